What follows belongs to an exercise in optimizing a design on an open flow for small area, a short achievable clock period and few clock cycles; a production flow would make more cautious choices.
Where RTL was checked, it was by simulation tests only, not by an equivalence proof against the original.
Order is by start time. A run may have started before the one above it ended, and the first run may already hold edits.
Some runs may be left out. An edit can pass the tests and still lose a function that they never use.
No functional check of the RTL was part of runs 1, 4, 18 and 22.
No activity file was given, so power comes from the tool's default toggle rates.

==> design.v <==
module alu (output reg [7:0] dataOut,
            input [7:0]      dataInACC,  
            input [7:0]      dataIn,  
            input [1:0]      control,  
            input [7:0]      pc
           );
    always @ (pc or control or dataIn or dataInACC) begin
        if(control == 2'b00) begin             
            dataOut = dataInACC + dataIn;
        end else if(control == 2'b01) begin    
            dataOut = ~(dataInACC & dataIn);
        end else if(control == 2'b10) begin    
            if(dataInACC !=   8'b0000_0000) begin
                dataOut =   pc;
            end else begin
                dataOut =   dataIn;
            end
        end else begin                         
            if(dataInACC < dataIn) begin
                dataOut = 8'b0000_0001;
            end else begin
                dataOut = 8'b0000_0000;
            end
        end
    end
endmodule
module controlunit(input            clk,
                   input [2:0]      opcode,
                   output reg [1:0] cntr_alu, 
                   output reg       regWE,  
                   output reg       memWE,  
                   output reg       brnch,  
                   output reg       selAluIn, 
                   output reg       lw, 
                   output reg       accWE,  
                   output reg       selAccIn, 
                   output reg       selMemIn 
                    );
    always @ (opcode) begin
        cntr_alu = 2'b00;
        selAluIn = 0;
        lw = 0;
        selAccIn = 0;
        case (opcode)
            3'b000: begin  
                memWE = 0;
                regWE = 0;
                brnch = 0;
                accWE = 1;
                selAccIn = 0;
                selMemIn = 0;
            end
            3'b001: begin  
                memWE = 0;
                regWE = 0;
                brnch = 0;
                accWE = 1;
                selAccIn = 1;
                selMemIn = 0;
            end
            3'b010: begin  
                memWE = 0;
                regWE = 1;
                brnch = 0;
                accWE = 0;
                selAluIn = 1;
                lw = 0;
                cntr_alu = 2'b00;
                selMemIn = 0;
            end
            3'b011: begin  
                memWE = 0;
                regWE = 1;
                brnch = 0;
                accWE = 0;
                selAluIn = 1;
                lw = 0;
                cntr_alu = 2'b01;
                selMemIn = 0;
            end
            3'b100: begin  
                memWE = 0;
                regWE = 1;  
                lw = 0;
                brnch = 1;
                accWE = 0;
                selAluIn = 0;
                cntr_alu = 2'b10;
                selMemIn = 0;
            end
            3'b101: begin  
                memWE = 0;
                regWE = 1;
                brnch = 0;
                accWE = 0;
                selAluIn = 1;
                lw = 0;
                cntr_alu = 2'b11;
                selMemIn = 0;
            end
            3'b110: begin  
                memWE = 1;
                regWE = 0;
                brnch = 0;
                accWE = 0;
                selMemIn = 1;
            end
            default: begin  
                memWE = 0;
                regWE = 1;
                brnch = 0;
                accWE = 0;
                lw = 1;
                selMemIn = 1;
            end
      endcase
    end
endmodule
module mux2to1(output reg [7:0] dout,
               input [7:0]      din1,
               input [7:0]      din2,
               input            select  
              );
    always @ (din1 or din2 or select) begin
        if(select == 1'b0) begin
            dout = din1;
        end
        else begin
            dout = din2;
        end
    end
endmodule
module signexten(output reg [7:0] dout,  
                 input [4:0]      din
                );
    always @ (din) begin
        dout = {{3{din[4]}},din};  
    end
endmodule
module accumulator(output reg [7:0] data_out,  
                   input [7:0]      data_in,  
                   input            enable,  
                   input            clk,
                   input            rst
                  );
    reg [7:0] acc;
    always @ (*) begin
        data_out = acc;
    end
    always @ (posedge clk) begin
        if (rst) begin
            acc <= 8'b0000_0000;
        end else if (enable) begin
            acc <= data_in;
        end
    end
endmodule
module pc(output reg [7:0] dout,  
          input [7:0]      din,  
          input            clk,
          input            rst,
          input            step,  
          input            control  
         );
    always @ (posedge clk) begin
        if (rst) begin
            dout <= 8'b0000_0000;
        end else if (step) begin
            if (control == 1) begin
                dout <= din;  
            end else begin
                dout <= dout + 1;  
            end
        end
    end
endmodule
module shiftregs(output reg [7:0] data_out,
                 output [7:0]     v0,  
                 output           halt_req,  
                 input [4:0]      address,  
                 input [7:0]      data_in,  
                 input            enable,  
                 input            clk,
                 input            rst
                );
    reg [7:0] regfile [0:31];  
    always @ (*) begin
        data_out = regfile[address];  
    end
    assign v0 = regfile[1];
    assign halt_req = regfile[31] != 8'b0000_0000;
    integer i;
    always @ (posedge clk) begin
        if (rst) begin  
            for (i = 0; i < 32; i = i + 1)
                regfile[i] <= (i == 29) ? 8'b1111_1111 : 8'b0000_0000;
        end else if (enable) begin
            regfile[address] <= data_in;
        end
    end
endmodule
module processor(input            clk,
                 input            rst,         
                 output [7:0]     mem_addr,
                 output           mem_we,
                 output [7:0]     mem_wdata,
                 input  [7:0]     mem_rdata,   
                 output           halted,
                 output [7:0]     v0
                );
    localparam S_FETCH = 2'd0, S_EXEC = 2'd1, S_LOAD = 2'd2, S_HALT = 2'd3;
    reg [1:0] state;
    reg [7:0] instr;
    wire regWE, memWE, brnch, alu_sc, lw, accWE, acc_sc, mem_sc, halt_req;
    wire [1:0] cntr_alu;
    wire [7:0] addr, ext_imm, regIn, regOut, alu_out, acc_out, acc_in, pc_inc;
    wire       exec = (state == S_EXEC);
    wire       load = (state == S_LOAD);
    wire [7:0] cur_instr = exec ? mem_rdata : instr;
    wire [2:0] opcode = cur_instr[7:5];
    wire [4:0] immediate = cur_instr[4:0];
    controlunit cu(clk, opcode, cntr_alu, regWE, memWE, brnch, alu_sc, lw, accWE, acc_sc, mem_sc);
    wire acc_n0 = |acc_out;
    wire brnch_yes = acc_n0 & brnch;  
    wire step = exec & ~(lw & regWE);    
    pc pc(addr, regOut, clk, rst, step | load, brnch_yes & exec);
    assign pc_inc = addr + 8'd1;
    mux2to1 m1(mem_addr, addr, acc_out, exec & mem_sc);  
    assign mem_we = exec & memWE;
    assign mem_wdata = regOut;
    mux2to1 m2(regIn, alu_out, mem_rdata, load);  
    shiftregs regfile(regOut, v0, halt_req, immediate, regIn,
                      (exec & regWE & ~lw) | load, clk, rst);  
    mux2to1 m3(acc_in, regOut, ext_imm, acc_sc);  
    accumulator accum(acc_out, acc_in, accWE & exec, clk, rst);
    alu alu(alu_out, acc_out, regOut, cntr_alu, pc_inc);
    signexten se(ext_imm, immediate);
    assign halted = (state == S_HALT);
    always @ (posedge clk) begin
        if (rst) begin
            state <= S_FETCH;
            instr <= 8'b0000_0000;
        end else begin
            case (state)
                S_FETCH: state <= halt_req ? S_HALT : S_EXEC;  
                S_EXEC: begin
                    instr <= mem_rdata;
                    state <= (lw & regWE) ? S_LOAD : S_FETCH;
                end
                S_LOAD: state <= S_FETCH;
                default: state <= S_HALT;
            endcase
        end
    end
endmodule
==> run.sh <==
#!/bin/bash
# synth_recipe.tcl (not shown) runs the flow's synth.tcl, then flattens the netlist and writes it again
# the make line also repeats each setting of config.mk as NAME=value (left out here)
make -C /OpenROAD-flow-scripts/flow DESIGN_CONFIG=/design/flow/config.mk WORK_HOME=/design/flow/orfs CLKGATE_MAP_FILE= SYNTH_SCRIPT=/design/flow/synth_recipe.tcl finish
==> config.mk <==
export PLATFORM = sky130hd
export DESIGN_NAME = processor
export DESIGN_NICKNAME = processor
export VERILOG_FILES = /design/flow/design.v
export SDC_FILE = /design/flow/constraint.sdc
export NUM_CORES = 4
export LEC_CHECK = 0
export CAP_MARGIN = 20
export CORE_MARGIN = 2
export CORE_UTILIZATION = 40
export SLEW_MARGIN = 20
==> constraint.sdc <==
create_clock -name core_clock -period 6.0 [get_ports {clk}]
set_input_delay 1.2000 -clock core_clock [delete_from_list [all_inputs] [get_ports {clk}]]
set_output_delay 1.2000 -clock core_clock [all_outputs]
set_load 0.01 [all_outputs]
==> flow_metrics.tcl, run 1 <==
set metrics [dict create \
    drc 0 \
    required_ns 4.80 \
    drtIter0Drc 1148 \
    ys_seq_elements 282 \
    hold_violations 0 \
    power_frac_comb_pct 41.4 \
    slew_headroom_pct 29.93 \
    syn_area_um2 14240 \
    clock_sink_count 282 \
    antenna_found_initial 0 \
    min_path_type "flop to flop" \
    clk-insertion-delay-late_ns 0.57 \
    cp.arrival_ns 4.68 \
    viasPerCell 5.878 \
    die_area_um2 37120 \
    layout-drive-gt1-share_pct 18.17 \
    drv_slew 0 \
    die_w_um 192.7 \
    grt_max_degree 44 \
    antennaDiodeCount 0 \
    p_sw_mw 2.717 \
    r2r_setup_slack_ns 0.56 \
    timing.final.crit_share_pct 97.98 \
    worstSetupPathType "flop to output port" \
    synth_warnings 8 \
    skew_ns 0.01441 \
    final_area_um2 16460 \
    ys_seq_area_share_pct 57.66 \
    place_congestion 0.9217 \
    swShare_pct 37.94 \
    syn_to_final_growth_pct 15.64 \
    max_freq_mhz 170.1 \
    cts.path.max_buffers 3 \
    fin_crit_ns 5.879 \
    overflow 0 \
    post_cts_buffers 0 \
    clk_pin_slew_worst_paths_ns 0.06 \
    vias 10440 \
    synth_ff_type "edfxtp_1" \
    grt_pass1_wl_um 63430 \
    critical_path.slowest_cell "or3b_1" \
    syn_nets 1254 \
    cp_common_cell "buf_4" \
    grt_use_total_pct 23.08 \
    netlist_instances 1221 \
    postRouteAntennaNets 0 \
    cts-root-buf "clkbuf_16" \
    tightest_slew_ns 1.048 \
    crit_path_cell_trace "inv_1 -> ha_1 -> or3b_1 -> buf_4 -> buf_4 -> a21oi_1 -> nor4_1 -> o22ai_1 -> nor4b_4 -> buf_4 -> clkdlybuf4s50_1" \
    peakVddDrop_mv 0.3930 \
    io_buffers 35 \
    maxCapViolations 0 \
    detailed_place_hpwl_um 28970 \
    slowest_delay_ns 0.62 \
    drt-total-wl_um 42630 \
    fillers 3157 \
    clkPwrFrac_pct 26.5 \
    grt_pass1_vias 9927 \
    die_h_um 192.7 \
    outcome "no timing/DRC/antenna violations" \
    setup_viol 0 \
    end_kind "output port" \
    boundaryPins 36 \
    h-tree-depth 1 \
    whs_ns 0.5205 \
    rows 69 \
    wl_per_cell_um 24.00 \
    first_pass_iters 6 \
    synth-edff-count 256 \
    power_frac_seq_pct 32.1 \
    core-area_um2 35310 \
    rsz0062_at_grt "no" \
    fin_nets 1324 \
    cts_buffers 30 \
    async_reset_ff_share_pct 0 \
    p_leak_nw 6.021 \
    powerDensity_nw_per_um2 435.1 \
    initial_core_util_pct 40.32 \
    cp_max_fo 13 \
    cts_tree "done" \
    syn_area_per_cell_um2 11.66 \
    yosysUniqueCellTypes 88 \
    cp-start-kind "flop" \
    dpl_cell_area_um2 15440 \
    fin_tns_setup_ns 0 \
    p_int_mw 4.445 \
]
## path summary, 6_finish.rpt
check                           startpoint                endpoint  depth (start not counted)
worst max-delay path              state[1]            mem_wdata[1]                         11
worst min-delay path            pc.dout[6]              pc.dout[6]                          2
worst max register to register    state[1]  regfile.regfile[12][7]                         17
worst min register to register  pc.dout[6]              pc.dout[6]                          2
## area by class of cell
type / instances / area [um2] / share of cell area (%)
clock inverters: 23 / 249.0 / 1.513
well taps: 461 / 576.8 / 3.504
repair buffers: 120 / 1164 / 7.069
flip-flops and latches: 282 / 8208 / 49.86
clock buffers: 33 / 762.0 / 4.629
inverters: 22 / 82.58 / 0.5016
multi-input cells: 835 / 5420 / 32.93
## registers in the layout, indices dropped and copies added, names as in the netlist
signal,cells
state,2
pc.dout,8
regfile.regfile,256
instr,8
accum.acc,8
## power by group through the flow
stage / clock network, mW / registers [mW] / logic, mW
6_report: 1.90 / 2.30 / 2.96
3_3_place_gp: 0 / 2.34 / 2.91
3_5_place_dp: 0 / 2.34 / 2.93
2_1_floorplan: 0 / 2.31 / 1.80
5_1_grt: 1.99 / 2.31 / 3.11
4_1_cts: 1.92 / 2.30 / 2.94
## synthesized netlist by cell type, types with 18 or more instances
cell	number	area, um2
dfxtp_1	26	520.5
inv_1	21	78.83
nor2_1	259	972.2
a21oi_1	118	590.6
o22ai_1	18	112.6
mux2i_1	19	190.2
edfxtp_1	256	7687
mux4_2	26	585.6
buf_2	21	105.1
ha_1	22	275.3
buf_4	20	150.1
nand2_1	91	341.6
o21ai_0	28	140.1
nor2_2	30	187.7
clkbuf_1	21	78.83
## per-layer routing
layer	global-route usage, %	wire length [um]	up-vias
li1	-	-	4652
met1	31.19	17630	5171
met2	37.65	20000	525
met3	3.492	3317	92
met4	8.544	1678	0
met5	0	0	-
## layout by cell type, fill, tap and decap left out, types with 7 or more instances in the layout
cell type        Yosys  routed
clkbuf_16            0      30
o41ai_1             15      12
inv_1               21      21
nand2_1             91      91
mux2i_1             19      19
buf_4               20      71
dfxtp_1             26      26
buf_12               3      14
edfxtp_1           256     256
nor3_1               7       7
nand2_2              8       8
nand3_1             16      16
mux4_2              26      26
clkinv_1             1       9
nor4_1              13      13
o22ai_1             18      18
nor2_2              30      30
nor2_1             259     259
a21oi_1            118     118
mux2_2              11      11
ha_1                22      22
clkdlybuf4s50_1      0      35
o21ai_0             28      28
nand2b_1             9       9
## repair_timing
item | in CTS | in global routing
setup endpoints to repair | 1 | 1
gates cloned | 0 | 0
resized for setup | 1 | 1
hold buffers | 0 | 0
## worst max-delay path: cells and delay by family, from the launching register on
| family | cells | cell delay [ns] |
|---|---|---|
| simple gates | 3 | 1.57 |
| flops | 1 | 0.33 |
| buf+inv | 5 | 1.33 |
| compound gates | 2 | 0.32 |
| fa+ha+maj | 1 | 0.55 |
## through the flow
step                      setup WS (ns)  util [%]  cells  power (mW)
after global routing            0.03721     46.62   1776       7.413
after CTS                        0.1346     46.60   1776       7.154
final                            0.1209     46.62   1776       7.162
after floorplan                   1.163         -   1221       4.117
after global placement          -0.1390     43.69   1720       5.253
after detailed placement        -0.1680     43.72   1720       5.268
## cell families after synthesis
family	count (synthesis)	share of synthesized area, %
flip-flops	282	57.66
buffers and inverters	104	4.588
AND/OR/NAND/NOR	487	15.91
multiplexers	60	7.031
XOR/XNOR	12	0.7383
AO/OA/AOI/OAI	253	12.01
adder cells (fa/ha/maj)	23	2.074
==> run 2: changes to the inputs <==
==> design.v (replaced) <==
module alu(output reg [7:0] y,
           input      [7:0] a,
           input      [7:0] b,
           input      [1:0] op
          );
    always @(*) begin
        case (op)
            2'b00:   y = a + b;
            2'b01:   y = ~(a & b);
            2'b10:   y = {7'b0, a < b};
            default: y = b;
        endcase
    end
endmodule
module shiftregs(output [7:0] data_out,
                 output [7:0] v0,        
                 input  [4:0] raddr,
                 input  [4:0] waddr,
                 input  [7:0] data_in,
                 input        enable,
                 input        clk,
                 input        rst
                );
    wire [7:0] q [0:31];
    wire [7:0] wd0  = rst ? 8'h00 : data_in;
    wire [7:0] wdsp = rst ? 8'hFF : data_in;
    genvar i;
    generate
        for (i = 0; i < 32; i = i + 1) begin : r
            reg [7:0] d;
            always @(posedge clk)
                if (rst | (enable & (waddr == i)))
                    d <= (i == 29) ? wdsp : wd0;
            assign q[i] = d;
        end
    endgenerate
    assign data_out = q[raddr];
    assign v0 = q[1];
endmodule
module processor(input            clk,
                 input            rst,         
                 output [7:0]     mem_addr,
                 output           mem_we,
                 output [7:0]     mem_wdata,
                 input  [7:0]     mem_rdata,   
                 output           halted,
                 output [7:0]     v0
                );
    reg  [7:0] ar;         
    reg        mv;         
    reg  [7:0] ir;         
    reg        xv;         
    reg  [7:0] acc;
    reg  [7:0] b;          
    reg  [4:0] rw;         
    reg  [1:0] opw;        
    reg        wv;         
    reg        we_q;
    reg  [7:0] wd_q;
    reg        d1;         
    reg        ld1, ld2;   
    reg        halt_q;
    wire [2:0] op = ir[7:5];
    wire [4:0] ri = ir[4:0];
    wire       ex = xv & ~halt_q;
    wire [7:0] rr, wres;
    wire       wen = wv & ~halt_q;
    shiftregs regfile(rr, v0, ri, rw, wres, wen, clk, rst);
    alu wb(wres, acc, b, opw);
    wire [7:0] rv = (wv & (rw == ri)) ? wres : rr;
    wire is_acm  = (op == 3'd0);
    wire is_acmi = (op == 3'd1);
    wire is_bnz  = (op == 3'd4);
    wire is_lw   = (op == 3'd7);
    wire is_sw   = (op == 3'd6);
    wire wr_op   = (op == 3'd2) | (op == 3'd3) | (op == 3'd5);
    wire taken = ex & is_bnz & (|acc);
    wire memop = ex & op[2] & op[1];
    wire [7:0] pcx1 = ar - 8'd1;    
    wire halt_set = wv & ~halt_q & (rw == 5'd31) & (|wres);
    assign mem_addr  = ar;
    assign mem_we    = we_q;
    assign mem_wdata = wd_q;
    assign halted    = halt_q;
    always @(posedge clk) begin
        ir   <= mem_rdata;
        wd_q <= rv;
        b    <= ld2 ? mem_rdata : (ex & (is_bnz | memop)) ? pcx1 : rv;
        opw  <= ld2 ? 2'b11 : {op[2], op[2] ^ op[0]};
        if (xv) rw <= ri;
        if (rst) begin
            ar     <= 8'd0;
            mv     <= 1'b0;
            xv     <= 1'b0;
            acc    <= 8'd0;
            wv     <= 1'b0;
            we_q   <= 1'b0;
            d1     <= 1'b0;
            ld1    <= 1'b0;
            ld2    <= 1'b0;
            halt_q <= 1'b0;
        end else begin
            ar     <= d1 ? b : taken ? rv : memop ? acc : ar + 8'd1;
            mv     <= ~(taken | memop | d1);
            xv     <= mv & ~(taken | memop);
            if (ex & is_acm)  acc <= rv;
            if (ex & is_acmi) acc <= {{3{ri[4]}}, ri};
            wv     <= (ex & (wr_op | taken)) | ld2;
            we_q   <= ex & is_sw & ~halt_set;
            d1     <= memop;
            ld1    <= memop & is_lw;
            ld2    <= ld1;
            halt_q <= halt_q | halt_set;
        end
    end
endmodule
==> run 2 against run 1 <==
- global-route usage is 1.5 points higher
- combinational power down 82%
- via count shrank 7.1%
- critical endpoint is now ar[6]
- synthesized area fell by 6.1%
- first-iteration DRC count grew 17%
- largest cell class unchanged
==> flow_metrics.tcl, run 2 <==
set metrics [dict create \
    powerDensity_nw_per_um2 341.9 \
    cts_buffers 31 \
    post_cts_buffers 0 \
    synth_area_leader_cell "edfxtp_1" \
    grt_max_degree 33 \
    cts-root-buf "clkbuf_16" \
    async_reset_ff_share_pct 0 \
    cp_max_fo 24 \
    yosys.area_share.simple_pct 14.38 \
    clock_sink_count 311 \
    drc 0 \
    clk-insertion-delay-late_ns 0.57 \
    synth_top_area_share_pct 58.65 \
    largest_reg_flops 256 \
    place_congestion 1.022 \
    cts.path.max_buffers 3 \
    synth_ff_type "edfxtp_1" \
    vias 9702 \
    netlist_instances 1041 \
    timing.final.crit_share_pct 60.19 \
    core-area_um2 32700 \
    skew_ns 0.01773 \
    crit_start "ir[3]" \
    slowest_delay_ns 0.79 \
    layout.cells.non_filler 1540 \
    boundaryPins 36 \
    cp-start-kind "flop" \
    wl_per_cell_um 28.43 \
    layout-drive-gt1-share_pct 9.563 \
    netlist_top_cells_count "261 x edfxtp_1, 73 x nand2_1, 61 x nor2_1, 56 x nand3_1, 50 x dfxtp_1" \
    dpl_cell_area_um2 14280 \
    rsz0062_at_grt "no" \
    grt_pass1_wl_um 63920 \
    rows 66 \
    worstSetupPathType "flop to flop" \
    ctsResizeCount 0 \
    hold_violations 0 \
    fin_util_pct 46.79 \
    fin_nets 1102 \
    clkPwrFrac_pct 37.9 \
    layout_common_cells "261 x edfxtp_1, 73 x nand2_1, 56 x nand3_1, 53 x nor2_1, 50 x dfxtp_1" \
    syn_area_um2 13360 \
    grt_use_total_pct 24.56 \
    postRouteAntennaNets 0 \
    final_common_cell "edfxtp_1" \
    synth-edff-count 261 \
    top_register "regfile.r.d" \
    slew_headroom_pct 26.60 \
    postCtsHoldBufs 0 \
    antenna_found_initial 1 \
    synth_warnings 3 \
    dp.cells 1482 \
    cts_tree "done" \
    p_leak_nw 5.508 \
    p_int_mw 3.927 \
    peakVddDrop_mv 0.2372 \
    crit_path_cell_trace "and3b_1 -> buf_4 -> and3_1 -> a2111oi_0 -> nand3_1 -> nor4_1 -> o22ai_1 -> a221o_1" \
    first_pass_iters 5 \
    hold_start "ld1" \
    drtIter0Drc 1339 \
    synth_top_family_by_area "simple AND/OR/NAND/NOR gates" \
    p_sw_mw 1.304 \
    setup_viol 0 \
    clk_pin_slew_worst_paths_ns 0.06 \
    synth_compound_area_share_pct 12.83 \
    maxCapViolations 0 \
    cp.arrival_ns 4.06 \
    fin_tns_setup_ns 0 \
    io_buffers 35 \
    max_freq_mhz 276.9 \
    antennaDiodeCount 0 \
    drv_slew 0 \
    die_area_um2 34880 \
    end_kind "flop" \
    grt_pass1_vias 9116 \
    synthTopCellsByArea "edfxtp_1 59%, dfxtp_1 7.5%, a32oi_1 2.4%" \
    fin_crit_ns 3.611 \
    muxShareOfSynthArea_pct 0.8708 \
    synth_xor_xnor_area_share_pct 1.180 \
    tightest_slew_ns 1.093 \
    fillers 2960 \
    synth_adder_area_share_pct 1.835 \
    ys_seq_elements 311 \
    post-place-ws_ns 2.275 \
    initial_core_util_pct 40.86 \
    overflow 0 \
    swShare_pct 24.93 \
    outcome "no timing/DRC/antenna violations" \
    required_ns 6.45 \
    yosysUniqueCellTypes 73 \
    syn_area_per_cell_um2 12.84 \
    h-tree-depth 1 \
    ys_seq_area_share_pct 66.14 \
    die_w_um 186.8 \
    detailed_place_hpwl_um 29740 \
    die_h_um 186.8 \
    viasPerCell 6.300 \
    power_frac_comb_pct 10.3 \
    min_path_type "flop to flop" \
    finalWorstSetupSlack_ns 2.389 \
    syn_nets 1070 \
    drt-total-wl_um 43780 \
    final_area_um2 15300 \
    power_frac_seq_pct 51.8 \
    r2r_start "ir[3]" \
    critical_path.slowest_cell "dfxtp_1" \
    synth.most_common_cell "edfxtp_1" \
    syn_to_final_growth_pct 14.50 \
]
## run 2: changes by cell type in the layout (fill, tap and decap cells not counted), moves of 36 or more
cell,change
and3_1,+42
nor2_1,-206
a21oi_1,-97
a32oi_1,+36
buf_4,-44
nand3_1,+40
## run 2: kinds of logic (layout without fill, tap and decap cells)
kind of cell,count (synthesis),count (layout)
adders and majority gates,19,19
xor gates and xnor gates,18,18
and+or+nand+nor,365,365
DFF,311,311
muxes,11,11
AOI/OAI and AO/OA,231,231
buffers and inverters,86,143
## run 2: critical path: cells and delay by family, from the launching register on
family          cells  cell delay, ns
simple gates        4            1.32
compound gates      3            1.11
buf+inv             1            0.25
flops               1            0.79
## run 2: path summary, 6_finish.rpt
check | cells past startpoint | slack [ns] | end
setup / recovery | 8 | 2.39 | ar[6]
hold / removal | 1 | 0.45 | ld2
setup reg to reg | 8 | 2.39 | ar[6]
hold reg to reg | 1 | 0.45 | ld2
## run 2: through the flow
step / power, mW / hold WS (ns)
floorplan: 2.998 / 0.4029
CTS: 5.225 / 0.4544
finish: 5.231 / 0.4510
global route: 5.374 / 0.4622
detailed placement: 3.279 / 0.4361
global placement: 3.275 / 0.4187
## run 2: cell type report
class | instances | area, um2 | share of cell area (%)
multi-input combinational | 644 | 4250 | 27.78
clock buffer | 40 | 809.5 | 5.291
tap | 442 | 553.0 | 3.614
sequential | 311 | 8838 | 57.76
clock inverter | 18 | 210.2 | 1.374
inverter | 23 | 86.33 | 0.5642
timing repair buffer | 62 | 553.0 | 3.614
## run 2: per-layer routing
metal | track usage [%] | routed length [um] | vias up
met3 | 5.247 | 4917 | 103
met1 | 35.45 | 18120 | 4795
met2 | 36.19 | 18890 | 649
li1 | - | - | 4155
met5 | 0 | 0 | -
met4 | 9.646 | 1855 | 0
## run 2: power groups by stage
stage	clock (mW)	combinational, mW	sequential [mW]
3_3_place_gp	0	0.526	2.75
6_report	1.98	0.541	2.71
4_1_cts	1.99	0.532	2.71
5_1_grt	2.07	0.574	2.73
2_1_floorplan	0	0.296	2.70
3_5_place_dp	0	0.530	2.75
Testbench counts for the RTL of run 2, summed over its fixed seeds: cycles 33,942.
==> run 3: changes to the inputs <==
--- a/config.mk
+++ b/config.mk
@@ -9,3 +9,4 @@
 export CORE_MARGIN = 2
 export CORE_UTILIZATION = 40
+export SETUP_SLACK_MARGIN = 3.2
 export SLEW_MARGIN = 20
==> run 3 against run 2 <==
- highest routed layer unchanged
- critical endpoint is now acc[0]
- clock skew increased by 0.0019 ns
- clock-buffer cell count is 1 lower
- die area is the same
- combinational power up 18%
- largest power group unchanged
==> flow_metrics.tcl, run 3 <==
set metrics [dict create \
    final_area_um2 16150 \
    seqCellArea_um2 8889 \
    boundaryPins 36 \
    core-area_um2 32700 \
    timing.final.crit_share_pct 47.36 \
    drv_slew 0 \
    max_freq_mhz 351.9 \
    rows 66 \
    synth_top_family_by_area "simple AND/OR/NAND/NOR gates" \
    power_frac_seq_pct 51.7 \
    slowest_delay_ns 0.43 \
    place_congestion 1.005 \
    synth_xor_xnor_area_share_pct 1.180 \
    fin_nets 1147 \
    powerDensity_nw_per_um2 325.6 \
    synth_compound_area_share_pct 12.83 \
    critical_path.slowest_cell "or3_4" \
    final_common_cell "edfxtp_1" \
    cts-root-buf "clkbuf_16" \
    end_kind "flop" \
    p_leak_nw 5.820 \
    p_int_mw 3.879 \
    dpl_cell_area_um2 14260 \
    postRouteAntennaNets 0 \
    rsz0062_at_grt "yes" \
    grt_max_degree 34 \
    top_register "regfile.r.d" \
    detailed_place_hpwl_um 29830 \
    crit_path_cell_trace "bufbuf_16 -> and3b_2 -> and3_1 -> a2111oi_1 -> nand4_1 -> or3_4 -> or2_1 -> a32o_1" \
    fillers 2916 \
    fin_tns_setup_ns 0 \
    post-place-ws_ns 2.373 \
    dp.cells 1483 \
    synth_adder_area_share_pct 1.835 \
    drtIter0Drc 1488 \
    cts_tree "done" \
    skew_ns 0.01968 \
    viasPerCell 6.280 \
    clk_pin_slew_worst_paths_ns 0.07 \
    h-tree-depth 1 \
    clock_sink_count 311 \
    hold_violations 0 \
    async_reset_ff_share_pct 0 \
    slew_headroom_pct 34.38 \
    first_pass_iters 5 \
    swShare_pct 26.24 \
    grt_pass1_wl_um 65210 \
    multi_input_area_um2 4614 \
    power_frac_comb_pct 12.1 \
    fin_util_pct 49.38 \
    muxShareOfSynthArea_pct 0.8708 \
    syn_to_final_growth_pct 20.85 \
    grt_pass1_vias 9356 \
    yosysUniqueCellTypes 73 \
    vias 9954 \
    wl_per_cell_um 28.54 \
    overflow 0 \
    clk-insertion-delay-late_ns 0.58 \
    cp_max_fo 12 \
    outcome "no timing/DRC/antenna violations" \
    drt-total-wl_um 45240 \
    cts.path.max_buffers 3 \
    initial_core_util_pct 40.86 \
    synth.most_common_cell "edfxtp_1" \
    netlist_instances 1041 \
    synth_top_area_share_pct 58.65 \
    setup_viol 0 \
    drc 0 \
    required_ns 6.46 \
    die_area_um2 34880 \
    synth_warnings 3 \
    peakVddDrop_mv 0.2207 \
    yosys.area_share.simple_pct 14.38 \
    synth_ff_type "edfxtp_1" \
    syn_area_per_cell_um2 12.84 \
    maxCapViolations 0 \
    io_buffers 35 \
    layout.cells.non_filler 1585 \
    largest_reg_flops 256 \
    ys_seq_area_share_pct 66.14 \
    die_w_um 186.8 \
    worstSetupPathType "flop to flop" \
    layout_common_cells "261 x edfxtp_1, 73 x nand2_1, 53 x nand3_1, 50 x buf_4, 49 x nor2_1" \
    clkPwrFrac_pct 36.2 \
    layout-drive-gt1-share_pct 20.12 \
    finalWorstSetupSlack_ns 3.158 \
    antenna_found_initial 0 \
    netlist_top_cells_count "261 x edfxtp_1, 73 x nand2_1, 61 x nor2_1, 56 x nand3_1, 50 x dfxtp_1" \
    syn_area_um2 13360 \
    antennaDiodeCount 0 \
    syn_nets 1070 \
    p_sw_mw 1.380 \
    tightest_slew_ns 0.9820 \
    cp-start-kind "flop" \
    cp.arrival_ns 3.30 \
    grt_use_total_pct 25.21 \
    min_path_type "flop to flop" \
    postCtsHoldBufs 0 \
    synth_area_leader_cell "edfxtp_1" \
    die_h_um 186.8 \
    synthTopCellsByArea "edfxtp_1 59%, dfxtp_1 7.5%, a32oi_1 2.4%" \
    ys_seq_elements 311 \
    fin_crit_ns 2.842 \
    synth-edff-count 261 \
    cts_buffers 31 \
]
## run 3: repair_timing
| action | CTS | global route |
|---|---|---|
| setup buffers | 6 | 33 |
| setup endpoints to repair | 223 | 389 |
| cloned | 5 | 0 |
| pin swaps | 11 | 19 |
| resized for setup | 82 | 54 |
## run 3: cell type report
cell class | instances | area share, %
Timing Repair inverter | 1 | 0.04649
Tap cell | 442 | 3.425
Timing Repair Buffer | 104 | 6.322
Sequential cell | 311 | 55.04
Clock buffer | 39 | 5.052
Multi-Input combinational cell | 646 | 28.57
Inverter | 23 | 0.5578
Clock inverter | 19 | 0.9840
## run 3: metrics by stage
step | total power [mW] | hold slack [ns]
2_1_floorplan | 2.998 | 0.4029
3_3_place_gp | 3.271 | 0.4180
3_5_place_dp | 3.276 | 0.4369
4_1_cts | 5.196 | 0.4394
5_1_grt | 5.402 | 0.4580
6_report | 5.259 | 0.4366
## run 3: logic make-up after synthesis
kind of cell,after synthesis
buffers and inverters,86
and+or+nand+nor,365
AOI/OAI and AO/OA,231
xor gates and xnor gates,18
adders and majority gates,19
DFF,311
muxes,11
## run 3: power by group through the flow
stage	sequential (mW)	clock, mW	combinational [mW]
after CTS	2.71	1.91	0.577
after floorplan	2.70	0	0.297
after detailed placement	2.75	0	0.525
after global placement	2.75	0	0.519
after global routing	2.73	1.99	0.677
final	2.72	1.90	0.638
## run 3: final timing paths
| kind | start | endpoint | slack [ns] | cells after the start |
|---|---|---|---|---|
| setup / recovery | ir[3] | acc[0] | 3.16 | 8 |
| hold / removal | ld1 | ld2 | 0.44 | 1 |
| setup reg to reg | ir[3] | acc[0] | 3.16 | 8 |
| hold reg to reg | ld1 | ld2 | 0.44 | 1 |
## run 3: worst max-delay path: cells and delay by family (launching register included)
kind,cells,cell delay (ns)
buffers and inverters,1,0.29
flip-flops,1,0.39
AND/OR/NAND/NOR,5,1.43
AO/OA/AOI/OAI,2,0.63
## run 3: layer usage
layer  GRT usage (%)  wire (um)  vias to the layer above
met2           38.02      19700                      676
met4           7.998       1693                        0
met3           5.398       5327                      103
li1                -          -                     4244
met1           36.36      18510                     4931
met5          0.1374          0                        -
==> run 4: changes to the inputs <==
--- a/design.v
+++ b/design.v
@@ -61,7 +61,13 @@
     reg        ld1, ld2;   
     reg        halt_q;
+    reg  [7:0] pm, px;     
+    reg        mp, xp;     
+    reg        bv;         
+    reg  [7:0] btb_pc, btb_tgt;
+    reg        chk;        
     wire [2:0] op = ir[7:5];
     wire [4:0] ri = ir[4:0];
-    wire       ex = xv & ~halt_q;
+    wire       mis = chk & (wd_q != btb_tgt);
+    wire       ex = xv & ~halt_q & ~mis;
     wire [7:0] rr, wres;
     wire       wen = wv & ~halt_q;
@@ -75,7 +81,11 @@
     wire is_sw   = (op == 3'd6);
     wire wr_op   = (op == 3'd2) | (op == 3'd3) | (op == 3'd5);
-    wire taken = ex & is_bnz & (|acc);
+    wire anz   = |acc;
+    wire taken = ex & is_bnz & anz & ~xp;                  
+    wire ptake = ex & is_bnz & anz & xp;                   
     wire memop = ex & op[2] & op[1];
-    wire [7:0] pcx1 = ar - 8'd1;    
+    wire seqfx = ex & xp & ~(is_bnz & anz) & ~memop;       
+    wire [7:0] pcx1 = px + 8'd1;
+    wire hit   = bv & (ar == btb_pc);
     wire halt_set = wv & ~halt_q & (rw == 5'd31) & (|wres);
     assign mem_addr  = ar;
@@ -89,4 +99,14 @@
         opw  <= ld2 ? 2'b11 : {op[2], op[2] ^ op[0]};
         if (xv) rw <= ri;
+        pm   <= ar;
+        px   <= pm;
+        mp   <= hit;
+        xp   <= mp;
+        if (taken) begin
+            btb_pc  <= px;
+            btb_tgt <= rv;
+        end else if (mis) begin
+            btb_tgt <= wd_q;
+        end
         if (rst) begin
             ar     <= 8'd0;
@@ -100,11 +120,16 @@
             ld2    <= 1'b0;
             halt_q <= 1'b0;
+            bv     <= 1'b0;
+            chk    <= 1'b0;
         end else begin
-            ar     <= d1 ? b : taken ? rv : memop ? acc : ar + 8'd1;
-            mv     <= ~(taken | memop | d1);
-            xv     <= mv & ~(taken | memop);
+            ar     <= d1 ? b : mis ? wd_q : taken ? rv : seqfx ? pcx1 :
+                      memop ? acc : hit ? btb_tgt : ar + 8'd1;
+            mv     <= ~(mis | taken | seqfx | memop | d1);
+            xv     <= mv & ~(mis | taken | seqfx | memop);
+            if (taken) bv <= 1'b1;
+            chk    <= ptake;
             if (ex & is_acm)  acc <= rv;
             if (ex & is_acmi) acc <= {{3{ri[4]}}, ri};
-            wv     <= (ex & (wr_op | taken)) | ld2;
+            wv     <= (ex & (wr_op | (is_bnz & anz))) | ld2;
             we_q   <= ex & is_sw & ~halt_set;
             d1     <= memop;
==> run 4 against run 3 <==
- still clean on timing, DRC and antenna
- fmax fell by 1.6%
- hold slack got worse by 0.11 ns
- combinational power fell by 2%
- synthesized area rose by 8.6%
- first-iteration DRC count rose by 2.3%
- power rose by 12%
- via count rose by 2.5%
- global-route usage fell by 1.2 points
- critical path type unchanged
- largest cell class unchanged
- largest power group unchanged
- highest routed layer unchanged
==> flow_metrics.tcl, run 4 <==
set metrics [dict create \
    die_area_um2 37830 \
    postRouteAntennaNets 0 \
    drt-total-wl_um 46600 \
    dpl_cell_area_um2 15430 \
    boundaryPins 36 \
    grt_pass1_vias 9741 \
    swShare_pct 25.15 \
    p_int_mw 4.427 \
    rows 69 \
    end_kind "flop" \
    reg2reg_to "ar[4]" \
    maxCapViolations 0 \
    core-area_um2 35660 \
    yosysUniqueCellTypes 75 \
    outcome "no timing/DRC/antenna violations" \
    cp.arrival_ns 3.31 \
    max_freq_mhz 346.2 \
    synth_area_leader_cell "edfxtp_1" \
    r2r_setup_slack_ns 3.11 \
    async_reset_ff_share_pct 0 \
    layout.cells.non_filler 1648 \
    drtIter0Drc 1522 \
    grt_use_total_pct 24.05 \
    vias 10210 \
    peakVddDrop_mv 0.2696 \
    place_congestion 1.019 \
    tightest_slew_ns 1.046 \
    clk-insertion-delay-late_ns 0.54 \
    grt_max_degree 47 \
    antenna_found_initial 1 \
    critical_path.slowest_cell "nor4_4" \
    dp.cells 1562 \
    syn_nets 1127 \
    antennaDiodeCount 0 \
    die_h_um 194.5 \
    rr_worst_depth 10 \
    timing.final.crit_share_pct 48.14 \
    min_delay_path_depth 0 \
    layout_common_cells "277 x edfxtp_1, 63 x nand2_1, 56 x nor2_1, 53 x dfxtp_1, 46 x a22oi_1" \
    final_common_cell "edfxtp_1" \
    fin_nets 1188 \
    cts_buffers 37 \
    finalWorstSetupSlack_ns 3.111 \
    overflow 0 \
    largest_reg_flops 256 \
    layout-drive-gt1-share_pct 18.20 \
    netlist_instances 1098 \
    detailed_place_hpwl_um 30520 \
    synth_top_area_share_pct 57.31 \
    cts-root-buf "clkbuf_16" \
    drv_slew 0 \
    io_buffers 35 \
    fillers 3137 \
    min_path_type "flop to flop" \
    netlist_top_cells_count "277 x edfxtp_1, 75 x nor2_1, 70 x dfxtp_1, 64 x nand2_1, 47 x a22oi_1" \
    p_leak_nw 6.204 \
    whs_ns 0.3232 \
    min_to "px[3]" \
    power_frac_seq_pct 50.6 \
    ys_seq_elements 347 \
    viasPerCell 6.194 \
    initial_core_util_pct 40.71 \
    die_w_um 194.5 \
    hold_start "pm[3]" \
    required_ns 6.42 \
    first_pass_iters 6 \
    syn_area_um2 14520 \
    syn_to_final_growth_pct 19.08 \
    cts_tree "done" \
    synthTopCellsByArea "edfxtp_1 57%, dfxtp_1 9.7%, a22oi_1 2.4%" \
    clock_sink_count 347 \
    post-place-ws_ns 2.297 \
    cp_max_fo 17 \
    power_frac_comb_pct 10.5 \
    r2r_start "ir[4]" \
    slowest_delay_ns 0.46 \
    wl_per_cell_um 28.28 \
    powerDensity_nw_per_um2 342.2 \
    cp-start-kind "flop" \
    fin_tns_setup_ns 0 \
    synth.most_common_cell "edfxtp_1" \
    drc 0 \
    grt_pass1_wl_um 66560 \
    hold_violations 0 \
    syn_area_per_cell_um2 13.22 \
    cts.path.max_buffers 3 \
    critical-path-top-delay-family "simple AND/OR/NAND/NOR gates" \
    slew_headroom_pct 29.64 \
    ys_seq_area_share_pct 66.96 \
    h-tree-depth 2 \
    worstSetupPathType "flop to flop" \
    final_area_um2 17280 \
    fin_crit_ns 2.889 \
    clkPwrFrac_pct 38.9 \
    top_register "regfile.r.d" \
    clk_pin_slew_worst_paths_ns 0.06 \
    skew_ns 0.01621 \
    cp_num_buf_inv 2 \
    synth_warnings 3 \
    synth-edff-count 277 \
    crit_path_cell_trace "buf_8 -> nor2b_2 -> buf_4 -> and3_1 -> a2111oi_4 -> nand4_1 -> nor4_4 -> o22ai_4 -> a221oi_2 -> o21ai_1" \
    synth_ff_type "edfxtp_1" \
    setup_viol 0 \
    rsz0062_at_grt "yes" \
    p_sw_mw 1.488 \
]
[run 4: cell count changes after synthesis, moves of 12 or more]
cell,delta
xor2_1,+14
a22oi_1,+23
edfxtp_1,+16
nor2_1,+14
o21ai_0,-16
o21bai_1,+12
a21o_1,+13
a21oi_1,+13
and3_1,-20
a211oi_1,-12
dfxtp_1,+20
nand3_1,-14
[run 4: cells by family after synthesis]
family / Yosys count / share of synthesized area (%)
flip-flops: 347 / 66.96
AO/OA/AOI/OAI: 255 / 13.13
XOR/XNOR: 38 / 2.293
multiplexers: 17 / 1.258
buffers and inverters: 87 / 2.595
AND/OR/NAND/NOR: 335 / 12.08
adder cells (fa/ha/maj): 19 / 1.690
[run 4: worst max-delay path by stage]
stage | from | endpoint | slack, ns | cells past startpoint
2_1_floorplan | rst | regfile.r[0].d[2] | 3.11 | 4
3_3_place_gp | b[4] | regfile.r[9].d[5] | 2.34 | 7
3_5_place_dp | ir[3] | ar[4] | 2.30 | 8
4_1_cts | ir[4] | ar[4] | 3.04 | 10
5_1_grt | ir[1] | acc[0] | 3.03 | 9
6_report | ir[4] | ar[4] | 3.11 | 10
[run 4: routing by layer]
metal	GRT usage, %	share of wire (%)	routed length [um]
met5	0	0	0
met4	10.09	4.5	2079
met3	5.223	9.2	4288
met2	38.98	46	21640
met1	31.36	40	18590
[run 4: final cells by class]
type / count / area (um2) / area share [%]
clock buffer: 51 / 1066 / 6.168
tap: 461 / 576.8 / 3.337
sequential: 347 / 9751 / 56.41
inverter: 30 / 115.1 / 0.6660
timing repair buffer: 77 / 742.0 / 4.293
clock inverter: 16 / 160.2 / 0.9266
multi-input combinational: 666 / 4873 / 28.20
[run 4: timing repair]
item	4_1_cts	5_1_grt
endpoints found under the hold margin	0	0
hold buffers	0	0
resized for setup	64	44
setup buffers	1	16
pin swaps	2	10
endpoints found under the setup margin	186	221
gates cloned	1	1
[run 4: power groups by stage]
stage	logic (mW)	registers [mW]	clock network, mW
2_1_floorplan	0.306	2.98	0
3_3_place_gp	0.527	3.03	0
3_5_place_dp	0.533	3.03	0
4_1_cts	0.565	2.99	2.32
5_1_grt	0.659	3.01	2.42
6_report	0.624	2.99	2.30
[run 4: through the flow]
step	utilization, %	power, mW
3_3_place_gp	43.23	3.561
4_1_cts	47.42	5.877
6_report	48.48	5.915
2_1_floorplan	-	3.287
3_5_place_dp	43.28	3.568
5_1_grt	48.48	6.087
==> run 5: changes to the inputs <==
--- a/design.v
+++ b/design.v
@@ -61,13 +61,7 @@
     reg        ld1, ld2;   
     reg        halt_q;
-    reg  [7:0] pm, px;     
-    reg        mp, xp;     
-    reg        bv;         
-    reg  [7:0] btb_pc, btb_tgt;
-    reg        chk;        
     wire [2:0] op = ir[7:5];
     wire [4:0] ri = ir[4:0];
-    wire       mis = chk & (wd_q != btb_tgt);
-    wire       ex = xv & ~halt_q & ~mis;
+    wire       ex = xv & ~halt_q;
     wire [7:0] rr, wres;
     wire       wen = wv & ~halt_q;
@@ -81,11 +75,7 @@
     wire is_sw   = (op == 3'd6);
     wire wr_op   = (op == 3'd2) | (op == 3'd3) | (op == 3'd5);
-    wire anz   = |acc;
-    wire taken = ex & is_bnz & anz & ~xp;                  
-    wire ptake = ex & is_bnz & anz & xp;                   
+    wire taken = ex & is_bnz & (|acc);
     wire memop = ex & op[2] & op[1];
-    wire seqfx = ex & xp & ~(is_bnz & anz) & ~memop;       
-    wire [7:0] pcx1 = px + 8'd1;
-    wire hit   = bv & (ar == btb_pc);
+    wire [7:0] pcx1 = ar - 8'd1;    
     wire halt_set = wv & ~halt_q & (rw == 5'd31) & (|wres);
     assign mem_addr  = ar;
@@ -99,14 +89,4 @@
         opw  <= ld2 ? 2'b11 : {op[2], op[2] ^ op[0]};
         if (xv) rw <= ri;
-        pm   <= ar;
-        px   <= pm;
-        mp   <= hit;
-        xp   <= mp;
-        if (taken) begin
-            btb_pc  <= px;
-            btb_tgt <= rv;
-        end else if (mis) begin
-            btb_tgt <= wd_q;
-        end
         if (rst) begin
             ar     <= 8'd0;
@@ -120,16 +100,11 @@
             ld2    <= 1'b0;
             halt_q <= 1'b0;
-            bv     <= 1'b0;
-            chk    <= 1'b0;
         end else begin
-            ar     <= d1 ? b : mis ? wd_q : taken ? rv : seqfx ? pcx1 :
-                      memop ? acc : hit ? btb_tgt : ar + 8'd1;
-            mv     <= ~(mis | taken | seqfx | memop | d1);
-            xv     <= mv & ~(mis | taken | seqfx | memop);
-            if (taken) bv <= 1'b1;
-            chk    <= ptake;
+            ar     <= d1 ? b : taken ? rv : memop ? acc : ar + 8'd1;
+            mv     <= ~(taken | memop | d1);
+            xv     <= mv & ~(taken | memop);
             if (ex & is_acm)  acc <= rv;
             if (ex & is_acmi) acc <= {{3{ri[4]}}, ri};
-            wv     <= (ex & (wr_op | (is_bnz & anz))) | ld2;
+            wv     <= (ex & (wr_op | taken)) | ld2;
             we_q   <= ex & is_sw & ~halt_set;
             d1     <= memop;
--- a/config.mk
+++ b/config.mk
@@ -9,4 +9,7 @@
 export CORE_MARGIN = 2
 export CORE_UTILIZATION = 40
+export CTS_BUF_LIST = sky130_fd_sc_hd__clkbuf_16
+export CTS_CLUSTER_DIAMETER = 100
+export CTS_CLUSTER_SIZE = 22
 export SETUP_SLACK_MARGIN = 3.2
 export SLEW_MARGIN = 20
==> run 5 against run 4 <==
- still clean on timing, DRC and antenna
- sequential power down 9.4%
- hold slack better by 0.12 ns
- clock power down 43%
- critical path type unchanged
- largest power group unchanged
==> flow_metrics.tcl, run 5 <==
set metrics [dict create \
    powerDensity_nw_per_um2 296.3 \
    ys_seq_elements 311 \
    end_kind "flop" \
    setup_viol 0 \
    yosysUniqueCellTypes 73 \
    die_w_um 186.8 \
    core-area_um2 32700 \
    die_area_um2 34880 \
    max_freq_mhz 354.8 \
    skew_ns 0.02627 \
    netlist_instances 1041 \
    fin_nets 1144 \
    syn_area_um2 13360 \
    final_area_um2 15800 \
    min_delay_path_depth 1 \
    postCtsHoldBufs 0 \
    rows 66 \
    syn_nets 1070 \
    dp.cells 1483 \
    boundaryPins 36 \
    layout_common_cells "261 x edfxtp_1, 69 x nand2_1, 59 x buf_4, 54 x nand3_1, 44 x nor2_1" \
    clock_sink_count 311 \
    synth_area_leader_cell "edfxtp_1" \
    cp.arrival_ns 3.22 \
    vias 9925 \
    final_common_cell "edfxtp_1" \
    largest_reg_flops 256 \
    synth_top_area_share_pct 58.65 \
    antennaDiodeCount 0 \
    cts.path.max_buffers 3 \
    cp_max_fo 5 \
    min_path_type "flop to flop" \
    maxCapViolations 0 \
    cp-start-kind "flop" \
    syn_to_final_growth_pct 18.26 \
    drtIter0Drc 1499 \
    fin_crit_ns 2.818 \
    viasPerCell 6.350 \
    hold_violations 0 \
    post-place-ws_ns 2.373 \
    clk-insertion-delay-late_ns 0.54 \
    finalWorstSetupSlack_ns 3.182 \
    layout.cells.non_filler 1563 \
    timing.final.crit_share_pct 46.97 \
    dpl_cell_area_um2 14260 \
    clk_pin_slew_worst_paths_ns 0.09 \
    drt-total-wl_um 45260 \
    cts_tree "done" \
    place_congestion 1.005 \
    grt_use_total_pct 25.06 \
    grt_max_degree 34 \
    power_mw 4.683 \
    top_register "regfile.r.d" \
    synth_ff_type "edfxtp_1" \
    async_reset_ff_share_pct 0 \
    worstSetupPathType "flop to flop" \
    fin_tns_setup_ns 0 \
    synth-edff-count 261 \
    layout-drive-gt1-share_pct 19.09 \
    synthTopCellsByArea "edfxtp_1 59%, dfxtp_1 7.5%, a32oi_1 2.4%" \
    synth.most_common_cell "edfxtp_1" \
    rsz0062_at_grt "yes" \
    h-tree-depth 1 \
    cts_buffers 18 \
    grt_pass1_wl_um 64670 \
    outcome "no timing/DRC/antenna violations" \
    antenna_found_initial 0 \
    netlist_top_cells_count "261 x edfxtp_1, 73 x nand2_1, 61 x nor2_1, 56 x nand3_1, 50 x dfxtp_1" \
    io_buffers 35 \
    p_leak_nw 5.676 \
    synth_warnings 3 \
    cts-root-buf "clkbuf_16" \
    initial_core_util_pct 40.86 \
    grt_pass1_vias 9272 \
    postRouteAntennaNets 0 \
    overflow 0 \
    fin_util_pct 48.32 \
    die_h_um 186.8 \
    rr_worst_depth 9 \
    fillers 2929 \
    required_ns 6.40 \
    whs_ns 0.4434 \
    drc 0 \
    tightest_slew_ns 0.9730 \
    peakVddDrop_mv 0.2354 \
    wl_per_cell_um 28.96 \
    syn_area_per_cell_um2 12.84 \
    detailed_place_hpwl_um 29830 \
    first_pass_iters 6 \
    slew_headroom_pct 34.55 \
    ys_seq_area_share_pct 66.14 \
    drv_slew 0 \
]
[run 5: path summary, 6_finish.rpt]
check	from	to	slack, ns
max	b[2]	we_q	3.18
min	ld1	ld2	0.44
max reg2reg	b[2]	we_q	3.18
min reg2reg	ld1	ld2	0.44
[run 5: repair_timing]
| action | CTS | global route |
|---|---|---|
| setup buffers | 15 | 34 |
| pin swaps | 12 | 13 |
| endpoints found under the setup margin | 271 | 239 |
| gates resized for setup | 79 | 50 |
| cloned | 3 | 2 |
[run 5: routing by layer]
metal / GRT usage, % / part of all wire (%)
met1: 35.34 / 40
met2: 37.56 / 43
met3: 6.489 / 13
met4: 8.669 / 4.2
met5: 0 / 0
[run 5: cell type report]
| cell class | count | area, um2 | share of cell area, % |
|---|---|---|---|
| Tap cell | 442 | 553.0 | 3.500 |
| Timing Repair Buffer | 113 | 1136 | 7.189 |
| Timing Repair inverter | 1 | 7.507 | 0.04751 |
| Inverter | 23 | 90.09 | 0.5701 |
| Clock inverter | 6 | 35.03 | 0.2217 |
| Sequential cell | 311 | 8874 | 56.15 |
| Multi-Input combinational cell | 647 | 4607 | 29.15 |
| Clock buffer | 20 | 500.5 | 3.167 |
[run 5: kinds of logic after synthesis]
family / synth area share, %
XOR/XNOR: 1.180
flip-flops: 66.14
AND/OR/NAND/NOR: 14.38
multiplexers: 0.8708
adder cells (fa/ha/maj): 1.835
buffers and inverters: 2.762
AO/OA/AOI/OAI: 12.83
[run 5: critical path, cell delays in order, from the launching register on]
cell and delay, ns:
dfxtp_1 0.47, inv_1 0.08, ha_1 0.36, nor2b_2 0.20, a211oi_2 0.22, mux2_2 0.40
nor2_4 0.19, and4b_1 0.22, nand4_1 0.18, a2111oi_2 0.40
[run 5: power by group]
part	internal, mW	leakage (nW)	total (mW)	switching (mW)
clock network	0.605	0.280	1.32	0.713
registers	2.59	3.07	2.71	0.120
logic	0.240	2.32	0.653	0.414
total	3.44	5.68	4.68	1.25
Testbench counts for the RTL of run 5, summed over its fixed seeds: cycles 33,942.
==> run 6: changes to the inputs <==
--- a/design.v
+++ b/design.v
@@ -15,5 +15,6 @@
 module shiftregs(output [7:0] data_out,
                  output [7:0] v0,        
-                 input  [4:0] raddr,
+                 input  [3:0] rsel_hi,   
+                 input  [7:0] rsel_lo,   
                  input  [4:0] waddr,
                  input  [7:0] data_in,
@@ -35,5 +36,12 @@
         end
     endgenerate
-    assign data_out = q[raddr];
+    reg [7:0] rd;
+    integer k;
+    always @(*) begin
+        rd = 8'h00;
+        for (k = 0; k < 32; k = k + 1)
+            rd = rd | ({8{rsel_hi[k / 8] & rsel_lo[k % 8]}} & q[k]);
+    end
+    assign data_out = rd;
     assign v0 = q[1];
 endmodule
@@ -50,4 +58,6 @@
     reg        mv;         
     reg  [7:0] ir;         
+    reg  [3:0] sel_hi;     
+    reg  [7:0] sel_lo;     
     reg        xv;         
     reg  [7:0] acc;
@@ -61,10 +71,16 @@
     reg        ld1, ld2;   
     reg        halt_q;
+    reg  [7:0] pm;         
+    reg        mp, xp;     
+    reg        bv;         
+    reg  [7:0] btb_nx, btb_tgt;    
+    reg        chk;        
     wire [2:0] op = ir[7:5];
     wire [4:0] ri = ir[4:0];
-    wire       ex = xv & ~halt_q;
+    wire       mis = chk & (wd_q != btb_tgt);
+    wire       ex = xv & ~halt_q & ~mis;
     wire [7:0] rr, wres;
     wire       wen = wv & ~halt_q;
-    shiftregs regfile(rr, v0, ri, rw, wres, wen, clk, rst);
+    shiftregs regfile(rr, v0, sel_hi, sel_lo, rw, wres, wen, clk, rst);
     alu wb(wres, acc, b, opw);
     wire [7:0] rv = (wv & (rw == ri)) ? wres : rr;
@@ -75,7 +91,12 @@
     wire is_sw   = (op == 3'd6);
     wire wr_op   = (op == 3'd2) | (op == 3'd3) | (op == 3'd5);
-    wire taken = ex & is_bnz & (|acc);
+    wire anz   = |acc;
+    wire taken = ex & is_bnz & anz & ~xp;                  
+    wire ptake = ex & is_bnz & anz & xp;                   
     wire memop = ex & op[2] & op[1];
-    wire [7:0] pcx1 = ar - 8'd1;    
+    wire seqfx = ex & xp & ~(is_bnz & anz) & ~memop;       
+    wire [7:0] pcx1 = xp ? btb_nx : pm;
+    wire [7:0] ar1  = ar + 8'd1;
+    wire hit   = bv & (ar1 == btb_nx);
     wire halt_set = wv & ~halt_q & (rw == 5'd31) & (|wres);
     assign mem_addr  = ar;
@@ -85,8 +106,19 @@
     always @(posedge clk) begin
         ir   <= mem_rdata;
+        sel_hi <= 4'b0001 << mem_rdata[4:3];
+        sel_lo <= 8'b0000_0001 << mem_rdata[2:0];
         wd_q <= rv;
         b    <= ld2 ? mem_rdata : (ex & (is_bnz | memop)) ? pcx1 : rv;
         opw  <= ld2 ? 2'b11 : {op[2], op[2] ^ op[0]};
         if (xv) rw <= ri;
+        pm   <= ar;
+        mp   <= hit;
+        xp   <= mp;
+        if (taken) begin
+            btb_nx  <= pm;
+            btb_tgt <= rv;
+        end else if (mis) begin
+            btb_tgt <= wd_q;
+        end
         if (rst) begin
             ar     <= 8'd0;
@@ -100,11 +132,16 @@
             ld2    <= 1'b0;
             halt_q <= 1'b0;
+            bv     <= 1'b0;
+            chk    <= 1'b0;
         end else begin
-            ar     <= d1 ? b : taken ? rv : memop ? acc : ar + 8'd1;
-            mv     <= ~(taken | memop | d1);
-            xv     <= mv & ~(taken | memop);
+            ar     <= d1 ? b : mis ? wd_q : taken ? rv : seqfx ? pcx1 :
+                      memop ? acc : hit ? btb_tgt : ar1;
+            mv     <= ~(mis | taken | seqfx | memop | d1);
+            xv     <= mv & ~(mis | taken | seqfx | memop);
+            if (taken) bv <= 1'b1;
+            chk    <= ptake;
             if (ex & is_acm)  acc <= rv;
             if (ex & is_acmi) acc <= {{3{ri[4]}}, ri};
-            wv     <= (ex & (wr_op | taken)) | ld2;
+            wv     <= (ex & (wr_op | (is_bnz & anz))) | ld2;
             we_q   <= ex & is_sw & ~halt_set;
             d1     <= memop;
--- a/config.mk
+++ b/config.mk
@@ -6,4 +6,5 @@
 export NUM_CORES = 4
 export LEC_CHECK = 0
+export ABC_AREA = 1
 export CAP_MARGIN = 20
 export CORE_MARGIN = 2
==> run 6 against run 5 <==
- fmax fell by 4.5%
- die area grew 13%
- clock skew shrank 0.00095 ns
- flip-flop and latch count up 40
- synthesized area is 13% higher
- setup slack lost 0.13 ns
- critical path depth decreased by 3
- routed wire length rose by 3.9%
- hold slack got worse by 0.11 ns
==> flow_metrics.tcl, run 6 <==
set metrics [dict create \
    slew_headroom_pct 19.73 \
    cts_buffers 19 \
    peakVddDrop_mv 0.2363 \
    grt_pass1_vias 10580 \
    required_ns 6.17 \
    skew_ns 0.02531 \
    h-tree-depth 1 \
    clock_sink_count 351 \
    synth_ff_type "edfxtp_1" \
    seqCellArea_um2 9816 \
    largest_reg_flops 256 \
    drtIter0Drc 1427 \
    fin_nets 1595 \
    hold_violations 0 \
    cts_tree "done" \
    setup_viol 0 \
    wl_per_cell_um 22.48 \
    fin_crit_ns 2.951 \
    final_common_cell "nand2_1" \
    antenna_found_initial 0 \
    fillers 3615 \
    layout.cells.non_filler 2091 \
    synth.most_common_cell "nand2_1" \
    initial_core_util_pct 40.44 \
    ys_seq_elements 351 \
    syn_to_final_growth_pct 10.99 \
    dp.cells 2054 \
    synth_top_area_share_pct 54.87 \
    drt-total-wl_um 47020 \
    die_area_um2 39470 \
    syn_nets 1552 \
    die_h_um 198.7 \
    max_freq_mhz 338.9 \
    drv_slew 0 \
    cts-root-buf "clkbuf_16" \
    core-area_um2 37490 \
    synth-edff-count 277 \
    cp-start-kind "flop" \
    rows 71 \
    grt_pass1_wl_um 68570 \
    clk-insertion-delay-late_ns 0.54 \
    netlist_instances 1524 \
    timing.final.crit_share_pct 49.19 \
    post_cts_buffers 0 \
    io_buffers 35 \
    async_reset_ff_share_pct 0 \
    die_w_um 198.7 \
    grt_use_total_pct 23.91 \
    cts.path.max_buffers 3 \
    powerDensity_nw_per_um2 290.8 \
    drc 0 \
    synthTopCellsByArea "edfxtp_1 55%, nand2_1 11%, dfxtp_1 9.8%" \
    top_register "regfile.r.d" \
    viasPerCell 5.339 \
    tightest_slew_ns 1.201 \
    boundaryPins 36 \
    multi_input_area_um2 4461 \
    ys_seq_area_share_pct 64.64 \
    place_congestion 1.019 \
    synth_area_leader_cell "edfxtp_1" \
    synth_warnings 3 \
    first_pass_iters 6 \
    final_area_um2 16830 \
    outcome "no timing/DRC/antenna violations" \
    netlist_top_cells_count "432 x nand2_1, 277 x edfxtp_1, 211 x inv_1, 129 x nor2_1, 74 x dfxtp_1" \
    power_mw 4.893 \
    p_leak_nw 7.121 \
    dpl_cell_area_um2 16150 \
    syn_area_um2 15160 \
    overflow 0 \
    detailed_place_hpwl_um 34000 \
    clk_pin_slew_worst_paths_ns 0.10 \
    syn_area_per_cell_um2 9.947 \
    layout-drive-gt1-share_pct 8.038 \
    antennaDiodeCount 0 \
    cp_max_fo 31 \
    rsz0062_at_grt "yes" \
    worstSetupPathType "flop to flop" \
    maxCapViolations 0 \
    min_path_type "flop to flop" \
    layout_common_cells "431 x nand2_1, 277 x edfxtp_1, 223 x inv_1, 121 x nor2_1, 63 x dfxtp_1" \
    vias 11160 \
    fin_tns_setup_ns 0 \
    end_kind "flop" \
    yosysUniqueCellTypes 45 \
    cp.arrival_ns 3.12 \
    grt_max_degree 41 \
    postRouteAntennaNets 0 \
]
## run 6: cell count changes after synthesis, sizes merged, moves of 14 or more
cell / previous run / this run
nand2: 73 / 438
inv: 23 / 245
nor2: 61 / 134
and3: 43 / 0
o21ai: 42 / 82
a32oi: 36 / 0
clkbuf: 41 / 16
a22oi: 24 / 0
dfxtp: 50 / 74
edfxtp: 261 / 277
nor2b: 14 / 0
o22ai: 3 / 17
## run 6: metrics by stage
step           util [%]  worst slack (ns)  hold WS [ns]
2_1_floorplan         -             3.294        0.3096
3_3_place_gp      43.07             2.659        0.3124
3_5_place_dp      43.07             2.594        0.3210
4_1_cts           44.53             3.197        0.3361
5_1_grt           44.88             3.053        0.3454
6_report          44.88             3.049        0.3358
## run 6: logic make-up (layout without fill, tap and decap cells)
family / Yosys count / after routing / share of synthesized area, %
AOI/OAI and AO/OA: 178 / 178 / 7.214
xor gates and xnor gates: 10 / 10 / 0.5777
adders and majority gates: 18 / 18 / 1.535
buffers and inverters: 272 / 328 / 6.801
DFF: 351 / 351 / 64.64
muxes: 1 / 1 / 0.06603
and+or+nand+nor: 694 / 694 / 19.16
## run 6: repair_timing
item                       in CTS  in global routing
hold buffers                    0                  0
gates resized for setup         9                 47
setup endpoints to repair      15                355
## run 6: layout make-up
cell class                 instances  share of cell area [%]
sequential                       351                   58.34
multi-input combinational        901                   26.51
inverter                         247                   5.510
tap                              511                   3.800
clock buffer                      19                   2.826
timing repair buffer              47                   2.655
clock inverter                    15                  0.3644
## run 6: layer usage
layer  vias up  share of wire, %  global-route usage, %
met4         0               3.2                  7.546
met5         -                 0                      0
met2       563                46                  37.98
li1       5150                 -                      -
met1      5367                42                  33.82
met3        84               8.9                  3.628
## run 6: power breakdown
part           internal [mW]  switching (mW)  total (mW)
combinational          0.150           0.394       0.543
sequential              2.87           0.116        2.99
clock                  0.584           0.779        1.36
## run 6: worst paths after layout
kind         startpoint                  to  slack [ns]  cells past startpoint
min reg2reg          mp                  xp        0.34                      0
max reg2reg        b[0]  regfile.r[20].d[1]        3.05                      6
min                  mp                  xp        0.34                      0
max                b[0]  regfile.r[20].d[1]        3.05                      6
## run 6: worst max-delay path: stages (launching register included)
cell	delay [ns]
dfxtp_1	0.38
ha_1	0.29
fa_1	0.52
nand2_1	0.06
o211ai_1	0.10
o21ai_0	0.30
nor2_4	0.92
Testbench counts for the RTL of run 6, summed over its fixed seeds: cycles 30,572.
==> run 7: changes to the inputs <==
--- a/config.mk
+++ b/config.mk
@@ -6,5 +6,4 @@
 export NUM_CORES = 4
 export LEC_CHECK = 0
-export ABC_AREA = 1
 export CAP_MARGIN = 20
 export CORE_MARGIN = 2
@@ -13,4 +12,4 @@
 export CTS_CLUSTER_DIAMETER = 100
 export CTS_CLUSTER_SIZE = 22
-export SETUP_SLACK_MARGIN = 3.2
+export SETUP_SLACK_MARGIN = 3.5
 export SLEW_MARGIN = 20
==> run 7 against run 6 <==
- first-iteration DRC count down 4.8%
- flip-flop and latch count unchanged
- die area down 4.1%
- hold slack about the same
- power up 3.8%
- combinational power up 33%
- synthesized cell count down 28%
- register-to-register slack better by 0.29 ns
- critical endpoint is now ar[6]
==> flow_metrics.tcl, run 7 <==
set metrics [dict create \
    outcome "no timing/DRC/antenna violations" \
    first_pass_iters 7 \
    syn_area_um2 14530 \
    peakVddDrop_mv 0.1638 \
    vias 10020 \
    largest_reg_flops 256 \
    whs_ns 0.3357 \
    swShare_pct 26.38 \
    hold_violations 0 \
    cts-root-buf "clkbuf_16" \
    clk-insertion-delay-late_ns 0.54 \
    synth_top_area_share_pct 57.27 \
    power_frac_seq_pct 59.1 \
    synthTopCellsByArea "edfxtp_1 57%, dfxtp_1 10%, a22oi_1 3.8%" \
    final_area_um2 17120 \
    antennaDiodeCount 0 \
    fillers 3106 \
    tightest_slew_ns 0.7843 \
    finalWorstSetupSlack_ns 3.335 \
    netlist_instances 1091 \
    p_sw_mw 1.339 \
    rows 69 \
    syn_area_per_cell_um2 13.31 \
    cp_num_buf_inv 2 \
    cp.arrival_ns 3.12 \
    postRouteAntennaNets 0 \
    clock_sink_count 351 \
    die_w_um 194.6 \
    worstSetupPathType "flop to flop" \
    power_mw 5.077 \
    place_congestion 0.9053 \
    cts.path.max_buffers 3 \
    cp_max_fo 4 \
    slew_headroom_pct 47.59 \
    cp-start-kind "flop" \
    synth.most_common_cell "edfxtp_1" \
    wl_per_cell_um 27.16 \
    slowest_delay_ns 0.40 \
    end_kind "flop" \
    dpl_cell_area_um2 15360 \
    cts_buffers 19 \
    viasPerCell 6.135 \
    syn_to_final_growth_pct 17.89 \
    overflow 0 \
    synth_ff_type "edfxtp_1" \
    p_leak_nw 6.109 \
    drtIter0Drc 1358 \
    powerDensity_nw_per_um2 296.5 \
    rsz0062_at_grt "yes" \
    antenna_found_initial 3 \
    timing.final.crit_share_pct 44.41 \
    critical_path.slowest_cell "fa_2" \
    post-place-ws_ns 2.536 \
    top_register "regfile.r.d" \
    power_frac_comb_pct 14.2 \
    syn_nets 1119 \
    p_int_mw 3.738 \
    multi_input_area_um2 4927 \
    core-area_um2 35660 \
    grt_max_degree 77 \
    drt-total-wl_um 44350 \
    required_ns 6.45 \
    die_area_um2 37850 \
    max_freq_mhz 375.3 \
    clkPwrFrac_pct 26.7 \
    async_reset_ff_share_pct 0 \
    drv_slew 0 \
    grt_use_total_pct 22.87 \
    layout-drive-gt1-share_pct 21.76 \
    critical-path-top-delay-family "compound AO/OA/AOI/OAI gates" \
    fin_nets 1187 \
    skew_ns 0.01995 \
    synth_area_leader_cell "edfxtp_1" \
    layout_common_cells "277 x edfxtp_1, 69 x nand2_1, 69 x a22oi_1, 64 x nor2_1, 51 x buf_4" \
    detailed_place_hpwl_um 28080 \
    synth_warnings 3 \
    seqCellArea_um2 9878 \
    final_common_cell "edfxtp_1" \
    io_buffers 35 \
    maxCapViolations 0 \
    grt_pass1_wl_um 64090 \
    netlist_top_cells_count "277 x edfxtp_1, 74 x a22oi_1, 74 x dfxtp_1, 72 x nand2_1, 72 x nor2_1" \
    ys_seq_area_share_pct 67.46 \
    initial_core_util_pct 40.74 \
    cts_tree "done" \
    fin_crit_ns 2.665 \
    die_h_um 194.6 \
    fin_tns_setup_ns 0 \
    cp_common_cell "buf_6" \
    grt_pass1_vias 9484 \
    yosysUniqueCellTypes 78 \
    boundaryPins 36 \
    crit_path_cell_trace "ha_4 -> fa_2 -> nor2b_4 -> o21a_1 -> a2111oi_4 -> xor2_1 -> a21oi_2 -> buf_6 -> buf_6 -> a21oi_4 -> nand2_2 -> a31oi_2" \
    postCtsHoldBufs 0 \
    clk_pin_slew_worst_paths_ns 0.10 \
    setup_viol 0 \
    synth-edff-count 277 \
    min_path_type "flop to flop" \
    drc 0 \
    h-tree-depth 1 \
    ys_seq_elements 351 \
]
run 7: cell count changes after synthesis, moves of 29 or more:
cell and delta:
inv_2 -31, nand3_1 -32, o21ai_0 -41, nand2_1 -360, a21oi_1 +31, nand4_1 -29
inv_1 -181, nor2_1 -57, a22oi_1 +74
run 7: power groups by stage:
stage | Combinational (mW) | Sequential [mW] | Clock [mW]
after CTS | 0.673 | 3.00 | 1.37
after detailed placement | 0.564 | 3.05 | 0
after global placement | 0.558 | 3.04 | 0
final | 0.723 | 3.00 | 1.35
after floorplan | 0.333 | 3.00 | 0
after global routing | 0.767 | 3.02 | 1.46
run 7: metrics by stage:
step / std cells / util (%)
after floorplan: 1091 / -
after global placement: 1545 / 43.01
after detailed placement: 1546 / 43.08
after CTS: 1610 / 46.89
after global routing: 1633 / 48.03
final: 1633 / 48.03
run 7: cells by family (layout without fill, tap and decap cells):
family / count (synthesis) / after routing / synth area share [%]
DFF: 351 / 351 / 67.46
buffers and inverters: 98 / 178 / 2.955
AOI/OAI and AO/OA: 301 / 301 / 15.26
and+or+nand+nor: 272 / 273 / 9.260
xor gates and xnor gates: 31 / 31 / 1.964
adders and majority gates: 18 / 18 / 1.602
muxes: 20 / 20 / 1.490
run 7: per-layer routing:
| layer | global-route usage, % | vias to the layer above | part of all wire, % |
|---|---|---|---|
| li1 | - | 4363 | - |
| met1 | 32.67 | 5058 | 43 |
| met2 | 34.90 | 494 | 44 |
| met3 | 4.668 | 101 | 9.4 |
| met4 | 7.578 | 2 | 3.5 |
| met5 | 0 | - | 0.036 |
run 7: repair_timing:
item | 4_1_cts | 5_1_grt
cloned | 4 | 1
buffers inserted | 26 | 22
endpoints found under the setup margin | 330 | 211
pin swaps | 33 | 28
resized for setup | 173 | 53
run 7: final cells by class:
class | instances | share of cell area [%]
Tap cell | 461 | 3.368
Timing Repair Buffer | 109 | 6.189
Clock buffer | 19 | 2.777
Inverter | 35 | 0.8476
Multi-Input combinational cell | 643 | 28.77
Sequential cell | 351 | 57.69
Clock inverter | 15 | 0.3580
run 7: path summary, 6_finish.rpt:
check	start	endpoint	slack [ns]	depth (start not counted)
setup / recovery	b[0]	ar[6]	3.34	12
hold / removal	mp	xp	0.34	0
setup reg to reg	b[0]	ar[6]	3.34	12
hold reg to reg	mp	xp	0.34	0
==> run 8: changes to the inputs <==
--- a/config.mk
+++ b/config.mk
@@ -12,4 +12,4 @@
 export CTS_CLUSTER_DIAMETER = 100
 export CTS_CLUSTER_SIZE = 22
-export SETUP_SLACK_MARGIN = 3.5
+export SETUP_SLACK_MARGIN = 3.8
 export SLEW_MARGIN = 20
==> run 8 against run 7 <==
- still clean on timing, DRC and antenna
- clock power barely moved
- sequential share of layout area fell by 5.4 points
- die area stayed put
- highest routed layer unchanged
==> flow_metrics.tcl, run 8 <==
set metrics [dict create \
    detailed_place_hpwl_um 28210 \
    seqCellArea_um2 9922 \
    syn_area_um2 14530 \
    ys_seq_elements 351 \
    vias 10730 \
    hold_violations 0 \
    postRouteAntennaNets 0 \
    cts-root-buf "clkbuf_16" \
    initial_core_util_pct 40.74 \
    min_path_type "flop to flop" \
    layout_common_cells "277 x edfxtp_1, 98 x buf_4, 71 x a22oi_1, 63 x nand2_1, 61 x buf_6" \
    cp_num_buf_inv 0 \
    cp.arrival_ns 3.04 \
    syn_nets 1119 \
    ys_seq_area_share_pct 67.46 \
    rsz0062_at_grt "yes" \
    drtIter0Drc 1604 \
    async_reset_ff_share_pct 0 \
    cp_common_cell "a2111oi_4" \
    critical-path-top-delay-family "compound AO/OA/AOI/OAI gates" \
    cp-start-kind "flop" \
    multi_input_area_um2 5384 \
    boundaryPins 36 \
    layout.cells.non_filler 1750 \
    synth.most_common_cell "edfxtp_1" \
    cp_max_fo 3 \
    syn_area_per_cell_um2 13.31 \
    timing.final.crit_share_pct 43.49 \
    synth_top_area_share_pct 57.27 \
    powerDensity_nw_per_um2 281.4 \
    peakVddDrop_mv 0.2073 \
    crit_path_cell_trace "ha_4 -> fa_2 -> nor2b_4 -> o21a_1 -> a2111oi_4 -> xor2_1 -> a21oi_4 -> and3_4 -> nand3_2 -> a2111oi_4" \
    maxCapViolations 0 \
    wl_per_cell_um 28.08 \
    skew_ns 0.01246 \
    netlist_instances 1091 \
    tightest_slew_ns 0.7324 \
    drt-total-wl_um 49130 \
    overflow 0 \
    largest_reg_flops 256 \
    place_congestion 0.8755 \
    first_pass_iters 6 \
    synthTopCellsByArea "edfxtp_1 57%, dfxtp_1 10%, a22oi_1 3.8%" \
    top_register "regfile.r.d" \
    drv_slew 0 \
    syn_to_final_growth_pct 30.62 \
    clk-insertion-delay-late_ns 0.53 \
    h-tree-depth 1 \
    grt_pass1_wl_um 68740 \
    cts_buffers 19 \
    fin_tns_setup_ns 0 \
    slew_headroom_pct 51.14 \
    netlist_top_cells_count "277 x edfxtp_1, 74 x a22oi_1, 74 x dfxtp_1, 72 x nand2_1, 72 x nor2_1" \
    grt_use_total_pct 24.72 \
    cts.path.max_buffers 3 \
    fillers 2921 \
    end_kind "flop" \
    synth_warnings 3 \
    layout-drive-gt1-share_pct 34.76 \
    synth_area_leader_cell "edfxtp_1" \
    io_buffers 35 \
    required_ns 6.43 \
    antennaDiodeCount 0 \
    rows 69 \
    outcome "no timing/DRC/antenna violations" \
    synth-edff-count 277 \
    postCtsHoldBufs 0 \
    die_h_um 194.6 \
    critical_path.slowest_cell "dfxtp_4" \
    fin_nets 1304 \
    grt_pass1_vias 10330 \
    worstSetupPathType "flop to flop" \
    slowest_delay_ns 0.38 \
    clock_sink_count 351 \
    die_w_um 194.6 \
    final_common_cell "edfxtp_1" \
    grt_max_degree 75 \
    yosysUniqueCellTypes 78 \
    p_leak_nw 6.855 \
    die_area_um2 37850 \
    max_freq_mhz 383.3 \
    cts_tree "done" \
    fin_crit_ns 2.609 \
    viasPerCell 6.130 \
    dp.cells 1541 \
    core-area_um2 35660 \
    synth_ff_type "edfxtp_1" \
    setup_viol 0 \
    clk_pin_slew_worst_paths_ns 0.10 \
    antenna_found_initial 0 \
    drc 0 \
]
## run 8: cell counts after synthesis
No cell type changed its count.
## run 8: final timing paths
kind / startpoint / end / slack, ns / depth (start not counted)
setup / recovery: b[0] / we_q / 3.39 / 10
hold reg to reg: mp / xp / 0.35 / 0
hold / removal: mp / xp / 0.35 / 0
setup reg to reg: b[0] / we_q / 3.39 / 10
## run 8: metal layers
| metal | vias to the layer above | part of all wire (%) | GRT usage [%] |
|---|---|---|---|
| met5 | - | 0.13 | 1.277 |
| met1 | 5274 | 39 | 33.11 |
| met4 | 2 | 4.7 | 9.772 |
| met2 | 691 | 47 | 39.64 |
| li1 | 4613 | - | - |
| met3 | 147 | 9.7 | 4.772 |
## run 8: kinds of logic after synthesis
logic type	count (synthesis)	share of synthesized area (%)
flops	351	67.46
compound gates	301	15.26
simple gates	272	9.260
buf+inv	98	2.955
xor+xnor	31	1.964
mux	20	1.490
fa+ha+maj	18	1.602
## run 8: power breakdown
part | internal (mW) | total, mW | switching, mW | leakage (nW)
Sequential | 2.88 | 3.00 | 0.118 | 3.44
Combinational | 0.434 | 0.981 | 0.547 | 3.11
Clock | 0.584 | 1.36 | 0.776 | 0.313
## run 8: what timing repair did
item / in CTS / in global routing
pin swaps: 63 / 55
setup buffers: 100 / 58
resized for setup: 358 / 103
cloned: 10 / 7
setup endpoints to repair: 597 / 341
## run 8: area by class of cell
type | instances | area share, %
flip-flops and latches | 351 | 52.29
clock buffers | 19 | 2.506
well taps | 461 | 3.040
repair inverters | 2 | 0.1451
clock inverters | 15 | 0.3231
inverters | 35 | 0.8837
repair buffers | 217 | 12.43
multi-input cells | 650 | 28.38
## run 8: per-stage QoR
stage | power (mW) | hold WS, ns | setup slack, ns | utilization [%] | cell area, um2
floorplan | 3.361 | 0.3096 | 3.571 | - | 14740
global placement | 3.624 | 0.3116 | 2.871 | 43.42 | 15480
detailed placement | 3.636 | 0.3233 | 2.873 | 43.43 | 15490
CTS | 5.188 | 0.3451 | 3.409 | 50.12 | 17870
global route | 5.492 | 0.3520 | 3.312 | 53.21 | 18970
finish | 5.339 | 0.3461 | 3.391 | 53.21 | 18970
==> run 9: changes to the inputs <==
--- a/config.mk
+++ b/config.mk
@@ -12,4 +12,4 @@
 export CTS_CLUSTER_DIAMETER = 100
 export CTS_CLUSTER_SIZE = 22
-export SETUP_SLACK_MARGIN = 3.8
+export SETUP_SLACK_MARGIN = 3.2
 export SLEW_MARGIN = 20
==> run 9 against run 8 <==
- still clean
- via count is 10% lower
- clock-buffer cell count stayed put
- clock power hardly changed
- non-clock buffer count is 151 lower
- hold slack worse by 0.011 ns
- routed wire length is 13% lower
- final cell count is 9.1% lower
- synthesized area stayed put
- global-route usage is 2.4 points lower
- power is 7.0% lower
- first-iteration DRC count is 9.9% lower
- critical path depth is 9 lower
- critical path type is now flop to output port
- critical endpoint is now mem_addr[2]
==> flow_metrics.tcl, run 9 <==
set metrics [dict create \
    rsz0062_at_grt "yes" \
    postRouteAntennaNets 0 \
    worstSetupPathType "flop to output port" \
    boundaryPins 36 \
    skew_ns 0.01540 \
    r2r_setup_slack_ns 3.26 \
    fin_crit_ns 2.757 \
    clock_sink_count 351 \
    required_ns 4.80 \
    layout_common_cells "277 x edfxtp_1, 73 x a22oi_1, 71 x nand2_1, 64 x nor2_1, 54 x dfxtp_1" \
    cts.path.max_buffers 3 \
    cts_buffers 19 \
    largest_reg_flops 256 \
    h-tree-depth 1 \
    die_h_um 194.6 \
    fin_tns_setup_ns 0 \
    min_delay_path_depth 0 \
    place_congestion 0.8638 \
    cts_tree "done" \
    syn_area_per_cell_um2 13.31 \
    clk-insertion-delay-late_ns 0.54 \
    async_reset_ff_share_pct 0 \
    synthTopCellsByArea "edfxtp_1 57%, dfxtp_1 10%, a22oi_1 3.8%" \
    cp.arrival_ns 1.56 \
    drt-total-wl_um 42630 \
    setup_viol 0 \
    crit_start "ar[2]" \
    netlist_instances 1091 \
    max_freq_mhz 362.7 \
    synth_top_area_share_pct 57.27 \
    layout-drive-gt1-share_pct 13.02 \
    rows 69 \
    hold_violations 0 \
    syn_nets 1119 \
    top_register "regfile.r.d" \
    yosysUniqueCellTypes 78 \
    first_pass_iters 7 \
    maxCapViolations 0 \
    synth.most_common_cell "edfxtp_1" \
    critical_path.slowest_cell "clkdlybuf4s50_1" \
    grt_pass1_wl_um 62770 \
    critical_path_depth 1 \
    grt_use_total_pct 22.33 \
    dpl_cell_area_um2 15370 \
    final_area_um2 16260 \
    min_to "xp" \
    reg2reg_to "regfile.r[24].d[6]" \
    overflow 0 \
    hold_start "mp" \
    wl_per_cell_um 26.81 \
    cp_max_fo 9 \
    viasPerCell 6.074 \
    cts-root-buf "clkbuf_16" \
    final_common_cell "edfxtp_1" \
    synth-edff-count 277 \
    drv_slew 0 \
    synth_ff_type "edfxtp_1" \
    synth_warnings 3 \
    ys_seq_area_share_pct 67.46 \
    postCtsHoldBufs 0 \
    crit_path_cell_trace "clkdlybuf4s50_1" \
    tightest_slew_ns 0.9153 \
    p_leak_nw 5.678 \
    initial_core_util_pct 40.74 \
    cp_num_buf_inv 1 \
    rr_worst_depth 8 \
    timing.final.crit_share_pct 45.95 \
    antenna_found_initial 1 \
    syn_to_final_growth_pct 11.93 \
    slowest_delay_ns 0.58 \
    outcome "no timing/DRC/antenna violations" \
    die_area_um2 37850 \
    synth_area_leader_cell "edfxtp_1" \
    critical-path-top-delay-family "buffers and inverters" \
    ys_seq_elements 351 \
    vias 9657 \
    die_w_um 194.6 \
    fin_util_pct 45.60 \
    fin_nets 1144 \
    finalWorstSetupSlack_ns 3.243 \
    powerDensity_nw_per_um2 305.4 \
    r2r_start "b[0]" \
    core-area_um2 35660 \
    post-place-ws_ns 2.559 \
    syn_area_um2 14530 \
    grt_max_degree 44 \
    fillers 3237 \
    drtIter0Drc 1445 \
    netlist_top_cells_count "277 x edfxtp_1, 74 x a22oi_1, 74 x dfxtp_1, 72 x nand2_1, 72 x nor2_1" \
    end_kind "output port" \
    whs_ns 0.3349 \
    drc 0 \
    clk_pin_slew_worst_paths_ns 0.09 \
    cp-start-kind "flop" \
    slew_headroom_pct 38.94 \
    detailed_place_hpwl_um 27380 \
    grt_pass1_vias 9495 \
    io_buffers 35 \
    antennaDiodeCount 0 \
    min_path_type "flop to flop" \
    peakVddDrop_mv 0.1884 \
]
-- run 9: cell counts after synthesis --
No cell type changed its count.
-- run 9: area by class of cell --
| cell class | count | area (um2) | share of cell area [%] |
|---|---|---|---|
| Clock buffer | 19 | 475.5 | 2.924 |
| Sequential cell | 351 | 9829 | 60.46 |
| Tap cell | 461 | 576.8 | 3.548 |
| Inverter | 35 | 138.9 | 0.8542 |
| Timing Repair Buffer | 66 | 608.1 | 3.740 |
| Multi-Input combinational cell | 643 | 4568 | 28.10 |
| Clock inverter | 15 | 61.31 | 0.3771 |
-- run 9: worst max-delay path by stage --
stage                                   end
final                           mem_addr[2]
after global routing                  ar[5]
after floorplan                        we_q
after global placement    regfile.r[7].d[6]
after detailed placement  regfile.r[1].d[6]
after CTS                 regfile.r[3].d[7]
-- run 9: where the power goes --
part | internal, mW | switching, mW
logic | 0.214 | 0.399
clock network | 0.583 | 0.769
registers | 2.88 | 0.122
total | 3.68 | 1.29
-- run 9: logic make-up after synthesis --
family          Yosys count  share of synthesized area [%]
compound gates          301                          15.26
fa+ha+maj                18                          1.602
flops                   351                          67.46
xor+xnor                 31                          1.964
buf+inv                  98                          2.955
mux                      20                          1.490
simple gates            272                          9.260
-- run 9: per-layer routing --
layer / track usage [%] / up-vias / routed length, um
met5: 0 / - / 0
met4: 7.436 / 0 / 1401
met3: 5.240 / 69 / 4375
met2: 33.82 / 511 / 18900
met1: 31.63 / 4796 / 17950
li1: - / 4281 / -
-- run 9: metrics by stage --
step	instances	total power [mW]
after detailed placement	1548	3.608
after CTS	1586	4.955
after floorplan	1091	3.336
after global placement	1548	3.600
after global routing	1590	5.132
final	1590	4.966
-- run 9: timing repair --
action,4_1_cts,5_1_grt
pin swaps,9,6
setup endpoints to repair,205,241
cloned,1,0
gates resized for setup,35,34
endpoints found under the hold margin,0,0
buffers inserted,3,4
==> run 10: changes to the inputs <==
--- a/design.v
+++ b/design.v
@@ -76,13 +76,22 @@
     reg  [7:0] btb_nx, btb_tgt;    
     reg        chk;        
+    reg  [7:0] wq;         
+    reg  [4:0] rw2;        
+    reg        rv2;        
+    reg        fwdb;       
+    reg        accfix;     
     wire [2:0] op = ir[7:5];
     wire [4:0] ri = ir[4:0];
     wire       mis = chk & (wd_q != btb_tgt);
-    wire       ex = xv & ~halt_q & ~mis;
+    wire       ex0 = xv & ~halt_q & ~mis;
     wire [7:0] rr, wres;
-    wire       wen = wv & ~halt_q;
-    shiftregs regfile(rr, v0, sel_hi, sel_lo, rw, wres, wen, clk, rst);
-    alu wb(wres, acc, b, opw);
-    wire [7:0] rv = (wv & (rw == ri)) ? wres : rr;
+    wire       wen = rv2 & ~halt_q;
+    shiftregs regfile(rr, v0, sel_hi, sel_lo, rw2, wq, wen, clk, rst);
+    wire [7:0] acc_e = accfix ? wq : acc;
+    wire [7:0] b_e   = fwdb ? wq : b;
+    alu wb(wres, acc_e, b_e, opw);
+    wire [7:0] rv  = (rv2 & (rw2 == ri)) ? wq : rr;
+    wire       whz = wv & (rw == ri);        
+    wire       p31 = (wv & (rw == 5'd31)) | (rv2 & (rw2 == 5'd31));
     wire is_acm  = (op == 3'd0);
     wire is_acmi = (op == 3'd1);
@@ -91,5 +100,7 @@
     wire is_sw   = (op == 3'd6);
     wire wr_op   = (op == 3'd2) | (op == 3'd3) | (op == 3'd5);
-    wire anz   = |acc;
+    wire rp    = ex0 & ((whz & (is_bnz | is_sw)) | (is_sw & p31));    
+    wire ex    = ex0 & ~rp;
+    wire anz   = |acc_e;
     wire taken = ex & is_bnz & anz & ~xp;                  
     wire ptake = ex & is_bnz & anz & xp;                   
@@ -97,7 +108,8 @@
     wire seqfx = ex & xp & ~(is_bnz & anz) & ~memop;       
     wire [7:0] pcx1 = xp ? btb_nx : pm;
+    wire [7:0] pcx  = pcx1 - 8'd1;
     wire [7:0] ar1  = ar + 8'd1;
     wire hit   = bv & (ar1 == btb_nx);
-    wire halt_set = wv & ~halt_q & (rw == 5'd31) & (|wres);
+    wire halt_set = rv2 & ~halt_q & (rw2 == 5'd31) & (|wq);
     assign mem_addr  = ar;
     assign mem_we    = we_q;
@@ -112,4 +124,7 @@
         opw  <= ld2 ? 2'b11 : {op[2], op[2] ^ op[0]};
         if (xv) rw <= ri;
+        wq   <= wres;
+        rw2  <= rw;
+        fwdb <= whz & xv & wr_op;
         pm   <= ar;
         mp   <= hit;
@@ -132,17 +147,21 @@
             ld2    <= 1'b0;
             halt_q <= 1'b0;
+            rv2    <= 1'b0;
+            accfix <= 1'b0;
             bv     <= 1'b0;
             chk    <= 1'b0;
         end else begin
-            ar     <= d1 ? b : mis ? wd_q : taken ? rv : seqfx ? pcx1 :
-                      memop ? acc : hit ? btb_tgt : ar1;
-            mv     <= ~(mis | taken | seqfx | memop | d1);
-            xv     <= mv & ~(mis | taken | seqfx | memop);
+            ar     <= d1 ? b : mis ? wd_q : rp ? pcx : taken ? rv : seqfx ? pcx1 :
+                      memop ? acc_e : hit ? btb_tgt : ar1;
+            mv     <= ~(mis | rp | taken | seqfx | memop | d1);
+            xv     <= mv & ~(mis | rp | taken | seqfx | memop);
             if (taken) bv <= 1'b1;
             chk    <= ptake;
-            if (ex & is_acm)  acc <= rv;
-            if (ex & is_acmi) acc <= {{3{ri[4]}}, ri};
+            acc    <= (ex & is_acm)  ? rv :
+                      (ex & is_acmi) ? {{3{ri[4]}}, ri} : acc_e;
+            accfix <= ex & is_acm & whz;
+            rv2    <= wv;
             wv     <= (ex & (wr_op | (is_bnz & anz))) | ld2;
-            we_q   <= ex & is_sw & ~halt_set;
+            we_q   <= ex & is_sw;
             d1     <= memop;
             ld1    <= memop & is_lw;
==> run 10 against run 9 <==
- highest routed layer unchanged
- clock-buffer cell count rose by 2
- clock skew rose by 0.012 ns
- sequential power rose by 4%
- synthesized area rose by 5.4%
- critical endpoint is now v0[0]
- global-route usage rose by 0.62 points
==> flow_metrics.tcl, run 10 <==
set metrics [dict create \
    min_path_type "flop to flop" \
    detailed_place_hpwl_um 28730 \
    antenna_found_initial 0 \
    largest_reg_flops 256 \
    clk_pin_slew_worst_paths_ns 0.09 \
    core-area_um2 37670 \
    synth_warnings 3 \
    ys_seq_elements 367 \
    top_register "regfile.r.d" \
    postCtsHoldBufs 0 \
    power_frac_comb_pct 11.2 \
    p_int_mw 3.842 \
    slowest_delay_ns 0.57 \
    dpl_cell_area_um2 16210 \
    ys_seq_area_share_pct 66.09 \
    syn_area_um2 15310 \
    fin_crit_ns 2.761 \
    netlist_top_cells_count "277 x edfxtp_1, 90 x dfxtp_1, 73 x nand2_1, 66 x a22oi_1, 65 x nor2_1" \
    tightest_slew_ns 1.052 \
    yosysUniqueCellTypes 69 \
    power_frac_seq_pct 60.0 \
    die_area_um2 39860 \
    rows 71 \
    critical-path-top-delay-family "buffers and inverters" \
    clk-insertion-delay-late_ns 0.54 \
    cts.path.max_buffers 3 \
    maxCapViolations 0 \
    seqCellArea_um2 10160 \
    initial_core_util_pct 40.65 \
    fillers 3428 \
    synth_ff_type "edfxtp_1" \
    critical_path.slowest_cell "clkdlybuf4s50_1" \
    h-tree-depth 1 \
    io_buffers 35 \
    worstSetupPathType "flop to output port" \
    powerDensity_nw_per_um2 304.1 \
    cp.arrival_ns 1.56 \
    clock_sink_count 367 \
    final_common_cell "edfxtp_1" \
    drt-total-wl_um 45410 \
    syn_nets 1176 \
    cp_max_fo 2 \
    multi_input_area_um2 4942 \
    overflow 0 \
    first_pass_iters 6 \
    swShare_pct 25.95 \
    final_area_um2 17060 \
    drv_slew 0 \
    hold_violations 0 \
    crit_path_cell_trace "clkdlybuf4s50_1" \
    viasPerCell 6.017 \
    end_kind "output port" \
    cts_tree "done" \
    postRouteAntennaNets 0 \
    clkPwrFrac_pct 28.8 \
    skew_ns 0.02764 \
    cts_buffers 21 \
    rr_worst_depth 7 \
    grt_use_total_pct 22.94 \
    antennaDiodeCount 0 \
    grt_pass1_wl_um 66140 \
    layout-drive-gt1-share_pct 13.03 \
    finalWorstSetupSlack_ns 3.239 \
    post-place-ws_ns 2.827 \
    die_w_um 199.6 \
    place_congestion 0.9185 \
    cp_num_buf_inv 1 \
    die_h_um 199.6 \
    whs_ns 0.3330 \
    syn_area_per_cell_um2 13.35 \
    required_ns 4.80 \
    boundaryPins 36 \
    p_sw_mw 1.347 \
    slew_headroom_pct 29.57 \
    peakVddDrop_mv 0.1912 \
    syn_to_final_growth_pct 11.45 \
    fin_tns_setup_ns 0 \
    max_freq_mhz 362.1 \
    drc 0 \
    setup_viol 0 \
    synth.most_common_cell "edfxtp_1" \
    outcome "no timing/DRC/antenna violations" \
    netlist_instances 1147 \
    cts-root-buf "clkbuf_16" \
    wl_per_cell_um 26.82 \
    layout_common_cells "277 x edfxtp_1, 73 x nand2_1, 72 x dfxtp_1, 66 x a22oi_1, 65 x nor2_1" \
    fin_nets 1197 \
    synth_area_leader_cell "edfxtp_1" \
    async_reset_ff_share_pct 0 \
    drtIter0Drc 1372 \
    cp-start-kind "flop" \
    synth_top_area_share_pct 54.33 \
    vias 10190 \
    synth-edff-count 277 \
    timing.final.crit_share_pct 46.02 \
    fin_util_pct 45.30 \
    min_delay_path_depth 0 \
    rsz0062_at_grt "yes" \
    grt_max_degree 49 \
    grt_pass1_vias 9762 \
    p_leak_nw 6.071 \
    critical_path_depth 1 \
    synthTopCellsByArea "edfxtp_1 54%, dfxtp_1 12%, a22oi_1 3.2%" \
]
==> run 10: cell types whose count changed in the layout (fill, tap and decap cells not counted), moves of 7 or more <==
cell,delta
dfxtp_1,+18
nor3_1,-16
mux2_2,+15
xnor2_1,+13
a22o_1,+12
o21ai_0,+12
or2_2,+10
a221oi_1,+8
mux2i_1,+8
a22oi_1,-7
nor2b_1,+7
nor2b_4,+7
o211ai_1,-7
o22ai_1,-7
==> run 10: timing repair <==
action | 4_1_cts | 5_1_grt
hold endpoints to repair | 0 | 0
setup buffers | 3 | 11
pin swaps | 2 | 9
resized for setup | 15 | 27
endpoints found under the setup margin | 30 | 45
gates cloned | 0 | 0
==> run 10: worst paths after layout <==
kind / slack (ns) / from / endpoint
max: 3.24 / regfile.r[1].d[0] / v0[0]
min: 0.33 / mp / xp
max reg2reg: 3.25 / sel_hi[3] / btb_tgt[6]
min reg2reg: 0.33 / mp / xp
==> run 10: per-stage QoR <==
stage	cells	power (mW)
4_1_cts	1682	5.185
2_1_floorplan	1147	3.441
3_3_place_gp	1642	3.714
5_1_grt	1693	5.358
3_5_place_dp	1642	3.722
6_report	1693	5.188
==> run 10: layout make-up <==
| cell class | count | area share (%) |
|---|---|---|
| sequential | 367 | 59.52 |
| timing repair buffer | 68 | 3.556 |
| clock buffer | 21 | 3.080 |
| clock inverter | 16 | 0.5206 |
| multi-input combinational | 683 | 28.96 |
| inverter | 27 | 0.6086 |
| tap | 511 | 3.747 |
==> run 10: layer usage <==
layer	track usage, %	up-vias	routed length, um
li1	-	4451	-
met1	33.95	5109	19480
met2	33.86	540	19990
met3	4.506	87	4467
met4	7.298	0	1475
met5	0	-	0
==> run 10: cell families after synthesis <==
kind of cell               after synthesis  share of synthesized area [%]
muxes                                   43                          2.966
DFF                                    367                          66.09
AOI/OAI and AO/OA                      310                          15.05
adders and majority gates               19                          1.602
buffers and inverters                   97                          2.705
and+or+nand+nor                        267                          8.793
xor gates and xnor gates                44                          2.787
==> run 10: power groups by stage <==
| stage | combinational [mW] | clock (mW) | sequential, mW |
|---|---|---|---|
| global route | 0.619 | 1.60 | 3.14 |
| finish | 0.579 | 1.49 | 3.12 |
| CTS | 0.558 | 1.52 | 3.11 |
| global placement | 0.549 | 0 | 3.17 |
| detailed placement | 0.554 | 0 | 3.17 |
| floorplan | 0.334 | 0 | 3.11 |
Testbench counts for the RTL of run 10, summed over its fixed seeds: cycles 30,636.
==> run 11: changes to the inputs <==
--- a/config.mk
+++ b/config.mk
@@ -12,4 +12,4 @@
 export CTS_CLUSTER_DIAMETER = 100
 export CTS_CLUSTER_SIZE = 22
-export SETUP_SLACK_MARGIN = 3.2
+export SETUP_SLACK_MARGIN = 3.7
 export SLEW_MARGIN = 20
==> run 11 against run 10 <==
- via count is 6.7% higher
- critical path type is now flop to flop
- synthesized area unchanged
- sequential power about the same
- critical endpoint is now btb_tgt[0]
- largest power group unchanged
- final cell count increased by 6.6%
- flip-flop and latch count is the same
==> flow_metrics.tcl, run 11 <==
set metrics [dict create \
    outcome "no timing/DRC/antenna violations" \
    layout.cells.non_filler 1804 \
    r2r_setup_slack_ns 3.41 \
    clock_sink_count 367 \
    end_kind "flop" \
    top_register "regfile.r.d" \
    place_congestion 0.8950 \
    drt-total-wl_um 48270 \
    clk_pin_slew_worst_paths_ns 0.10 \
    power_mw 5.355 \
    seqCellArea_um2 10240 \
    die_area_um2 39860 \
    grtUsageMet1_pct 32.94 \
    netlist_instances 1147 \
    drtIter0Drc 1502 \
    peakVddDrop_mv 0.1876 \
    crit_start "sel_lo[3]" \
    cp_max_fo 4 \
    fin_nets 1308 \
    drv_slew 0 \
    postRouteAntennaNets 0 \
    die_w_um 199.6 \
    reg2reg_to "btb_tgt[0]" \
    powerDensity_nw_per_um2 280.5 \
    die_h_um 199.6 \
    skew_ns 0.03353 \
    synth-edff-count 277 \
    post-place-ws_ns 2.792 \
    fin_tns_setup_ns 0 \
    min_to "xp" \
    h-tree-depth 1 \
    timing.final.crit_share_pct 43.22 \
    cts.path.max_buffers 3 \
    dp.cells 1640 \
    largest_reg_flops 256 \
    grtUsageMet3_pct 5.722 \
    viasPerCell 6.027 \
    grt_max_degree 55 \
    rows 71 \
    met2_usage_pct 36.18 \
    final_common_cell "edfxtp_1" \
    cts-root-buf "clkbuf_16" \
    syn_area_um2 15310 \
    cp-start-kind "flop" \
    fillers 3238 \
    max_freq_mhz 385.6 \
    finalWorstSetupSlack_ns 3.407 \
    multi_input_area_um2 5758 \
    tightest_slew_ns 0.7903 \
    rr_worst_depth 7 \
    syn_area_per_cell_um2 13.35 \
    grt_pass1_wl_um 68140 \
    syn_nets 1176 \
    hold_start "mp" \
    postCtsHoldBufs 0 \
    fin_crit_ns 2.593 \
    drc 0 \
    rsz0062_at_grt "yes" \
    antennaDiodeCount 0 \
    layout-drive-gt1-share_pct 33.57 \
    layout_common_cells "277 x edfxtp_1, 92 x buf_4, 66 x nand2_1, 62 x nor2_1, 55 x a22oi_1" \
    required_ns 6.31 \
    ys_seq_area_share_pct 66.09 \
    vias 10870 \
    min_path_type "flop to flop" \
    p_leak_nw 6.964 \
    boundaryPins 36 \
    yosysUniqueCellTypes 69 \
    cts_buffers 20 \
    syn_to_final_growth_pct 24.70 \
    core-area_um2 37670 \
    grt_use_total_pct 23.54 \
    antenna_found_initial 0 \
    synth_warnings 3 \
    ys_seq_elements 367 \
    busiest_layer "met2" \
    cts_tree "done" \
    synth_ff_type "edfxtp_1" \
    first_pass_iters 5 \
    min_delay_path_depth 0 \
    r2r_start "sel_lo[3]" \
    synth.most_common_cell "edfxtp_1" \
    slew_headroom_pct 47.32 \
    setup_viol 0 \
    synth_top_area_share_pct 54.33 \
    wl_per_cell_um 26.75 \
    cp.arrival_ns 2.90 \
    grt_pass1_vias 10220 \
    netlist_top_cells_count "277 x edfxtp_1, 90 x dfxtp_1, 73 x nand2_1, 66 x a22oi_1, 65 x nor2_1" \
    worstSetupPathType "flop to flop" \
    synthTopCellsByArea "edfxtp_1 54%, dfxtp_1 12%, a22oi_1 3.2%" \
    overflow 0 \
    maxCapViolations 0 \
    async_reset_ff_share_pct 0 \
    synth_area_leader_cell "edfxtp_1" \
    detailed_place_hpwl_um 28490 \
    initial_core_util_pct 40.65 \
    hold_violations 0 \
    io_buffers 35 \
    clk-insertion-delay-late_ns 0.55 \
]
-- run 11: cell count changes in the layout (fill, tap and decap cells not counted), moves of 12 or more --
cell,change
buf_6,+26
a21o_2,+12
dfxtp_1,-23
dfxtp_4,+22
buf_4,+63
buf_2,+21
a21oi_1,-15
a21o_1,-12
o21ai_0,-16
buf_12,+16
clkdlybuf4s50_1,-25
-- run 11: worst max path at each step --
stage / slack [ns] / to / depth (start not counted)
after CTS: 3.45 / btb_tgt[2] / 6
after global routing: 3.32 / btb_tgt[0] / 7
after floorplan: 3.48 / regfile.r[0].d[3] / 2
final: 3.41 / btb_tgt[0] / 7
after detailed placement: 2.79 / regfile.r[1].d[3] / 3
after global placement: 2.83 / regfile.r[1].d[3] / 3
-- run 11: report_power, final --
group          leakage (nW)  switching [mW]  internal, mW  total, mW
Sequential             3.57           0.147          2.98       3.12
Combinational          3.05           0.443         0.315      0.757
Clock                 0.344           0.808         0.665       1.47
-- run 11: layer usage --
layer / share of wire [%] / up-vias
li1: - / 4687
met1: 40 / 5369
met2: 45 / 708
met3: 11 / 108
met4: 3.6 / 0
met5: 0 / -
-- run 11: timing repair --
action                                  CTS  global route
endpoints found under the setup margin  520           332
resized for setup                       312           129
setup buffers                            69            48
pin swaps                                53            71
cloned                                    6             5
-- run 11: cell type report --
type | instances | area share (%)
clock buffer | 22 | 2.883
clock inverter | 14 | 0.2818
inverter | 27 | 0.5963
multi-input combinational | 687 | 30.16
sequential | 367 | 53.64
tap | 511 | 3.349
timing repair buffer | 176 | 9.096
-- run 11: critical path, cell delays in order, from the launching register on --
cell,delay (ns)
dfxtp_4,0.39
buf_12,0.13
a222oi_1,0.37
nand3_1,0.24
a222oi_1,0.60
a41oi_2,0.20
buf_6,0.19
mux2_4,0.25
-- run 11: kinds of logic after synthesis --
logic type,after synthesis,synth area share (%)
AO/OA/AOI/OAI,310,15.05
AND/OR/NAND/NOR,267,8.793
multiplexers,43,2.966
flip-flops,367,66.09
adder cells (fa/ha/maj),19,1.602
XOR/XNOR,44,2.787
buffers and inverters,97,2.705
-- run 11: per-stage QoR --
step / util, % / hold WS (ns) / instance area, um2
final: 50.69 / 0.3291 / 19090
after global routing: 50.69 / 0.3380 / 19090
after CTS: 48.06 / 0.3305 / 18100
after detailed placement: 42.88 / 0.3146 / 16150
after global placement: 42.88 / 0.3103 / 16150
after floorplan: - / 0.3096 / 15360
==> run 12: changes to the inputs <==
--- a/config.mk
+++ b/config.mk
@@ -12,4 +12,4 @@
 export CTS_CLUSTER_DIAMETER = 100
 export CTS_CLUSTER_SIZE = 22
-export SETUP_SLACK_MARGIN = 3.7
+export SETUP_SLACK_MARGIN = 3.5
 export SLEW_MARGIN = 20
==> run 12 against run 11 <==
- global-route usage decreased by 1.4 points
- flip-flop and latch count unchanged
- design area decreased by 8.5%
- still clean
- critical path depth unchanged
- synthesized area unchanged
==> flow_metrics.tcl, run 12 <==
set metrics [dict create \
    core-area_um2 37670 \
    die_h_um 199.6 \
    wl_per_cell_um 25.89 \
    fin_nets 1217 \
    netlist_instances 1147 \
    layout_common_cells "277 x edfxtp_1, 71 x nand2_1, 66 x a22oi_1, 65 x nor2_1, 61 x dfxtp_1" \
    fin_tns_setup_ns 0 \
    synthTopCellsByArea "edfxtp_1 54%, dfxtp_1 12%, a22oi_1 3.2%" \
    hold_violations 0 \
    min_delay_path_depth 0 \
    min_to "xp" \
    initial_core_util_pct 40.65 \
    whs_ns 0.3333 \
    hold_start "mp" \
    drt-total-wl_um 44350 \
    first_pass_iters 7 \
    syn_to_final_growth_pct 14.09 \
    timing.final.crit_share_pct 43.81 \
    cts_tree "done" \
    syn_nets 1176 \
    cts_buffers 20 \
    rsz0062_at_grt "yes" \
    cts.path.max_buffers 3 \
    boundaryPins 36 \
    ys_seq_area_share_pct 66.09 \
    tightest_slew_ns 1.114 \
    setup_viol 0 \
    synth_warnings 3 \
    layout-drive-gt1-share_pct 17.89 \
    synth_top_area_share_pct 54.33 \
    required_ns 6.29 \
    drtIter0Drc 1388 \
    grt_use_total_pct 22.17 \
    worstSetupPathType "flop to flop" \
    synth.most_common_cell "edfxtp_1" \
    overflow 0 \
    peakVddDrop_mv 0.1701 \
    grt_pass1_vias 9746 \
    outcome "no timing/DRC/antenna violations" \
    drv_slew 0 \
    slew_headroom_pct 25.58 \
    synth_area_leader_cell "edfxtp_1" \
    viasPerCell 5.910 \
    synth-edff-count 277 \
    antennaDiodeCount 0 \
    rows 71 \
    netlist_top_cells_count "277 x edfxtp_1, 90 x dfxtp_1, 73 x nand2_1, 66 x a22oi_1, 65 x nor2_1" \
    syn_area_per_cell_um2 13.35 \
    yosysUniqueCellTypes 69 \
    cp_max_fo 6 \
    cp.arrival_ns 2.92 \
    reg2reg_to "btb_tgt[0]" \
    ys_seq_elements 367 \
    grt_pass1_wl_um 64210 \
    place_congestion 0.8939 \
    cp-start-kind "flop" \
    antenna_found_initial 0 \
    clock_sink_count 367 \
    drc 0 \
    largest_reg_flops 256 \
    io_buffers 35 \
    rr_worst_depth 7 \
    postRouteAntennaNets 0 \
    end_kind "flop" \
    detailed_place_hpwl_um 28160 \
    skew_ns 0.02486 \
    cts-root-buf "clkbuf_16" \
    grt_max_degree 54 \
    maxCapViolations 0 \
    syn_area_um2 15310 \
    async_reset_ff_share_pct 0 \
    clk-insertion-delay-late_ns 0.55 \
    powerDensity_nw_per_um2 296.0 \
    clk_pin_slew_worst_paths_ns 0.09 \
    fin_crit_ns 2.628 \
    r2r_setup_slack_ns 3.37 \
    r2r_start "sel_lo[3]" \
    p_leak_nw 6.308 \
    final_common_cell "edfxtp_1" \
    h-tree-depth 1 \
    top_register "regfile.r.d" \
    min_path_type "flop to flop" \
    die_area_um2 39860 \
    vias 10120 \
    synth_ff_type "edfxtp_1" \
    max_freq_mhz 380.4 \
    die_w_um 199.6 \
]
run 12: per-stage QoR:
| stage | utilization (%) | total power [mW] | worst slack [ns] | instances | area, um2 |
|---|---|---|---|---|---|
| 6_report | 46.38 | 5.170 | 3.372 | 1713 | 17470 |
| 5_1_grt | 46.38 | 5.341 | 3.336 | 1713 | 17470 |
| 4_1_cts | 45.44 | 5.150 | 3.397 | 1692 | 17120 |
| 3_5_place_dp | 42.86 | 3.712 | 2.865 | 1638 | 16140 |
| 3_3_place_gp | 42.79 | 3.700 | 2.879 | 1638 | 16120 |
| 2_1_floorplan | - | 3.441 | 3.274 | 1147 | 15310 |
run 12: worst max-delay path by stage:
stage,startpoint,endpoint,slack (ns),cells past startpoint
after floorplan,rst,regfile.r[0].d[0],3.27,3
after global placement,rst,regfile.r[1].d[7],2.88,2
after detailed placement,rst,regfile.r[1].d[5],2.86,2
after CTS,sel_lo[3],btb_tgt[2],3.40,7
after global routing,sel_lo[3],btb_tgt[0],3.34,7
final,sel_lo[3],btb_tgt[0],3.37,7
run 12: repair_timing:
item	4_1_cts	5_1_grt
hold buffers	0	0
gates cloned	1	0
resized for setup	99	47
pin swaps	14	14
setup buffers	17	20
setup endpoints to repair	182	80
run 12: routing by layer:
metal	vias up	GRT usage (%)	wire length, um
met1	5068	31.69	19000
met4	0	5.487	936
met3	63	4.371	3955
li1	4489	-	-
met2	504	34.71	20460
met5	-	0	0
run 12: cell type report:
class / count / area [um2]
flip-flops and latches: 367 / 10190
clock buffers: 21 / 525.5
multi-input cells: 683 / 5114
well taps: 511 / 639.4
repair buffers: 89 / 819.5
inverters: 27 / 108.9
clock inverters: 15 / 70.07
fillers: 3391 / 20200
run 12: cell families (layout without fill, tap and decap cells):
group,after synthesis,in the layout,synth area share (%)
flip-flops,367,367,66.09
AO/OA/AOI/OAI,310,310,15.05
AND/OR/NAND/NOR,267,267,8.793
buffers and inverters,97,152,2.705
XOR/XNOR,44,44,2.787
multiplexers,43,43,2.966
adder cells (fa/ha/maj),19,19,1.602
run 12: power by group:
part,total (mW),internal [mW],switching [mW]
Combinational,0.596,0.219,0.377
Clock,1.46,0.643,0.821
Sequential,3.11,2.98,0.134
run 12: critical path, cell delays in order, from the launching register on:
cell	delay [ns]
dfxtp_4	0.37
buf_12	0.14
a222oi_1	0.36
nand3_2	0.19
a222oi_1	0.66
a41oi_2	0.20
buf_6	0.19
mux2_4	0.25
==> run 13: changes to the inputs <==
==> design.v: back to that of run 6 <==
--- a/config.mk
+++ b/config.mk
@@ -8,8 +8,9 @@
 export CAP_MARGIN = 20
 export CORE_MARGIN = 2
-export CORE_UTILIZATION = 40
+export CORE_UTILIZATION = 60
 export CTS_BUF_LIST = sky130_fd_sc_hd__clkbuf_16
 export CTS_CLUSTER_DIAMETER = 100
 export CTS_CLUSTER_SIZE = 22
-export SETUP_SLACK_MARGIN = 3.5
+export PLACE_DENSITY = 0.7
+export SETUP_SLACK_MARGIN = 3.2
 export SLEW_MARGIN = 20
==> run 13 against run 12 <==
- setup slack worse by 0.16 ns
- clock power shrank 8%
- register-to-register slack worse by 0.16 ns
- sequential share of layout area is 2.8 points higher
- sequential power fell by 4%
- clock-buffer cell count decreased by 2
- synthesized area shrank 5.1%
- fmax down 5.6%
- final cell count is 15% lower
- routed wire length is 6.3% lower
==> flow_metrics.tcl, run 13 <==
set metrics [dict create \
    cp_num_buf_inv 0 \
    initial_core_util_pct 61.51 \
    first_pass_iters 6 \
    netlist_instances 1091 \
    dp.cells 1409 \
    timing.final.crit_share_pct 46.42 \
    reg2reg_to "we_q" \
    max_freq_mhz 359.0 \
    clk_pin_slew_worst_paths_ns 0.10 \
    drc 0 \
    peakVddDrop_mv 0.2753 \
    die_h_um 159.6 \
    clock_sink_count 351 \
    top_register "regfile.r.d" \
    required_ns 6.43 \
    slew_headroom_pct 23.82 \
    io_buffers 35 \
    drtIter0Drc 1552 \
    h-tree-depth 1 \
    post-place-ws_ns 2.582 \
    rsz0062_at_grt "yes" \
    crit_path_cell_trace "ha_4 -> fa_2 -> nor2b_1 -> o21bai_1 -> a2111oi_1 -> nor3b_2 -> and4_1 -> and3_4 -> nand3_1 -> a2111oi_2" \
    layout.cells.non_filler 1456 \
    synth_area_leader_cell "edfxtp_1" \
    antennaDiodeCount 0 \
    grt_pass1_wl_um 61160 \
    syn_area_um2 14530 \
    critical-path-top-delay-family "simple AND/OR/NAND/NOR gates" \
    postRouteAntennaNets 0 \
    powerDensity_nw_per_um2 308.8 \
    synthTopCellsByArea "edfxtp_1 57%, dfxtp_1 10%, a22oi_1 3.8%" \
    cp-start-kind "flop" \
    antenna_found_initial 0 \
    crit_path_end "we_q" \
    overflow 0 \
    clk-insertion-delay-late_ns 0.54 \
    syn_area_per_cell_um2 13.31 \
    skew_ns 0.01620 \
    die_w_um 159.6 \
    boundaryPins 36 \
    cts_buffers 19 \
    drt-total-wl_um 41540 \
    synth_top_area_share_pct 57.27 \
    finalWorstSetupSlack_ns 3.215 \
    r2r_setup_slack_ns 3.21 \
    rr_worst_depth 10 \
    netlist_top_cells_count "277 x edfxtp_1, 74 x a22oi_1, 74 x dfxtp_1, 72 x nand2_1, 72 x nor2_1" \
    p_leak_nw 5.719 \
    slowest_delay_ns 0.41 \
    ys_seq_elements 351 \
    crit_start "b[0]" \
    min_path_type "flop to flop" \
    async_reset_ff_share_pct 0 \
    drv_slew 0 \
    synth.most_common_cell "edfxtp_1" \
    cts.path.max_buffers 3 \
    synth-edff-count 277 \
    viasPerCell 6.844 \
    cp.arrival_ns 3.21 \
    layout_common_cells "277 x edfxtp_1, 72 x a22oi_1, 71 x nand2_1, 64 x nor2_1, 60 x dfxtp_1" \
    yosysUniqueCellTypes 78 \
    fin_crit_ns 2.785 \
    setup_viol 0 \
    cts_tree "done" \
    critical_path_depth 10 \
    cp_max_fo 4 \
    end_kind "flop" \
    fin_nets 1152 \
    vias 9965 \
    final_common_cell "edfxtp_1" \
    fin_util_pct 68.06 \
    cts-root-buf "clkbuf_16" \
    grt_max_degree 45 \
    outcome "no timing/DRC/antenna violations" \
    maxCapViolations 0 \
    fin_tns_setup_ns 0 \
    tightest_slew_ns 1.140 \
    rows 56 \
    wl_per_cell_um 28.53 \
    grt_use_total_pct 32.51 \
    worstSetupPathType "flop to flop" \
    syn_to_final_growth_pct 10.65 \
    core-area_um2 23610 \
    die_area_um2 25470 \
    grt_pass1_vias 9250 \
    synth_ff_type "edfxtp_1" \
    r2r_start "b[0]" \
    layout-drive-gt1-share_pct 12.23 \
    detailed_place_hpwl_um 26680 \
    critical_path.slowest_cell "nor3b_2" \
    synth_warnings 3 \
    ys_seq_area_share_pct 67.46 \
    syn_nets 1119 \
    hold_violations 0 \
    place_congestion 0.9071 \
    largest_reg_flops 256 \
]
## run 13: worst reg2reg max path, delay by kind of cell (launching register included)
family,cells,cell delay (ns)
AO/OA/AOI/OAI,3,0.69
adder cells (fa/ha/maj),2,0.53
flip-flops,1,0.37
AND/OR/NAND/NOR,5,1.10
## run 13: per-stage QoR
step	cell area (um2)	total power, mW	hold slack (ns)
after floorplan	14530	3.336	0.3096
after global placement	15200	3.593	0.3125
after detailed placement	15200	3.603	0.3207
after CTS	15930	4.927	0.3426
after global routing	16070	5.090	0.3527
final	16070	4.963	0.3385
## run 13: final cells by class
cell class / count / area (um2)
multi-input combinational: 644 / 4513
fill: 1721 / 7541
tap: 319 / 399.1
timing repair buffer: 73 / 661.9
sequential: 351 / 9822
inverter: 35 / 138.9
clock inverter: 15 / 61.31
clock buffer: 19 / 475.5
## run 13: power by group
group          switching, mW  internal, mW
logic                  0.414         0.218
clock network          0.758         0.583
registers              0.113          2.88
total                   1.28          3.68
## run 13: worst min-delay path by stage
stage / slack, ns / cells past startpoint / to / start
finish: 0.34 / 0 / xp / mp
global route: 0.35 / 0 / xp / mp
CTS: 0.34 / 0 / xp / mp
detailed placement: 0.32 / 0 / xp / mp
global placement: 0.31 / 0 / xp / mp
floorplan: 0.31 / 0 / xp / mp
## run 13: repair_timing
action,in CTS,in global routing
buffers inserted,8,3
gates resized for setup,29,26
cloned,2,0
endpoints found under the setup margin,150,171
hold buffers,0,0
pin swaps,13,11
## run 13: per-layer routing
metal  part of all wire [%]  vias up  global-route usage, %
li1                       -     4290                      -
met1                     41     4903                  50.58
met2                     42      692                  46.30
met3                     14       80                  7.788
met4                    2.6        0                  8.223
met5                      0        -                      0
## run 13: kinds of logic (layout without fill, tap and decap cells)
group,count (synthesis),after routing,share of synthesized area [%]
multiplexers,20,20,1.490
AND/OR/NAND/NOR,272,274,9.260
adder cells (fa/ha/maj),18,18,1.602
buffers and inverters,98,142,2.955
XOR/XNOR,31,31,1.964
AO/OA/AOI/OAI,301,301,15.26
flip-flops,351,351,67.46
Testbench counts for the RTL of run 13, summed over its fixed seeds: cycles 30,572.
==> run 14: changes to the inputs <==
==> design.v: back to that of run 10 <==
--- a/config.mk
+++ b/config.mk
@@ -13,4 +13,4 @@
 export CTS_CLUSTER_SIZE = 22
 export PLACE_DENSITY = 0.7
-export SETUP_SLACK_MARGIN = 3.2
+export SETUP_SLACK_MARGIN = 3.5
 export SLEW_MARGIN = 20
==> run 14 against run 13 <==
- critical path depth fell by 2
- die area grew 5.3%
- routed wire length rose by 6.8%
- hold slack about the same
- combinational power shrank 3.5%
- critical path type unchanged
- synthesized cell count increased by 5.1%
- still clean on timing, DRC and antenna
- synthesized area increased by 5.4%
- non-clock buffer count is 26 higher
- final cell count increased by 5.9%
==> flow_metrics.tcl, run 14 <==
set metrics [dict create \
    outcome "no timing/DRC/antenna violations" \
    postRouteAntennaNets 0 \
    skew_ns 0.02126 \
    core-area_um2 25110 \
    yosys.area_share.simple_pct 8.793 \
    cts-root-buf "clkbuf_16" \
    synth_top_family_by_area "compound AO/OA/AOI/OAI gates" \
    r2r_setup_slack_ns 3.49 \
    grt_pass1_vias 10100 \
    synth_area_leader_cell "edfxtp_1" \
    fin_tns_setup_ns 0 \
    cts_tree "done" \
    die_w_um 163.7 \
    drt-total-wl_um 44350 \
    initial_core_util_pct 60.98 \
    synthTopCellsByArea "edfxtp_1 54%, dfxtp_1 12%, a22oi_1 3.2%" \
    cts.path.max_buffers 3 \
    min_delay_path_depth 0 \
    synth.most_common_cell "edfxtp_1" \
    synth_ff_type "edfxtp_1" \
    syn_area_per_cell_um2 13.35 \
    overflow 0 \
    synth_xor_xnor_area_share_pct 2.787 \
    timing.final.crit_share_pct 41.90 \
    io_buffers 35 \
    clk_pin_slew_worst_paths_ns 0.09 \
    h-tree-depth 1 \
    first_pass_iters 8 \
    slew_headroom_pct 42.39 \
    fin_crit_ns 2.514 \
    seqCellArea_um2 10190 \
    whs_ns 0.3389 \
    ys_seq_elements 367 \
    die_h_um 163.7 \
    setup_viol 0 \
    rr_worst_depth 8 \
    dp.cells 1465 \
    cp_max_fo 4 \
    fin_util_pct 69.12 \
    critical_path.slowest_cell "a222oi_1" \
    dpl_cell_area_um2 16000 \
    synth-edff-count 277 \
    grt_use_total_pct 32.81 \
    layout-drive-gt1-share_pct 18.56 \
    crit_path_cell_trace "buf_12 -> a222oi_1 -> inv_1 -> a221oi_2 -> nand4_1 -> nor2b_4 -> nor2_4 -> mux2_2" \
    wl_per_cell_um 28.76 \
    peakVddDrop_mv 0.2605 \
    hold_violations 0 \
    p_leak_nw 6.356 \
    antenna_found_initial 0 \
    boundaryPins 36 \
    fillers 1801 \
    die_area_um2 26810 \
    grt_pass1_wl_um 64160 \
    clk-insertion-delay-late_ns 0.53 \
    place_congestion 0.9185 \
    layout.cells.non_filler 1542 \
    min_path_type "flop to flop" \
    maxCapViolations 0 \
    detailed_place_hpwl_um 28060 \
    multi_input_area_um2 5126 \
    vias 10550 \
    cts_buffers 20 \
    top_register "regfile.r.d" \
    synth_top_area_share_pct 54.33 \
    muxShareOfSynthArea_pct 2.966 \
    layout_common_cells "277 x edfxtp_1, 72 x nand2_1, 66 x a22oi_1, 63 x nor2_1, 57 x dfxtp_1" \
    drc 0 \
    ys_seq_area_share_pct 66.09 \
    yosysUniqueCellTypes 69 \
    drtIter0Drc 1620 \
    fin_nets 1227 \
    syn_nets 1176 \
    syn_to_final_growth_pct 13.34 \
    powerDensity_nw_per_um2 297.4 \
    antennaDiodeCount 0 \
    end_kind "flop" \
    final_common_cell "edfxtp_1" \
    tightest_slew_ns 0.8636 \
    netlist_instances 1147 \
    final_area_um2 17350 \
    synth_warnings 3 \
    cp-start-kind "flop" \
    synth_compound_area_share_pct 15.05 \
    syn_area_um2 15310 \
    clock_sink_count 367 \
    rows 58 \
    cp.arrival_ns 2.81 \
    netlist_top_cells_count "277 x edfxtp_1, 90 x dfxtp_1, 73 x nand2_1, 66 x a22oi_1, 65 x nor2_1" \
    largest_reg_flops 256 \
    viasPerCell 6.842 \
    rsz0062_at_grt "yes" \
    drv_slew 0 \
    slowest_delay_ns 0.48 \
    required_ns 6.29 \
    max_freq_mhz 397.8 \
    worstSetupPathType "flop to flop" \
    synth_adder_area_share_pct 1.602 \
    grt_max_degree 51 \
    async_reset_ff_share_pct 0 \
]
==> run 14: cell types whose count changed in the layout (fill, tap and decap cells not counted), moves of 8 or more <==
cell             change
clkdlybuf4s50_1     -26
dlygate4sd2_1       +24
nor3_1              -16
buf_4               +13
mux2_2              +13
a22o_1              +12
xnor2_1             +12
nor2b_4             +11
dfxtp_4             +10
or2_2               +10
dfxtp_2              +9
o21ai_0              +9
o22ai_1              -9
a211oi_2             +8
==> run 14: through the flow <==
stage	power [mW]	worst slack, ns
5_1_grt	5.299	3.409
4_1_cts	5.104	3.462
3_3_place_gp	3.699	2.744
3_5_place_dp	3.712	2.890
6_report	5.162	3.486
2_1_floorplan	3.441	3.274
==> run 14: what timing repair did <==
action | 4_1_cts | 5_1_grt
setup buffers | 14 | 24
gates resized for setup | 89 | 60
gates cloned | 0 | 3
hold buffers | 0 | 0
endpoints found under the setup margin | 149 | 60
pin swaps | 8 | 21
==> run 14: final cells by class <==
cell class	count	share of cell area, %
Clock buffer	21	3.028
Tap cell	330	2.379
Clock inverter	15	0.3533
Sequential cell	367	58.72
Multi-Input combinational cell	683	29.54
Inverter	27	0.6128
Timing Repair Buffer	99	5.364
==> run 14: cell families (layout without fill, tap and decap cells) <==
logic type / count (synthesis) / count (layout)
AO/OA/AOI/OAI: 310 / 310
XOR/XNOR: 44 / 44
adder cells (fa/ha/maj): 19 / 19
buffers and inverters: 97 / 162
flip-flops: 367 / 367
multiplexers: 43 / 43
AND/OR/NAND/NOR: 267 / 267
==> run 14: final timing paths <==
kind | to | from
min reg2reg | xp | mp
max | btb_tgt[6] | sel_hi[1]
max reg2reg | btb_tgt[6] | sel_hi[1]
min | xp | mp
==> run 14: report_power, final <==
group,switching (mW),internal (mW)
Combinational,0.379,0.231
Clock,0.787,0.640
Sequential,0.145,2.98
==> run 14: critical path, delay by kind of cell, from the launching register on <==
family,cells,cell delay [ns]
buf+inv,2,0.25
mux,1,0.27
compound gates,2,0.73
flops,1,0.37
simple gates,3,0.66
==> run 14: layer usage <==
| metal | wire length (um) | track usage, % | up-vias | share of wire (%) |
|---|---|---|---|---|
| met2 | 21260 | 53.84 | 746 | 48 |
| met4 | 2065 | 14.39 | 0 | 4.7 |
| li1 | - | - | 4522 | - |
| met5 | 0 | 0 | - | 0 |
| met3 | 4619 | 5.530 | 120 | 10 |
| met1 | 16410 | 43.47 | 5163 | 37 |
Testbench counts for the RTL of run 14, summed over its fixed seeds: cycles 30,636.
==> run 15: changes to the inputs <==
--- a/config.mk
+++ b/config.mk
@@ -11,6 +11,6 @@
 export CTS_BUF_LIST = sky130_fd_sc_hd__clkbuf_16
 export CTS_CLUSTER_DIAMETER = 100
-export CTS_CLUSTER_SIZE = 22
+export CTS_CLUSTER_SIZE = 28
 export PLACE_DENSITY = 0.7
-export SETUP_SLACK_MARGIN = 3.5
+export SETUP_SLACK_MARGIN = 3.4
 export SLEW_MARGIN = 20
==> run 15 against run 14 <==
- combinational power fell by 5.1%
- synthesized area unchanged
- routed wire length decreased by 2.4%
- register-to-register slack worse by 0.16 ns
- critical path type unchanged
==> flow_metrics.tcl, run 15 <==
set metrics [dict create \
    whs_ns 0.3328 \
    netlist_instances 1147 \
    boundaryPins 36 \
    ys_seq_area_share_pct 66.09 \
    die_w_um 163.7 \
    drv_slew 0 \
    powerDensity_nw_per_um2 293.3 \
    hold_violations 0 \
    timing.final.crit_share_pct 44.59 \
    met2_usage_pct 53.76 \
    drc 0 \
    antenna_found_initial 0 \
    clkPwrFrac_pct 26.1 \
    synth_top_area_share_pct 54.33 \
    detailed_place_hpwl_um 28080 \
    required_ns 6.29 \
    grt_pass1_vias 9879 \
    core-area_um2 25110 \
    place_congestion 0.9670 \
    syn_nets 1176 \
    synth_area_leader_cell "edfxtp_1" \
    yosysUniqueCellTypes 69 \
    final_common_cell "edfxtp_1" \
    layout_common_cells "277 x edfxtp_1, 72 x nand2_1, 66 x a22oi_1, 65 x nor2_1, 59 x dfxtp_1" \
    fillers 1846 \
    die_area_um2 26810 \
    tightest_slew_ns 1.018 \
    maxCapViolations 0 \
    dp.cells 1460 \
    rows 58 \
    grt_pass1_wl_um 63000 \
    seqCellArea_um2 10210 \
    h-tree-depth 1 \
    fin_crit_ns 2.675 \
    cp-start-kind "flop" \
    syn_to_final_growth_pct 11.90 \
    setup_viol 0 \
    fin_nets 1222 \
    layout-drive-gt1-share_pct 17.19 \
    synthTopCellsByArea "edfxtp_1 54%, dfxtp_1 12%, a22oi_1 3.2%" \
    die_h_um 163.7 \
    power_frac_comb_pct 11.5 \
    cp_max_fo 11 \
    grt_max_degree 40 \
    swShare_pct 25.71 \
    cts_buffers 17 \
    fin_util_pct 68.23 \
    max_freq_mhz 373.8 \
    power_frac_seq_pct 62.3 \
    top_register "regfile.r.d" \
    async_reset_ff_share_pct 0 \
    layout.cells.non_filler 1534 \
    slew_headroom_pct 32.00 \
    cts-root-buf "clkbuf_16" \
    syn_area_um2 15310 \
    grt_use_total_pct 32.14 \
    p_leak_nw 6.286 \
    drtIter0Drc 1661 \
    ys_seq_elements 367 \
    cts_tree "done" \
    drt-total-wl_um 43300 \
    grtUsageMet3_pct 4.343 \
    p_int_mw 3.734 \
    synth.most_common_cell "edfxtp_1" \
    grtUsageMet1_pct 43.09 \
    largest_reg_flops 256 \
    synth-edff-count 277 \
    fin_tns_setup_ns 0 \
    io_buffers 35 \
    min_path_type "flop to flop" \
    rsz0062_at_grt "yes" \
    clk_pin_slew_worst_paths_ns 0.10 \
    cts.path.max_buffers 3 \
    initial_core_util_pct 60.98 \
    clk-insertion-delay-late_ns 0.53 \
    end_kind "flop" \
    worstSetupPathType "flop to flop" \
    skew_ns 0.02404 \
    viasPerCell 6.749 \
    p_sw_mw 1.292 \
    busiest_layer "met2" \
    multi_input_area_um2 4997 \
    netlist_top_cells_count "277 x edfxtp_1, 90 x dfxtp_1, 73 x nand2_1, 66 x a22oi_1, 65 x nor2_1" \
    wl_per_cell_um 28.23 \
    syn_area_per_cell_um2 13.35 \
    overflow 0 \
    clock_sink_count 367 \
    synth_ff_type "edfxtp_1" \
    first_pass_iters 9 \
    antennaDiodeCount 0 \
    outcome "no timing/DRC/antenna violations" \
    synth_warnings 3 \
    cp.arrival_ns 2.97 \
    postRouteAntennaNets 0 \
    vias 10350 \
    peakVddDrop_mv 0.2722 \
]
## run 15: final timing paths
path,start,cells after the start,slack [ns],endpoint
setup reg to reg,sel_lo[2],7,3.32,btb_tgt[2]
hold reg to reg,mp,0,0.33,xp
setup / recovery,sel_lo[2],7,3.32,btb_tgt[2]
hold / removal,mp,0,0.33,xp
## run 15: critical path, stage by stage, from the launching register on
cell,delay [ns]
dfxtp_4,0.36
buf_12,0.12
buf_4,0.20
a22oi_1,0.23
nand3_1,0.19
a222oi_1,0.68
a31oi_2,0.33
mux2_4,0.33
## run 15: cell families after synthesis
logic type	Yosys count	synth area share [%]
DFF	367	66.09
AOI/OAI and AO/OA	310	15.05
and+or+nand+nor	267	8.793
buffers and inverters	97	2.705
xor gates and xnor gates	44	2.787
muxes	43	2.966
adders and majority gates	19	1.602
## run 15: through the flow
stage               total power, mW  area [um2]  worst slack [ns]
finish                        5.026       17130             3.325
global route                  5.164       17130             3.286
CTS                           4.980       16650             3.353
detailed placement            3.713       15910             2.804
global placement              3.698       15910             2.873
floorplan                     3.441       15310             3.274
## run 15: per-layer routing
metal | wire [um] | share of wire (%)
met2 | 21070 | 49
met5 | 0 | 0
met4 | 1930 | 4.5
met3 | 3947 | 9.1
met1 | 16350 | 38
## run 15: layout make-up
type / instances / share of cell area [%]
Multi-Input combinational cell: 683 / 29.17
Tap cell: 330 / 2.410
Clock inverter: 13 / 0.4309
Inverter: 27 / 0.6208
Timing Repair Buffer: 97 / 5.317
Clock buffer: 17 / 2.483
Sequential cell: 367 / 59.57
## run 15: repair_timing
item | 4_1_cts | 5_1_grt
setup endpoints to repair | 121 | 146
endpoints found under the hold margin | 0 | 0
pin swaps | 9 | 14
gates resized for setup | 83 | 50
setup buffers | 14 | 27
hold buffers | 0 | 0
cloned | 0 | 3
## run 15: power groups by stage
stage / Clock (mW) / Combinational (mW) / Sequential, mW
after floorplan: 0 / 0.334 / 3.11
after global placement: 0 / 0.520 / 3.18
after detailed placement: 0 / 0.529 / 3.18
after CTS: 1.32 / 0.534 / 3.13
after global routing: 1.40 / 0.620 / 3.15
final: 1.31 / 0.579 / 3.13
==> run 16: changes to the inputs <==
==> flow/run.sh (new file) <==
#!/bin/bash
set -euo pipefail
export BUFFER_PORTS_ARGS="-buffer_cell sky130_fd_sc_hd__buf_2"
bash standard.sh > standard_flow.log 2>&1
==> standard.sh (new file) <==
#!/bin/bash
# synth_recipe.tcl (not shown) runs the flow's synth.tcl, then flattens the netlist and writes it again
# the make line also repeats each setting of config.mk as NAME=value (left out here)
make -C /OpenROAD-flow-scripts/flow DESIGN_CONFIG=/design/flow/config.mk WORK_HOME=/design/flow/orfs CLKGATE_MAP_FILE= SYNTH_SCRIPT=/design/flow/synth_recipe.tcl "${@:-finish}"
--- a/config.mk
+++ b/config.mk
@@ -11,6 +11,6 @@
 export CTS_BUF_LIST = sky130_fd_sc_hd__clkbuf_16
 export CTS_CLUSTER_DIAMETER = 100
-export CTS_CLUSTER_SIZE = 28
+export CTS_CLUSTER_SIZE = 22
 export PLACE_DENSITY = 0.7
-export SETUP_SLACK_MARGIN = 3.4
+export SETUP_SLACK_MARGIN = 3.5
 export SLEW_MARGIN = 20
removed: run.sh
==> run 16 against run 15 <==
- first-iteration DRC count up 0.48%
- largest power group unchanged
- hold slack worse by 0.00087 ns
- critical endpoint is now btb_tgt[0]
- via count up 0.55%
- non-clock buffer count unchanged
- register-to-register slack better by 0.14 ns
- clock power up 8%
==> flow_metrics.tcl, run 16 <==
set metrics [dict create \
    outcome "no timing/DRC/antenna violations" \
    fin_tns_setup_ns 0 \
    yosysUniqueCellTypes 69 \
    wl_met2_um 20910 \
    die_area_um2 26810 \
    slew_headroom_pct 26.96 \
    core-area_um2 25110 \
    post-place-ws_ns 2.865 \
    boundaryPins 36 \
    postRouteAntennaNets 0 \
    finalWorstSetupSlack_ns 3.465 \
    largest_reg_flops 256 \
    die_h_um 163.7 \
    clk_pin_slew_worst_paths_ns 0.09 \
    fin_crit_ns 2.535 \
    swShare_pct 25.27 \
    drt-total-wl_um 43610 \
    cts_buffers 20 \
    final_common_cell "edfxtp_1" \
    drtIter0Drc 1669 \
    maxCapViolations 0 \
    highest_layer "met4" \
    slowest_delay_ns 0.43 \
    fin_nets 1225 \
    worstSetupPathType "flop to flop" \
    ys_seq_elements 367 \
    wl_per_cell_um 28.32 \
    skew_ns 0.02008 \
    synth_warnings 3 \
    peakVddDrop_mv 0.2095 \
    cts.path.max_buffers 3 \
    power_frac_comb_pct 11.4 \
    io_buffers 35 \
    layout-drive-gt1-share_pct 19.09 \
    grt_pass1_vias 9807 \
    tightest_slew_ns 1.091 \
    critical_path.slowest_cell "a222oi_1" \
    clk-insertion-delay-late_ns 0.53 \
    crit_path_cell_trace "buf_12 -> buf_4 -> a222oi_1 -> o221ai_1 -> a31oi_1 -> a41oi_2 -> mux2_2" \
    synth_area_leader_cell "edfxtp_1" \
    power_frac_seq_pct 60.8 \
    vias 10410 \
    p_int_mw 3.828 \
    grt_use_total_pct 32.52 \
    grt_max_degree 52 \
    min_path_type "flop to flop" \
    place_congestion 0.8922 \
    die_w_um 163.7 \
    timing.final.crit_share_pct 42.25 \
    synth.most_common_cell "edfxtp_1" \
    rr_worst_depth 7 \
    fin_util_pct 68.23 \
    required_ns 6.29 \
    setup_viol 0 \
    synthTopCellsByArea "edfxtp_1 54%, dfxtp_1 12%, a22oi_1 3.2%" \
    cts_tree "done" \
    clock_sink_count 367 \
    hold_violations 0 \
    min_delay_path_depth 0 \
    hold_start "mp" \
    layout_common_cells "277 x edfxtp_1, 77 x dfxtp_1, 72 x nand2_1, 66 x a22oi_1, 64 x nor2_1" \
    end_kind "flop" \
    netlist_top_cells_count "277 x edfxtp_1, 90 x dfxtp_1, 73 x nand2_1, 66 x a22oi_1, 65 x nor2_1" \
    powerDensity_nw_per_um2 299.0 \
    top_register "regfile.r.d" \
    async_reset_ff_share_pct 0 \
    wl_met3_um 4451 \
    syn_area_um2 15310 \
    grt_pass1_wl_um 62750 \
    cp-start-kind "flop" \
    synth-edff-count 277 \
    r2r_start "sel_lo[1]" \
    m1WireLength_um 15980 \
    first_pass_iters 7 \
    min_to "xp" \
    ys_seq_area_share_pct 66.09 \
    synth_top_area_share_pct 54.33 \
    synth_ff_type "edfxtp_1" \
    drv_slew 0 \
    syn_area_per_cell_um2 13.35 \
    antenna_found_initial 0 \
    clkPwrFrac_pct 27.8 \
    rows 58 \
    initial_core_util_pct 60.98 \
    rsz0062_at_grt "yes" \
    reg2reg_to "btb_tgt[0]" \
    p_leak_nw 6.275 \
    antennaDiodeCount 0 \
    overflow 0 \
    cp_num_buf_inv 2 \
    p_sw_mw 1.294 \
    drc 0 \
    r2r_setup_slack_ns 3.46 \
    syn_nets 1176 \
    detailed_place_hpwl_um 27370 \
    max_freq_mhz 394.5 \
    critical-path-top-delay-family "compound AO/OA/AOI/OAI gates" \
    netlist_instances 1147 \
    h-tree-depth 1 \
    cts-root-buf "clkbuf_16" \
    cp.arrival_ns 2.82 \
    viasPerCell 6.760 \
    cp_max_fo 6 \
    syn_to_final_growth_pct 11.89 \
]
-- run 16: worst max-delay path by stage --
stage | startpoint | endpoint | cells after the start
5_1_grt | accfix | wq[6] | 11
2_1_floorplan | rst | regfile.r[0].d[0] | 3
6_report | sel_lo[1] | btb_tgt[0] | 7
3_5_place_dp | rst | regfile.r[1].d[5] | 3
3_3_place_gp | rst | regfile.r[1].d[5] | 3
4_1_cts | sel_lo[1] | btb_tgt[2] | 6
-- run 16: logic make-up after synthesis --
family	after synthesis	share of synthesized area, %
fa+ha+maj	19	1.602
flops	367	66.09
xor+xnor	44	2.787
compound gates	310	15.05
simple gates	267	8.793
buf+inv	97	2.705
mux	43	2.966
-- run 16: layer usage --
layer | vias to the layer above | track usage [%]
li1 | 4510 | -
met1 | 5083 | 43.22
met2 | 680 | 53.09
met3 | 137 | 5.025
met4 | 0 | 15.23
met5 | - | 0
-- run 16: what timing repair did --
item,CTS,global route
hold buffers,0,0
endpoints found under the hold margin,0,0
pin swaps,9,21
setup buffers,14,19
resized for setup,41,49
endpoints found under the setup margin,147,70
cloned,1,1
-- run 16: cell type report --
type / count / area [um2]
Clock buffer: 21 / 525.5
Clock inverter: 15 / 61.31
Fill cell: 1874 / 7978
Inverter: 27 / 108.9
Multi-Input combinational cell: 683 / 5114
Sequential cell: 367 / 10160
Tap cell: 330 / 412.9
Timing Repair Buffer: 97 / 753.2
-- run 16: metrics by stage --
step | power, mW | hold slack (ns) | area, um2 | cells
2_1_floorplan | 3.441 | 0.3096 | 15310 | 1147
3_3_place_gp | 3.665 | 0.3101 | 15820 | 1469
3_5_place_dp | 3.680 | 0.3186 | 15820 | 1469
4_1_cts | 5.071 | 0.3356 | 16720 | 1520
5_1_grt | 5.269 | 0.3368 | 17130 | 1540
6_report | 5.122 | 0.3319 | 17130 | 1540
-- run 16: power groups by stage --
stage          logic (mW)  registers (mW)  clock network, mW
3_5_place_dp        0.516            3.16                  0
6_report            0.584            3.11               1.42
3_3_place_gp        0.508            3.16                  0
4_1_cts             0.536            3.11               1.43
5_1_grt             0.622            3.13               1.51
2_1_floorplan       0.334            3.11                  0
-- run 16: worst register-to-register path, delay by kind of cell (launching register included) --
family                 cells  cell delay (ns)
buffers and inverters      2             0.30
multiplexers               1             0.38
AO/OA/AOI/OAI              4             1.28
flip-flops                 1             0.36
==> run 17: changes to the inputs <==
==> run.sh (new file) <==
#!/bin/bash
# synth_recipe.tcl (not shown) runs the flow's synth.tcl, then flattens the netlist and writes it again
# the make line also repeats each setting of config.mk as NAME=value (left out here)
make -C /OpenROAD-flow-scripts/flow DESIGN_CONFIG=/design/flow/config.mk WORK_HOME=/design/flow/orfs CLKGATE_MAP_FILE= SYNTH_SCRIPT=/design/flow/synth_recipe.tcl finish
--- a/config.mk
+++ b/config.mk
@@ -13,4 +13,4 @@
 export CTS_CLUSTER_SIZE = 22
 export PLACE_DENSITY = 0.7
-export SETUP_SLACK_MARGIN = 3.5
+export SETUP_SLACK_MARGIN = 3.3
 export SLEW_MARGIN = 20
removed: flow/run.sh
removed: standard.sh
==> run 17 against run 16 <==
- still clean on timing, DRC and antenna
- first-iteration DRC count decreased by 10%
- hold slack got worse by 0.0015 ns
- power decreased by 0.52%
- critical endpoint is now btb_tgt[2]
- largest cell class unchanged
==> flow_metrics.tcl, run 17 <==
set metrics [dict create \
    syn_area_um2 15310 \
    ys_seq_area_share_pct 66.09 \
    power_frac_seq_pct 61.4 \
    viasPerCell 6.751 \
    postCtsHoldBufs 0 \
    r2r_setup_slack_ns 3.22 \
    hold_start "mp" \
    yosys.area_share.simple_pct 8.793 \
    wl_per_cell_um 27.84 \
    ys_seq_elements 367 \
    cts_buffers 20 \
    clkPwrFrac_pct 27.6 \
    netlist_top_cells_count "277 x edfxtp_1, 90 x dfxtp_1, 73 x nand2_1, 66 x a22oi_1, 65 x nor2_1" \
    final_area_um2 16890 \
    synth_top_area_share_pct 54.33 \
    die_w_um 163.7 \
    io_buffers 35 \
    synth.most_common_cell "edfxtp_1" \
    die_h_um 163.7 \
    synth_top_family_by_area "compound AO/OA/AOI/OAI gates" \
    slew_headroom_pct 27.96 \
    largest_reg_flops 256 \
    antenna_found_initial 0 \
    maxCapViolations 0 \
    netlist_instances 1147 \
    muxShareOfSynthArea_pct 2.966 \
    fin_nets 1199 \
    syn_to_final_growth_pct 10.30 \
    hold_violations 0 \
    skew_ns 0.02594 \
    synth_compound_area_share_pct 15.05 \
    synth_xor_xnor_area_share_pct 2.787 \
    yosysUniqueCellTypes 69 \
    drc 0 \
    timing.final.crit_share_pct 46.27 \
    grt_pass1_wl_um 62680 \
    peakVddDrop_mv 0.2782 \
    h-tree-depth 1 \
    drtIter0Drc 1496 \
    clk-insertion-delay-late_ns 0.54 \
    cp.arrival_ns 3.06 \
    p_sw_mw 1.293 \
    vias 10220 \
    p_leak_nw 6.245 \
    layout-drive-gt1-share_pct 14.02 \
    synth-edff-count 277 \
    first_pass_iters 9 \
    layout_common_cells "277 x edfxtp_1, 72 x nand2_1, 66 x a22oi_1, 65 x nor2_1, 64 x dfxtp_1" \
    cts.path.max_buffers 3 \
    die_area_um2 26810 \
    power_frac_comb_pct 11.0 \
    core-area_um2 25110 \
    cp_max_fo 27 \
    syn_nets 1176 \
    clock_sink_count 367 \
    r2r_start "sel_lo[2]" \
    critical_path.slowest_cell "a222oi_1" \
    max_freq_mhz 360.2 \
    cp_common_cell "a222oi_1" \
    antennaDiodeCount 0 \
    grt_max_degree 40 \
    place_congestion 0.9670 \
    min_to "xp" \
    cts-root-buf "clkbuf_16" \
    async_reset_ff_share_pct 0 \
    top_register "regfile.r.d" \
    grt_pass1_vias 9987 \
    p_int_mw 3.803 \
    synth_warnings 3 \
    fin_tns_setup_ns 0 \
    whs_ns 0.3304 \
    worstSetupPathType "flop to flop" \
    cp-start-kind "flop" \
    min_path_type "flop to flop" \
    overflow 0 \
    initial_core_util_pct 60.98 \
    syn_area_per_cell_um2 13.35 \
    dpl_cell_area_um2 15910 \
    tightest_slew_ns 1.078 \
    min_delay_path_depth 0 \
    required_ns 6.28 \
    crit_path_cell_trace "buf_12 -> a222oi_1 -> nand3_1 -> a222oi_1 -> a31oi_2 -> mux2_4" \
    rr_worst_depth 6 \
    powerDensity_nw_per_um2 301.7 \
    setup_viol 0 \
    rows 58 \
    rsz0062_at_grt "yes" \
    detailed_place_hpwl_um 28080 \
    postRouteAntennaNets 0 \
    clk_pin_slew_worst_paths_ns 0.09 \
    slowest_delay_ns 0.72 \
    drt-total-wl_um 42150 \
    fin_crit_ns 2.776 \
    fillers 1858 \
    drv_slew 0 \
    synthTopCellsByArea "edfxtp_1 54%, dfxtp_1 12%, a22oi_1 3.2%" \
    boundaryPins 36 \
    outcome "no timing/DRC/antenna violations" \
    cts_tree "done" \
    end_kind "flop" \
    final_common_cell "edfxtp_1" \
    reg2reg_to "btb_tgt[2]" \
    grt_use_total_pct 32.01 \
    synth_area_leader_cell "edfxtp_1" \
    synth_adder_area_share_pct 1.602 \
    synth_ff_type "edfxtp_1" \
    swShare_pct 25.37 \
]
[run 17: worst max path at each step]
stage,start,end,slack (ns),cells after the start
floorplan,rst,regfile.r[0].d[0],3.27,3
global placement,rst,regfile.r[19].d[2],2.87,3
detailed placement,rst,regfile.r[1].d[6],2.80,3
CTS,sel_lo[2],btb_tgt[2],3.30,6
global route,rw2[1],ar[5],3.28,9
finish,sel_lo[2],btb_tgt[2],3.22,6
[run 17: cells by family after synthesis]
family / after synthesis
flip-flops: 367
buffers and inverters: 97
adder cells (fa/ha/maj): 19
multiplexers: 43
AND/OR/NAND/NOR: 267
XOR/XNOR: 44
AO/OA/AOI/OAI: 310
[run 17: per-stage QoR]
| stage | std cells | total power, mW | util (%) | setup slack (ns) |
|---|---|---|---|---|
| 2_1_floorplan | 1147 | 3.441 | - | 3.274 |
| 3_3_place_gp | 1460 | 3.698 | 63.37 | 2.873 |
| 3_5_place_dp | 1460 | 3.713 | 63.37 | 2.804 |
| 4_1_cts | 1506 | 5.076 | 66.29 | 3.300 |
| 5_1_grt | 1514 | 5.244 | 67.26 | 3.280 |
| 6_report | 1514 | 5.096 | 67.26 | 3.224 |
[run 17: area by class of cell]
| type | count | area (um2) | share of cell area, % |
|---|---|---|---|
| clock buffers | 20 | 500.5 | 2.963 |
| multi-input cells | 683 | 4938 | 29.24 |
| inverters | 27 | 106.4 | 0.6297 |
| clock inverters | 16 | 77.57 | 0.4593 |
| well taps | 330 | 412.9 | 2.445 |
| repair buffers | 71 | 680.7 | 4.030 |
| flip-flops and latches | 367 | 10170 | 60.23 |
[run 17: power by group through the flow]
stage                     Clock (mW)  Combinational [mW]  Sequential [mW]
after floorplan                    0               0.334             3.11
after global placement             0               0.520             3.18
after detailed placement           0               0.529             3.18
after CTS                       1.41               0.538             3.13
after global routing            1.50               0.599             3.15
final                           1.41               0.559             3.13
[run 17: routing by layer]
metal | track usage [%] | share of wire (%) | up-vias
li1 | - | - | 4458
met1 | 42.85 | 38 | 5025
met2 | 52.14 | 48 | 616
met3 | 4.571 | 8.7 | 122
met4 | 15.15 | 5.4 | 0
met5 | 0 | 0 | -
[run 17: critical path: cells and delay by family (launching register included)]
family / cells / cell delay, ns
AO/OA/AOI/OAI: 3 / 1.44
flip-flops: 1 / 0.34
multiplexers: 1 / 0.34
AND/OR/NAND/NOR: 1 / 0.24
buffers and inverters: 1 / 0.17
[run 17: what timing repair did]
| item | CTS | global route |
|---|---|---|
| hold endpoints to repair | 0 | 0 |
| pin swaps | 8 | 10 |
| setup buffers | 10 | 8 |
| setup endpoints to repair | 69 | 70 |
| resized for setup | 42 | 47 |
==> run 18: changes to the inputs <==
--- a/design.v
+++ b/design.v
@@ -15,6 +15,5 @@
 module shiftregs(output [7:0] data_out,
                  output [7:0] v0,        
-                 input  [3:0] rsel_hi,   
-                 input  [7:0] rsel_lo,   
+                 input  [4:0] raddr,
                  input  [4:0] waddr,
                  input  [7:0] data_in,
@@ -36,12 +35,5 @@
         end
     endgenerate
-    reg [7:0] rd;
-    integer k;
-    always @(*) begin
-        rd = 8'h00;
-        for (k = 0; k < 32; k = k + 1)
-            rd = rd | ({8{rsel_hi[k / 8] & rsel_lo[k % 8]}} & q[k]);
-    end
-    assign data_out = rd;
+    assign data_out = q[raddr];
     assign v0 = q[1];
 endmodule
@@ -58,6 +50,4 @@
     reg        mv;         
     reg  [7:0] ir;         
-    reg  [3:0] sel_hi;     
-    reg  [7:0] sel_lo;     
     reg        xv;         
     reg  [7:0] acc;
@@ -87,5 +77,5 @@
     wire [7:0] rr, wres;
     wire       wen = rv2 & ~halt_q;
-    shiftregs regfile(rr, v0, sel_hi, sel_lo, rw2, wq, wen, clk, rst);
+    shiftregs regfile(rr, v0, ri, rw2, wq, wen, clk, rst);
     wire [7:0] acc_e = accfix ? wq : acc;
     wire [7:0] b_e   = fwdb ? wq : b;
@@ -118,6 +108,4 @@
     always @(posedge clk) begin
         ir   <= mem_rdata;
-        sel_hi <= 4'b0001 << mem_rdata[4:3];
-        sel_lo <= 8'b0000_0001 << mem_rdata[2:0];
         wd_q <= rv;
         b    <= ld2 ? mem_rdata : (ex & (is_bnz | memop)) ? pcx1 : rv;
--- a/config.mk
+++ b/config.mk
@@ -13,4 +13,4 @@
 export CTS_CLUSTER_SIZE = 22
 export PLACE_DENSITY = 0.7
-export SETUP_SLACK_MARGIN = 3.3
+export SETUP_SLACK_MARGIN = 3.5
 export SLEW_MARGIN = 20
==> run 18 against run 17 <==
- largest power group unchanged
- synthesized cell count is 8.5% higher
- still clean on timing, DRC and antenna
- clock skew is 0.0055 ns higher
- global-route usage is 8.7 points higher
==> flow_metrics.tcl, run 18 <==
set metrics [dict create \
    outcome "no timing/DRC/antenna violations" \
    detailed_place_hpwl_um 33230 \
    netlist_instances 1244 \
    synth_top_area_share_pct 53.22 \
    power_frac_seq_pct 56.9 \
    antenna_found_initial 0 \
    layout_common_cells "277 x edfxtp_1, 118 x buf_4, 80 x nand3_1, 62 x nor2_1" \
    worstSetupPathType "flop to flop" \
    synth_area_leader_cell "edfxtp_1" \
    cts-root-buf "clkbuf_16" \
    tightest_slew_ns 0.9720 \
    final_common_cell "edfxtp_1" \
    critical-path-top-delay-family "simple AND/OR/NAND/NOR gates" \
    cts_tree "done" \
    initial_core_util_pct 60.49 \
    overflow 0 \
    grt_pass1_vias 11590 \
    clock_sink_count 355 \
    clk_pin_slew_worst_paths_ns 0.10 \
    core-area_um2 25840 \
    cp_num_buf_inv 3 \
    synth_warnings 3 \
    drt-total-wl_um 57850 \
    slowest_delay_ns 0.56 \
    cts_buffers 20 \
    antennaDiodeCount 0 \
    h-tree-depth 1 \
    required_ns 6.45 \
    cp_max_fo 6 \
    clk-insertion-delay-late_ns 0.54 \
    fin_tns_setup_ns 0 \
    ys_seq_elements 355 \
    min_delay_path_depth 0 \
    cp.arrival_ns 3.25 \
    powerDensity_nw_per_um2 272.4 \
    cp-start-kind "flop" \
    postCtsHoldBufs 0 \
    maxCapViolations 0 \
    p_int_mw 3.917 \
    grt_use_total_pct 40.75 \
    cp_common_cell "buf_12" \
    first_pass_iters 9 \
    p_leak_nw 7.543 \
    die_area_um2 27360 \
    vias 12610 \
    synth_ff_type "edfxtp_1" \
    rr_worst_depth 11 \
    synth.most_common_cell "edfxtp_1" \
    power_mw 5.407 \
    grt_pass1_wl_um 78520 \
    syn_to_final_growth_pct 27.00 \
    swShare_pct 27.56 \
    setup_viol 0 \
    top_register "regfile.r.d" \
    place_congestion 0.9638 \
    grt_max_degree 51 \
    die_w_um 165.4 \
    yosysUniqueCellTypes 77 \
    viasPerCell 7.220 \
    postRouteAntennaNets 0 \
    slew_headroom_pct 35.05 \
    drc 0 \
    cts.path.max_buffers 3 \
    p_sw_mw 1.490 \
    largest_reg_flops 256 \
    end_kind "flop" \
    layout-drive-gt1-share_pct 32.60 \
    syn_nets 1273 \
    boundaryPins 36 \
    async_reset_ff_share_pct 0 \
    ys_seq_area_share_pct 63.21 \
    drtIter0Drc 2116 \
    syn_area_per_cell_um2 12.56 \
    netlist_top_cells_count "277 x edfxtp_1, 86 x nand3_1, 78 x dfxtp_1, 78 x nor2_1, 51 x nand2_1" \
    critical_path.slowest_cell "or4_4" \
    timing.final.crit_share_pct 46.69 \
    synthTopCellsByArea "edfxtp_1 53%, dfxtp_1 10%, nand3_1 2.8%" \
    clkPwrFrac_pct 27.0 \
    synth-edff-count 277 \
    wl_per_cell_um 33.13 \
    max_freq_mhz 357.0 \
    hold_violations 0 \
    fin_crit_ns 2.801 \
    critical_path_depth 11 \
    die_h_um 165.4 \
    dp.cells 1562 \
    power_frac_comb_pct 16.1 \
    drv_slew 0 \
    layout.cells.non_filler 1746 \
    peakVddDrop_mv 0.2673 \
    syn_area_um2 15630 \
    crit_path_cell_trace "buf_12 -> buf_16 -> and3_4 -> o21ai_4 -> nand4_1 -> or4_4 -> or3_4 -> a22oi_4 -> buf_12 -> a211oi_2 -> a21o_1" \
    min_path_type "flop to flop" \
    fin_nets 1426 \
    rsz0062_at_grt "yes" \
    io_buffers 35 \
    rows 59 \
    skew_ns 0.03141 \
]
-- run 18: cell types whose count changed after synthesis, sizes merged, moves of 11 or more --
cell / before / now
a221oi: 14 / 3
and3: 4 / 31
xnor2: 19 / 30
nand4: 9 / 30
dfxtp: 90 / 78
a32oi: 1 / 33
nand3: 27 / 86
clkbuf: 32 / 45
a22o: 27 / 8
a22oi: 67 / 16
nor2: 65 / 78
a222oi: 29 / 5
nand2: 73 / 51
-- run 18: final timing paths --
path	end	start	slack, ns
max	b[4]	ir[2]	3.20
min	xp	mp	0.34
max reg2reg	b[4]	ir[2]	3.20
min reg2reg	xp	mp	0.34
-- run 18: cells by family (layout without fill, tap and decap cells) --
kind of cell	Yosys count	after routing	share of synthesized area [%]
AOI/OAI and AO/OA	252	252	11.85
xor gates and xnor gates	46	46	2.842
adders and majority gates	19	19	1.569
buffers and inverters	111	278	2.914
DFF	355	355	63.21
muxes	54	54	3.675
and+or+nand+nor	407	407	13.94
-- run 18: per-layer routing --
metal | track usage (%) | part of all wire (%)
met4 | 28.37 | 9.8
met1 | 50.33 | 33
met3 | 8.841 | 13
met2 | 64.32 | 45
met5 | 0 | 0
-- run 18: area by class of cell --
cell class | count | area (um2)
flip-flops and latches | 355 | 9952
multi-input cells | 778 | 6585
fillers | 1550 | 5989
repair buffers | 210 | 2160
clock buffers | 21 | 525.5
well taps | 335 | 419.2
inverters | 32 | 132.6
clock inverters | 15 | 73.82
-- run 18: repair_timing --
action,CTS,global route
pin swaps,53,61
endpoints found under the setup margin,114,90
gates cloned,7,2
resized for setup,251,144
hold endpoints to repair,0,0
buffers inserted,99,40
-- run 18: power by group through the flow --
stage	Clock [mW]	Combinational [mW]	Sequential [mW]
finish	1.46	0.872	3.08
global route	1.53	0.903	3.09
CTS	1.45	0.739	3.05
detailed placement	0	0.589	3.11
global placement	0	0.581	3.11
floorplan	0	0.363	3.03
-- run 18: metrics by stage --
| step | hold slack (ns) | setup slack, ns | instance area, um2 | utilization (%) |
|---|---|---|---|---|
| after floorplan | 0.3096 | 3.274 | 15660 | - |
| after global placement | 0.3150 | 2.278 | 16320 | 63.18 |
| after detailed placement | 0.3180 | 2.193 | 16330 | 63.22 |
| after CTS | 0.3404 | 3.252 | 18750 | 72.57 |
| after global routing | 0.3508 | 3.146 | 19850 | 76.82 |
| final | 0.3379 | 3.199 | 19850 | 76.82 |
==> run 19: changes to the inputs <==
--- a/design.v
+++ b/design.v
@@ -15,5 +15,5 @@
 module shiftregs(output [7:0] data_out,
                  output [7:0] v0,        
-                 input  [4:0] raddr,
+                 input  [31:0] rsel,     
                  input  [4:0] waddr,
                  input  [7:0] data_in,
@@ -35,5 +35,12 @@
         end
     endgenerate
-    assign data_out = q[raddr];
+    reg [7:0] rd;
+    integer k;
+    always @(*) begin
+        rd = 8'h00;
+        for (k = 0; k < 32; k = k + 1)
+            rd = rd | ({8{rsel[k]}} & q[k]);
+    end
+    assign data_out = rd;
     assign v0 = q[1];
 endmodule
@@ -50,4 +57,5 @@
     reg        mv;         
     reg  [7:0] ir;         
+    reg  [31:0] sel;       
     reg        xv;         
     reg  [7:0] acc;
@@ -77,5 +85,5 @@
     wire [7:0] rr, wres;
     wire       wen = rv2 & ~halt_q;
-    shiftregs regfile(rr, v0, ri, rw2, wq, wen, clk, rst);
+    shiftregs regfile(rr, v0, sel, rw2, wq, wen, clk, rst);
     wire [7:0] acc_e = accfix ? wq : acc;
     wire [7:0] b_e   = fwdb ? wq : b;
@@ -108,4 +116,5 @@
     always @(posedge clk) begin
         ir   <= mem_rdata;
+        sel  <= 32'd1 << mem_rdata[4:0];
         wd_q <= rv;
         b    <= ld2 ? mem_rdata : (ex & (is_bnz | memop)) ? pcx1 : rv;
==> run 19 against run 18 <==
- still clean on timing, DRC and antenna
- die area shrank 0.47%
- via count down 17%
- synthesized area fell by 0.48%
- global-route usage decreased by 6.3 points
- combinational power shrank 37%
- first-iteration DRC count shrank 24%
- sequential power up 6.5%
- critical endpoint is now mem_addr[0]
- largest power group unchanged
==> flow_metrics.tcl, run 19 <==
set metrics [dict create \
    io_buffers 35 \
    clock_sink_count 387 \
    vias 10400 \
    whs_ns 0.3328 \
    netlist_instances 1159 \
    clk_pin_slew_worst_paths_ns 0.09 \
    cts_tree "done" \
    fin_crit_ns 2.523 \
    postRouteAntennaNets 0 \
    reg_top3 "regfile.r.d (256), sel (32)" \
    p_leak_nw 6.311 \
    grt_pass1_vias 10190 \
    initial_core_util_pct 61.41 \
    fin_tns_setup_ns 0 \
    drt-total-wl_um 46170 \
    outcome "no timing/DRC/antenna violations" \
    layout_common_cells "277 x edfxtp_1, 92 x a22oi_1, 89 x nor2_1, 80 x dfxtp_1, 49 x inv_1" \
    peakVddDrop_mv 0.2475 \
    worstSetupPathType "flop to output port" \
    fin_nets 1210 \
    setup_viol 0 \
    h-tree-depth 1 \
    final_common_cell "edfxtp_1" \
    dpl_cell_area_um2 16130 \
    final_area_um2 17280 \
    end_kind "output port" \
    largest_reg_flops 256 \
    synth_warnings 3 \
    detailed_place_hpwl_um 30350 \
    cp_max_fo 4 \
    drtIter0Drc 1606 \
    netlist_top_cells_count "277 x edfxtp_1, 110 x dfxtp_1, 93 x a22oi_1, 93 x nor2_1, 55 x clkbuf_1" \
    rsz0062_at_grt "yes" \
    max_freq_mhz 396.4 \
    skew_ns 0.01549 \
    drv_slew 0 \
    overflow 0 \
    yosysUniqueCellTypes 62 \
    top_register "regfile.r.d" \
    die_w_um 165.0 \
    powerDensity_nw_per_um2 306.6 \
    first_pass_iters 6 \
    syn_nets 1188 \
    tightest_slew_ns 1.027 \
    grt_pass1_wl_um 66440 \
    required_ns 4.80 \
    antenna_found_initial 0 \
    syn_area_per_cell_um2 13.42 \
    die_area_um2 27230 \
    cp-start-kind "flop" \
    synthTopCellsByArea "edfxtp_1 53%, dfxtp_1 14%, a22oi_1 4.5%" \
    cts-root-buf "clkbuf_16" \
    drc 0 \
    clk-insertion-delay-late_ns 0.53 \
    synth_ff_type "edfxtp_1" \
    synth-edff-count 277 \
    grt_max_degree 32 \
    place_congestion 0.9407 \
    grt_use_total_pct 34.47 \
    maxCapViolations 0 \
    syn_to_final_growth_pct 11.07 \
    boundaryPins 36 \
    ys_seq_elements 387 \
    rows 58 \
    async_reset_ff_share_pct 0 \
    synth_top_area_share_pct 53.48 \
    cts_buffers 21 \
    synth_area_leader_cell "edfxtp_1" \
    die_h_um 165.0 \
    cp.arrival_ns 1.32 \
    synth.most_common_cell "edfxtp_1" \
    hold_violations 0 \
    layout-drive-gt1-share_pct 15.31 \
    core-area_um2 25330 \
    ys_seq_area_share_pct 67.64 \
    timing.final.crit_share_pct 42.05 \
    min_path_type "flop to flop" \
    slew_headroom_pct 31.38 \
    viasPerCell 6.822 \
    wl_per_cell_um 30.27 \
    antennaDiodeCount 0 \
    cts.path.max_buffers 3 \
    syn_area_um2 15550 \
]
-- run 19: power by group --
group,leakage [nW],switching (mW),total (mW),internal (mW)
logic,2.25,0.346,0.547,0.201
registers,3.72,0.152,3.28,3.13
clock network,0.345,0.827,1.47,0.644
-- run 19: what timing repair did --
item,CTS,global route
buffers inserted,12,10
pin swaps,5,14
hold buffers,0,0
resized for setup,74,55
gates cloned,1,0
hold endpoints to repair,0,0
setup endpoints to repair,141,123
-- run 19: path summary, 6_finish.rpt --
| kind | from | endpoint | slack [ns] | cells past startpoint |
|---|---|---|---|---|
| worst max-delay path | ar[0] | mem_addr[0] | 3.48 | 2 |
| worst min-delay path | mp | xp | 0.33 | 0 |
| worst max register to register | sel[27] | b[2] | 3.53 | 8 |
| worst min register to register | mp | xp | 0.33 | 0 |
-- run 19: cells by family after synthesis --
group / synth area share [%]
muxes: 2.751
DFF: 67.64
AOI/OAI and AO/OA: 13.14
and+or+nand+nor: 9.235
xor gates and xnor gates: 2.832
buffers and inverters: 2.832
adders and majority gates: 1.577
-- run 19: routing by layer --
layer	wire length [um]	vias to the layer above	GRT usage [%]	part of all wire, %
met2	20990	693	54.39	45
met4	2819	0	17.00	6.1
met3	5157	174	7.233	11
met1	17200	5091	45.72	37
li1	-	4446	-	-
met5	0	-	0	0
-- run 19: layout make-up --
class / count / area, um2
clock buffer: 21 / 525.5
clock inverter: 16 / 67.56
fill: 1749 / 8051
inverter: 35 / 135.1
multi-input combinational: 665 / 4932
sequential: 387 / 10580
tap: 330 / 412.9
timing repair buffer: 71 / 626.9
-- run 19: worst max-delay path, cell delays in order (launching register included) --
cell and delay, ns:
dfxtp_4 0.37, buf_4 0.15, dlygate4sd2_1 0.28
-- run 19: through the flow --
stage / util [%] / total power, mW / worst slack (ns) / cells
global route: 68.21 / 5.444 / 3.371 / 1525
CTS: 66.94 / 5.253 / 3.286 / 1515
detailed placement: 63.68 / 3.834 / 2.874 / 1465
global placement: 63.66 / 3.823 / 2.872 / 1465
floorplan: - / 3.579 / 3.445 / 1159
finish: 68.21 / 5.297 / 3.477 / 1525
Testbench counts for the RTL of run 19, summed over its fixed seeds: cycles 30,636.
==> run 20: changes to the inputs <==
--- a/config.mk
+++ b/config.mk
@@ -13,4 +13,4 @@
 export CTS_CLUSTER_SIZE = 22
 export PLACE_DENSITY = 0.7
-export SETUP_SLACK_MARGIN = 3.5
+export SETUP_SLACK_MARGIN = 3.7
 export SLEW_MARGIN = 20
==> run 20 against run 19 <==
- synthesized area unchanged
- core utilization increased by 3.2 points
- power increased by 2.2%
- critical endpoint is now ar[6]
- via count increased by 1.7%
- sequential share of layout area decreased by 2.4 points
- hold slack about the same
- synthesized cell count unchanged
- clock-buffer cell count unchanged
==> flow_metrics.tcl, run 20 <==
set metrics [dict create \
    synth_area_leader_cell "edfxtp_1" \
    fin_tns_setup_ns 0 \
    synth_xor_xnor_area_share_pct 2.832 \
    outcome "no timing/DRC/antenna violations" \
    skew_ns 0.02378 \
    syn_nets 1188 \
    swShare_pct 25.69 \
    grt_pass1_vias 10130 \
    first_pass_iters 5 \
    yosys.area_share.simple_pct 9.235 \
    place_congestion 0.9501 \
    async_reset_ff_share_pct 0 \
    layout_common_cells "277 x edfxtp_1, 90 x a22oi_1, 86 x nor2_1, 82 x buf_4, 58 x dfxtp_1" \
    initial_core_util_pct 61.41 \
    end_kind "flop" \
    powerDensity_nw_per_um2 299.4 \
    synth_ff_type "edfxtp_1" \
    grt_max_degree 50 \
    drc 0 \
    clock_sink_count 387 \
    cp_max_fo 8 \
    die_area_um2 27230 \
    largest_reg_flops 256 \
    synth_top_area_share_pct 53.48 \
    synthTopCellsByArea "edfxtp_1 53%, dfxtp_1 14%, a22oi_1 4.5%" \
    detailed_place_hpwl_um 30590 \
    vias 10580 \
    muxShareOfSynthArea_pct 2.751 \
    synth_top_family_by_area "compound AO/OA/AOI/OAI gates" \
    grt_pass1_wl_um 67270 \
    final_area_um2 18090 \
    slew_headroom_pct 50.31 \
    multi_input_area_um2 5244 \
    drt-total-wl_um 47130 \
    netlist_instances 1159 \
    cts-root-buf "clkbuf_16" \
    grt_use_total_pct 34.84 \
    power_frac_comb_pct 11.6 \
    p_int_mw 4.024 \
    postRouteAntennaNets 0 \
    timing.final.crit_share_pct 40.84 \
    cp-start-kind "flop" \
    final_common_cell "edfxtp_1" \
    power_frac_seq_pct 60.6 \
    tightest_slew_ns 0.7448 \
    setup_viol 0 \
    synth_warnings 3 \
    maxCapViolations 0 \
    reg_top3 "regfile.r.d (256), sel (32)" \
    synth_adder_area_share_pct 1.577 \
    synth-edff-count 277 \
    clk_pin_slew_worst_paths_ns 0.09 \
    boundaryPins 36 \
    cp.arrival_ns 2.90 \
    hold_violations 0 \
    clk-insertion-delay-late_ns 0.55 \
    peakVddDrop_mv 0.2450 \
    dpl_cell_area_um2 16120 \
    drtIter0Drc 1301 \
    yosysUniqueCellTypes 62 \
    top_register "regfile.r.d" \
    overflow 0 \
    netlist_top_cells_count "277 x edfxtp_1, 110 x dfxtp_1, 93 x a22oi_1, 93 x nor2_1, 55 x clkbuf_1" \
    clkPwrFrac_pct 27.7 \
    ys_seq_elements 387 \
    layout-drive-gt1-share_pct 26.57 \
    syn_area_per_cell_um2 13.42 \
    cts_tree "done" \
    io_buffers 35 \
    power_mw 5.415 \
    rows 58 \
    fin_crit_ns 2.451 \
    fillers 1702 \
    cts.path.max_buffers 3 \
    p_leak_nw 6.720 \
    finalWorstSetupSlack_ns 3.549 \
    drv_slew 0 \
    die_h_um 165.0 \
    syn_area_um2 15550 \
    cts_buffers 21 \
    p_sw_mw 1.391 \
    synth.most_common_cell "edfxtp_1" \
    ys_seq_area_share_pct 67.64 \
    required_ns 6.45 \
    fin_nets 1271 \
    antennaDiodeCount 0 \
    synth_compound_area_share_pct 13.14 \
    core-area_um2 25330 \
    rsz0062_at_grt "yes" \
    max_freq_mhz 408.1 \
    post-place-ws_ns 3.000 \
    min_path_type "flop to flop" \
    antenna_found_initial 0 \
    syn_to_final_growth_pct 16.30 \
    h-tree-depth 1 \
    die_w_um 165.0 \
    worstSetupPathType "flop to flop" \
    seqCellArea_um2 10640 \
    viasPerCell 6.669 \
    wl_per_cell_um 29.70 \
]
## run 20: cell counts after synthesis
No cell type changed its count.
## run 20: per-layer routing
metal | vias up | GRT usage, % | routed length (um)
met5 | - | 0 | 0
met4 | 0 | 19.33 | 3723
met3 | 195 | 4.671 | 4146
met2 | 655 | 57.35 | 22240
met1 | 5171 | 44.95 | 17020
li1 | 4563 | - | -
## run 20: worst max-delay path, stage by stage (launching register included)
cell	delay (ns)
dfxtp_4	0.38
ha_4	0.19
xor2_4	0.15
or2_4	0.24
a2111oi_4	0.30
nand4_1	0.21
buf_6	0.20
buf_4	0.13
mux2i_1	0.11
o22ai_1	0.14
o211ai_1	0.11
a211oi_2	0.20
## run 20: repair_timing
action | 4_1_cts | 5_1_grt
hold buffers | 0 | 0
setup buffers | 50 | 35
setup endpoints to repair | 253 | 131
endpoints found under the hold margin | 0 | 0
resized for setup | 225 | 76
pin swaps | 12 | 44
cloned | 0 | 2
## run 20: worst paths after layout
kind	from	end	slack, ns	cells past startpoint
worst max register to register	ar[0]	ar[6]	3.55	11
worst max-delay path	ar[0]	ar[6]	3.55	11
worst min-delay path	mp	xp	0.33	0
worst min register to register	mp	xp	0.33	0
## run 20: final cells by class
class	count	share of cell area [%]
Timing Repair Buffer	132	5.831
Multi-Input combinational cell	665	28.99
Sequential cell	387	58.82
Clock inverter	17	0.4219
Inverter	35	0.7470
Tap cell	330	2.283
Clock buffer	21	2.905
## run 20: cells by family after synthesis
logic type | after synthesis
buffers and inverters | 107
adder cells (fa/ha/maj) | 19
flip-flops | 387
AO/OA/AOI/OAI | 284
multiplexers | 41
XOR/XNOR | 44
AND/OR/NAND/NOR | 277
## run 20: power groups by stage
stage                     Sequential [mW]  Combinational [mW]  Clock (mW)
final                                3.28               0.630        1.50
after floorplan                      3.27               0.316           0
after detailed placement             3.34               0.503           0
after global placement               3.34               0.499           0
after CTS                            3.27               0.574        1.49
after global routing                 3.30               0.669        1.58
## run 20: per-stage QoR
step,hold WS (ns),utilization (%),std cells
2_1_floorplan,0.3096,-,1159
3_3_place_gp,0.3113,63.63,1462
3_5_place_dp,0.3188,63.64,1462
4_1_cts,0.3322,68.92,1550
5_1_grt,0.3424,71.42,1587
6_report,0.3323,71.42,1587
==> run 21: changes to the inputs <==
==> flow/run.sh (new file) <==
#!/bin/bash
set -euo pipefail
export BUFFER_PORTS_ARGS="-buffer_cell sky130_fd_sc_hd__buf_2"
bash standard.sh > standard_flow.log 2>&1
==> standard.sh (new file) <==
#!/bin/bash
# synth_recipe.tcl (not shown) runs the flow's synth.tcl, then flattens the netlist and writes it again
# the make line also repeats each setting of config.mk as NAME=value (left out here)
make -C /OpenROAD-flow-scripts/flow DESIGN_CONFIG=/design/flow/config.mk WORK_HOME=/design/flow/orfs CLKGATE_MAP_FILE= SYNTH_SCRIPT=/design/flow/synth_recipe.tcl "${@:-finish}"
--- a/config.mk
+++ b/config.mk
@@ -13,4 +13,4 @@
 export CTS_CLUSTER_SIZE = 22
 export PLACE_DENSITY = 0.7
-export SETUP_SLACK_MARGIN = 3.7
+export SETUP_SLACK_MARGIN = 3.5
 export SLEW_MARGIN = 20
removed: run.sh
==> run 21 against run 20 <==
- synthesized cell count did not move
- clock power barely moved
- core utilization fell by 4.0 points
- hold slack improved by 0.00072 ns
- first-iteration DRC count rose by 19%
- global-route usage fell by 0.48 points
- die area did not move
- sequential power barely moved
- register-to-register slack got worse by 0.05 ns
- highest routed layer unchanged
==> flow_metrics.tcl, run 21 <==
set metrics [dict create \
    drt-total-wl_um 45920 \
    largest_reg_flops 256 \
    postRouteAntennaNets 0 \
    cts_buffers 21 \
    first_pass_iters 7 \
    finalWorstSetupSlack_ns 3.502 \
    netlist_top_cells_count "277 x edfxtp_1, 110 x dfxtp_1, 93 x a22oi_1, 93 x nor2_1, 55 x clkbuf_1" \
    min_path_type "flop to flop" \
    powerDensity_nw_per_um2 310.3 \
    h-tree-depth 1 \
    required_ns 6.47 \
    p_sw_mw 1.332 \
    reg_top3 "regfile.r.d (256), sel (32)" \
    synth_ff_type "edfxtp_1" \
    clk_pin_slew_worst_paths_ns 0.10 \
    antenna_found_initial 0 \
    ys_seq_area_share_pct 67.64 \
    p_leak_nw 6.242 \
    yosysUniqueCellTypes 62 \
    synth-edff-count 277 \
    antennaDiodeCount 0 \
    synth_top_area_share_pct 53.48 \
    place_congestion 0.9529 \
    maxCapViolations 0 \
    slowest_delay_ns 0.54 \
    critical-path-top-delay-family "simple AND/OR/NAND/NOR gates" \
    skew_ns 0.01811 \
    grt_max_degree 35 \
    crit_path_cell_trace "nor4_4 -> a21oi_1 -> o311a_4 -> nor2b_4 -> nand2b_4 -> nand2_4 -> or4_4 -> nor2_1" \
    critical_path.slowest_cell "or4_4" \
    post-place-ws_ns 2.810 \
    fillers 1797 \
    syn_to_final_growth_pct 9.790 \
    p_int_mw 3.967 \
    syn_area_per_cell_um2 13.42 \
    vias 10290 \
    clk-insertion-delay-late_ns 0.53 \
    cts.path.max_buffers 3 \
    cp_max_fo 9 \
    syn_area_um2 15550 \
    async_reset_ff_share_pct 0 \
    grt_use_total_pct 34.36 \
    layout-drive-gt1-share_pct 16.50 \
    fin_tns_setup_ns 0 \
    fin_util_pct 67.42 \
    die_w_um 165.0 \
    synth.most_common_cell "edfxtp_1" \
    power_frac_seq_pct 61.8 \
    initial_core_util_pct 61.41 \
    netlist_instances 1159 \
    power_frac_comb_pct 10.4 \
    hold_violations 0 \
    slew_headroom_pct 39.82 \
    whs_ns 0.3330 \
    max_freq_mhz 400.3 \
    worstSetupPathType "flop to flop" \
    clock_sink_count 387 \
    cp.arrival_ns 2.97 \
    cts_tree "done" \
    setup_viol 0 \
    postCtsHoldBufs 0 \
    syn_nets 1188 \
    end_kind "flop" \
    grt_pass1_vias 9820 \
    die_area_um2 27230 \
    viasPerCell 6.753 \
    swShare_pct 25.14 \
    rsz0062_at_grt "yes" \
    synth_area_leader_cell "edfxtp_1" \
    clkPwrFrac_pct 27.8 \
    timing.final.crit_share_pct 41.64 \
    wl_per_cell_um 30.13 \
    cp_num_buf_inv 0 \
    ys_seq_elements 387 \
    boundaryPins 36 \
    die_h_um 165.0 \
    drv_slew 0 \
    io_buffers 35 \
    cp-start-kind "flop" \
    overflow 0 \
    synth_warnings 3 \
    grt_pass1_wl_um 65780 \
    top_register "regfile.r.d" \
    drc 0 \
    drtIter0Drc 1544 \
    peakVddDrop_mv 0.2184 \
    outcome "no timing/DRC/antenna violations" \
    fin_nets 1209 \
    core-area_um2 25330 \
    tightest_slew_ns 0.9008 \
    rows 58 \
    cts-root-buf "clkbuf_16" \
    final_common_cell "edfxtp_1" \
    fin_crit_ns 2.498 \
    synthTopCellsByArea "edfxtp_1 53%, dfxtp_1 14%, a22oi_1 4.5%" \
    layout_common_cells "277 x edfxtp_1, 95 x dfxtp_1, 92 x a22oi_1, 89 x nor2_1, 49 x inv_1" \
    detailed_place_hpwl_um 30020 \
]
run 21: cell type report:
class	instances	area, um2	share of cell area [%]
Sequential cell	387	10550	61.77
Multi-Input combinational cell	665	4935	28.90
Clock buffer	21	525.5	3.077
Timing Repair Buffer	70	451.7	2.645
Tap cell	330	412.9	2.418
Inverter	35	135.1	0.7913
Clock inverter	16	67.56	0.3957
run 21: power groups by stage:
stage / logic (mW) / clock network [mW] / registers (mW)
floorplan: 0.315 / 0 / 3.26
global placement: 0.483 / 0 / 3.32
detailed placement: 0.488 / 0 / 3.33
CTS: 0.523 / 1.48 / 3.27
global route: 0.588 / 1.57 / 3.29
finish: 0.550 / 1.47 / 3.28
run 21: worst paths after layout:
check | to | startpoint | depth (start not counted) | slack [ns]
min | xp | mp | 0 | 0.33
max reg2reg | mv | accfix | 8 | 3.50
max | mv | accfix | 8 | 3.50
min reg2reg | xp | mp | 0 | 0.33
run 21: what timing repair did:
action,in CTS,in global routing
pin swaps,8,12
buffers inserted,13,5
cloned,1,0
endpoints found under the setup margin,119,159
gates resized for setup,50,28
run 21: kinds of logic (layout without fill, tap and decap cells):
| group | after synthesis | after routing | synth area share, % |
|---|---|---|---|
| xor+xnor | 44 | 44 | 2.832 |
| flops | 387 | 387 | 67.64 |
| buf+inv | 107 | 142 | 2.832 |
| compound gates | 284 | 284 | 13.14 |
| simple gates | 277 | 277 | 9.235 |
| fa+ha+maj | 19 | 19 | 1.577 |
| mux | 41 | 41 | 2.751 |
run 21: routing by layer:
metal | GRT usage, % | wire, um | vias up
met5 | 0 | 0 | -
met4 | 15.38 | 2689 | 0
met3 | 7.032 | 4905 | 183
met2 | 55.19 | 21210 | 670
met1 | 45.50 | 17110 | 5002
li1 | - | - | 4437
run 21: metrics by stage:
step	instance area [um2]	power (mW)	cells
after CTS	16920	5.268	1519
after global placement	15970	3.806	1468
after global routing	17080	5.449	1524
final	17080	5.299	1524
after detailed placement	15980	3.816	1468
after floorplan	15550	3.579	1159
==> run 22: changes to the inputs <==
--- a/design.v
+++ b/design.v
@@ -58,4 +58,6 @@
     reg  [7:0] ir;         
     reg  [31:0] sel;       
+    reg        d_acm, d_acmi, d_bnz, d_sw, d_lw, d_wr;
+    reg        whz_q, f2_q, p31_q;
     reg        xv;         
     reg  [7:0] acc;
@@ -89,13 +91,13 @@
     wire [7:0] b_e   = fwdb ? wq : b;
     alu wb(wres, acc_e, b_e, opw);
-    wire [7:0] rv  = (rv2 & (rw2 == ri)) ? wq : rr;
-    wire       whz = wv & (rw == ri);        
-    wire       p31 = (wv & (rw == 5'd31)) | (rv2 & (rw2 == 5'd31));
-    wire is_acm  = (op == 3'd0);
-    wire is_acmi = (op == 3'd1);
-    wire is_bnz  = (op == 3'd4);
-    wire is_lw   = (op == 3'd7);
-    wire is_sw   = (op == 3'd6);
-    wire wr_op   = (op == 3'd2) | (op == 3'd3) | (op == 3'd5);
+    wire [7:0] rv  = f2_q ? wq : rr;
+    wire       whz = whz_q;                  
+    wire       p31 = p31_q;                  
+    wire is_acm  = d_acm;
+    wire is_acmi = d_acmi;
+    wire is_bnz  = d_bnz;
+    wire is_lw   = d_lw;
+    wire is_sw   = d_sw;
+    wire wr_op   = d_wr;
     wire rp    = ex0 & ((whz & (is_bnz | is_sw)) | (is_sw & p31));    
     wire ex    = ex0 & ~rp;
@@ -103,5 +105,5 @@
     wire taken = ex & is_bnz & anz & ~xp;                  
     wire ptake = ex & is_bnz & anz & xp;                   
-    wire memop = ex & op[2] & op[1];
+    wire memop = ex & (d_sw | d_lw);
     wire seqfx = ex & xp & ~(is_bnz & anz) & ~memop;       
     wire [7:0] pcx1 = xp ? btb_nx : pm;
@@ -109,4 +111,8 @@
     wire [7:0] ar1  = ar + 8'd1;
     wire hit   = bv & (ar1 == btb_nx);
+    wire       wv_n = ~rst & ((ex & (wr_op | (is_bnz & anz))) | ld2);
+    wire [4:0] rw_n = xv ? ri : rw;
+    wire [2:0] mop  = mem_rdata[7:5];
+    wire [4:0] mri  = mem_rdata[4:0];
     wire halt_set = rv2 & ~halt_q & (rw2 == 5'd31) & (|wq);
     assign mem_addr  = ar;
@@ -117,8 +123,17 @@
         ir   <= mem_rdata;
         sel  <= 32'd1 << mem_rdata[4:0];
+        d_acm  <= (mop == 3'd0);
+        d_acmi <= (mop == 3'd1);
+        d_bnz  <= (mop == 3'd4);
+        d_sw   <= (mop == 3'd6);
+        d_lw   <= (mop == 3'd7);
+        d_wr   <= (mop == 3'd2) | (mop == 3'd3) | (mop == 3'd5);
+        whz_q  <= wv_n & (rw_n == mri);
+        f2_q   <= ~rst & wv & (rw == mri);
+        p31_q  <= (wv_n & (rw_n == 5'd31)) | (~rst & wv & (rw == 5'd31));
         wd_q <= rv;
         b    <= ld2 ? mem_rdata : (ex & (is_bnz | memop)) ? pcx1 : rv;
         opw  <= ld2 ? 2'b11 : {op[2], op[2] ^ op[0]};
-        if (xv) rw <= ri;
+        rw   <= rw_n;
         wq   <= wres;
         rw2  <= rw;
@@ -159,5 +174,5 @@
             accfix <= ex & is_acm & whz;
             rv2    <= wv;
-            wv     <= (ex & (wr_op | (is_bnz & anz))) | ld2;
+            wv     <= wv_n;
             we_q   <= ex & is_sw;
             d1     <= memop;
==> run.sh (new file) <==
#!/bin/bash
# synth_recipe.tcl (not shown) runs the flow's synth.tcl, then flattens the netlist and writes it again
# the make line also repeats each setting of config.mk as NAME=value (left out here)
make -C /OpenROAD-flow-scripts/flow DESIGN_CONFIG=/design/flow/config.mk WORK_HOME=/design/flow/orfs CLKGATE_MAP_FILE= SYNTH_SCRIPT=/design/flow/synth_recipe.tcl finish
removed: flow/run.sh
removed: standard.sh
==> run 22 against run 21 <==
- combinational power is 7.5% higher
- sequential share of layout area is 0.55 points lower
- clock power hardly changed
- routed wire length is 0.20% lower
- setup slack worse by 0.018 ns
- clock skew is 0.0011 ns higher
- hold slack worse by 0.0023 ns
- fmax is 0.71% lower
- first-iteration DRC count is 19% lower
- sequential power is 3% higher
- global-route usage is 1.7 points lower
- design area is 2.1% higher
==> flow_metrics.tcl, run 22 <==
set metrics [dict create \
    ys_seq_area_share_pct 67.21 \
    cp-start-kind "flop" \
    dp.cells 1512 \
    required_ns 6.38 \
    async_reset_ff_share_pct 0 \
    boundaryPins 36 \
    cts_tree "done" \
    reg_top3 "regfile.r.d (256), sel (32)" \
    syn_area_um2 15820 \
    antenna_found_initial 0 \
    maxCapViolations 0 \
    setup_viol 0 \
    cts_buffers 21 \
    grt_use_total_pct 32.61 \
    first_pass_iters 5 \
    yosysUniqueCellTypes 69 \
    postRouteAntennaNets 0 \
    synth_area_leader_cell "edfxtp_1" \
    clkPwrFrac_pct 27.1 \
    clk_pin_slew_worst_paths_ns 0.09 \
    cts-root-buf "clkbuf_16" \
    power_frac_comb_pct 10.8 \
    largest_reg_flops 256 \
    skew_ns 0.01917 \
    grt_pass1_vias 10270 \
    synthTopCellsByArea "edfxtp_1 52%, dfxtp_1 16%, nand2_1 2.1%" \
    h-tree-depth 1 \
    fin_nets 1252 \
    clk-insertion-delay-late_ns 0.54 \
    layout_common_cells "272 x edfxtp_1, 101 x dfxtp_1, 86 x nand2_1, 73 x nor2_1, 50 x a21oi_1" \
    die_h_um 166.4 \
    fin_tns_setup_ns 0 \
    finalWorstSetupSlack_ns 3.484 \
    viasPerCell 6.736 \
    top_register "regfile.r.d" \
    grt_max_degree 43 \
    power_frac_seq_pct 62.1 \
    max_freq_mhz 397.4 \
    r2r_setup_slack_ns 3.48 \
    timing.final.crit_share_pct 41.94 \
    hold_violations 0 \
    synth_top_area_share_pct 51.64 \
    p_leak_nw 6.511 \
    worstSetupPathType "flop to flop" \
    syn_to_final_growth_pct 10.27 \
    clock_sink_count 395 \
    synth.most_common_cell "edfxtp_1" \
    synth_warnings 3 \
    synth-edff-count 272 \
    place_congestion 0.9624 \
    netlist_instances 1206 \
    rsz0062_at_grt "yes" \
    post-place-ws_ns 2.861 \
    drt-total-wl_um 45830 \
    min_path_type "flop to flop" \
    wl_per_cell_um 29.15 \
    swShare_pct 25.90 \
    grt_pass1_wl_um 66660 \
    cp_max_fo 8 \
    peakVddDrop_mv 0.2904 \
    syn_nets 1235 \
    slew_headroom_pct 22.14 \
    ys_seq_elements 395 \
    p_sw_mw 1.414 \
    final_common_cell "edfxtp_1" \
    rows 59 \
    die_area_um2 27680 \
    core-area_um2 25980 \
    layout-drive-gt1-share_pct 13.34 \
    antennaDiodeCount 0 \
    cp.arrival_ns 2.90 \
    vias 10590 \
    tightest_slew_ns 1.165 \
    fin_crit_ns 2.516 \
    drtIter0Drc 1248 \
    drc 0 \
    die_w_um 166.4 \
    io_buffers 35 \
    overflow 0 \
    powerDensity_nw_per_um2 313.0 \
    end_kind "flop" \
    p_int_mw 4.045 \
    layout.cells.non_filler 1572 \
    outcome "no timing/DRC/antenna violations" \
    detailed_place_hpwl_um 31350 \
    drv_slew 0 \
    cts.path.max_buffers 3 \
    netlist_top_cells_count "272 x edfxtp_1, 123 x dfxtp_1, 87 x nand2_1, 81 x nor2_1, 64 x clkbuf_1" \
    initial_core_util_pct 60.87 \
    syn_area_per_cell_um2 13.11 \
    synth_ff_type "edfxtp_1" \
]
==> run 22: cell families after synthesis <==
| logic type | after synthesis | share of synthesized area, % |
|---|---|---|
| XOR/XNOR | 42 | 2.856 |
| adder cells (fa/ha/maj) | 19 | 1.551 |
| AND/OR/NAND/NOR | 312 | 9.762 |
| flip-flops | 395 | 67.21 |
| AO/OA/AOI/OAI | 294 | 13.53 |
| multiplexers | 37 | 2.460 |
| buffers and inverters | 107 | 2.634 |
==> run 22: critical path, cell delays in order, from the launching register on <==
cell and delay (ns):
dfxtp_1 0.47, a22o_1 0.28, a221oi_1 0.50, nand4_1 0.21, nor3_2 0.27, a21oi_1 0.23
o22ai_1 0.24, o22ai_1 0.15
==> run 22: layer usage <==
layer	routed length, um	vias to the layer above	GRT usage, %
li1	-	4586	-
met2	21970	703	54.62
met5	0	-	0
met1	16200	5139	41.03
met4	2956	0	16.04
met3	4693	161	6.196
==> run 22: repair_timing <==
| action | 4_1_cts | 5_1_grt |
|---|---|---|
| pin swaps | 2 | 5 |
| endpoints found under the hold margin | 0 | 0 |
| resized for setup | 76 | 39 |
| hold buffers | 0 | 0 |
| gates cloned | 0 | 1 |
| setup endpoints to repair | 132 | 87 |
| setup buffers | 3 | 19 |
==> run 22: layout make-up <==
cell class	count	area, um2
well taps	335	419.2
inverters	33	126.4
multi-input cells	705	5059
flip-flops and latches	395	10680
repair buffers	67	573.1
clock inverters	16	60.06
fillers	1929	8544
clock buffers	21	525.5
==> run 22: power groups by stage <==
stage	logic (mW)	clock network [mW]	registers, mW
floorplan	0.355	0	3.34
global placement	0.555	0	3.44
detailed placement	0.559	0	3.44
CTS	0.560	1.48	3.38
global route	0.634	1.56	3.41
finish	0.591	1.48	3.39
==> run 22: path summary, 6_finish.rpt <==
| check | from | end | cells past startpoint |
|---|---|---|---|
| max | sel[2] | ar[4] | 7 |
| min | mp | xp | 0 |
| max reg2reg | sel[2] | ar[4] | 7 |
| min reg2reg | mp | xp | 0 |
==> run 22: per-stage QoR <==
step                instance area [um2]  util, %  hold WS, ns  total power, mW
global placement                  16390    63.07       0.3131            3.991
detailed placement                16390    63.07       0.3143            3.996
CTS                               17130    65.92       0.3327            5.417
finish                            17440    67.12       0.3307            5.458
floorplan                         15840        -       0.3096            3.700
global route                      17440    67.12       0.3471            5.599
==> run 23: changes to the inputs <==
==> design.v: back to that of run 19 <==
--- a/config.mk
+++ b/config.mk
@@ -8,9 +8,9 @@
 export CAP_MARGIN = 20
 export CORE_MARGIN = 2
-export CORE_UTILIZATION = 60
+export CORE_UTILIZATION = 70
 export CTS_BUF_LIST = sky130_fd_sc_hd__clkbuf_16
 export CTS_CLUSTER_DIAMETER = 100
 export CTS_CLUSTER_SIZE = 22
-export PLACE_DENSITY = 0.7
+export PLACE_DENSITY = 0.8
 export SETUP_SLACK_MARGIN = 3.5
 export SLEW_MARGIN = 20
==> run 23 against run 22 <==
- still clean
- clock-buffer cell count stayed put
- combinational power is 4.1% lower
- synthesized area is 1.7% lower
- non-clock buffer count is 16 higher
- first-iteration DRC count is 16% higher
==> flow_metrics.tcl, run 23 <==
set metrics [dict create \
    grtUsageMet1_pct 49.14 \
    core-area_um2 21820 \
    wl_per_cell_um 31.20 \
    required_ns 6.43 \
    place_congestion 1.035 \
    power_mw 5.330 \
    layout-drive-gt1-share_pct 16.80 \
    largest_reg_flops 256 \
    synth_top_area_share_pct 53.48 \
    reg_top3 "regfile.r.d (256), sel (32)" \
    async_reset_ff_share_pct 0 \
    outcome "no timing/DRC/antenna violations" \
    synth_ff_type "edfxtp_1" \
    netlist_top_cells_count "277 x edfxtp_1, 110 x dfxtp_1, 93 x a22oi_1, 93 x nor2_1, 55 x clkbuf_1" \
    rows 54 \
    dp.cells 1413 \
    worstSetupPathType "flop to flop" \
    clk-insertion-delay-late_ns 0.54 \
    ys_seq_area_share_pct 67.64 \
    synth_area_leader_cell "edfxtp_1" \
    synth_warnings 3 \
    grt_use_total_pct 38.75 \
    syn_area_um2 15550 \
    drt-total-wl_um 46430 \
    viasPerCell 7.215 \
    syn_to_final_growth_pct 11.86 \
    postCtsHoldBufs 0 \
    end_kind "flop" \
    fin_nets 1222 \
    busiest_layer "met2" \
    netlist_instances 1159 \
    cp-start-kind "flop" \
    grt_max_degree 43 \
    antennaDiodeCount 0 \
    final_common_cell "edfxtp_1" \
    synthTopCellsByArea "edfxtp_1 53%, dfxtp_1 14%, a22oi_1 4.5%" \
    rsz0062_at_grt "yes" \
    post-place-ws_ns 2.625 \
    detailed_place_hpwl_um 30920 \
    initial_core_util_pct 71.27 \
    timing.final.crit_share_pct 42.72 \
    boundaryPins 36 \
    antenna_found_initial 0 \
    die_area_um2 23430 \
    drc 0 \
    grtUsageMet3_pct 8.166 \
    die_h_um 153.1 \
    clk_pin_slew_worst_paths_ns 0.09 \
    clock_sink_count 387 \
    first_pass_iters 7 \
    cts-root-buf "clkbuf_16" \
    postRouteAntennaNets 0 \
    cp_max_fo 6 \
    syn_area_per_cell_um2 13.42 \
    finalWorstSetupSlack_ns 3.437 \
    yosysUniqueCellTypes 62 \
    layout_common_cells "277 x edfxtp_1, 92 x a22oi_1, 88 x nor2_1, 81 x dfxtp_1, 49 x inv_1" \
    syn_nets 1188 \
    drtIter0Drc 1442 \
    grt_pass1_vias 10140 \
    layout.cells.non_filler 1488 \
    fin_tns_setup_ns 0 \
    grt_pass1_wl_um 66390 \
    tightest_slew_ns 1.091 \
    fin_crit_ns 2.563 \
    synth-edff-count 277 \
    synth.most_common_cell "edfxtp_1" \
    met2_usage_pct 63.35 \
    min_path_type "flop to flop" \
    skew_ns 0.01948 \
    io_buffers 35 \
    cp.arrival_ns 3.00 \
    vias 10740 \
    cts.path.max_buffers 3 \
    drv_slew 0 \
    hold_violations 0 \
    die_w_um 153.1 \
    p_leak_nw 6.385 \
    setup_viol 0 \
    h-tree-depth 1 \
    peakVddDrop_mv 0.3063 \
    cts_tree "done" \
    ys_seq_elements 387 \
    slew_headroom_pct 27.14 \
    top_register "regfile.r.d" \
    cts_buffers 21 \
    maxCapViolations 0 \
    max_freq_mhz 390.1 \
    powerDensity_nw_per_um2 306.4 \
    overflow 0 \
]
run 23: cell count changes after synthesis, sizes merged, moves of 9 or more:
cell    change
a22oi      +53
nor2       +11
dfxtp      -13
a22o       -18
nand2      -42
a21oi      -17
clkbuf      -9
xnor2      +12
run 23: report_power, final:
group / internal, mW / total, mW / leakage (nW) / switching [mW]
combinational: 0.214 / 0.567 / 2.32 / 0.353
clock: 0.647 / 1.47 / 0.349 / 0.819
sequential: 3.13 / 3.30 / 3.72 / 0.170
total: 3.99 / 5.33 / 6.38 / 1.34
run 23: metal layers:
layer / part of all wire (%) / vias to the layer above / routed length (um)
met2: 47 / 924 / 21600
met5: 0 / - / 0
li1: - / 4464 / -
met1: 33 / 5117 / 15510
met3: 12 / 231 / 5685
met4: 7.8 / 0 / 3630
run 23: logic make-up after synthesis:
kind of cell	Yosys count	share of synthesized area (%)
AOI/OAI and AO/OA	284	13.14
xor gates and xnor gates	44	2.832
adders and majority gates	19	1.577
buffers and inverters	107	2.832
DFF	387	67.64
muxes	41	2.751
and+or+nand+nor	277	9.235
run 23: final cells by class:
type | count | area, um2
sequential | 387 | 10570
tap | 280 | 350.3
clock inverter | 17 | 76.32
inverter | 35 | 135.1
timing repair buffer | 83 | 718.2
multi-input combinational | 665 | 5021
fill | 1246 | 4425
clock buffer | 21 | 525.5
run 23: worst max-delay path, cell delays in order (launching register included):
cell	delay, ns
dfxtp_4	0.40
ha_4	0.16
and3_4	0.19
xnor3_1	0.25
a2111oi_4	0.29
nand4_1	0.21
buf_6	0.20
mux2i_2	0.16
o22ai_1	0.20
o211ai_1	0.14
a211oi_1	0.26
run 23: stage by stage:
stage	utilization [%]	instance area, um2	hold slack (ns)
floorplan	-	15550	0.3096
global placement	73.51	16040	0.3119
detailed placement	73.60	16060	0.3201
CTS	77.99	17020	0.3440
global route	79.72	17400	0.3455
finish	79.72	17400	0.3416
run 23: final timing paths:
kind / to / cells past startpoint / start / slack (ns)
max: ar[6] / 10 / ar[0] / 3.44
max reg2reg: ar[6] / 10 / ar[0] / 3.44
min reg2reg: xp / 0 / mp / 0.34
min: xp / 0 / mp / 0.34
run 23: what timing repair did:
| action | 4_1_cts | 5_1_grt |
|---|---|---|
| gates resized for setup | 92 | 48 |
| pin swaps | 2 | 24 |
| setup buffers | 15 | 20 |
| setup endpoints to repair | 422 | 105 |
| cloned | 1 | 0 |
Testbench counts for the RTL of run 23, summed over its fixed seeds: cycles 30,636.
==> run 24: changes to the inputs <==
--- a/config.mk
+++ b/config.mk
@@ -8,9 +8,9 @@
 export CAP_MARGIN = 20
 export CORE_MARGIN = 2
-export CORE_UTILIZATION = 70
+export CORE_UTILIZATION = 60
 export CTS_BUF_LIST = sky130_fd_sc_hd__clkbuf_16
 export CTS_CLUSTER_DIAMETER = 100
 export CTS_CLUSTER_SIZE = 22
-export PLACE_DENSITY = 0.8
-export SETUP_SLACK_MARGIN = 3.5
+export PLACE_DENSITY = 0.7
+export SETUP_SLACK_MARGIN = 3.6
 export SLEW_MARGIN = 20
==> run 24 against run 23 <==
- still clean on timing, DRC and antenna
- clock-buffer cell count did not move
- design area rose by 1.9%
- combinational power rose by 6.3%
- fmax rose by 3.8%
- clock power barely moved
- synthesized cell count did not move
==> flow_metrics.tcl, run 24 <==
set metrics [dict create \
    viasPerCell 6.877 \
    overflow 0 \
    layout.cells.non_filler 1553 \
    netlist_top_cells_count "277 x edfxtp_1, 110 x dfxtp_1, 93 x a22oi_1, 93 x nor2_1, 55 x clkbuf_1" \
    io_buffers 35 \
    cts.path.max_buffers 3 \
    p_int_mw 4.008 \
    synth-edff-count 277 \
    crit_path_cell_trace "ha_4 -> and3_4 -> xnor3_1 -> a2111oi_4 -> nand4_1 -> buf_4 -> buf_6 -> buf_6 -> nor2_4 -> a2111oi_4 -> o221ai_1 -> o21ai_1" \
    rr_worst_depth 12 \
    synth_top_area_share_pct 53.48 \
    synth_area_leader_cell "edfxtp_1" \
    multi_input_area_um2 5146 \
    fin_crit_ns 2.469 \
    r2r_setup_slack_ns 3.53 \
    yosysUniqueCellTypes 62 \
    cp_max_fo 4 \
    vias 10680 \
    end_kind "flop" \
    min_delay_path_depth 0 \
    slew_headroom_pct 24.82 \
    detailed_place_hpwl_um 30370 \
    rsz0062_at_grt "yes" \
    cp.arrival_ns 2.88 \
    synthTopCellsByArea "edfxtp_1 53%, dfxtp_1 14%, a22oi_1 4.5%" \
    slowest_delay_ns 0.39 \
    grt_pass1_wl_um 67920 \
    syn_to_final_growth_pct 13.99 \
    wl_per_cell_um 30.56 \
    fin_util_pct 70.00 \
    peakVddDrop_mv 0.2242 \
    place_congestion 0.9260 \
    crit_start "ar[1]" \
    timing.final.crit_share_pct 41.16 \
    worstSetupPathType "flop to flop" \
    clk_pin_slew_worst_paths_ns 0.09 \
    netlist_instances 1159 \
    dp.cells 1464 \
    drtIter0Drc 1733 \
    ys_seq_area_share_pct 67.64 \
    max_freq_mhz 405.0 \
    first_pass_iters 5 \
    critical-path-top-delay-family "compound AO/OA/AOI/OAI gates" \
    setup_viol 0 \
    fin_tns_setup_ns 0 \
    drv_slew 0 \
    synth_warnings 3 \
    largest_reg_flops 256 \
    syn_area_per_cell_um2 13.42 \
    whs_ns 0.3309 \
    power_frac_seq_pct 61.4 \
    drt-total-wl_um 47450 \
    synth.most_common_cell "edfxtp_1" \
    synth_ff_type "edfxtp_1" \
    reg_top3 "regfile.r.d (256), sel (32)" \
    die_area_um2 27230 \
    finalWorstSetupSlack_ns 3.531 \
    die_w_um 165.0 \
    min_to "xp" \
    postRouteAntennaNets 0 \
    antenna_found_initial 0 \
    reg2reg_to "ar[0]" \
    skew_ns 0.01325 \
    drc 0 \
    dpl_cell_area_um2 16120 \
    maxCapViolations 0 \
    antennaDiodeCount 0 \
    powerDensity_nw_per_um2 302.7 \
    hold_violations 0 \
    grt_pass1_vias 10110 \
    layout-drive-gt1-share_pct 21.01 \
    clk-insertion-delay-late_ns 0.53 \
    power_frac_comb_pct 11.2 \
    ys_seq_elements 387 \
    cp_num_buf_inv 3 \
    h-tree-depth 1 \
    rows 58 \
    fin_nets 1238 \
    core-area_um2 25330 \
    outcome "no timing/DRC/antenna violations" \
    die_h_um 165.0 \
    final_area_um2 17730 \
    boundaryPins 36 \
    cts-root-buf "clkbuf_16" \
    hold_start "mp" \
    cts_tree "done" \
    r2r_start "ar[1]" \
    min_path_type "flop to flop" \
    required_ns 6.42 \
    clock_sink_count 387 \
    async_reset_ff_share_pct 0 \
    grt_max_degree 51 \
    grt_use_total_pct 35.40 \
    p_sw_mw 1.358 \
    syn_nets 1188 \
    post-place-ws_ns 2.893 \
    seqCellArea_um2 10610 \
    final_common_cell "edfxtp_1" \
    fillers 1767 \
    p_leak_nw 6.454 \
    cts_buffers 21 \
    swShare_pct 25.31 \
    cp-start-kind "flop" \
    layout_common_cells "277 x edfxtp_1, 92 x a22oi_1, 89 x nor2_1, 63 x dfxtp_1, 54 x buf_4" \
    initial_core_util_pct 61.41 \
    top_register "regfile.r.d" \
    syn_area_um2 15550 \
    clkPwrFrac_pct 27.4 \
    power_mw 5.366 \
    critical_path.slowest_cell "dfxtp_4" \
    tightest_slew_ns 1.123 \
]
[run 24: worst reg2reg max path, delay by kind of cell, from the launching register on]
| kind | cells | cell delay, ns |
|---|---|---|
| xor+xnor | 1 | 0.26 |
| compound gates | 4 | 0.60 |
| buf+inv | 3 | 0.44 |
| fa+ha+maj | 1 | 0.18 |
| flops | 1 | 0.39 |
| simple gates | 3 | 0.50 |
[run 24: final cells by class]
class,instances,area share [%]
sequential,387,59.82
tap,330,2.329
multi-input combinational,665,29.03
clock buffer,21,2.964
inverter,35,0.7622
clock inverter,16,0.3811
timing repair buffer,99,4.714
[run 24: logic make-up after synthesis]
family	share of synthesized area, %
compound gates	13.14
xor+xnor	2.832
fa+ha+maj	1.577
buf+inv	2.832
flops	67.64
mux	2.751
simple gates	9.235
[run 24: worst max-delay path by stage]
stage / endpoint / slack, ns / depth (start not counted)
6_report: ar[0] / 3.53 / 12
5_1_grt: mv / 3.46 / 9
4_1_cts: regfile.r[14].d[2] / 3.57 / 2
3_5_place_dp: ar[5] / 2.89 / 7
3_3_place_gp: ar[5] / 2.92 / 7
2_1_floorplan: regfile.r[0].d[0] / 3.44 / 2
[run 24: timing repair]
action / CTS / global route
setup endpoints to repair: 187 / 239
buffers inserted: 32 / 19
cloned: 1 / 0
gates resized for setup: 147 / 76
hold buffers: 0 / 0
pin swaps: 8 / 30
[run 24: power groups by stage]
stage                     Combinational [mW]  Sequential (mW)  Clock (mW)
after global placement                 0.501             3.33           0
final                                  0.603             3.29        1.47
after floorplan                        0.315             3.26           0
after CTS                              0.555             3.28        1.47
after detailed placement               0.507             3.34           0
after global routing                   0.638             3.31        1.57
[run 24: metal layers]
metal,wire [um],GRT usage (%),vias up
met5,0,0,-
met4,3202,17.87,0
met2,21770,56.21,767
met3,5078,6.781,181
li1,-,-,4505
met1,17400,46.91,5227

## separate check: timing with driven ports
The flow's constraints put no driver on any port. The routed layouts listed below were extracted and timed again, unchanged, in two steps.
Step 1 sets driving cells, clkbuf_16 on the clock port and buf_2 on the other inputs (assumed; they add their load-dependent delay and slew).
Step 2 times the ports against the registers' clock, not the clock port: input delays grow and output delays shrink by t, the midpoint of the rising clock arrivals with the driver on.
Three values: ideal ports, drivers, drivers and shift; two values: the first two.
run	t (ns)	setup WS [ns]	slew at the worst register clock pin (ns)	worst slew at a driven data input, ns	pins driven straight from the clock port
run 1	0.612	0.121 / 0.070 / 0.041	0.06 / 0.06	0.04	1
run 2	0.609	2.389 / 2.389 / 2.192	0.07 / 0.07	0.04	1
run 3	0.625	3.158 / 3.158 / 2.677	0.07 / 0.07	0.04	1
run 4	0.587	3.111 / 3.111 / 2.823	0.07 / 0.07	0.04	1
run 5	0.570	3.182 / 3.182 / 2.732	0.10 / 0.10	0.04	1
run 6	0.588	3.049 / 3.049 / 2.742	0.10 / 0.10	0.03	1
run 7	0.579	3.335 / 3.335 / 3.105	0.10 / 0.10	0.04	1
run 8	0.575	3.391 / 3.391 / 3.297	0.10 / 0.10	0.03	1
run 9	0.583	3.243 / 3.188 / 2.880	0.10 / 0.10	0.04	1
run 10	0.577	3.239 / 3.188 / 2.891	0.10 / 0.10	0.03	1
run 11	0.588	3.407 / 3.407 / 3.179	0.10 / 0.10	0.03	1
run 12	0.590	3.372 / 3.372 / 3.061	0.10 / 0.10	0.03	1
run 13	0.579	3.215 / 3.182 / 2.902	0.10 / 0.10	0.03	1
run 14	0.571	3.486 / 3.483 / 2.974	0.09 / 0.09	0.03	1
run 15	0.566	3.325 / 3.325 / 3.003	0.11 / 0.11	0.03	1
run 16	0.568	3.465 / 3.465 / 3.089	0.09 / 0.09	0.03	1
run 17	0.579	3.224 / 3.224 / 2.814	0.09 / 0.09	0.03	1
run 18	0.582	3.199 / 3.199 / 2.964	0.10 / 0.10	0.05	1
run 19	0.565	3.477 / 3.429 / 3.073	0.09 / 0.09	0.03	1
run 20	0.583	3.549 / 3.549 / 3.213	0.10 / 0.10	0.03	1
run 21	0.575	3.502 / 3.502 / 3.043	0.10 / 0.10	0.03	1
run 22	0.578	3.484 / 3.470 / 3.060	0.10 / 0.10	0.03	1
run 23	0.573	3.437 / 3.432 / 3.051	0.10 / 0.10	0.04	1
run 24	0.578	3.531 / 3.531 / 3.008	0.09 / 0.09	0.03	1
After both steps setup and hold are still met in every run listed. For run 24, which loses most, drivers alone change the setup slack by 0.000 ns; drivers and shift together by -0.523 ns.
